From an optimization exercise on the open Yosys and OpenROAD flow, aimed at small area, a short achievable clock period and few clock cycles per item; shortcuts taken in it are not production practice. Where RTL was checked, it was by simulation tests only, not by an equivalence proof against the original. Order is by start time. A run may have started before the one above it ended, and the first run may already hold edits. Some runs may be left out. An edit can pass the tests and still lose a function that they never use. No functional check of the RTL was part of runs 5 to 8. Power and IR drop assume default switching activity.

**flow/run.sh**
```bash
#!/bin/bash
# synth_recipe.tcl (not shown) runs the flow's synth.tcl, then flattens the netlist and writes it again
# the make line also repeats each setting of config.mk as NAME=value (left out here)
make -C /OpenROAD-flow-scripts/flow DESIGN_CONFIG=/design/flow/config.mk WORK_HOME=/design/flow/orfs CLKGATE_MAP_FILE= SYNTH_SCRIPT=/design/flow/synth_recipe.tcl finish
```
**flow/config.mk**
```make
export PLATFORM = sky130hd
export DESIGN_NAME = future_enc
export DESIGN_NICKNAME = future_enc
export VERILOG_FILES = /design/flow/design.v
export SDC_FILE = /design/flow/constraint.sdc
export NUM_CORES = 4
export LEC_CHECK = 0
export CAP_MARGIN = 20
export CORE_MARGIN = 2
export CORE_UTILIZATION = 40
export SLEW_MARGIN = 20
```
**flow/constraint.sdc**
```tcl
create_clock -name core_clock -period 4.0 [get_ports {clk}]
set_input_delay 0.8000 -clock core_clock [delete_from_list [all_inputs] [get_ports {clk}]]
set_output_delay 0.8000 -clock core_clock [all_outputs]
set_load 0.01 [all_outputs]
```
**flow/design.v**
```verilog
`timescale 1ns / 1ps
module sb1(x0,x1,x2,x3,y0,y1,y2,y3);
	input x0,x1,x2,x3;
	output y0,y1,y2,y3;
	assign y3 = x3;
	assign y2 = x2;
	assign y1 = (x0 & x2) ^ x1;
	assign y0 = x0;
endmodule
`timescale 1ns / 1ps
module sb2(x0,x1,x2,x3,y0,y1,y2,y3);
	input x0,x1,x2,x3;
	output y0,y1,y2,y3;
	assign y3 = x3;
	assign y2 = x2;
	assign y1 = x0;
	assign y0 = ~((x0 & x3) ^ x1); 
endmodule
`timescale 1ns / 1ps
module sb3(x0,x1,x2,x3,y0,y1,y2,y3);
	input x0,x1,x2,x3;
	output y0,y1,y2,y3;
	assign y3 = ( x0 & x2 ) ^ x3;
	assign y2 = x2;
	assign y1 = x1;
	assign y0 = x0;
endmodule
`timescale 1ns / 1ps
module sb4(x0,x1,x2,x3,y0,y1,y2,y3);
	input x0,x1,x2,x3;
	output y0,y1,y2,y3;
	assign y3 = x3;
	assign y2 = ( x1 & x3 ) ^ x2;
	assign y1 = x1;
	assign y0 = x0;
endmodule
`timescale 1ns / 1ps
module sbox(x0,x1,x2,x3,y0,y1,y2,y3);
	input x0,x1,x2,x3;
	output y0,y1,y2,y3;
	sb4 sb4i(x0,x1,x2,x3,t0,t1,t2,t3);
	sb3 sb3i(t0,t1,t2,t3,t4,t5,t6,t7);
	sb2 sb2i(t4,t5,t6,t7,t8,t9,t10,t11);
	sb1 sb1i(t8,t9,t10,t11,y0,y1,y2,y3);
endmodule
`timescale 1ns / 1ps
module m1(b0,b1,b2,b3,b4,b5,b6,b7,b8,b9,b10,b11,b12,b13,b14,b15,c0,c1,c2,c3,c4,c5,c6,c7,c8,c9,c10,c11,c12,c13,c14,c15);
	input b0,b1,b2,b3,b4,b5,b6,b7,b8,b9,b10,b11,b12,b13,b14,b15;
	output c0,c1,c2,c3,c4,c5,c6,c7,c8,c9,c10,c11,c12,c13,c14,c15;
	assign c0= b12 ^ b8;
	assign c1= b13 ^ b9;
	assign c2= b10 ^ b14;
	assign c3= b11 ^ b15;
	assign c4= b0;
	assign c5= b1;
	assign c6= b2;
	assign c7= b3;
	assign c8= b0 ^ b4;
	assign c9= b1 ^ b5;
	assign c10= b2 ^ b6;
	assign c11= b3 ^ b7;
	assign c12= b8;
	assign c13= b9;
	assign c14= b10;
	assign c15= b11;
endmodule
`timescale 1ns / 1ps
module m2(b0,b1,b2,b3,b4,b5,b6,b7,b8,b9,b10,b11,b12,b13,b14,b15,c0,c1,c2,c3,c4,c5,c6,c7,c8,c9,c10,c11,c12,c13,c14,c15);
	input b0,b1,b2,b3,b4,b5,b6,b7,b8,b9,b10,b11,b12,b13,b14,b15;
	output c0,c1,c2,c3,c4,c5,c6,c7,c8,c9,c10,c11,c12,c13,c14,c15;
	assign c0= b13 ^ b8;
	assign c1= b14 ^ b9;
	assign c2= b10 ^ b12 ^ b15;
	assign c3= b11 ^ b12;
	assign c4= b0;
	assign c5= b1;
	assign c6= b2;
	assign c7= b3;
	assign c8= b3 ^ b4;
	assign c9= b0 ^ b5;
	assign c10= b1 ^ b6;
	assign c11= b2 ^ b3 ^ b7;
	assign c12= b8;
	assign c13= b9;
	assign c14= b10;
	assign c15= b11;
endmodule
`timescale 1ns / 1ps
module m3(b0,b1,b2,b3,b4,b5,b6,b7,b8,b9,b10,b11,b12,b13,b14,b15,c0,c1,c2,c3,c4,c5,c6,c7,c8,c9,c10,c11,c12,c13,c14,c15);
	input b0,b1,b2,b3,b4,b5,b6,b7,b8,b9,b10,b11,b12,b13,b14,b15;
	output c0,c1,c2,c3,c4,c5,c6,c7,c8,c9,c10,c11,c12,c13,c14,c15;
	assign c0= b12 ^ b8;
	assign c1= b13 ^ b9;
	assign c2= b10 ^ b14;
	assign c3= b11 ^ b15;
	assign c4= b0;
	assign c5= b1;
	assign c6= b2;
	assign c7= b3;
	assign c8= b3 ^ b4;
	assign c9= b0 ^ b5;
	assign c10= b1 ^ b6;
	assign c11= b2 ^ b3 ^ b7;
	assign c12= b8;
	assign c13= b9;
	assign c14= b10;
	assign c15= b11;
endmodule
`timescale 1ns / 1ps
module m4(b0,b1,b2,b3,b4,b5,b6,b7,b8,b9,b10,b11,b12,b13,b14,b15,c0,c1,c2,c3,c4,c5,c6,c7,c8,c9,c10,c11,c12,c13,c14,c15);
	input b0,b1,b2,b3,b4,b5,b6,b7,b8,b9,b10,b11,b12,b13,b14,b15;
	output c0,c1,c2,c3,c4,c5,c6,c7,c8,c9,c10,c11,c12,c13,c14,c15;
	assign c0= b12 ^ b8;
	assign c1= b13 ^ b9;
	assign c2= b10 ^ b14;
	assign c3= b11 ^ b15;
	assign c4= b0;
	assign c5= b1;
	assign c6= b2;
	assign c7= b3;
	assign c8= b0 ^ b4;
	assign c9= b1 ^ b5;
	assign c10= b2 ^ b6;
	assign c11= b3 ^ b7;
	assign c12= b8;
	assign c13= b9;
	assign c14= b10;
	assign c15= b11;
endmodule
`timescale 1ns / 1ps
module m(b0,b1,b2,b3,b4,b5,b6,b7,b8,b9,b10,b11,b12,b13,b14,b15,c0,c1,c2,c3,c4,c5,c6,c7,c8,c9,c10,c11,c12,c13,c14,c15);
	input b0,b1,b2,b3,b4,b5,b6,b7,b8,b9,b10,b11,b12,b13,b14,b15;
	output c0,c1,c2,c3,c4,c5,c6,c7,c8,c9,c10,c11,c12,c13,c14,c15;
	m4 m4i(b0,b1,b2,b3,b4,b5,b6,b7,b8,b9,b10,b11,b12,b13,b14,b15,t0,t1,t2,t3,t4,t5,t6,t7,t8,t9,t10,t11,t12,t13,t14,t15);
	m3 m3i(t0,t1,t2,t3,t4,t5,t6,t7,t8,t9,t10,t11,t12,t13,t14,t15,tt0,tt1,tt2,tt3,tt4,tt5,tt6,tt7,tt8,tt9,tt10,tt11,tt12,tt13,tt14,tt15);
	m2 m2i(tt0,tt1,tt2,tt3,tt4,tt5,tt6,tt7,tt8,tt9,tt10,tt11,tt12,tt13,tt14,tt15,ttt0,ttt1,ttt2,ttt3,ttt4,ttt5,ttt6,ttt7,ttt8,ttt9,ttt10,ttt11,ttt12,ttt13,ttt14,ttt15);
	m1 m1i(ttt0,ttt1,ttt2,ttt3,ttt4,ttt5,ttt6,ttt7,ttt8,ttt9,ttt10,ttt11,ttt12,ttt13,ttt14,ttt15,c0,c1,c2,c3,c4,c5,c6,c7,c8,c9,c10,c11,c12,c13,c14,c15);
endmodule
`timescale 1ns / 1ps
module mux2x1(a,b,s,c);
	input a,b,s;
	output c;
	assign c = ~s & a | s & b;
endmodule
`timescale 1ns / 1ps
module sbmx(a,s,c);
	input [0:15]a,s;
	output [0:15]c;
	wire [0:15]t,b;
	sbox sb_inst1(.x0(a[0]),.x1(a[1]),.x2(a[2]),.x3(a[3]),.y0(t[0]),.y1(t[1]),.y2(t[2]),.y3(t[3]));
	sbox sb_inst2(.x0(a[4]),.x1(a[5]),.x2(a[6]),.x3(a[7]),.y0(t[4]),.y1(t[5]),.y2(t[6]),.y3(t[7]));
	sbox sb_inst3(.x0(a[8]),.x1(a[9]),.x2(a[10]),.x3(a[11]),.y0(t[8]),.y1(t[9]),.y2(t[10]),.y3(t[11]));
	sbox sb_inst4(.x0(a[12]),.x1(a[13]),.x2(a[14]),.x3(a[15]),.y0(t[12]),.y1(t[13]),.y2(t[14]),.y3(t[15]));
	m m_inst(.b0(t[0]),.b1(t[1]),.b2(t[2]),.b3(t[3]),.b4(t[4]),.b5(t[5]),.b6(t[6]),.b7(t[7]),.b8(t[8]),.b9(t[9]),.b10(t[10]),.b11(t[11]),.b12(t[12]),.b13(t[13]),.b14(t[14]),.b15(t[15]),.c0(b[0]),.c1(b[1]),.c2(b[2]),.c3(b[3]),.c4(b[4]),.c5(b[5]),.c6(b[6]),.c7(b[7]),.c8(b[8]),.c9(b[9]),.c10(b[10]),.c11(b[11]),.c12(b[12]),.c13(b[13]),.c14(b[14]),.c15(b[15]));
	mux2x1 mux_inst1(t[0],b[0],s[0],c[0]);
	mux2x1 mux_inst2(t[1],b[1],s[1],c[1]);
	mux2x1 mux_inst3(t[2],b[2],s[2],c[2]);
	mux2x1 mux_inst4(t[3],b[3],s[3],c[3]);
	mux2x1 mux_inst5(t[4],b[4],s[4],c[4]);
	mux2x1 mux_inst6(t[5],b[5],s[5],c[5]);
	mux2x1 mux_inst7(t[6],b[6],s[6],c[6]);
	mux2x1 mux_inst8(t[7],b[7],s[7],c[7]);
	mux2x1 mux_inst9(t[8],b[8],s[8],c[8]);
	mux2x1 mux_inst10(t[9],b[9],s[9],c[9]);
	mux2x1 mux_inst11(t[10],b[10],s[10],c[10]);
	mux2x1 mux_inst12(t[11],b[11],s[11],c[11]);
	mux2x1 mux_inst13(t[12],b[12],s[12],c[12]);
	mux2x1 mux_inst14(t[13],b[13],s[13],c[13]);
	mux2x1 mux_inst15(t[14],b[14],s[14],c[14]);
	mux2x1 mux_inst16(t[15],b[15],s[15],c[15]);
endmodule
`timescale 1ns / 1ps
module mux2x1_16bit(a,b,s,c);
	input [0:15]a,b,s;
	output [0:15]c;
	assign c= ~s & a | s & b;
endmodule
`timescale 1ns / 1ps
module split1_16(a,b);
	input a;
	output [0:15]b;
	assign b = {a,a,a,a, a,a,a,a, a,a,a,a, a,a,a,a};
endmodule
`timescale 1ns / 1ps
module xor16bit(
    input [0:15] a,
    input [0:15] b,
    output [0:15] c
    );
	assign c = a ^ b;
endmodule
`timescale 1ns / 1ps
module Reg64bit(clk,rst,en,sh16,sh5,sr,x,y);
	input clk,rst,en,sh16,sh5,sr;
	input [0:63]x;
	output reg [0:63]y;
	always@(posedge clk)begin
		if (~en) begin
			y <= y;
		end else begin
			if (rst) begin
				y <= x;
			end else begin
				if (sh16) begin
					y <= (y << 16)|(y >> 48);
				end
				if (sh5) begin
					y <= (y << 5)|(y >> 59);
				end
				if (sr) begin
					y[ 0 ] <= y[ 0 ];
					y[ 1 ] <= y[ 1 ];
					y[ 2 ] <= y[ 2 ];
					y[ 3 ] <= y[ 3 ];
					y[ 4 ] <= y[ 52 ];
					y[ 5 ] <= y[ 53 ];
					y[ 6 ] <= y[ 54 ];
					y[ 7 ] <= y[ 55 ];
					y[ 8 ] <= y[ 40 ];
					y[ 9 ] <= y[ 41 ];
					y[ 10 ] <= y[ 42 ];
					y[ 11 ] <= y[ 43 ];
					y[ 12 ] <= y[ 28 ];
					y[ 13 ] <= y[ 29 ];
					y[ 14 ] <= y[ 30 ];
					y[ 15 ] <= y[ 31 ];
					y[ 16 ] <= y[ 16 ];
					y[ 17 ] <= y[ 17 ];
					y[ 18 ] <= y[ 18 ];
					y[ 19 ] <= y[ 19 ];
					y[ 20 ] <= y[ 4 ];
					y[ 21 ] <= y[ 5 ];
					y[ 22 ] <= y[ 6 ];
					y[ 23 ] <= y[ 7 ];
					y[ 24 ] <= y[ 56 ];
					y[ 25 ] <= y[ 57 ];
					y[ 26 ] <= y[ 58 ];
					y[ 27 ] <= y[ 59 ];
					y[ 28 ] <= y[ 44 ];
					y[ 29 ] <= y[ 45 ];
					y[ 30 ] <= y[ 46 ];
					y[ 31 ] <= y[ 47 ];
					y[ 32 ] <= y[ 32 ];
					y[ 33 ] <= y[ 33 ];
					y[ 34 ] <= y[ 34 ];
					y[ 35 ] <= y[ 35 ];
					y[ 36 ] <= y[ 20 ];
					y[ 37 ] <= y[ 21 ];
					y[ 38 ] <= y[ 22 ];
					y[ 39 ] <= y[ 23 ];
					y[ 40 ] <= y[ 8 ];
					y[ 41 ] <= y[ 9 ];
					y[ 42 ] <= y[ 10 ];
					y[ 43 ] <= y[ 11 ];
					y[ 44 ] <= y[ 60 ];
					y[ 45 ] <= y[ 61 ];
					y[ 46 ] <= y[ 62 ];
					y[ 47 ] <= y[ 63 ];
					y[ 48 ] <= y[ 48 ];
					y[ 49 ] <= y[ 49 ];
					y[ 50 ] <= y[ 50 ];
					y[ 51 ] <= y[ 51 ];
					y[ 52 ] <= y[ 36 ];
					y[ 53 ] <= y[ 37 ];
					y[ 54 ] <= y[ 38 ];
					y[ 55 ] <= y[ 39 ];
					y[ 56 ] <= y[ 24 ];
					y[ 57 ] <= y[ 25 ];
					y[ 58 ] <= y[ 26 ];
					y[ 59 ] <= y[ 27 ];
					y[ 60 ] <= y[ 12 ];
					y[ 61 ] <= y[ 13 ];
					y[ 62 ] <= y[ 14 ];
					y[ 63 ] <= y[ 15 ];
				end
			end
		end
	end
endmodule
`timescale 1ns / 1ps
module full_cir(X_out,clk,X_en,X_rst,X_sh16,X_sr,X_in,K0_en,cip,K0_rst,K0_in,K1_en,K1_rst,K1_in,K_sh16,K_sh5,RC_en,RC_rst,RC_sh16,RC_sh5,RC_in,sm,b0,b1,b2,b3,tw3);
	input clk;
	input X_en,X_rst,X_sh16,X_sr;
	input [0:63]X_in;
	output reg [0:63]X_out;
	input K0_en,K0_rst;
	input [0:63]K0_in;
	wire [0:63]K0_out;
	input K1_en,K1_rst;
	input [0:63]K1_in;
	wire [0:63]K1_out;
	input K_sh16,K_sh5;
	input RC_en,RC_rst,RC_sh16,RC_sh5;
	input [0:63]RC_in;
	wire [0:63]RC_out;
	input b0,b1,b2,b3;
	input sm;
	output [0:15]tw3;
	always @(posedge clk) begin
		if (X_en) begin
			if (X_rst) begin
				X_out <= X_in;
			end else if (X_sh16) begin
				X_out <= (X_out << 16) | (X_out >> 48);
			end else if (X_sr) begin
				X_out[ 0 ] <= X_out[ 0 ];				X_out[ 1 ] <= X_out[ 1 ];				X_out[ 2 ] <= X_out[ 2 ];				X_out[ 3 ] <= X_out[ 3 ];
				X_out[ 4 ] <= X_out[ 52 ];				X_out[ 5 ] <= X_out[ 53 ];				X_out[ 6 ] <= X_out[ 54 ];				X_out[ 7 ] <= X_out[ 55 ];
				X_out[ 8 ] <= X_out[ 40 ];				X_out[ 9 ] <= X_out[ 41 ];				X_out[ 10 ] <= X_out[ 42 ];				X_out[ 11 ] <= X_out[ 43 ];
				X_out[ 12 ] <= X_out[ 28 ];				X_out[ 13 ] <= X_out[ 29 ];				X_out[ 14 ] <= X_out[ 30 ];				X_out[ 15 ] <= X_out[ 31 ];
				X_out[ 16 ] <= X_out[ 16 ];				X_out[ 17 ] <= X_out[ 17 ];				X_out[ 18 ] <= X_out[ 18 ];				X_out[ 19 ] <= X_out[ 19 ];
				X_out[ 20 ] <= X_out[ 4 ];				X_out[ 21 ] <= X_out[ 5 ];				X_out[ 22 ] <= X_out[ 6 ];				X_out[ 23 ] <= X_out[ 7 ];
				X_out[ 24 ] <= X_out[ 56 ];				X_out[ 25 ] <= X_out[ 57 ];				X_out[ 26 ] <= X_out[ 58 ];				X_out[ 27 ] <= X_out[ 59 ];
				X_out[ 28 ] <= X_out[ 44 ];				X_out[ 29 ] <= X_out[ 45 ];				X_out[ 30 ] <= X_out[ 46 ];				X_out[ 31 ] <= X_out[ 47 ];
				X_out[ 32 ] <= X_out[ 32 ];				X_out[ 33 ] <= X_out[ 33 ];				X_out[ 34 ] <= X_out[ 34 ];				X_out[ 35 ] <= X_out[ 35 ];
				X_out[ 36 ] <= X_out[ 20 ];				X_out[ 37 ] <= X_out[ 21 ];				X_out[ 38 ] <= X_out[ 22 ];				X_out[ 39 ] <= X_out[ 23 ];
				X_out[ 40 ] <= X_out[ 8 ];				X_out[ 41 ] <= X_out[ 9 ];				X_out[ 42 ] <= X_out[ 10 ];				X_out[ 43 ] <= X_out[ 11 ];
				X_out[ 44 ] <= X_out[ 60 ];				X_out[ 45 ] <= X_out[ 61 ];				X_out[ 46 ] <= X_out[ 62 ];				X_out[ 47 ] <= X_out[ 63 ];
				X_out[ 48 ] <= X_out[ 48 ];				X_out[ 49 ] <= X_out[ 49 ];				X_out[ 50 ] <= X_out[ 50 ];				X_out[ 51 ] <= X_out[ 51 ];
				X_out[ 52 ] <= X_out[ 36 ];				X_out[ 53 ] <= X_out[ 37 ];				X_out[ 54 ] <= X_out[ 38 ];				X_out[ 55 ] <= X_out[ 39 ];
				X_out[ 56 ] <= X_out[ 24 ];				X_out[ 57 ] <= X_out[ 25 ];				X_out[ 58 ] <= X_out[ 26 ];				X_out[ 59 ] <= X_out[ 27 ];
				X_out[ 60 ] <= X_out[ 12 ];				X_out[ 61 ] <= X_out[ 13 ];				X_out[ 62 ] <= X_out[ 14 ];				X_out[ 63 ] <= X_out[ 15 ];
			end else begin
				X_out <= {tw3 , X_out [16:63]};
			end
		end
	end
	Reg64bit K0Reg64bit(.clk(clk),.rst(K0_rst),.en(K0_en),.sh16(K_sh16 & ~b3),.sh5(K_sh5 & ~b3),.sr(1'b0),.x(K0_in),.y(K0_out)); 
	Reg64bit K1Reg64bit(.clk(clk),.rst(K1_rst),.en(K1_en),.sh16(K_sh16 & b3),.sh5(K_sh5 & b3),.sr(1'b0),.x(K1_in),.y(K1_out)); 
	Reg64bit RCReg64bit(.clk(clk),.rst(RC_rst),.en(RC_en),.sh16(RC_sh16),.sh5(1'b0),.sr(1'b0),.x(RC_in),.y(RC_out)); 
	wire [0:15] w1;
	wire [0:15] rk;
	split1_16 sp1(.a(b3),.b(w1));
	mux2x1_16bit mux1(.a(K0_out[0:15]),.b(K1_out[0:15]),.s(w1),.c(rk));
	wire [0:15] w2;
	wire [0:15] rc;
	split1_16 sp2(.a((b0 ^ b2)|(b1 ^ b3)),.b(w2));
	mux2x1_16bit mux2(.a(16'h0000),.b(RC_out[0:15]),.s(w2),.c(rc));
	wire [0:15] tw1;
	wire [0:15] tw2; 
	xor16bit xor1(.a(X_out[0:15]),.b(rk),.c(tw1));
	xor16bit xor2(.a(tw1),.b(rc),.c(tw2));
	wire [0:15]w3;
	wire [0:15] tw4;
	split1_16 sp3(.a(~(b0 & b2)),.b(w3));
	sbmx sboxMixSel(.a(X_out[0:15]),.s(w3),.c(tw4));
	wire [0:15] w4;
	split1_16 sp4(.a(sm),.b(w4));
	mux2x1_16bit mux0(.a(tw2),.b(tw4),.s(w4),.c(tw3)); 
	output [0:63] cip;
	assign cip = {tw3,X_out[16:63]};
endmodule
`timescale 1ns / 1ps
module counter(clk,en,rst,b0,b1,b2,b3,B0,B1,Xr,X6,K6,K5,C6,sm,d0,d1,d2,d3,C0,C1,Yr,Y6,L6,L5,D6,sm1);
input clk,en,rst;
input b0,b1,b2,b3,B0,B1,Xr,X6,K6,K5,C6,sm;
output reg d0,d1,d2,d3,C0,C1,Yr,Y6,L6,L5,D6,sm1;
always @( posedge clk) begin
	if (en) begin
		if (rst) begin
			d0 <= b0;
			d1 <= b1;
			d2 <= b2;
			d3 <= b3;
			C0 <= B0;
			C1 <= B1;
			Yr <= Xr;
			Y6 <= X6;
			L6 <= K6;
			L5 <= K5;
			D6 <= C6;
			sm1 <= sm;
		end else begin
			d0 <= d0 & ~d1 & ~d2 & d3 & ~Yr & ~Y6 & ~L6 & ~L5 & ~D6 | d0 & ~d1 & ~d3 & C0 & ~Yr & ~Y6 & ~L6 & ~L5 & ~D6 |d0 & ~d1 & ~d3 & C1 & ~Yr & ~Y6 & ~L6 & ~L5 & ~D6 |d0 & ~d1 & ~d3 & ~Yr & ~Y6 & ~L6 & ~L5 & ~D6 & sm1 |d0 & ~d1 & ~d2 & ~Yr & Y6 & L6 & ~L5 & D6 & ~sm1 |d0 & ~d1 & ~d3 & ~Yr & Y6 & L6 & ~L5 & D6 & ~sm1 |d0 & ~d1 & ~d2 & C0 & C1 & ~Y6 & ~L6 & ~L5 & ~D6 & ~sm1 | d0 & ~d1 & ~d3 & C0 & C1 & ~Y6 & ~L6 & ~L5 & ~D6 & ~sm1 | d0 & ~d1 & ~d3 & ~C0 & ~C1 & ~Yr & ~Y6 & ~L6 & L5 & ~D6 & ~sm1 | ~d0 & d1 & d2 & d3 & C0 & C1 & Yr & ~Y6 & ~L6 & ~L5 & ~D6 & ~sm1;
			d1 <= ~d0 & d1 & d3 & ~Yr & ~Y6 & ~L6 & ~L5 & ~D6 | ~d0 & d1 & C0 & ~Yr & ~Y6 & ~L6 & ~L5 & ~D6 | ~d0 & d1 & C1 & ~Yr & ~Y6 & ~L6 & ~L5 & ~D6 | ~d0 & d1 & ~Yr & ~Y6 & ~L6 & ~L5 & ~D6 & sm1 |~d0 & d1 & ~Yr & Y6 & L6 & ~L5 & D6 & ~sm1| ~d0 & d1 & ~d2 & C0 & C1 & ~Y6 & ~L6 & ~L5 & ~D6 & ~sm1 | ~d0 & d1 & ~d3 & C0 & C1 & ~Y6 & ~L6 & ~L5 & ~D6 & ~sm1 | ~d0 & d1 & ~d3 & ~C0 & ~C1 & ~Yr & ~Y6 & ~L6 & L5 & ~D6 & ~sm1 | ~d0 & ~d1 & d2 & d3 & C0 & C1 & Yr & ~Y6 & ~L6 & ~L5 & ~D6 & ~sm1;
			d2 <= ~d0 & d2 & d3 & ~Yr & ~Y6 & ~L6 & ~L5 & ~D6 | ~d0 & d2 & C0 & ~Yr & ~Y6 & ~L6 & ~L5 & ~D6 |~d0 & d2 & C1 & ~Yr & ~Y6 & ~L6 & ~L5 & ~D6 | ~d0 & d2 & ~Yr & ~Y6 & ~L6 & ~L5 & ~D6 & sm1 | ~d0 & d2 & ~Yr & Y6 & L6 & ~L5 & D6 & ~sm1 | ~d1 & d2 & ~d3 & C0 & ~Yr & ~Y6 & ~L6 & ~L5 & ~D6 | ~d1 & d2 & ~d3 & C1 & ~Yr & ~Y6 & ~L6 & ~L5 & ~D6 | ~d1 & d2 & ~d3 & ~Yr & ~Y6 & ~L6 & ~L5 & ~D6 & sm1 | ~d1 & d2 & ~d3 & ~Yr & Y6 & L6 & ~L5 & D6 & ~sm1 | ~d0 & d2 & ~d3 & C0 & C1 & ~Y6 & ~L6 & ~L5 & ~D6 & ~sm1 | ~d1 & d2 & ~d3 & C0 & C1 & ~Y6 & ~L6 & ~L5 & ~D6 & ~sm1 | ~d0 & d2 & ~d3 & ~C0 & ~C1 & ~Yr & ~Y6 & ~L6 & L5 & ~D6 & ~sm1 | ~d1 & d2 & ~d3 & ~C0 & ~C1 & ~Yr & ~Y6 & ~L6 & L5 & ~D6 & ~sm1 | ~d0 & ~d2 & d3 & C0 & C1 & Yr & ~Y6 & ~L6 & ~L5 & ~D6 & ~sm1 | ~d1 & ~d2 & d3 & C0 & C1 & Yr & ~Y6 & ~L6 & ~L5 & ~D6 & ~sm1;
			d3 <= ~d0 & d3 & ~Yr & ~Y6 & ~L6 & ~L5 & ~D6 | ~d1 & ~d2 & d3 & ~Yr & ~Y6 & ~L6 & ~L5 & ~D6 | ~d0 & d3 & ~Yr & Y6 & L6 & ~L5 & D6 & ~sm1 | ~d1 & ~d2 & d3 & ~Yr & Y6 & L6 & ~L5 & D6 & ~sm1 | ~d0 & ~d3 & C0 & C1 & Yr & ~Y6 & ~L6 & ~L5 & ~D6 & ~sm1 | ~d1 & ~d2 & ~d3 & C0 & C1 & Yr & ~Y6 & ~L6 & ~L5 & ~D6 & ~sm1;
			C0 <= ~d0 & C0 & ~Yr & ~Y6 & ~L6 & ~L5 & ~D6 | ~d1 & ~d2 & C0  & ~Yr & ~Y6 & ~L6 & ~L5 & ~D6 | ~d1 & ~d3 & C0 & ~Yr & ~Y6 & ~L6 & ~L5 & ~D6 | ~d0 & C0 & ~Yr & Y6 & L6 & ~L5 & D6 & ~sm1 | ~d0 & C1 & ~Yr & Y6 & L6 & ~L5 & D6 & ~sm1 | ~d1 & ~d2 & C0 & ~Yr & Y6 & L6 & ~L5 & D6 & ~sm1 | ~d1 & ~d3 & C0 & ~Yr & Y6 & L6 & ~L5 & D6 & ~sm1 | ~d1 & ~d2 & C1 & ~Yr & Y6 & L6 & ~L5 & D6 & ~sm1 | ~d1 & ~d3 & C1 & ~Yr & Y6 & L6 & ~L5 & D6 & ~sm1 | d0 & ~d1 & d2 & ~d3 & C0 & C1 & ~Y6 & ~L6 & ~L5 & ~D6 & ~sm1;
			C1 <= ~d0 & C1 & ~Yr & ~Y6 & ~L6 & ~L5 & ~D6 | ~d1 & ~d2 & C1 & ~Yr & ~Y6 & ~L6 & ~L5 & ~D6 | ~d1 & ~d3 & C1 & ~Yr & ~Y6 & ~L6 & ~L5 & ~D6 | ~d0 & C0 & ~Yr & Y6 & L6 & ~L5 & D6 & ~sm1 | ~d0 & ~C1 & ~Yr & Y6 & L6 & ~L5 & D6 & ~sm1 | ~d1 & ~d2 & C0 & ~Yr & Y6 & L6 & ~L5 & D6 & ~sm1 | ~d1 & ~d3 & C0 & ~Yr & Y6 & L6 & ~L5 & D6 & ~sm1 | ~d1 & ~d2 & ~C1 & ~Yr & Y6 & L6 & ~L5 & D6 & ~sm1 | ~d1 & ~d3 & ~C1 & ~Yr & Y6 & L6 & ~L5 & D6 & ~sm1 | d0 & ~d1 & d2 & ~d3 & C0 & C1 & ~Y6 & ~L6 & ~L5 & ~D6 & ~sm1;
			Yr <= ~d0 & C0 & C1 & ~Yr & Y6 & L6 & ~L5 & D6 & ~sm1 | ~d1 & ~d2 & C0 & C1 & ~Yr & Y6 & L6 & ~L5 & D6 & ~sm1 | ~d1 & ~d3 & C0 & C1 & ~Yr & Y6 & L6 & ~L5 & D6 & ~sm1 | d0 & ~d1 & d2 & ~d3 & C0 & C1 & Yr & ~Y6 & ~L6 & ~L5 & ~D6 & ~sm1;
			Y6 <= ~d0 & ~Yr & ~Y6 & ~L6 & ~L5 & ~D6 & sm1 | ~d1 & ~d2 & ~Yr & ~Y6 & ~L6 & ~L5 & ~D6 & sm1 | ~d1 & ~d3 & ~Yr & ~Y6 & ~L6 & ~L5 & ~D6 & sm1;
			L6 <= ~d0 & ~Yr & ~Y6 & ~L6 & ~L5 & ~D6 & sm1 | ~d1 & ~d2 & ~Yr & ~Y6 & ~L6 & ~L5 & ~D6 & sm1 | ~d1 & ~d3 & ~Yr & ~Y6 & ~L6 & ~L5 & ~D6 & sm1;
			L5 <= ~d0 & d3 & C0 & C1 & Yr & ~Y6 & ~L6 & ~L5 & ~D6 & ~sm1 | ~d1 & ~d2 & d3 & C0 & C1 & Yr & ~Y6 & ~L6 & ~L5 & ~D6 & ~sm1;
			D6 <= ~d0 & ~Yr & ~Y6 & ~L6 & ~L5 & ~D6 & sm1 | ~d1 & ~d2 & ~Yr & ~Y6 & ~L6 & ~L5 & ~D6 & sm1 | ~d1 & ~d3 & ~Yr & ~Y6 & ~L6 & ~L5 & ~D6 & sm1;
			sm1 <= ~d0 & d3 & ~Yr & ~Y6 & ~L6 & ~L5 & ~D6 & ~sm1 | ~d0 & C0 & ~Yr & ~Y6 & ~L6 & ~L5 & ~D6 & ~sm1 | ~d0 & C1 & ~Yr & ~Y6 & ~L6 & ~L5 & ~D6 & ~sm1 | ~d0 & ~d1 & ~d2 & ~Yr & ~Y6 & ~L6 & ~L5 & ~D6 & ~sm1 | ~d1 & ~d2 & d3 & ~Yr & ~Y6 & ~L6 & ~L5 & ~D6 & ~sm1 | ~d1 & ~d3 & C0 & ~Yr & ~Y6 & ~L6 & ~L5 & ~D6 & ~sm1 | ~d1 & ~d3 & C1 & ~Yr & ~Y6 & ~L6 & ~L5 & ~D6 & ~sm1 | ~d0 & d1 & ~d3 & ~C0 & ~C1 & ~Yr & ~Y6 & ~L6 & L5 & ~D6 & ~sm1 | d0 & ~d1 & ~d3 & ~C0 & ~C1 & ~Yr & ~Y6 & ~L6 & L5 & ~D6 & ~sm1 | ~d1 & d2 & ~d3 & ~C0 & ~C1 & ~Yr & ~Y6 & ~L6 & L5 & ~D6 & ~sm1;
		end
	end
end
endmodule
`timescale 1ns / 1ps
module future_enc(
	input clk,
	input rst,
	input start,
	input [0:63] pt,
	input [0:63] key0,
	input [0:63] key1,
	input [0:63] rc,
	output [0:63] ct,
	output busy,
	output done
	);
	reg busy_r, done_r;
	wire d0,d1,d2,d3,C0,C1,Yr,Y6,L6,L5,D6,sm1;
	wire load = start & ~busy_r;
	wire run = load | busy_r;
	wire last = busy_r & d0 & ~d1 & d2 & ~d3 & C0 & C1 & Yr;
	wire [0:63] cip;
	wire [0:15] tw3;
	always @(posedge clk) begin
		if (rst) begin
			busy_r <= 1'b0;
			done_r <= 1'b0;
		end else if (load) begin
			busy_r <= 1'b1;
			done_r <= 1'b0;
		end else if (last) begin
			busy_r <= 1'b0;
			done_r <= 1'b1;
		end
	end
	counter seq(.clk(clk),.en(run),.rst(load),
		.b0(1'b0),.b1(1'b0),.b2(1'b0),.b3(1'b0),.B0(1'b0),.B1(1'b0),
		.Xr(1'b0),.X6(1'b0),.K6(1'b0),.K5(1'b0),.C6(1'b0),.sm(1'b0),
		.d0(d0),.d1(d1),.d2(d2),.d3(d3),.C0(C0),.C1(C1),
		.Yr(Yr),.Y6(Y6),.L6(L6),.L5(L5),.D6(D6),.sm1(sm1));
	full_cir dp(.X_out(ct),.clk(clk),
		.X_en(run),.X_rst(load),.X_sh16(Y6),.X_sr(Yr),.X_in(pt),
		.K0_en(run),.K0_rst(load),.K0_in(key0),
		.K1_en(run),.K1_rst(load),.K1_in(key1),
		.K_sh16(L6),.K_sh5(L5),
		.RC_en(run),.RC_rst(load),.RC_sh16(D6),.RC_sh5(1'b0),.RC_in(rc),
		.sm(sm1),.b0(d0),.b1(d1),.b2(d2),.b3(d3),.tw3(tw3),.cip(cip));
	assign busy = busy_r;
	assign done = done_r;
endmodule
```
==> metrics.log, run 1 <==
INFO  metric period_share = 0.735
INFO  metric route.detailed.vias_per_inst = approximately 5.5
INFO  metric count_of_cells_resized_by_post_cts_repair = 0
INFO  metric initial_core_util = 0.407
INFO  metric post_synth_num_cell_types = 65
INFO  metric clock_sinks = 268
INFO  metric setup_viol = 0
INFO  metric num-nets-final = just over 2000
INFO  metric synth_async_sr_flop_share = 0
INFO  metric die_x = roughly 200 um
INFO  metric globalRoute.totalOverflow = 0
INFO  metric drcViolationCount = 0
INFO  metric drt_iter0_markers = between 1000 and 1500
INFO  metric port_buffers = about 320
INFO  metric crit_path_max_incr_delay = between 0.6 and 0.7 ns
INFO  metric post_route_cells_drive_above_1_share = 0.0497
INFO  metric startpoint_type = register
INFO  metric finish.utilization = 0.533
INFO  metric syn-cell-area = between 0.01 and 0.015 mm2
INFO  metric die_outline_area = about 0.039 mm2
INFO  metric crit_family = flip-flops
INFO  metric run_status = complete, no violations
INFO  metric pwr_density_cell = 547 mW/mm2
INFO  metric maxCapViolations = 0
INFO  metric number_of_register_bits_inferred_by_synthesis = 268
INFO  metric cts.htree.levels = 1
INFO  metric slew_viol_final = 0
INFO  metric postRouteWirelength = ~51 mm
INFO  metric timing.clock.skew = roughly 0.018 ns
INFO  metric cts-buffers-inserted = 30
INFO  metric holdCritPathClass = reg -> reg
INFO  metric slowest_stage = edfxtp_1
INFO  metric postLayoutCellArea = a little under 0.02 mm2
INFO  metric maximum_number_of_pins_on_one_net_before_global_route_repair = 166
INFO  metric timing.critical_path.fanout_max = 10
INFO  metric grt_first_pass_wirelength = approximately 75 mm
INFO  metric antenna_found_initial = 4
INFO  metric fin_worst_hold_slack = about 0.51 ns
INFO  metric worst_skew_pair.late_latency = between 0.5 and 0.6 ns
INFO  metric routed-via-count = ~13000
INFO  metric grt.total_usage = 0.259
INFO  metric ant_nets = 0
INFO  metric cts_hold_repair.buffers = 0
INFO  metric clock_tree_from_tritoncts = built
INFO  metric synthFlopType = edfxtp_1
INFO  metric worst_ep_arrival_time = about 3.3 ns
INFO  metric synthCells = approximately 1600
INFO  metric cts.path.max_buffers = 3
INFO  metric grt_pass1_vias = around 12000
INFO  metric worst-path-buf-inv = 0
INFO  metric rows = 70
INFO  metric post-layout-total-power = around 11 mW
INFO  metric drt_pass1_iterations = 5
INFO  metric crit_path_cell_trace = mux2_2 > a22oi_2 > xor2_2 > xor2_1 > xnor2_1 > or4_1 > o211ai_1 > o22ai_1
INFO  metric grt_setup_unrepaired = no
INFO  metric clk_transition_reported_paths = roughly 0.070 ns
INFO  metric synth_edf_count = 266
INFO  metric ir_worst_vdd = 0.352 mV
INFO  metric syn_to_final_growth = 30.8%
INFO  metric ys.warnings.count = 64
INFO  metric synth_seq_area_share = 0.537
INFO  metric worstSetupPathType = reg -> reg
INFO  metric num_io_pins = 325
INFO  metric finalCriticalPeriod = ~2.9 ns
INFO  metric floorplan.core_area = about 0.037 mm2
INFO  metric static-leakage-power = 7.69 nW
INFO  metric die_h = around 200 um
INFO  metric post_dp_area = roughly 0.019 mm2
INFO  metric cts_post_setup_buffers_inserted = 0
INFO  metric dp.final_hpwl = 38.5 mm
INFO  metric maxClockFrequency = 340 MHz
INFO  metric timing.critical_path.required = 4.30 ns
INFO  metric cts_root_buf = clkbuf_16
INFO  metric slew_at_the_pin_with_the_worst_max_slew_slack = between 0.8 and 0.9 ns
INFO  metric critPathCaptureType = register
INFO  metric finalHoldViolations = 0
INFO  metric gp_congestion = between 0.9 and 1
INFO  metric slew_headroom = 0.424
INFO  metric synthesis.area_per_instance = around 9.6 um2
INFO  metric wl_per_cell = ~22 um
==> flip-flops by register name (all words and copies together), names as in the netlist, 64 cells and up <==
name	flops
dp.K0Reg64bit.y	64
dp.K1Reg64bit.y	64
dp.RCReg64bit.y	64
dp.X_out	64
==> cell usage in the layout (no fill, tap or decap), types with 4 or more instances in the layout <==
master             n
buf_4             11
nor3_1            13
o211ai_1           7
xnor2_1           53
nand2b_1           6
edfxtp_1         266
mux2i_1          105
xor2_1            17
clkinv_2           9
nand2_1          511
ha_1               4
a221oi_1           8
clkdlybuf4s50_1  324
a31oi_1           65
clkbuf_1           7
nand3b_1           4
nor2_1           102
inv_1             17
a21oi_1           35
nand3_1            4
nor2b_1            7
bufinv_16          5
or3_1              4
o21ai_0          123
buf_12             9
clkbuf_16         30
o22ai_1            7
==> cell type report <==
cell class	instances	area [um2]
antenna	2	5.00
clock buffer	37	777
clock inverter	19	239
fill	3388	17100
inverter	17	63.8
multi-input combinational	1144	6320
sequential	268	8030
tap	468	586
timing repair buffer	345	3530
==> power breakdown <==
part / total (mW) / internal, mW / switching [mW] / leakage (nW)
Combinational: 3.76 / 1.81 / 1.95 / 4.59
Sequential: 4.04 / 3.59 / 0.451 / 2.61
Clock: 2.89 / 1.71 / 1.18 / 0.497
==> cells in the mapped netlist, drive strengths merged, types with 3 or more instances <==
library cell	count	area, um2
nor4	3	18.8
nand3b	4	30.0
nand3	5	25.0
or3	4	25.0
nor2b	8	50.1
or2	3	18.8
o21ai	128	641
mux2i	105	1050
nand2b	7	43.8
a221o	3	30.0
clkbuf	90	338
inv	17	63.8
a21oi	35	175
buf	44	270
edfxtp	266	7990
and3	3	18.8
a221oi	8	70.1
nand2	514	1930
o211ai	7	52.6
a31oi	65	407
nor2	103	387
xnor2	55	497
o21a	3	22.5
xnor3	3	67.6
nor3	13	65.1
ha	4	50.1
xor2	18	165
o22ai	7	43.8
a22oi	3	41.3
a211oi	3	22.5
==> path summary, 6_finish.rpt <==
kind | startpoint | to | slack [ns] | depth (start not counted)
worst max-delay path | dp.X_out[7]$_DFFE_PP_ | dp.X_out[10]$_DFFE_PP_ | 1.06 | 8
worst min register to register | dp.RCReg64bit.y[26]$_DFFE_PP_ | dp.RCReg64bit.y[10]$_DFFE_PP_ | 0.51 | 2
worst max register to register | dp.X_out[7]$_DFFE_PP_ | dp.X_out[10]$_DFFE_PP_ | 1.06 | 8
worst min-delay path | dp.RCReg64bit.y[26]$_DFFE_PP_ | dp.RCReg64bit.y[10]$_DFFE_PP_ | 0.51 | 2
==> per-stage QoR <==
step	setup WS, ns	setup TNS, ns	instances
3_5_place_dp	1.06	0	2241
3_3_place_gp	1.06	0	2241
6_report	1.06	0	2300
5_1_grt	0.960	0	2300
4_1_cts	1.08	0	2297
2_1_floorplan	-0.661	-84.55	1563
==> kinds of logic (layout without fill, tap and decap cells) <==
family                   count (synthesis)  after routing  synth area share
AO/OA/AOI/OAI                          281            281             0.113
buffers and inverters                  151            418            0.0449
flip-flops                             268            268             0.537
other                                    0              2                 0
XOR/XNOR                                77             77            0.0504
adder cells (fa/ha/maj)                  4              4           0.00335
AND/OR/NAND/NOR                        676            676             0.180
multiplexers                           106            106            0.0711
==> worst reg2reg max path: stages (launching register included) <==
cell and delay [ns]:
edfxtp_1 0.65, mux2_2 0.40, a22oi_2 0.36, xor2_2 0.33, xor2_1 0.20, xnor2_1 0.10, or4_1 0.42, o211ai_1 0.11
o22ai_1 0.10
==> routing by layer <==
metal  track usage  share of wire
met4        0.0618          0.023
met5             0        0.00056
met2         0.396           0.45
met3        0.0420          0.080
met1         0.384           0.45
Testbench counts, summed over its fixed seeds: cycles 18,432, items 128.
==> inputs of run 2 (changes only) <==
==> flow/design.v (replaced) <==
`timescale 1ns / 1ps
module sbox(x0,x1,x2,x3,y0,y1,y2,y3);
	input x0,x1,x2,x3;
	output y0,y1,y2,y3;
	wire t2 = (x1 & x3) ^ x2;
	wire t3 = (x0 & t2) ^ x3;
	assign y0 = ~((x0 & t3) ^ x1);
	assign y1 = (y0 & t2) ^ x0;
	assign y2 = t2;
	assign y3 = t3;
endmodule
`timescale 1ns / 1ps
module m(input [0:15] b, output [0:15] c);
	assign c[0]  = b[0]^b[3]^b[7]^b[8]^b[12]^b[15];
	assign c[1]  = b[0]^b[1]^b[4]^b[9]^b[12]^b[13];
	assign c[2]  = b[1]^b[2]^b[5]^b[10]^b[13]^b[14];
	assign c[3]  = b[2]^b[6]^b[7]^b[11]^b[14];
	assign c[4]  = b[0]^b[1]^b[5]^b[11]^b[15];
	assign c[5]  = b[1]^b[2]^b[6]^b[8]^b[12];
	assign c[6]  = b[0]^b[2]^b[3]^b[4]^b[7]^b[9]^b[13];
	assign c[7]  = b[0]^b[3]^b[4]^b[10]^b[11]^b[14]^b[15];
	assign c[8]  = b[1]^b[4]^b[5]^b[8]^b[11]^b[15];
	assign c[9]  = b[2]^b[5]^b[6]^b[8]^b[9]^b[12];
	assign c[10] = b[0]^b[3]^b[4]^b[6]^b[7]^b[9]^b[10]^b[13];
	assign c[11] = b[0]^b[4]^b[7]^b[10]^b[14]^b[15];
	assign c[12] = b[3]^b[7]^b[8]^b[11]^b[12];
	assign c[13] = b[0]^b[4]^b[8]^b[9]^b[13];
	assign c[14] = b[1]^b[5]^b[9]^b[10]^b[14];
	assign c[15] = b[2]^b[3]^b[6]^b[7]^b[10]^b[15];
endmodule
`timescale 1ns / 1ps
module future_enc(
	input clk,
	input rst,
	input start,
	input [0:63] pt,
	input [0:63] key0,
	input [0:63] key1,
	input [0:63] rc,
	output [0:63] ct,
	output busy,
	output done
	);
	reg busy_r, done_r;
	reg [3:0] cnt;
	reg [0:63] X, K0, K1, R;
	wire load = start & ~busy_r;
	wire last = (cnt == 4'd9);
	function [0:63] srow(input [0:63] x);
		srow = {x[0:3],   x[52:55], x[40:43], x[28:31],
		        x[16:19], x[4:7],   x[56:59], x[44:47],
		        x[32:35], x[20:23], x[8:11],  x[60:63],
		        x[48:51], x[36:39], x[24:27], x[12:15]};
	endfunction
	wire [0:63] sx, mx;
	genvar i;
	generate
		for (i = 0; i < 16; i = i + 1) begin : g_sb
			sbox sb(.x0(X[4*i]),.x1(X[4*i+1]),.x2(X[4*i+2]),.x3(X[4*i+3]),
				.y0(sx[4*i]),.y1(sx[4*i+1]),.y2(sx[4*i+2]),.y3(sx[4*i+3]));
		end
		for (i = 0; i < 4; i = i + 1) begin : g_m
			m mc(.b(sx[16*i +: 16]), .c(mx[16*i +: 16]));
		end
	endgenerate
	wire [0:63] k0r = {K0[0:15], K0[21:63], K0[0:4]};
	wire [0:63] kn = cnt[0] ? k0r : K1;
	wire rcon = (cnt != 4'd4) & (cnt != 4'd9);
	wire [0:63] rkn = kn ^ (R & {64{rcon}});
	wire [0:63] nx = srow(mx) ^ rkn;
	assign ct = srow(sx);
	always @(posedge clk) begin
		if (rst) begin
			busy_r <= 1'b0;
			done_r <= 1'b0;
		end else if (load) begin
			busy_r <= 1'b1;
			done_r <= 1'b0;
		end else if (busy_r & last) begin
			busy_r <= 1'b0;
			done_r <= 1'b1;
		end
	end
	always @(posedge clk) begin
		if (busy_r) begin
			cnt <= cnt + 4'd1;
			X <= nx;
			if (cnt[0]) K0 <= {K0[5:63], K0[0:4]};
		end else begin
			cnt <= 4'd0;
			if (start) begin
				X <= pt ^ key0;
				K0 <= key0;
			end
			K1 <= key1;
			R <= rc;
		end
	end
	assign busy = busy_r;
	assign done = done_r;
endmodule
==> run 2 against run 1 <==
- still clean
- critical path depth is 4 lower
- utilization shrank 2.4 points
- via count shrank 5.7%
- register-to-register slack worse by 0.12 ns
- count of clock-buffer cells in the layout increased by 10
- fmax shrank 15%
- global-route usage is 0.91 points lower
- sequential share of layout area down 4.3 points
- die area up 12%
- setup slack got worse by 0.53 ns
- critical path type is now reg -> out
- largest cell class is now multi-input combinational cells
==> metrics.log, run 2 <==
INFO  metric run_status = complete, no violations
INFO  metric synth_xor_area_frac = 0.214 (+0.164)
INFO  metric number_of_register_bits_inferred_by_synthesis = 262 (-2.2%)
INFO  metric synth_seq_area_share = 0.463 (-0.0737)
INFO  metric synth_async_sr_flop_share = 0 (unchanged)
INFO  metric grt_setup_unrepaired = no
INFO  metric grt_first_pass_wirelength = 78.8 mm (+4.7%)
INFO  metric slew_headroom = 0.271 (-0.154)
INFO  metric floorplan.core_area = 0.0418 mm2 (+14%)
INFO  metric syn-cell-area = 0.0169 mm2 (+13%)
INFO  metric synth.cells.most_frequent = edfxtp_1 (256), xnor2_1 (222), xor2_1 (136)
INFO  metric gp_congestion = 0.839 (-10%)
INFO  metric syn_to_final_growth = 26.1%
INFO  metric synthFlopType = edfxtp_1
INFO  metric clock_sinks = 262 (-2.2%)
INFO  metric timing.critical_path.fanout_max = 10 (unchanged)
INFO  metric route.detailed.vias_per_inst = 5.26 (-3.9%)
INFO  metric setup_viol = 0 (unchanged)
INFO  metric cts_root_buf = clkbuf_16
INFO  metric ys.warnings.count = 1 (-98%)
INFO  metric startpoint_type = register
INFO  metric post_synth_num_cell_types = 69 (+6.2%)
INFO  metric grt_pass1_vias = 11639 (-4.0%)
INFO  metric drt_iter0_markers = 947 (-30%)
INFO  metric layout.cells.most_common_list = clkdlybuf4s50_1 (324), edfxtp_1 (256), xnor2_1 (222)
INFO  metric clock_tree_from_tritoncts = built
INFO  metric count_of_cells_resized_by_post_cts_repair = 0 (unchanged)
INFO  metric synthesis.area_per_instance = 11.5 um2 (+21%)
INFO  metric rows = 75 (+7.1%)
INFO  metric cts_hold_repair.buffers = 0 (unchanged)
INFO  metric synth_top_family_by_area = XOR/XNOR gates
INFO  metric post_route_cells_drive_above_1_share = 0.119 (+0.0697)
INFO  metric crit_path_cell_trace = mux2_2 > a22oi_1 > inv_1 > clkdlybuf4s50_1
INFO  metric grt.total_usage = 0.250 (-0.00914)
INFO  metric maximum_number_of_pins_on_one_net_before_global_route_repair = 112 (-33%)
INFO  metric routed-via-count = 11862 (-5.7%)
INFO  metric holdCritPathClass = reg -> reg
INFO  metric postRouteWirelength = 55.4 mm (+7.6%)
INFO  metric die_h = 209 um (+6.0%)
INFO  metric num-nets-final = 1953 (-5.6%)
INFO  metric die_x = 209 um (+6.0%)
INFO  metric timing.clock.skew = 0.0237 ns (+0.00569 ns)
INFO  metric slew_viol_final = 0 (unchanged)
INFO  metric final.setup.tns = 0 ns (unchanged)
INFO  metric wl_per_cell = 24.6 um (+9.7%)
INFO  metric drcViolationCount = 0 (unchanged)
INFO  metric adder_cell_fraction_of_synth_area = 0.00223 (-0.00112)
INFO  metric cts_post_setup_buffers_inserted = 0 (unchanged)
INFO  metric area_fraction_in_compound_gates_after_synthesis = 0.0880 (-0.0254)
INFO  metric clk_transition_reported_paths = 0.06 ns (about the same)
INFO  metric critPathCaptureType = output port
INFO  metric timing.critical_path.required = 3.20 ns (-1.10 ns)
INFO  metric worstSetupPathType = reg -> out
INFO  metric ant_nets = 0 (unchanged)
INFO  metric initial_core_util = 0.404 (-0.00383)
INFO  metric synthCells = 1461 (-6.5%)
INFO  metric die_outline_area = 0.0438 mm2 (+12%)
INFO  metric maxCapViolations = 0 (unchanged)
INFO  metric worst_skew_pair.late_latency = 0.54 ns (-0.03 ns)
INFO  metric crit_path_max_incr_delay = 0.57 ns (-0.08 ns)
INFO  metric cts.path.max_buffers = 3 (unchanged)
INFO  metric maxClockFrequency = 288 MHz (-15%)
INFO  metric most_common_cell_after_layout_fill_and_taps_aside = clkdlybuf4s50_1
INFO  metric period_share = 0.869 (+0.133)
INFO  metric antenna_found_initial = 3 (-1)
INFO  metric synth.mux.area_fraction = 0.0993 (+0.0283)
INFO  metric worst_ep_arrival_time = 2.67 ns (-0.58 ns)
INFO  metric synth_simple_gate_area_share = 0.0677 (-0.112)
INFO  metric synth_top_area_cell = edfxtp_1
INFO  metric synth_top_area_share = 0.456 (-0.0781)
INFO  metric finalHoldViolations = 0 (unchanged)
INFO  metric synth.most_common_cell = edfxtp_1
INFO  metric slowest_stage = edfxtp_1
INFO  metric cts-buffers-inserted = 34 (+13%)
INFO  metric ys_top_cells_by_area = edfxtp_1 (46%), xnor2_1 (12%), xor2_1 (7.1%)
INFO  metric port_buffers = 324 (unchanged)
INFO  metric finalCriticalPeriod = 3.47 ns (+0.534 ns)
INFO  metric crit_family = buffers and inverters
INFO  metric cts.htree.levels = 2 (+1)
INFO  metric synth_edf_count = 256 (-3.8%)
INFO  metric slew_at_the_pin_with_the_worst_max_slew_slack = 1.09 ns (+0.236 ns)
INFO  metric dp.final_hpwl = 41.7 mm (+8.2%)
INFO  metric globalRoute.totalOverflow = 0 (unchanged)
INFO  metric num_io_pins = 325 (unchanged)
INFO  metric worst-path-buf-inv = 2 (+2)
INFO  metric drt_pass1_iterations = 5 (unchanged)
==> run 2: worst reg2reg max path, delay by kind of cell, from the launching register on <==
family | cells | cell delay (ns)
AO/OA/AOI/OAI | 1 | 0.11
buffers and inverters | 2 | 0.38
XOR/XNOR | 3 | 1.11
adder cells (fa/ha/maj) | 1 | 0.22
AND/OR/NAND/NOR | 2 | 0.24
flip-flops | 1 | 0.71
==> run 2: area by class of cell <==
cell class / count / area [um2]
antenna: 1 / 2.50
clock buffer: 47 / 993
clock inverter: 15 / 149
fill: 3691 / 20500
inverter: 65 / 251
multi-input combinational: 986 / 7950
sequential: 262 / 7820
tap: 539 / 674
timing repair buffer: 342 / 3420
==> run 2: metrics by stage <==
step                      std cells  area (um2)  hold WS (ns)  worst slack [ns]  utilization
after CTS                      2256       21200         0.493             0.522        0.509
final                          2257       21300         0.498             0.526        0.509
after global routing           2257       21300         0.524             0.462        0.509
after detailed placement       2194       20100         0.483             0.926        0.481
after global placement         2194       20100         0.471             0.939        0.481
after floorplan                1461       16900         0.492             0.813            -
==> run 2: cells by family (layout without fill, tap and decap cells) <==
kind of cell	after synthesis	after routing
other cells	0	1
simple gates	242	242
xor+xnor	380	380
compound gates	205	205
flops	262	262
buf+inv	213	469
fa+ha+maj	3	3
mux	156	156
==> run 2: path summary, 6_finish.rpt <==
| path | start | endpoint | slack [ns] | cells after the start |
|---|---|---|---|---|
| min | done_r$_SDFFE_PP0P_ | done_r$_SDFFE_PP0P_ | 0.50 | 2 |
| max | X[61]$_DFFE_PP_ | ct[44] | 0.53 | 4 |
| max reg2reg | cnt[0]$_SDFF_PN0_ | X[8]$_DFFE_PP_ | 0.94 | 9 |
| min reg2reg | done_r$_SDFFE_PP0P_ | done_r$_SDFFE_PP0P_ | 0.50 | 2 |
==> run 2: layer usage <==
layer | global-route usage | share of wire | wire length (um)
met1 | 0.356 | 0.45 | 25100
met2 | 0.387 | 0.45 | 25200
met3 | 0.0423 | 0.065 | 3630
met4 | 0.0823 | 0.028 | 1530
met5 | 0 | 0.00049 | 27
Testbench counts for the RTL of run 2, summed over its fixed seeds: cycles 1,408, items 128.
Power of run 2 is not shown: the default activity estimate is doubtful for this run.
==> inputs of run 3 (changes only) <==
--- a/flow/config.mk
+++ b/flow/config.mk
@@ -6,6 +6,8 @@
 export NUM_CORES = 4
 export LEC_CHECK = 0
+export ABC_CLOCK_PERIOD_IN_PS = 2000
 export CAP_MARGIN = 20
 export CORE_MARGIN = 2
-export CORE_UTILIZATION = 40
+export CORE_UTILIZATION = 55
+export SETUP_SLACK_MARGIN = 1.5
 export SLEW_MARGIN = 20
==> run 3 against run 2 <==
- critical path type unchanged
- via count is 21% higher
- synthesized area stayed put
- first-iteration DRC count increased by 78%
- non-clock buffer count is 357 higher
- hold slack about the same
- largest cell class unchanged
- die area shrank 27%
==> metrics.log, run 3 <==
INFO  metric run_status = complete, no violations
INFO  metric holdCritPathClass = reg -> reg
INFO  metric clk_transition_reported_paths = 0.06 ns (about the same)
INFO  metric post_route_cells_drive_above_1_share = 0.375 (+0.255)
INFO  metric fin_worst_hold_slack = 0.499 ns (+0.000377 ns)
INFO  metric synth_seq_area_share = 0.463 (unchanged)
INFO  metric worstSetupPathType = reg -> out
INFO  metric grt_pass1_vias = 13631 (+17%)
INFO  metric ant_nets = 0 (unchanged)
INFO  metric critical_path_startpoint = X[7]$_DFFE_PP_
INFO  metric worst_ep_arrival_time = 1.98 ns (-0.69 ns)
INFO  metric cts_root_buf = clkbuf_16
INFO  metric cts.htree.levels = 1 (-1)
INFO  metric die_outline_area = 0.0321 mm2 (-27%)
INFO  metric grt_most_used_layer = met2
INFO  metric timing.critical_path.fanout_max = 5 (-5)
INFO  metric dp.final_hpwl = 36.9 mm (-11%)
INFO  metric route.detailed.vias_per_inst = 5.83 (+11%)
INFO  metric synthesis.area_per_instance = 11.5 um2 (unchanged)
INFO  metric port_buffers = 324 (unchanged)
INFO  metric grt.total_usage = 0.351 (+0.101)
INFO  metric die_h = 179 um (-14%)
INFO  metric groute.layer.met1.usage = 0.464 (+0.107)
INFO  metric num-nets-final = 2306 (+18%)
INFO  metric wl_per_cell = 25.1 um (+2.4%)
INFO  metric post_dp_area = 0.0200 mm2 (-0.73%)
INFO  metric layout.cells.most_common_list = buf_4 (277), clkdlybuf4s50_1 (260), edfxtp_1 (256)
INFO  metric drt_iter0_markers = 1690 (+78%)
INFO  metric worst_skew_pair.late_latency = 0.59 ns (+0.05 ns)
INFO  metric synth.cells.most_frequent = edfxtp_1 (256), xnor2_1 (222), xor2_1 (136)
INFO  metric slew_viol_final = 0 (unchanged)
INFO  metric grt_first_pass_wirelength = 82.0 mm (+4.1%)
INFO  metric timing.critical_path.required = 3.20 ns (about the same)
INFO  metric slew_headroom = 0.250 (-0.0202)
INFO  metric critPathCaptureType = output port
INFO  metric ys_top_cells_by_area = edfxtp_1 (46%), xnor2_1 (12%), xor2_1 (7.1%)
INFO  metric die_x = 179 um (-14%)
INFO  metric antenna_found_initial = 0 (-3)
INFO  metric cts.path.max_buffers = 3 (unchanged)
INFO  metric initial_core_util = 0.555 (+0.152)
INFO  metric drcViolationCount = 0 (unchanged)
INFO  metric cts_hold_repair.buffers = 0 (unchanged)
INFO  metric startpoint_type = register
INFO  metric number_of_register_bits_inferred_by_synthesis = 262 (unchanged)
INFO  metric post_synth_num_cell_types = 69 (unchanged)
INFO  metric synth_async_sr_flop_share = 0 (unchanged)
INFO  metric postLayoutCellArea = 0.0252 mm2 (+19%)
INFO  metric final.setup.tns = 0 ns (unchanged)
INFO  metric worst_flop_to_flop_path_startpoint = X[61]$_DFFE_PP_
INFO  metric setup_viol = 0 (unchanged)
INFO  metric period_share = 0.695 (-0.173)
INFO  metric syn-cell-area = 0.0169 mm2 (unchanged)
INFO  metric rows = 64 (-15%)
INFO  metric maxCapViolations = 0 (unchanged)
INFO  metric slew_at_the_pin_with_the_worst_max_slew_slack = 1.12 ns (+0.0303 ns)
INFO  metric synth_top_area_cell = edfxtp_1
INFO  metric maxClockFrequency = 359 MHz (+25%)
INFO  metric finalHoldViolations = 0 (unchanged)
INFO  metric clock_tree_from_tritoncts = built
INFO  metric global_route.usage.met2 = 0.567 (+0.180)
INFO  metric gp_congestion = 0.895 (+6.6%)
INFO  metric floorplan.core_area = 0.0303 mm2 (-27%)
INFO  metric finalCriticalPeriod = 2.78 ns (-0.693 ns)
INFO  metric syn_to_final_growth = 49.6%
INFO  metric num_io_pins = 325 (unchanged)
INFO  metric worst_hold_startpoint = done_r$_SDFFE_PP0P_
INFO  metric grt_setup_unrepaired = yes
INFO  metric synth.most_common_cell = edfxtp_1
INFO  metric ys.warnings.count = 1 (unchanged)
INFO  metric routed-via-count = 14353 (+21%)
INFO  metric synthCells = 1461 (unchanged)
INFO  metric timing.clock.skew = 0.0240 ns (+0.000262 ns)
INFO  metric postRouteWirelength = 61.9 mm (+12%)
INFO  metric grt_util_met3 = 0.0666 (+0.0242)
INFO  metric globalRoute.totalOverflow = 0 (unchanged)
INFO  metric drt_pass1_iterations = 5 (unchanged)
INFO  metric diodes = 0 (-1)
INFO  metric synth_top_area_share = 0.456 (unchanged)
INFO  metric synthFlopType = edfxtp_1
INFO  metric most_common_cell_after_layout_fill_and_taps_aside = buf_4
INFO  metric synth_edf_count = 256 (unchanged)
INFO  metric cts-buffers-inserted = 30 (-12%)
INFO  metric maximum_number_of_pins_on_one_net_before_global_route_repair = 96 (-14%)
INFO  metric clock_sinks = 262 (unchanged)
[run 3: cell counts after synthesis]
No cell type changed its count.
[run 3: final cells by class]
class	instances	area (um2)
Clock buffer	36	773
Clock inverter	18	179
Fill cell	1646	5140
Inverter	65	260
Multi-Input combinational cell	986	9310
Sequential cell	262	7820
Tap cell	396	495
Timing Repair Buffer	699	6370
[run 3: layer usage]
| metal | wire length, um | up-vias |
|---|---|---|
| li1 | - | 6191 |
| met1 | 23700 | 7006 |
| met2 | 28700 | 926 |
| met3 | 5860 | 230 |
| met4 | 3590 | 0 |
| met5 | 0 | - |
[run 3: path summary, 6_finish.rpt]
check / slack, ns / endpoint / cells past startpoint
hold reg to reg: 0.50 / done_r$_SDFFE_PP0P_ / 2
setup reg to reg: 1.29 / X[6]$_DFFE_PP_ / 8
setup / recovery: 1.22 / ct[20] / 4
hold / removal: 0.50 / done_r$_SDFFE_PP0P_ / 2
[run 3: cells by family (layout without fill, tap and decap cells)]
family,count (synthesis),count (layout),synth area share
XOR/XNOR,380,380,0.214
adder cells (fa/ha/maj),3,3,0.00223
AO/OA/AOI/OAI,205,205,0.0880
buffers and inverters,213,818,0.0654
multiplexers,156,156,0.0993
AND/OR/NAND/NOR,242,242,0.0677
flip-flops,262,262,0.463
[run 3: stage by stage]
step,setup slack [ns],util,instances
final,1.22,0.831,2462
after global routing,1.19,0.831,2462
after CTS,1.24,0.789,2390
after detailed placement,1.01,0.658,2051
after global placement,1.09,0.658,2051
after floorplan,1.51,-,1461
[run 3: what timing repair did]
action                                  in CTS  in global routing
cloned                                       0                  1
pin swaps                                   80                 97
gates resized for setup                    469                174
setup buffers                              285                 71
endpoints found under the setup margin      95                 99
[run 3: worst max-delay path: stages, from the launching register on]
cell and delay [ns]:
edfxtp_1 0.54, mux2_4 0.34, a22oi_2 0.28, inv_1 0.08, buf_2 0.15
Power of run 3 is not shown: the default activity estimate is doubtful for this run.
==> inputs of run 4 (changes only) <==
--- a/flow/config.mk
+++ b/flow/config.mk
@@ -6,5 +6,4 @@
 export NUM_CORES = 4
 export LEC_CHECK = 0
-export ABC_CLOCK_PERIOD_IN_PS = 2000
 export CAP_MARGIN = 20
 export CORE_MARGIN = 2
==> run 4 against run 3 <==
- critical path type unchanged
- sequential cell count unchanged
- first-iteration DRC count unchanged
- synthesized area unchanged
==> metrics.log, run 4 <==
INFO  metric synth_top_area_cell = edfxtp_1
INFO  metric initial_core_util = 0.555 (unchanged)
INFO  metric drt_iter0_markers = 1690 (unchanged)
INFO  metric clock_sinks = 262 (unchanged)
INFO  metric gp_congestion = 0.895 (unchanged)
INFO  metric syn-cell-area = 0.0169 mm2 (unchanged)
INFO  metric worst_flop_to_flop_path_startpoint = X[61]$_DFFE_PP_
INFO  metric layout.cells.most_common_list = buf_4 (277), clkdlybuf4s50_1 (260), edfxtp_1 (256)
INFO  metric critPathCaptureType = output port
INFO  metric synth_seq_area_share = 0.463 (unchanged)
INFO  metric postRouteWirelength = 61.9 mm (unchanged)
INFO  metric finalCriticalPeriod = 2.78 ns (unchanged)
INFO  metric synth_async_sr_flop_share = 0 (unchanged)
INFO  metric synthCells = 1461 (unchanged)
INFO  metric r2r.worst_path.cells = 8 (unchanged)
INFO  metric number_of_register_bits_inferred_by_synthesis = 262 (unchanged)
INFO  metric clk_transition_reported_paths = 0.06 ns (about the same)
INFO  metric slew_at_the_pin_with_the_worst_max_slew_slack = 1.12 ns (unchanged)
INFO  metric final.setup.tns = 0 ns (unchanged)
INFO  metric run_status = complete, no violations
INFO  metric antenna_found_initial = 0 (unchanged)
INFO  metric slew_viol_final = 0 (unchanged)
INFO  metric ys_top_cells_by_area = edfxtp_1 (46%), xnor2_1 (12%), xor2_1 (7.1%)
INFO  metric timing.critical_path.required = 3.20 ns (about the same)
INFO  metric most_common_cell_after_layout_fill_and_taps_aside = buf_4
INFO  metric port_buffers = 324 (unchanged)
INFO  metric ant_nets = 0 (unchanged)
INFO  metric grt_pass1_vias = 13631 (unchanged)
INFO  metric rows = 64 (unchanged)
INFO  metric maxClockFrequency = 359 MHz (unchanged)
INFO  metric synth.most_common_cell = edfxtp_1
INFO  metric worst_ep_arrival_time = 1.98 ns (about the same)
INFO  metric syn_to_final_growth = 49.6% (unchanged)
INFO  metric setup_viol = 0 (unchanged)
INFO  metric routed-via-count = 14353 (unchanged)
INFO  metric worstSetupPathType = reg -> out
INFO  metric ys.warnings.count = 1 (unchanged)
INFO  metric critical_path_startpoint = X[7]$_DFFE_PP_
INFO  metric finalHoldViolations = 0 (unchanged)
INFO  metric slew_headroom = 0.250 (unchanged)
INFO  metric num_io_pins = 325 (unchanged)
INFO  metric grt_first_pass_wirelength = 82.0 mm (unchanged)
INFO  metric cts_root_buf = clkbuf_16
INFO  metric timing.clock.skew = 0.0240 ns (unchanged)
INFO  metric fin_worst_hold_slack = 0.499 ns (unchanged)
INFO  metric route.detailed.vias_per_inst = 5.83 (unchanged)
INFO  metric critical_path.endpoint = ct[20]
INFO  metric grt.total_usage = 0.351 (unchanged)
INFO  metric die_outline_area = 0.0321 mm2 (unchanged)
INFO  metric floorplan.core_area = 0.0303 mm2 (unchanged)
INFO  metric period_share = 0.695 (unchanged)
INFO  metric worst_skew_pair.late_latency = 0.59 ns (about the same)
INFO  metric maximum_number_of_pins_on_one_net_before_global_route_repair = 96 (unchanged)
INFO  metric regToRegEndpoint = X[6]$_DFFE_PP_
INFO  metric cts.htree.levels = 1 (unchanged)
INFO  metric maxCapViolations = 0 (unchanged)
INFO  metric cts.path.max_buffers = 3 (unchanged)
INFO  metric synth.cells.most_frequent = edfxtp_1 (256), xnor2_1 (222), xor2_1 (136)
INFO  metric drcViolationCount = 0 (unchanged)
INFO  metric synth_edf_count = 256 (unchanged)
INFO  metric drt_pass1_iterations = 5 (unchanged)
INFO  metric die_x = 179 um (unchanged)
INFO  metric globalRoute.totalOverflow = 0 (unchanged)
INFO  metric synthesis.area_per_instance = 11.5 um2 (unchanged)
INFO  metric synth_top_area_share = 0.456 (unchanged)
INFO  metric timing.critical_path.fanout_max = 5 (unchanged)
INFO  metric diodes = 0 (unchanged)
INFO  metric clock_tree_from_tritoncts = built
INFO  metric reg2reg_slack = 1.29 ns (about the same)
INFO  metric die_h = 179 um (unchanged)
INFO  metric post_synth_num_cell_types = 69 (unchanged)
INFO  metric wl_per_cell = 25.1 um (unchanged)
INFO  metric startpoint_type = register
INFO  metric synthFlopType = edfxtp_1
INFO  metric holdCritPathClass = reg -> reg
INFO  metric grt_setup_unrepaired = yes
INFO  metric post_route_cells_drive_above_1_share = 0.375 (unchanged)
INFO  metric num-nets-final = 2306 (unchanged)
INFO  metric dp.final_hpwl = 36.9 mm (unchanged)
INFO  metric cts-buffers-inserted = 30 (unchanged)
## run 4: cell counts after synthesis
No cell type changed its count.
## run 4: logic make-up (layout without fill, tap and decap cells)
family                     count (synthesis)  in the layout  synth area share
xor gates and xnor gates                 380            380             0.214
DFF                                      262            262             0.463
and+or+nand+nor                          242            242            0.0677
buffers and inverters                    213            818            0.0654
AOI/OAI and AO/OA                        205            205            0.0880
muxes                                    156            156            0.0993
adders and majority gates                  3              3           0.00223
## run 4: critical path, stage by stage (launching register included)
cell      delay [ns]
edfxtp_1        0.54
mux2_4          0.34
a22oi_2         0.28
inv_1           0.08
buf_2           0.15
## run 4: timing repair
item                                    CTS  global route
gates cloned                              0             1
gates resized for setup                 469           174
endpoints found under the setup margin   95            99
pin swaps                                80            97
hold buffers                              0             0
setup buffers                           285            71
## run 4: area by class of cell
type                       instances  area (um2)
tap                              396         495
fill                            1646        5140
clock inverter                    18         179
multi-input combinational        986        9310
timing repair buffer             699        6370
sequential                       262        7820
clock buffer                      36         773
inverter                          65         260
## run 4: routing by layer
metal,GRT usage,wire length (um)
met4,0.149,3590
met2,0.567,28700
met3,0.0666,5860
met5,0,0
met1,0.464,23700
## run 4: worst min-delay path by stage
stage / start / endpoint / slack (ns) / depth (start not counted)
2_1_floorplan: cnt[3]$_SDFF_PN0_ / cnt[3]$_SDFF_PN0_ / 0.49 / 2
3_3_place_gp: done_r$_SDFFE_PP0P_ / done_r$_SDFFE_PP0P_ / 0.47 / 2
3_5_place_dp: done_r$_SDFFE_PP0P_ / done_r$_SDFFE_PP0P_ / 0.49 / 2
4_1_cts: done_r$_SDFFE_PP0P_ / done_r$_SDFFE_PP0P_ / 0.51 / 2
5_1_grt: done_r$_SDFFE_PP0P_ / done_r$_SDFFE_PP0P_ / 0.52 / 2
6_report: done_r$_SDFFE_PP0P_ / done_r$_SDFFE_PP0P_ / 0.50 / 2
## run 4: stage by stage
stage	cells	setup WS (ns)	utilization	area (um2)
6_report	2462	1.22	0.831	25200
5_1_grt	2462	1.19	0.831	25200
4_1_cts	2390	1.24	0.789	23900
3_5_place_dp	2051	1.01	0.658	20000
3_3_place_gp	2051	1.09	0.658	20000
2_1_floorplan	1461	1.51	-	16900
Power of run 4 is not shown: the default activity estimate is doubtful for this run.
==> inputs of run 5 (changes only) <==
--- a/flow/design.v
+++ b/flow/design.v
@@ -44,4 +44,5 @@
 	reg busy_r, done_r;
 	reg [3:0] cnt;
+	reg ksel, rcon;    
 	reg [0:63] X, K0, K1, R;
 	wire load = start & ~busy_r;
@@ -65,6 +66,5 @@
 	endgenerate
 	wire [0:63] k0r = {K0[0:15], K0[21:63], K0[0:4]};
-	wire [0:63] kn = cnt[0] ? k0r : K1;
-	wire rcon = (cnt != 4'd4) & (cnt != 4'd9);
+	wire [0:63] kn = ksel ? k0r : K1;
 	wire [0:63] rkn = kn ^ (R & {64{rcon}});
 	wire [0:63] nx = srow(mx) ^ rkn;
@@ -85,8 +85,12 @@
 		if (busy_r) begin
 			cnt <= cnt + 4'd1;
+			ksel <= ~ksel;
+			rcon <= (cnt != 4'd3) & (cnt != 4'd8);
 			X <= nx;
-			if (cnt[0]) K0 <= {K0[5:63], K0[0:4]};
+			if (ksel) K0 <= {K0[5:63], K0[0:4]};
 		end else begin
 			cnt <= 4'd0;
+			ksel <= 1'b0;
+			rcon <= 1'b1;
 			if (start) begin
 				X <= pt ^ key0;
==> flow/flow/run.sh (new file) <==
#!/bin/bash
# Standard ORFS layout (standard.sh, standard synthesis unchanged), with the
# port buffers that buffer_ports inserts made the smallest buffer instead of
# the default choice.
set -euo pipefail
bash standard.sh BUFFER_PORTS_ARGS="-buffer_cell sky130_fd_sc_hd__buf_1" finish > standard.log 2>&1
==> flow/standard.sh (new file) <==
#!/bin/bash
# synth_recipe.tcl (not shown) runs the flow's synth.tcl, then flattens the netlist and writes it again
# the make line also repeats each setting of config.mk as NAME=value (left out here)
make -C /OpenROAD-flow-scripts/flow DESIGN_CONFIG=/design/flow/config.mk WORK_HOME=/design/flow/orfs CLKGATE_MAP_FILE= SYNTH_SCRIPT=/design/flow/synth_recipe.tcl "${@:-finish}"
--- a/flow/config.mk
+++ b/flow/config.mk
@@ -8,5 +8,4 @@
 export CAP_MARGIN = 20
 export CORE_MARGIN = 2
-export CORE_UTILIZATION = 55
-export SETUP_SLACK_MARGIN = 1.5
+export CORE_UTILIZATION = 40
 export SLEW_MARGIN = 20
removed: flow/run.sh
==> run 5 against run 4 <==
- utilization decreased by 37 points
- die area increased by 34%
- count of clock-buffer cells in the layout increased by 7
- design area decreased by 25%
- synthesized area decreased by 2.3%
- register-to-register slack got worse by 0.23 ns
- via count decreased by 22%
- clock skew decreased by 0.010 ns
- largest cell class is now flip-flops and latches
==> metrics.log, run 5 <==
INFO  metric run_status = complete, no violations
INFO  metric routed-via-count = 11214 (-22%)
INFO  metric number_of_register_bits_inferred_by_synthesis = 264 (+0.76%)
INFO  metric synth_simple_gate_area_share = 0.0669 (-0.000852)
INFO  metric grt_setup_unrepaired = no
INFO  metric syn_to_final_growth = 14.1%
INFO  metric clock_sinks = 264 (+0.76%)
INFO  metric drt_iter0_markers = 707 (-58%)
INFO  metric grt.total_usage = 0.232 (-0.119)
INFO  metric clock_tree_from_tritoncts = built
INFO  metric synthesis.area_per_instance = 11.5 um2 (-0.30%)
INFO  metric grt_first_pass_wirelength = 71.2 mm (-13%)
INFO  metric filler_cell_count = 3883 (+140%)
INFO  metric whs_path_depth = 1 (-1)
INFO  metric seq_area = 0.00786 mm2 (+0.51%)
INFO  metric synth_top_area_share = 0.467 (+0.0106)
INFO  metric slew_viol_final = 0 (unchanged)
INFO  metric worst_skew_pair.late_latency = 0.58 ns (about the same)
INFO  metric synth_edf_count = 256 (unchanged)
INFO  metric adder_cell_fraction_of_synth_area = 0.00228 (+0.0000520)
INFO  metric slew_headroom = 0.255 (+0.00429)
INFO  metric die_h = 207 um (+16%)
INFO  metric post_synth_num_cell_types = 63 (-8.7%)
INFO  metric ant_nets = 0 (unchanged)
INFO  metric critical_path_startpoint = X[56]$_DFFE_PP_
INFO  metric postRouteWirelength = 50.6 mm (-18%)
INFO  metric finalHoldViolations = 0 (unchanged)
INFO  metric maximum_number_of_pins_on_one_net_before_global_route_repair = 123 (+28%)
INFO  metric num-nets-final = 1941 (-16%)
INFO  metric drt_pass1_iterations = 5 (unchanged)
INFO  metric setup_viol = 0 (unchanged)
INFO  metric cts_hold_repair.buffers = 0 (unchanged)
INFO  metric ys_top_cells_by_area = edfxtp_1 (47%), xnor2_1 (14%), xor2_1 (7.0%)
INFO  metric clk_transition_reported_paths = 0.06 ns (about the same)
INFO  metric die_outline_area = 0.0428 mm2 (+34%)
INFO  metric timing.critical_path.required = 3.20 ns (about the same)
INFO  metric multi_input_area = 0.00758 mm2 (-19%)
INFO  metric finalCriticalPeriod = 3.12 ns (+0.343 ns)
INFO  metric maxCapViolations = 0 (unchanged)
INFO  metric timing.critical_path.fanout_max = 7 (+2)
INFO  metric synth.cells.most_frequent = xnor2_1 (258), edfxtp_1 (256), nand2_1 (162)
INFO  metric port_buffers = 324 (unchanged)
INFO  metric regToRegEndpoint = X[12]$_DFFE_PP_
INFO  metric worst_flop_to_flop_path_startpoint = rcon$_SDFF_PN1_
INFO  metric timing.clock.skew = 0.0140 ns (-0.00997 ns)
INFO  metric synth_async_sr_flop_share = 0 (unchanged)
INFO  metric cts_post_setup_buffers_inserted = 0 (-100%)
INFO  metric synth_top_area_cell = edfxtp_1
INFO  metric final.setup.tns = 0 ns (unchanged)
INFO  metric die_x = 207 um (+16%)
INFO  metric dp.final_hpwl = 38.5 mm (+4.3%)
INFO  metric startpoint_type = register
INFO  metric gp_congestion = 0.852 (-4.8%)
INFO  metric critPathCaptureType = output port
INFO  metric post_route_cells_drive_above_1_share = 0.108 (-0.267)
INFO  metric count_of_cells_resized_by_post_cts_repair = 0 (-100%)
INFO  metric synthFlopType = edfxtp_1
INFO  metric syn-cell-area = 0.0165 mm2 (-2.3%)
INFO  metric grt_pass1_vias = 11065 (-19%)
INFO  metric r2r.worst_path.cells = 7 (-1)
INFO  metric synth.mux.area_fraction = 0.0960 (-0.00331)
INFO  metric crit_family = compound AO/OA/AOI/OAI gates
INFO  metric ys.warnings.count = 1 (unchanged)
INFO  metric slowest_stage = a311oi_2
INFO  metric antenna_found_initial = 1 (+1)
INFO  metric floorplan.core_area = 0.0407 mm2 (+34%)
INFO  metric worstSetupPathDepth = 3 (-1)
INFO  metric cts.path.max_buffers = 3 (unchanged)
INFO  metric critical_path.endpoint = ct[27]
INFO  metric most_common_cell_after_layout_fill_and_taps_aside = buf_1
INFO  metric drcViolationCount = 0 (unchanged)
INFO  metric maxClockFrequency = 320 MHz (-11%)
INFO  metric layout.cells.most_common_list = buf_1 (324), xnor2_1 (258), edfxtp_1 (256)
INFO  metric initial_core_util = 0.404 (-0.151)
INFO  metric worst-path-buf-inv = 1 (-1)
INFO  metric synth_xor_area_frac = 0.219 (+0.00499)
INFO  metric wl_per_cell = 22.6 um (-10%)
INFO  metric worst_ep_arrival_time = 2.32 ns (+0.34 ns)
INFO  metric crit_path_cell_trace = and4b_1 > a311oi_2 > buf_1
INFO  metric synth.most_common_cell = xnor2_1
INFO  metric period_share = 0.781 (+0.0857)
INFO  metric cts.htree.levels = 1 (unchanged)
INFO  metric crit_path_max_incr_delay = 0.68 ns (+0.14 ns)
INFO  metric num_io_pins = 325 (unchanged)
INFO  metric synth_seq_area_share = 0.477 (+0.0132)
INFO  metric diodes = 0 (unchanged)
INFO  metric cts_root_buf = clkbuf_16
INFO  metric area_fraction_in_compound_gates_after_synthesis = 0.0755 (-0.0125)
INFO  metric reg2reg_slack = 1.06 ns (-0.23 ns)
INFO  metric worstSetupPathType = reg -> out
INFO  metric fin_worst_hold_slack = 0.380 ns (-0.119 ns)
INFO  metric rows = 74 (+16%)
INFO  metric slew_at_the_pin_with_the_worst_max_slew_slack = 1.12 ns (-0.00643 ns)
INFO  metric globalRoute.totalOverflow = 0 (unchanged)
INFO  metric route.detailed.vias_per_inst = 5.02 (-14%)
INFO  metric cts-buffers-inserted = 31 (+3.3%)
INFO  metric synthCells = 1432 (-2.0%)
INFO  metric synth_top_family_by_area = XOR/XNOR gates
INFO  metric holdCritPathClass = in -> reg
==> run 5: area by class of cell <==
cell class              instances  area share
flip-flops and latches        264       0.418
repair buffers                345      0.0751
well taps                     532      0.0354
multi-input cells             967       0.403
clock buffers                  43      0.0447
inverters                      70      0.0144
clock inverters                13     0.00892
==> run 5: cell families after synthesis <==
| family | Yosys count |
|---|---|
| DFF | 264 |
| muxes | 148 |
| xor gates and xnor gates | 399 |
| adders and majority gates | 3 |
| buffers and inverters | 201 |
| and+or+nand+nor | 238 |
| AOI/OAI and AO/OA | 179 |
==> run 5: worst min path at each step <==
stage                           start                 to  slack, ns
global route                    rc[2]     R[2]$_DFFE_PN_       0.36
finish                       key1[45]   K1[45]$_DFFE_PN_       0.38
floorplan           cnt[0]$_SDFF_PN0_  cnt[0]$_SDFF_PN0_       0.43
global placement    cnt[0]$_SDFF_PN0_  cnt[0]$_SDFF_PN0_       0.45
CTS                          key1[45]   K1[45]$_DFFE_PN_       0.35
detailed placement  cnt[0]$_SDFF_PN0_  cnt[0]$_SDFF_PN0_       0.47
==> run 5: worst register-to-register path, stage by stage, from the launching register on <==
cell and delay, ns:
dfxtp_2 0.86, buf_4 0.33, buf_4 0.20, nand2_1 0.08, xnor2_1 0.27, xnor3_1 0.28, xnor2_1 0.15, o21ai_0 0.48
==> run 5: per-stage QoR <==
stage	instance area, um2	utilization	instances	setup slack [ns]
after floorplan	16500	-	1432	0.726
after global placement	17800	0.436	2178	1.16
after detailed placement	17800	0.436	2178	1.15
after CTS	18800	0.461	2234	0.893
after global routing	18800	0.461	2234	0.835
final	18800	0.461	2234	0.875
==> run 5: routing by layer <==
layer	GRT usage	up-vias	share of wire
met1	0.319	5425	0.44
met5	0	-	0
li1	-	5351	-
met4	0.0560	0	0.020
met2	0.386	387	0.48
met3	0.0331	51	0.059
Power of run 5 is not shown: the default activity estimate is doubtful for this run.
==> inputs of run 6 (changes only) <==
--- a/flow/config.mk
+++ b/flow/config.mk
@@ -9,3 +9,4 @@
 export CORE_MARGIN = 2
 export CORE_UTILIZATION = 40
+export SETUP_SLACK_MARGIN = 1.0
 export SLEW_MARGIN = 20
==> run 6 against run 5 <==
- global-route usage about the same
- synthesized area unchanged
- sequential cell count unchanged
- critical path type unchanged
- critical endpoint is now ct[31]
- largest cell class unchanged
- highest routed layer unchanged
==> metrics.log, run 6 <==
INFO  metric run_status = complete, no violations
INFO  metric numPlacedInstances = 2171 (-0.32%)
INFO  metric slowest_stage = edfxtp_1
INFO  metric most_common_cell_after_layout_fill_and_taps_aside = buf_1
INFO  metric synth.most_common_cell = xnor2_1
INFO  metric port_buffers = 324 (unchanged)
INFO  metric synthCells = 1432 (unchanged)
INFO  metric crit_path_cell_trace = and4b_1 > nor3_1 > buf_1
INFO  metric timing.clock.skew = 0.0197 ns (+0.00564 ns)
INFO  metric drcViolationCount = 0 (unchanged)
INFO  metric crit_path_max_incr_delay = 0.54 ns (-0.14 ns)
INFO  metric adder_cell_fraction_of_synth_area = 0.00228 (unchanged)
INFO  metric drt_pass1_iterations = 5 (unchanged)
INFO  metric initial_core_util = 0.404 (unchanged)
INFO  metric startpoint_type = register
INFO  metric period_share = 0.732 (-0.0487)
INFO  metric slew_headroom = 0.400 (+0.145)
INFO  metric cts_root_buf = clkbuf_16
INFO  metric grt_first_pass_wirelength = 70.9 mm (-0.45%)
INFO  metric number_of_register_bits_inferred_by_synthesis = 264 (unchanged)
INFO  metric critPathCaptureType = output port
INFO  metric worstSetupPathType = reg -> out
INFO  metric timing.critical_path.fanout_max = 12 (+5)
INFO  metric synth_top_area_share = 0.467 (unchanged)
INFO  metric clock_sinks = 264 (unchanged)
INFO  metric route.detailed.vias_per_inst = 5.07 (+1.0%)
INFO  metric cts.path.max_buffers = 3 (unchanged)
INFO  metric floorplan.core_area = 0.0407 mm2 (unchanged)
INFO  metric globalRoute.totalOverflow = 0 (unchanged)
INFO  metric maxClockFrequency = 341 MHz (+6.7%)
INFO  metric synth_seq_area_share = 0.477 (unchanged)
INFO  metric antenna_found_initial = 1 (unchanged)
INFO  metric maxCapViolations = 0 (unchanged)
INFO  metric die_h = 207 um (unchanged)
INFO  metric holdCritPathClass = in -> reg
INFO  metric layout.cells.most_common_list = buf_1 (324), xnor2_1 (257), edfxtp_1 (256)
INFO  metric whs_path_depth = 1 (unchanged)
INFO  metric postLayoutCellArea = 0.0189 mm2 (+0.76%)
INFO  metric ant_nets = 0 (unchanged)
INFO  metric area_fraction_in_compound_gates_after_synthesis = 0.0755 (unchanged)
INFO  metric post_dp_area = 0.0177 mm2 (-0.37%)
INFO  metric r2r.worst_path.cells = 7 (unchanged)
INFO  metric synth_top_family_by_area = XOR/XNOR gates
INFO  metric slew_viol_final = 0 (unchanged)
INFO  metric synth_xor_area_frac = 0.219 (unchanged)
INFO  metric grt_setup_unrepaired = yes
INFO  metric synth_top_area_cell = edfxtp_1
INFO  metric routed-via-count = 11346 (+1.2%)
INFO  metric cts.htree.levels = 2 (+1)
INFO  metric synth_edf_count = 256 (unchanged)
INFO  metric finalCriticalPeriod = 2.93 ns (-0.195 ns)
INFO  metric grt_pass1_vias = 11066 (+0.0090%)
INFO  metric worst_ep_arrival_time = 2.13 ns (-0.19 ns)
INFO  metric final.setup.tns = 0 ns (unchanged)
INFO  metric reg2reg_slack = 1.27 ns (+0.21 ns)
INFO  metric num_io_pins = 325 (unchanged)
INFO  metric ys_top_cells_by_area = edfxtp_1 (47%), xnor2_1 (14%), xor2_1 (7.0%)
INFO  metric ys.warnings.count = 1 (unchanged)
INFO  metric cts_hold_repair.buffers = 0 (unchanged)
INFO  metric wl_per_cell = 22.5 um (-0.74%)
INFO  metric crit_family = simple AND/OR/NAND/NOR gates
INFO  metric diodes = 0 (unchanged)
INFO  metric worst-path-buf-inv = 1 (unchanged)
INFO  metric synthFlopType = edfxtp_1
INFO  metric synth.cells.most_frequent = xnor2_1 (258), edfxtp_1 (256), nand2_1 (162)
INFO  metric syn-cell-area = 0.0165 mm2 (unchanged)
INFO  metric worst_skew_pair.late_latency = 0.55 ns (-0.03 ns)
INFO  metric post_synth_num_cell_types = 63 (unchanged)
INFO  metric num-nets-final = 1943 (+0.10%)
INFO  metric clock_tree_from_tritoncts = built
INFO  metric post_route_cells_drive_above_1_share = 0.116 (+0.00743)
INFO  metric maximum_number_of_pins_on_one_net_before_global_route_repair = 104 (-15%)
INFO  metric gp_congestion = 0.882 (+3.6%)
INFO  metric synthesis.area_per_instance = 11.5 um2 (unchanged)
INFO  metric postRouteWirelength = 50.3 mm (-0.61%)
INFO  metric cts-buffers-inserted = 35 (+13%)
INFO  metric layout.cells.non_filler = 2237 (+0.13%)
INFO  metric die_outline_area = 0.0428 mm2 (unchanged)
INFO  metric drt_iter0_markers = 718 (+1.6%)
INFO  metric timing.critical_path.required = 3.20 ns (about the same)
INFO  metric slew_at_the_pin_with_the_worst_max_slew_slack = 0.900 ns (-0.218 ns)
INFO  metric clk_transition_reported_paths = 0.06 ns (about the same)
INFO  metric dp.final_hpwl = 37.8 mm (-1.7%)
INFO  metric finish.utilization = 0.465 (+0.00350)
INFO  metric die_x = 207 um (unchanged)
INFO  metric grt.total_usage = 0.232 (about the same)
INFO  metric synth_async_sr_flop_share = 0 (unchanged)
INFO  metric finalHoldViolations = 0 (unchanged)
INFO  metric synth_simple_gate_area_share = 0.0669 (unchanged)
INFO  metric syn_to_final_growth = 15.0%
INFO  metric worstSetupPathDepth = 3 (unchanged)
INFO  metric setup_viol = 0 (unchanged)
INFO  metric synth.mux.area_fraction = 0.0960 (unchanged)
INFO  metric rows = 74 (unchanged)
==> run 6: changes by cell type in the layout (fill, tap and decap cells not counted), moves of 2 or more <==
cell and delta:
a22oi_2 +4, buf_4 -2, clkinvlp_4 +2, a22oi_1 -4
clkbuf_16 +4, inv_6 +3, a311oi_4 +2, clkinv_1 +3
clkbuf_1 -6
==> run 6: metrics by stage <==
step / hold slack (ns) / setup WS [ns]
global route: 0.383 / 0.982
global placement: 0.453 / 1.08
floorplan: 0.430 / 1.13
CTS: 0.373 / 1.01
finish: 0.410 / 1.07
detailed placement: 0.460 / 1.10
==> run 6: final timing paths <==
path / startpoint / end
min: rc[0] / R[0]$_DFFE_PN_
max reg2reg: rcon$_SDFF_PN1_ / X[56]$_DFFE_PP_
min reg2reg: cnt[0]$_SDFF_PN0_ / cnt[0]$_SDFF_PN0_
max: X[47]$_DFFE_PP_ / ct[31]
==> run 6: cell families after synthesis <==
family	after synthesis
AOI/OAI and AO/OA	179
xor gates and xnor gates	399
muxes	148
buffers and inverters	201
adders and majority gates	3
DFF	264
and+or+nand+nor	238
==> run 6: repair_timing <==
action,4_1_cts,5_1_grt
setup endpoints to repair,0,11
resized for setup,0,9
setup buffers,0,5
==> run 6: area by class of cell <==
type,count,area (um2)
repair buffers,343,1390
multi-input cells,967,7640
clock buffers,41,918
clock inverters,20,194
flip-flops and latches,264,7860
well taps,532,666
fillers,3868,21800
inverters,70,270
==> run 6: per-layer routing <==
metal,share of wire,track usage,wire (um),up-vias
met1,0.44,0.311,22000,5542
met5,0,0,0,-
met2,0.48,0.386,24300,388
met3,0.060,0.0402,3040,53
li1,-,-,-,5363
met4,0.020,0.0633,1010,0
Power of run 6 is not shown: the default activity estimate is doubtful for this run.
==> inputs of run 7 (changes only) <==
--- a/flow/config.mk
+++ b/flow/config.mk
@@ -9,4 +9,4 @@
 export CORE_MARGIN = 2
 export CORE_UTILIZATION = 40
-export SETUP_SLACK_MARGIN = 1.0
+export SETUP_SLACK_MARGIN = 1.5
 export SLEW_MARGIN = 20
==> run 7 against run 6 <==
- wire length is 12% higher
- still clean on timing, DRC and antenna
- register-to-register slack better by 0.12 ns
- via count is 13% higher
- sequential share of layout area is 6.1 points lower
- hold slack worse by 0.0043 ns
- clock skew is 0.0043 ns higher
- die area stayed put
- synthesized cell count stayed put
- global-route usage is 2.2 points higher
- cell count is 11% higher
- fmax is 9.4% higher
==> metrics.log, run 7 <==
INFO  metric run_status = complete, no violations
INFO  metric timing.critical_path.fanout_max = 6 (-6)
INFO  metric ys.warnings.count = 1 (unchanged)
INFO  metric finalCriticalPeriod = 2.68 ns (-0.252 ns)
INFO  metric number_of_register_bits_inferred_by_synthesis = 264 (unchanged)
INFO  metric synth_top_area_share = 0.467 (unchanged)
INFO  metric multi_input_area = 0.00862 mm2 (+13%)
INFO  metric syn_to_final_growth = 35.0%
INFO  metric most_common_cell_after_layout_fill_and_taps_aside = buf_1
INFO  metric crit_path_cell_trace = buf_4 > a21oi_1 > a311oi_4 > buf_2
INFO  metric slowest_stage = edfxtp_1
INFO  metric num-nets-final = 2196 (+13%)
INFO  metric worst_skew_pair.late_latency = 0.56 ns (about the same)
INFO  metric clock_sinks = 264 (unchanged)
INFO  metric drt_pass1_iterations = 5 (unchanged)
INFO  metric critPathCaptureType = output port
INFO  metric clk_transition_reported_paths = 0.06 ns (about the same)
INFO  metric synth_seq_area_share = 0.477 (unchanged)
INFO  metric cts-buffers-inserted = 35 (unchanged)
INFO  metric synthCells = 1432 (unchanged)
INFO  metric worstSetupPathType = reg -> out
INFO  metric syn-cell-area = 0.0165 mm2 (unchanged)
INFO  metric maximum_number_of_pins_on_one_net_before_global_route_repair = 197 (+89%)
INFO  metric synth.cells.most_frequent = xnor2_1 (258), edfxtp_1 (256), nand2_1 (162)
INFO  metric synthFlopType = edfxtp_1
INFO  metric gp_congestion = 0.875 (-0.78%)
INFO  metric die_h = 207 um (unchanged)
INFO  metric worst-path-buf-inv = 2 (+1)
INFO  metric die_outline_area = 0.0428 mm2 (unchanged)
INFO  metric globalRoute.totalOverflow = 0 (unchanged)
INFO  metric ant_nets = 0 (unchanged)
INFO  metric grt_setup_unrepaired = yes
INFO  metric postRouteWirelength = 56.4 mm (+12%)
INFO  metric grt_pass1_vias = 12675 (+15%)
INFO  metric drt_iter0_markers = 1077 (+50%)
INFO  metric slew_at_the_pin_with_the_worst_max_slew_slack = 1.14 ns (+0.240 ns)
INFO  metric grt_first_pass_wirelength = 78.5 mm (+11%)
INFO  metric rows = 74 (unchanged)
INFO  metric setup_viol = 0 (unchanged)
INFO  metric floorplan.core_area = 0.0407 mm2 (unchanged)
INFO  metric clock_tree_from_tritoncts = built
INFO  metric numPlacedInstances = 2169 (-0.092%)
INFO  metric seq_area = 0.00786 mm2 (unchanged)
INFO  metric antenna_found_initial = 1 (unchanged)
INFO  metric synth.most_common_cell = xnor2_1
INFO  metric cts.path.max_buffers = 3 (unchanged)
INFO  metric slew_headroom = 0.240 (-0.160)
INFO  metric filler_cell_count = 3503 (-9.4%)
INFO  metric timing.critical_path.required = 3.20 ns (about the same)
INFO  metric drcViolationCount = 0 (unchanged)
INFO  metric timing.clock.skew = 0.0239 ns (+0.00429 ns)
INFO  metric maxClockFrequency = 373 MHz (+9.4%)
INFO  metric ys_top_cells_by_area = edfxtp_1 (47%), xnor2_1 (14%), xor2_1 (7.0%)
INFO  metric final.setup.tns = 0 ns (unchanged)
INFO  metric slew_viol_final = 0 (unchanged)
INFO  metric dp.final_hpwl = 37.5 mm (-0.90%)
INFO  metric post_synth_num_cell_types = 63 (unchanged)
INFO  metric die_x = 207 um (unchanged)
INFO  metric wl_per_cell = 22.6 um (+0.78%)
INFO  metric worst_ep_arrival_time = 1.88 ns (-0.25 ns)
INFO  metric route.detailed.vias_per_inst = 5.14 (+1.3%)
INFO  metric cts.htree.levels = 2 (unchanged)
INFO  metric port_buffers = 324 (unchanged)
INFO  metric initial_core_util = 0.404 (unchanged)
INFO  metric holdCritPathClass = in -> reg
INFO  metric cts_hold_repair.buffers = 0 (unchanged)
INFO  metric num_io_pins = 325 (unchanged)
INFO  metric synth_edf_count = 256 (unchanged)
INFO  metric finalHoldViolations = 0 (unchanged)
INFO  metric crit_path_max_incr_delay = 0.51 ns (-0.03 ns)
INFO  metric post_route_cells_drive_above_1_share = 0.313 (+0.197)
INFO  metric synth_async_sr_flop_share = 0 (unchanged)
INFO  metric synthesis.area_per_instance = 11.5 um2 (unchanged)
INFO  metric synth_top_area_cell = edfxtp_1
INFO  metric grt.total_usage = 0.254 (+0.0224)
INFO  metric layout.cells.non_filler = 2492 (+11%)
INFO  metric cts_root_buf = clkbuf_16
INFO  metric maxCapViolations = 0 (unchanged)
INFO  metric crit_family = flip-flops
INFO  metric period_share = 0.670 (-0.0629)
INFO  metric layout.cells.most_common_list = buf_1 (276), edfxtp_1 (256), xnor2_1 (232)
INFO  metric routed-via-count = 12803 (+13%)
INFO  metric startpoint_type = register
run 7: path summary, 6_finish.rpt:
kind                        to  slack [ns]  cells past startpoint         startpoint
max                     ct[43]        1.32                      4    X[11]$_DFFE_PP_
min            R[58]$_DFFE_PN_        0.41                      1             rc[58]
max reg2reg    X[29]$_DFFE_PP_        1.39                     11    X[41]$_DFFE_PP_
min reg2reg  cnt[0]$_SDFF_PN0_        0.47                      1  cnt[0]$_SDFF_PN0_
run 7: kinds of logic (layout without fill, tap and decap cells):
kind of cell             after synthesis  count (layout)  share of synthesized area
XOR/XNOR                             399             399                      0.219
flip-flops                           264             264                      0.477
AND/OR/NAND/NOR                      238             238                     0.0669
buffers and inverters                201             728                     0.0637
AO/OA/AOI/OAI                        179             179                     0.0755
multiplexers                         148             148                     0.0960
adder cells (fa/ha/maj)                3               3                    0.00228
other                                  0               1                          0
run 7: worst register-to-register path: cells and delay by family, from the launching register on:
kind / cells / cell delay, ns
buffers and inverters: 5 / 0.70
xor gates and xnor gates: 3 / 0.69
DFF: 1 / 0.49
AOI/OAI and AO/OA: 2 / 0.24
and+or+nand+nor: 1 / 0.15
run 7: area by class of cell:
| cell class | count | share of cell area |
|---|---|---|
| clock inverter | 19 | 0.00935 |
| clock buffer | 43 | 0.0408 |
| tap | 532 | 0.0300 |
| inverter | 70 | 0.0124 |
| sequential | 264 | 0.354 |
| timing repair buffer | 596 | 0.166 |
| multi-input combinational | 967 | 0.388 |
| antenna | 1 | 0.000113 |
run 7: metal layers:
layer | wire length, um | GRT usage | part of all wire | vias up
met5 | 0 | 0 | 0 | -
met4 | 2360 | 0.109 | 0.042 | 0
met3 | 3380 | 0.0378 | 0.060 | 132
met2 | 26600 | 0.411 | 0.47 | 494
met1 | 24100 | 0.340 | 0.43 | 6323
li1 | - | - | - | 5854
run 7: metrics by stage:
step / util / hold WS [ns] / cell area (um2) / setup slack, ns
2_1_floorplan: - / 0.430 / 16500 / 1.56
3_3_place_gp: 0.435 / 0.451 / 17700 / 0.985
3_5_place_dp: 0.435 / 0.456 / 17700 / 0.978
4_1_cts: 0.515 / 0.382 / 21000 / 1.25
5_1_grt: 0.546 / 0.391 / 22200 / 1.28
6_report: 0.546 / 0.406 / 22200 / 1.32
run 7: timing repair:
item                       4_1_cts  5_1_grt
pin swaps                       60       63
gates cloned                     0        0
gates resized for setup        173      156
setup endpoints to repair       89       89
buffers inserted               179       81
Power of run 7 is not shown: the default activity estimate is doubtful for this run.
==> inputs of run 8 (changes only) <==
--- a/flow/config.mk
+++ b/flow/config.mk
@@ -8,5 +8,5 @@
 export CAP_MARGIN = 20
 export CORE_MARGIN = 2
-export CORE_UTILIZATION = 40
+export CORE_UTILIZATION = 60
 export SETUP_SLACK_MARGIN = 1.5
 export SLEW_MARGIN = 20
==> run 8 against run 7 <==
- still clean on timing, DRC and antenna
- utilization rose by 27 points
- setup slack better by 0.0056 ns
- wire length decreased by 9.4%
- via count is 1.0% higher
- critical path depth unchanged
- sequential share of layout area is 0.57 points higher
- clock skew down 0.0099 ns
- hold slack better by 0.0037 ns
- global-route usage up 7.6 points
- synthesized area did not move
- register-to-register slack better by 0.04 ns
- fmax rose by 0.21%
==> metrics.log, run 8 <==
INFO  metric crit_path_max_incr_delay = 0.48 ns (-0.03 ns)
INFO  metric synthFlopType = edfxtp_1
INFO  metric worst_skew_pair.late_latency = 0.56 ns (about the same)
INFO  metric finalHoldViolations = 0 (unchanged)
INFO  metric period_share = 0.668 (-0.00139)
INFO  metric worst-path-buf-inv = 2 (unchanged)
INFO  metric critPathCaptureType = output port
INFO  metric globalRoute.totalOverflow = 0 (unchanged)
INFO  metric setup_viol = 0 (unchanged)
INFO  metric maxClockFrequency = 374 MHz (+0.21%)
INFO  metric num_io_pins = 325 (unchanged)
INFO  metric grt_first_pass_wirelength = 70.8 mm (-9.8%)
INFO  metric synthCells = 1432 (unchanged)
INFO  metric grt_pass1_vias = 12319 (-2.8%)
INFO  metric post_synth_num_cell_types = 63 (unchanged)
INFO  metric syn-cell-area = 0.0165 mm2 (unchanged)
INFO  metric synth_async_sr_flop_share = 0 (unchanged)
INFO  metric timing.critical_path.fanout_max = 5 (-1)
INFO  metric grt_util_met3 = 0.0599 (+0.0221)
INFO  metric maxCapViolations = 0 (unchanged)
INFO  metric ys.warnings.count = 1 (unchanged)
INFO  metric final.setup.tns = 0 ns (unchanged)
INFO  metric reg2reg_slack = 1.43 ns (+0.04 ns)
INFO  metric grt_most_used_layer = met2
INFO  metric synth_top_area_cell = edfxtp_1
INFO  metric timing.critical_path.required = 3.20 ns (about the same)
INFO  metric die_outline_area = 0.0288 mm2 (-33%)
INFO  metric num-nets-final = 2190 (-0.27%)
INFO  metric dp.final_hpwl = 32.2 mm (-14%)
INFO  metric post_route_cells_drive_above_1_share = 0.316 (+0.00350)
INFO  metric filler_cell_count = 1620 (-54%)
INFO  metric route.detailed.vias_per_inst = 5.64 (+9.8%)
INFO  metric routed-via-count = 12931 (+1.0%)
INFO  metric die_x = 170 um (-18%)
INFO  metric synth_edf_count = 256 (unchanged)
INFO  metric cts-buffers-inserted = 29 (-17%)
INFO  metric crit_family = flip-flops
INFO  metric synth_seq_area_share = 0.477 (unchanged)
INFO  metric cts.htree.levels = 1 (-1)
INFO  metric drcViolationCount = 0 (unchanged)
INFO  metric synthesis.area_per_instance = 11.5 um2 (unchanged)
INFO  metric postRouteWirelength = 51.1 mm (-9.4%)
INFO  metric crit_path_cell_trace = mux2_4 > a22oi_2 > inv_1 > clkbuf_2
INFO  metric layout.cells.most_common_list = buf_1 (275), edfxtp_1 (256), xnor2_1 (239)
INFO  metric floorplan.core_area = 0.0270 mm2 (-34%)
INFO  metric synth.cells.most_frequent = xnor2_1 (258), edfxtp_1 (256), nand2_1 (162)
INFO  metric port_buffers = 324 (unchanged)
INFO  metric finalCriticalPeriod = 2.67 ns (-0.00555 ns)
INFO  metric initial_core_util = 0.611 (+0.207)
INFO  metric startpoint_type = register
INFO  metric number_of_register_bits_inferred_by_synthesis = 264 (unchanged)
INFO  metric most_common_cell_after_layout_fill_and_taps_aside = buf_1
INFO  metric clock_tree_from_tritoncts = built
INFO  metric cts_hold_repair.buffers = 0 (unchanged)
INFO  metric maximum_number_of_pins_on_one_net_before_global_route_repair = 131 (-34%)
INFO  metric cts.path.max_buffers = 3 (unchanged)
INFO  metric clock_sinks = 264 (unchanged)
INFO  metric groute.layer.met1.usage = 0.449 (+0.108)
INFO  metric slew_at_the_pin_with_the_worst_max_slew_slack = 0.915 ns (-0.225 ns)
INFO  metric slowest_stage = edfxtp_1
INFO  metric antenna_found_initial = 1 (unchanged)
INFO  metric wl_per_cell = 22.3 um (-1.5%)
INFO  metric slew_headroom = 0.390 (+0.150)
INFO  metric rows = 60 (-19%)
INFO  metric run_status = complete, no violations
INFO  metric cts_root_buf = clkbuf_16
INFO  metric synth.most_common_cell = xnor2_1
INFO  metric slew_viol_final = 0 (unchanged)
INFO  metric global_route.usage.met2 = 0.538 (+0.127)
INFO  metric ant_nets = 0 (unchanged)
INFO  metric grt.total_usage = 0.330 (+0.0758)
INFO  metric drt_pass1_iterations = 5 (unchanged)
INFO  metric worst_ep_arrival_time = 1.87 ns (about the same)
INFO  metric clk_transition_reported_paths = 0.07 ns (about the same)
INFO  metric holdCritPathClass = in -> reg
INFO  metric gp_congestion = 0.862 (-1.5%)
INFO  metric ys_top_cells_by_area = edfxtp_1 (47%), xnor2_1 (14%), xor2_1 (7.0%)
INFO  metric timing.clock.skew = 0.0140 ns (-0.00991 ns)
INFO  metric drt_iter0_markers = 1319 (+22%)
INFO  metric synth_top_area_share = 0.467 (unchanged)
INFO  metric grt_setup_unrepaired = yes
INFO  metric syn_to_final_growth = 32.9%
INFO  metric worstSetupPathType = reg -> out
INFO  metric die_h = 170 um (-18%)
[run 8: through the flow]
step	instances	hold WS [ns]	util	setup slack (ns)	area (um2)
2_1_floorplan	1432	0.430	-	1.56	16500
3_3_place_gp	1977	0.448	0.648	1.32	17500
3_5_place_dp	1977	0.458	0.648	1.26	17500
4_1_cts	2208	0.397	0.768	1.32	20700
5_1_grt	2291	0.397	0.812	1.28	21900
6_report	2292	0.409	0.812	1.33	21900
[run 8: cell families (layout without fill, tap and decap cells)]
logic type	count (synthesis)	in the layout	synth area share
AO/OA/AOI/OAI	179	179	0.0755
XOR/XNOR	399	399	0.219
adder cells (fa/ha/maj)	3	3	0.00228
buffers and inverters	201	719	0.0637
flip-flops	264	264	0.477
multiplexers	148	148	0.0960
other	0	1	0
AND/OR/NAND/NOR	238	238	0.0669
[run 8: cell type report]
type,instances,area (um2),area share
repair buffers,596,3640,0.166
clock buffers,38,790,0.0361
well taps,341,427,0.0195
diodes,1,2.50,0.000114
flip-flops and latches,264,7860,0.359
clock inverters,15,196,0.00898
multi-input cells,967,8680,0.397
inverters,70,284,0.0130
[run 8: timing repair]
action | 4_1_cts | 5_1_grt
gates cloned | 0 | 0
gates resized for setup | 182 | 145
pin swaps | 67 | 76
setup endpoints to repair | 79 | 85
buffers inserted | 178 | 83
[run 8: metal layers]
metal	share of wire	vias up
met2	0.48	693
met4	0.041	0
li1	-	5850
met5	0	-
met1	0.39	6264
met3	0.086	124
[run 8: final timing paths]
path / depth (start not counted) / from / to
max: 4 / X[41]$_DFFE_PP_ / ct[8]
min: 1 / key1[54] / K1[54]$_DFFE_PN_
max reg2reg: 13 / X[57]$_DFFE_PP_ / X[25]$_DFFE_PP_
min reg2reg: 1 / cnt[0]$_SDFF_PN0_ / cnt[0]$_SDFF_PN0_
Power of run 8 is not shown: the default activity estimate is doubtful for this run.
==> inputs of run 9 (changes only) <==
--- a/flow/design.v
+++ b/flow/design.v
@@ -45,5 +45,5 @@
 	reg [3:0] cnt;
 	reg ksel, rcon;    
-	reg [0:63] X, K0, K1, R;
+	reg [0:63] Y, K0, K1, R;
 	wire load = start & ~busy_r;
 	wire last = (cnt == 4'd9);
@@ -54,20 +54,22 @@
 		        x[48:51], x[36:39], x[24:27], x[12:15]};
 	endfunction
-	wire [0:63] sx, mx;
-	genvar i;
-	generate
-		for (i = 0; i < 16; i = i + 1) begin : g_sb
-			sbox sb(.x0(X[4*i]),.x1(X[4*i+1]),.x2(X[4*i+2]),.x3(X[4*i+3]),
-				.y0(sx[4*i]),.y1(sx[4*i+1]),.y2(sx[4*i+2]),.y3(sx[4*i+3]));
-		end
-		for (i = 0; i < 4; i = i + 1) begin : g_m
-			m mc(.b(sx[16*i +: 16]), .c(mx[16*i +: 16]));
-		end
-	endgenerate
 	wire [0:63] k0r = {K0[0:15], K0[21:63], K0[0:4]};
 	wire [0:63] kn = ksel ? k0r : K1;
 	wire [0:63] rkn = kn ^ (R & {64{rcon}});
-	wire [0:63] nx = srow(mx) ^ rkn;
-	assign ct = srow(sx);
+	wire [0:63] mx, sin, sy;
+	genvar i;
+	generate
+		for (i = 0; i < 4; i = i + 1) begin : g_m
+			m mc(.b(Y[16*i +: 16]), .c(mx[16*i +: 16]));
+		end
+	endgenerate
+	assign sin = busy_r ? (srow(mx) ^ rkn) : (pt ^ key0);
+	generate
+		for (i = 0; i < 16; i = i + 1) begin : g_sb
+			sbox sb(.x0(sin[4*i]),.x1(sin[4*i+1]),.x2(sin[4*i+2]),.x3(sin[4*i+3]),
+				.y0(sy[4*i]),.y1(sy[4*i+1]),.y2(sy[4*i+2]),.y3(sy[4*i+3]));
+		end
+	endgenerate
+	assign ct = srow(Y);
 	always @(posedge clk) begin
 		if (rst) begin
@@ -83,9 +85,9 @@
 	end
 	always @(posedge clk) begin
+		if (busy_r | start) Y <= sy;
 		if (busy_r) begin
 			cnt <= cnt + 4'd1;
 			ksel <= ~ksel;
 			rcon <= (cnt != 4'd3) & (cnt != 4'd8);
-			X <= nx;
 			if (ksel) K0 <= {K0[5:63], K0[0:4]};
 		end else begin
@@ -93,8 +95,5 @@
 			ksel <= 1'b0;
 			rcon <= 1'b1;
-			if (start) begin
-				X <= pt ^ key0;
-				K0 <= key0;
-			end
+			if (start) K0 <= key0;
 			K1 <= key1;
 			R <= rc;
--- a/flow/config.mk
+++ b/flow/config.mk
@@ -8,5 +8,5 @@
 export CAP_MARGIN = 20
 export CORE_MARGIN = 2
-export CORE_UTILIZATION = 60
-export SETUP_SLACK_MARGIN = 1.5
+export CORE_UTILIZATION = 40
+export SETUP_SLACK_MARGIN = 0.5
 export SLEW_MARGIN = 20
==> run 9 against run 8 <==
- fmax shrank 16%
- synthesized cell count shrank 17%
- global-route usage down 9.1 points
- utilization decreased by 33 points
- count of clock-buffer cells in the layout is 6 higher
- critical path type is now reg -> reg
==> metrics.log, run 9 <==
INFO  metric num_io_pins = 325 (unchanged)
INFO  metric num-nets-final = 1788 (-18%)
INFO  metric grt_setup_unrepaired = no
INFO  metric layout.cells.non_filler = 2062 (-10%)
INFO  metric finish.utilization = 0.484 (-0.327)
INFO  metric ant_nets = 0 (unchanged)
INFO  metric synth_top_area_share = 0.500 (+0.0333)
INFO  metric critPathCaptureType = register
INFO  metric port_buffers = 324 (unchanged)
INFO  metric synth.most_common_cell = edfxtp_1
INFO  metric cts-buffers-inserted = 34 (+17%)
INFO  metric multi_input_area = 0.00727 mm2 (-16%)
INFO  metric drt_iter0_markers = 907 (-31%)
INFO  metric clock_sinks = 264 (unchanged)
INFO  metric clk_transition_reported_paths = 0.06 ns (about the same)
INFO  metric number_of_register_bits_inferred_by_synthesis = 264 (unchanged)
INFO  metric rows = 71 (+18%)
INFO  metric cts_post_setup_buffers_inserted = 0 (-100%)
INFO  metric drcViolationCount = 0 (unchanged)
INFO  metric post-layout-total-power = 18.5 mW
INFO  metric worst_skew_pair.late_latency = 0.54 ns (-0.02 ns)
INFO  metric diodes = 0 (-1)
INFO  metric period_share = 0.793 (+0.125)
INFO  metric whs_path_depth = 1 (unchanged)
INFO  metric maxCapViolations = 0 (unchanged)
INFO  metric timing.critical_path.required = 4.26 ns (+1.06 ns)
INFO  metric ir_worst_vdd = slightly below 0.4 mV
INFO  metric grt.total_usage = 0.239 (-0.0906)
INFO  metric filler_cell_count = 3463 (+110%)
INFO  metric globalRoute.totalOverflow = 0 (unchanged)
INFO  metric startpoint_type = register
INFO  metric pre_cts_ws = 0.784 ns (-0.479 ns)
INFO  metric gp_congestion = 0.898 (+4.2%)
INFO  metric routed-via-count = 10560 (-18%)
INFO  metric holdCritPathClass = in -> reg
INFO  metric timing.clock.skew = 0.0200 ns (+0.00598 ns)
INFO  metric synthFlopType = edfxtp_1
INFO  metric ys.warnings.count = 1 (unchanged)
INFO  metric postRouteWirelength = 48.3 mm (-5.5%)
INFO  metric synthesis.area_per_instance = 13.0 um2 (+13%)
INFO  metric finalCriticalPeriod = 3.17 ns (+0.500 ns)
INFO  metric die_x = 200 um (+18%)
INFO  metric clock_tree_from_tritoncts = built
INFO  metric initial_core_util = 0.407 (-0.204)
INFO  metric dp.final_hpwl = 37.3 mm (+16%)
INFO  metric route.detailed.vias_per_inst = 5.12 (-9.2%)
INFO  metric post_synth_num_cell_types = 47 (-25%)
INFO  metric cts_hold_repair.buffers = 0 (unchanged)
INFO  metric maxClockFrequency = 315 MHz (-16%)
INFO  metric wl_per_cell = 23.4 um (+5.0%)
INFO  metric post_route_cells_drive_above_1_share = 0.109 (-0.207)
INFO  metric die_h = 200 um (+18%)
INFO  metric finalWorstSetupSlack = 0.827 ns (-0.500 ns)
INFO  metric cts_root_buf = clkbuf_16
INFO  metric synth_async_sr_flop_share = 0 (unchanged)
INFO  metric synth.cells.most_frequent = edfxtp_1 (256), xnor2_1 (163), nand2_1 (127)
INFO  metric seq_area = 0.00786 mm2 (about the same)
INFO  metric final.setup.tns = 0 ns (unchanged)
INFO  metric worst_ep_arrival_time = 3.43 ns (+1.56 ns)
INFO  metric count_of_cells_resized_by_post_cts_repair = 0 (-100%)
INFO  metric slew_headroom = 0.461 (+0.0710)
INFO  metric ys_top_cells_by_area = edfxtp_1 (50%), xnor2_1 (9.3%), xnor3_1 (7.9%)
INFO  metric cts.htree.levels = 2 (+1)
INFO  metric synth_edf_count = 256 (unchanged)
INFO  metric static-leakage-power = around 6.9 nW
INFO  metric slew_at_the_pin_with_the_worst_max_slew_slack = 0.807 ns (-0.108 ns)
INFO  metric drt_pass1_iterations = 5 (unchanged)
INFO  metric synthCells = 1185 (-17%)
INFO  metric syn-cell-area = 0.0154 mm2 (-6.7%)
INFO  metric numPlacedInstances = 2001 (+1.2%)
INFO  metric worstSetupPathType = reg -> reg
INFO  metric pwr_density_cell = 1010 mW/mm2
INFO  metric grt_first_pass_wirelength = 67.5 mm (-4.7%)
INFO  metric syn_to_final_growth = 19.0%
INFO  metric run_status = complete, no violations
INFO  metric layout.cells.most_common_list = buf_1 (324), edfxtp_1 (256), xnor2_1 (163)
INFO  metric synth_seq_area_share = 0.511 (+0.0340)
INFO  metric grt_pass1_vias = 10457 (-15%)
INFO  metric setup_viol = 0 (unchanged)
INFO  metric most_common_cell_after_layout_fill_and_taps_aside = buf_1
INFO  metric synth_top_area_cell = edfxtp_1
INFO  metric timing.critical_path.fanout_max = 33 (+28)
INFO  metric maximum_number_of_pins_on_one_net_before_global_route_repair = 105 (-20%)
INFO  metric finalHoldViolations = 0 (unchanged)
INFO  metric antenna_found_initial = 0 (-1)
INFO  metric cts.path.max_buffers = 3 (unchanged)
INFO  metric floorplan.core_area = 0.0378 mm2 (+40%)
INFO  metric die_outline_area = 0.0400 mm2 (+39%)
INFO  metric slew_viol_final = 0 (unchanged)
INFO  metric r2r.worst_path.cells = 8 (-5)
-- run 9: report_power, final --
group | internal, mW | switching [mW]
Sequential | 3.94 | 0.836
Clock | 1.73 | 1.22
Combinational | 5.42 | 5.38
Total | 11.1 | 7.43
-- run 9: kinds of logic after synthesis --
logic type / Yosys count / synth area share
DFF: 264 / 0.511
and+or+nand+nor: 253 / 0.0702
muxes: 145 / 0.101
AOI/OAI and AO/OA: 135 / 0.0588
xor gates and xnor gates: 328 / 0.241
adders and majority gates: 3 / 0.00244
buffers and inverters: 57 / 0.0168
-- run 9: worst max-delay path: stages, from the launching register on --
cell	delay, ns
dfxtp_2	0.82
buf_12	0.29
nand2_1	0.12
xnor2_1	0.48
xnor2_1	0.15
xnor2_1	0.16
a21oi_2	0.30
nor4b_1	0.40
a221oi_1	0.13
-- run 9: worst paths after layout --
kind / startpoint / to / slack, ns
worst min-delay path: rc[22] / R[22]$_DFFE_PN_ / 0.42
worst min register to register: cnt[0]$_SDFF_PN0_ / cnt[0]$_SDFF_PN0_ / 0.47
worst max-delay path: rcon$_SDFF_PN1_ / Y[5]$_DFFE_PP_ / 0.83
worst max register to register: rcon$_SDFF_PN1_ / Y[5]$_DFFE_PP_ / 0.83
-- run 9: routing by layer --
layer / share of wire / vias up / GRT usage
met1: 0.43 / 5134 / 0.328
met4: 0.017 / 0 / 0.0606
li1: - / 4912 / -
met5: 0 / - / 0
met2: 0.48 / 460 / 0.396
met3: 0.075 / 54 / 0.0413
-- run 9: layout make-up --
cell class                 instances  area share
tap                              511      0.0350
sequential                       264       0.430
clock buffer                      44      0.0497
inverter                          21     0.00472
multi-input combinational        864       0.398
clock inverter                    17     0.00725
timing repair buffer             341      0.0762
-- run 9: through the flow --
stage / hold WS, ns / instance area, um2
after floorplan: 0.430 / 15400
after global placement: 0.450 / 17200
after detailed placement: 0.456 / 17200
after CTS: 0.397 / 18300
after global routing: 0.411 / 18300
final: 0.424 / 18300
Testbench counts for the RTL of run 9, summed over its fixed seeds: cycles 1,408, items 128.
==> inputs of run 10 (changes only) <==
--- a/flow/config.mk
+++ b/flow/config.mk
@@ -9,4 +9,4 @@
 export CORE_MARGIN = 2
 export CORE_UTILIZATION = 40
-export SETUP_SLACK_MARGIN = 0.5
+export SETUP_SLACK_MARGIN = 1.0
 export SLEW_MARGIN = 20
==> run 10 against run 9 <==
- non-clock buffer count shrank 4
- register-to-register slack improved by 0.29 ns
- utilization shrank 0.18 points
- sequential share of layout area increased by 0.17 points
- total power is 0.88% lower
- critical path depth decreased by 1
- clock power is 4% lower
- synthesized cell count unchanged
- count of clock-buffer cells in the layout is 6 lower
- design area down 0.36%
- highest routed layer unchanged
==> metrics.log, run 10 <==
INFO  metric slew_at_the_pin_with_the_worst_max_slew_slack = 0.906 ns (+0.0988 ns)
INFO  metric postRouteWirelength = 48.8 mm (+0.97%)
INFO  metric drt_iter0_markers = 823 (-9.3%)
INFO  metric post_synth_num_cell_types = 47 (unchanged)
INFO  metric post-layout-total-power = 18.4 mW (-0.88%)
INFO  metric rows = 71 (unchanged)
INFO  metric synth_top_family_by_area = XOR/XNOR gates
INFO  metric synth_seq_area_share = 0.511 (unchanged)
INFO  metric synth_async_sr_flop_share = 0 (unchanged)
INFO  metric clk_transition_reported_paths = 0.06 ns (about the same)
INFO  metric dp.final_hpwl = 37.0 mm (-0.89%)
INFO  metric grt_setup_unrepaired = no
INFO  metric die_x = 200 um (unchanged)
INFO  metric cts-buffers-inserted = 31 (-8.8%)
INFO  metric area_fraction_in_compound_gates_after_synthesis = 0.0588 (unchanged)
INFO  metric seq_area = 0.00786 mm2 (about the same)
INFO  metric power.net_switching = 7.33 mW (-1.4%)
INFO  metric cts.htree.levels = 1 (-1)
INFO  metric setup_viol = 0 (unchanged)
INFO  metric syn_to_final_growth = 18.6%
INFO  metric cts_hold_repair.buffers = 0 (unchanged)
INFO  metric timing.clock.skew = 0.0104 ns (-0.00965 ns)
INFO  metric finish.utilization = 0.483 (-0.00176)
INFO  metric static-leakage-power = 6.88 nW (-0.68%)
INFO  metric most_common_cell_after_layout_fill_and_taps_aside = buf_1
INFO  metric clock_tree_from_tritoncts = built
INFO  metric synth_simple_gate_area_share = 0.0702 (unchanged)
INFO  metric drcViolationCount = 0 (unchanged)
INFO  metric syn-cell-area = 0.0154 mm2 (unchanged)
INFO  metric cell_internal_pwr = 11.0 mW (-0.53%)
INFO  metric slew_headroom = 0.396 (-0.0646)
INFO  metric finalHoldViolations = 0 (unchanged)
INFO  metric synth_xor_area_frac = 0.241 (unchanged)
INFO  metric worst_flop_to_flop_path_startpoint = Y[14]$_DFFE_PP_
INFO  metric worst_skew_pair.late_latency = 0.58 ns (+0.04 ns)
INFO  metric critPathCaptureType = register
INFO  metric timing.critical_path.required = 4.32 ns (+0.06 ns)
INFO  metric worst_hold_startpoint = key1[1]
INFO  metric critical_path_startpoint = Y[14]$_DFFE_PP_
INFO  metric startpoint_type = register
INFO  metric cts.path.max_buffers = 3 (unchanged)
INFO  metric pwr-share-comb = 0.586 (+0.003)
INFO  metric power.share.switching = 0.399 (-0.00207)
INFO  metric final.setup.tns = 0 ns (unchanged)
INFO  metric crit_path_max_incr_delay = 0.52 ns (-0.30 ns)
INFO  metric die_outline_area = 0.0400 mm2 (unchanged)
INFO  metric synth.cells.most_frequent = edfxtp_1 (256), xnor2_1 (163), nand2_1 (127)
INFO  metric diodes = 0 (unchanged)
INFO  metric drt_pass1_iterations = 5 (unchanged)
INFO  metric timing.critical_path.mode_cell = xnor3_1
INFO  metric maxCapViolations = 0 (unchanged)
INFO  metric wl_per_cell = 23.8 um (+1.5%)
INFO  metric port_buffers = 324 (unchanged)
INFO  metric die_h = 200 um (unchanged)
INFO  metric grt_pass1_vias = 10521 (+0.61%)
INFO  metric maxClockFrequency = 346 MHz (+9.9%)
INFO  metric synthFlopType = edfxtp_1
INFO  metric cts_root_buf = clkbuf_16
INFO  metric p_clk_frac = 0.153 (-0.006)
INFO  metric finalCriticalPeriod = 2.89 ns (-0.286 ns)
INFO  metric antenna_found_initial = 0 (unchanged)
INFO  metric routed-via-count = 10592 (+0.30%)
INFO  metric maximum_number_of_pins_on_one_net_before_global_route_repair = 132 (+26%)
INFO  metric run_status = complete, no violations
INFO  metric synthesis.area_per_instance = 13.0 um2 (unchanged)
INFO  metric synth_top_area_cell = edfxtp_1
INFO  metric finalWorstSetupSlack = 1.11 ns (+0.286 ns)
INFO  metric slowest_stage = edfxtp_1
INFO  metric worstSetupPathType = reg -> reg
INFO  metric adder_cell_fraction_of_synth_area = 0.00244 (unchanged)
INFO  metric pwr_density_cell = 1010 mW/mm2 (-0.52%)
INFO  metric number_of_register_bits_inferred_by_synthesis = 264 (unchanged)
INFO  metric pre_cts_ws = 1.05 ns (+0.263 ns)
INFO  metric period_share = 0.722 (-0.0716)
INFO  metric crit_path_cell_trace = xor2_1 > xnor3_1 > xnor3_1 > o21ai_1 > nand2_1 > mux2_2 > o22a_1
INFO  metric timing.critical_path.fanout_max = 6 (-82%)
INFO  metric ant_nets = 0 (unchanged)
INFO  metric ir_worst_vdd = 0.682 mV (+72%)
INFO  metric synth_edf_count = 256 (unchanged)
INFO  metric ys.warnings.count = 1 (unchanged)
INFO  metric post_route_cells_drive_above_1_share = 0.108 (-0.00117)
INFO  metric num-nets-final = 1781 (-0.39%)
INFO  metric synth.mux.area_fraction = 0.101 (unchanged)
INFO  metric initial_core_util = 0.407 (unchanged)
INFO  metric synthCells = 1185 (unchanged)
INFO  metric ys_top_cells_by_area = edfxtp_1 (50%), xnor2_1 (9.3%), xnor3_1 (7.9%)
INFO  metric worst_ep_arrival_time = 3.21 ns (-0.22 ns)
INFO  metric filler_cell_count = 3452 (-0.32%)
INFO  metric synth_top_area_share = 0.500 (unchanged)
INFO  metric route.detailed.vias_per_inst = 5.16 (+0.84%)
INFO  metric layout.cells.most_common_list = buf_1 (324), edfxtp_1 (256), xnor2_1 (162)
INFO  metric holdCritPathClass = in -> reg
INFO  metric grt.total_usage = 0.241 (+0.00162)
INFO  metric gp_congestion = 0.893 (-0.55%)
INFO  metric globalRoute.totalOverflow = 0 (unchanged)
INFO  metric worst-path-buf-inv = 0 (-1)
INFO  metric floorplan.core_area = 0.0378 mm2 (unchanged)
INFO  metric clock_sinks = 264 (unchanged)
INFO  metric slew_viol_final = 0 (unchanged)
INFO  metric num_io_pins = 325 (unchanged)
INFO  metric fin_worst_hold_slack = 0.389 ns (-0.0349 ns)
INFO  metric synth.most_common_cell = edfxtp_1
INFO  metric crit_family = XOR/XNOR gates
INFO  metric grt_first_pass_wirelength = 68.6 mm (+1.6%)
INFO  metric sequentialPowerShare = 0.261 (+0.003)
INFO  metric multi_input_area = 0.00729 mm2 (+0.21%)
-- run 10: cell counts after synthesis --
Identical to the previous run, type by type.
-- run 10: layout make-up --
class / count / area share
clock buffers: 38 / 0.0440
flip-flops and latches: 264 / 0.431
well taps: 511 / 0.0351
inverters: 21 / 0.00474
multi-input cells: 864 / 0.400
clock inverters: 16 / 0.00982
repair buffers: 337 / 0.0752
-- run 10: worst reg2reg max path, cell delays in order (launching register included) --
cell	delay [ns]
edfxtp_1	0.52
xor2_1	0.35
xnor3_1	0.43
xnor3_1	0.38
o21ai_1	0.33
nand2_1	0.16
mux2_2	0.29
o22a_1	0.18
-- run 10: power groups by stage --
stage                     Clock (mW)  Combinational (mW)  Sequential (mW)
final                           2.82                10.8             4.80
after global routing            2.97                11.6             4.86
after CTS                       2.88                10.8             4.80
after detailed placement           0                10.7             4.85
after global placement             0                10.5             4.85
after floorplan                    0                8.11             4.62
-- run 10: per-stage QoR --
stage               std cells  instance area, um2
floorplan                1185               15400
global placement         1996               17200
detailed placement       1996               17200
CTS                      2051               18200
global route             2051               18200
finish                   2051               18200
-- run 10: cells by family after synthesis --
group	after synthesis
DFF	264
buffers and inverters	57
AOI/OAI and AO/OA	135
muxes	145
and+or+nand+nor	253
adders and majority gates	3
xor gates and xnor gates	328
-- run 10: worst paths after layout --
kind                  endpoint  slack, ns  cells after the start
max            Y[41]$_DFFE_PP_       1.11                      7
min            K1[1]$_DFFE_PN_       0.39                      1
max reg2reg    Y[41]$_DFFE_PP_       1.11                      7
min reg2reg  cnt[0]$_SDFF_PN0_       0.47                      1
-- run 10: layer usage --
layer,GRT usage,share of wire
met3,0.0373,0.071
met4,0.0738,0.028
met5,0,0
met2,0.397,0.47
met1,0.329,0.43
-- run 10: timing repair --
action / 4_1_cts / 5_1_grt
setup buffers: 1 / 0
gates cloned: 0 / 0
resized for setup: 0 / 5
pin swaps: 0 / 0
endpoints found under the setup margin: 1 / 11
==> inputs of run 11 (changes only) <==
--- a/flow/config.mk
+++ b/flow/config.mk
@@ -8,5 +8,5 @@
 export CAP_MARGIN = 20
 export CORE_MARGIN = 2
-export CORE_UTILIZATION = 40
-export SETUP_SLACK_MARGIN = 1.0
+export CORE_UTILIZATION = 60
+export SETUP_SLACK_MARGIN = 1.6
 export SLEW_MARGIN = 20
==> run 11 against run 10 <==
- design area rose by 12%
- still clean on timing, DRC and antenna
- register-to-register slack improved by 0.33 ns
- critical path depth fell by 1
- first-iteration DRC count rose by 80%
- clock skew rose by 0.0020 ns
- fmax rose by 13%
==> metrics.log, run 11 <==
INFO  metric post_dp_area = 0.0171 mm2 (-0.89%)
INFO  metric timing.clock.skew = 0.0124 ns (+0.00204 ns)
INFO  metric cts_root_buf = clkbuf_16
INFO  metric synth_edf_count = 256 (unchanged)
INFO  metric route.detailed.vias_per_inst = 5.79 (+12%)
INFO  metric slew_at_the_pin_with_the_worst_max_slew_slack = 0.965 ns (+0.0588 ns)
INFO  metric synth_async_sr_flop_share = 0 (unchanged)
INFO  metric finalCriticalPeriod = 2.56 ns (-0.327 ns)
INFO  metric filler_cell_count = 1483 (-57%)
INFO  metric wl_per_cell = 23.9 um (+0.40%)
INFO  metric post_synth_num_cell_types = 47 (unchanged)
INFO  metric synthesis.area_per_instance = 13.0 um2 (unchanged)
INFO  metric number_of_register_bits_inferred_by_synthesis = 264 (unchanged)
INFO  metric holdCritPathClass = in -> reg
INFO  metric maximum_number_of_pins_on_one_net_before_global_route_repair = 115 (-13%)
INFO  metric worstSetupPathType = reg -> reg
INFO  metric startpoint_type = register
INFO  metric clock_sinks = 264 (unchanged)
INFO  metric ys_top_cells_by_area = edfxtp_1 (50%), xnor2_1 (9.3%), xnor3_1 (7.9%)
INFO  metric timing.critical_path.required = 4.35 ns (+0.03 ns)
INFO  metric worst_ep_arrival_time = 2.91 ns (-0.30 ns)
INFO  metric grt_setup_unrepaired = yes
INFO  metric layout.cells.most_common_list = buf_1 (324), edfxtp_1 (256), buf_4 (150)
INFO  metric final.setup.tns = 0 ns (unchanged)
INFO  metric rows = 58 (-18%)
INFO  metric synth_top_area_cell = edfxtp_1
INFO  metric die_x = 164 um (-18%)
INFO  metric crit_path_cell_trace = xor2_2 > xor2_1 > xnor3_2 > a21oi_4 > nor2_1 > a221oi_2
INFO  metric port_buffers = 324 (unchanged)
INFO  metric grt.total_usage = 0.329 (+0.0878)
INFO  metric syn-cell-area = 0.0154 mm2 (unchanged)
INFO  metric postRouteWirelength = 48.5 mm (-0.43%)
INFO  metric crit_path_max_incr_delay = 0.50 ns (-0.02 ns)
INFO  metric seq_area = 0.00786 mm2 (unchanged)
INFO  metric clock_tree_from_tritoncts = built
INFO  metric slew_headroom = 0.357 (-0.0392)
INFO  metric most_common_cell_after_layout_fill_and_taps_aside = buf_1
INFO  metric drt_pass1_iterations = 6 (+1)
INFO  metric die_outline_area = 0.0269 mm2 (-33%)
INFO  metric worst-path-buf-inv = 0 (unchanged)
INFO  metric slew_viol_final = 0 (unchanged)
INFO  metric drcViolationCount = 0 (unchanged)
INFO  metric critPathCaptureType = register
INFO  metric num-nets-final = 1943 (+9.1%)
INFO  metric globalRoute.totalOverflow = 0 (unchanged)
INFO  metric period_share = 0.640 (-0.0818)
INFO  metric cts-buffers-inserted = 29 (-6.5%)
INFO  metric gp_congestion = 0.885 (-0.87%)
INFO  metric postLayoutCellArea = 0.0204 mm2 (+12%)
INFO  metric clk_transition_reported_paths = 0.06 ns (about the same)
INFO  metric ant_nets = 0 (unchanged)
INFO  metric synth.cells.most_frequent = edfxtp_1 (256), xnor2_1 (163), nand2_1 (127)
INFO  metric initial_core_util = 0.610 (+0.203)
INFO  metric routed-via-count = 11773 (+11%)
INFO  metric cts.path.max_buffers = 3 (unchanged)
INFO  metric maxCapViolations = 0 (unchanged)
INFO  metric grt_first_pass_wirelength = 64.3 mm (-6.1%)
INFO  metric antenna_found_initial = 1 (+1)
INFO  metric grt_pass1_vias = 10923 (+3.8%)
INFO  metric timing.critical_path.fanout_max = 5 (-1)
INFO  metric num_io_pins = 325 (unchanged)
INFO  metric cts_hold_repair.buffers = 0 (unchanged)
INFO  metric post_route_cells_drive_above_1_share = 0.278 (+0.170)
INFO  metric slowest_stage = edfxtp_1
INFO  metric die_h = 164 um (-18%)
INFO  metric drt_iter0_markers = 1480 (+80%)
INFO  metric synthFlopType = edfxtp_1
INFO  metric multi_input_area = 0.00837 mm2 (+15%)
INFO  metric synth_seq_area_share = 0.511 (unchanged)
INFO  metric syn_to_final_growth = 32.9%
INFO  metric synth_top_area_share = 0.500 (unchanged)
INFO  metric worst_skew_pair.late_latency = 0.56 ns (-0.02 ns)
INFO  metric finalHoldViolations = 0 (unchanged)
INFO  metric synth.most_common_cell = edfxtp_1
INFO  metric crit_family = XOR/XNOR gates
INFO  metric run_status = complete, no violations
INFO  metric synthCells = 1185 (unchanged)
INFO  metric ys.warnings.count = 1 (unchanged)
INFO  metric dp.final_hpwl = 31.9 mm (-14%)
INFO  metric cts.htree.levels = 1 (unchanged)
INFO  metric maxClockFrequency = 391 MHz (+13%)
INFO  metric floorplan.core_area = 0.0252 mm2 (-33%)
INFO  metric setup_viol = 0 (unchanged)
==> run 11: cells by family after synthesis <==
family,count (synthesis),share of synthesized area
adder cells (fa/ha/maj),3,0.00244
AO/OA/AOI/OAI,135,0.0588
XOR/XNOR,328,0.241
buffers and inverters,57,0.0168
AND/OR/NAND/NOR,253,0.0702
flip-flops,264,0.511
multiplexers,145,0.101
==> run 11: per-layer routing <==
metal / vias up / track usage / wire length (um)
met3: 100 / 0.0437 / 4400
li1: 5224 / - / -
met2: 715 / 0.554 / 23800
met1: 5734 / 0.451 / 18800
met4: 0 / 0.0917 / 1550
met5: - / 0 / 0
==> run 11: what timing repair did <==
item / in CTS / in global routing
setup buffers: 73 / 82
gates resized for setup: 92 / 131
pin swaps: 34 / 73
endpoints found under the setup margin: 128 / 58
gates cloned: 0 / 3
==> run 11: final timing paths <==
kind	start	end	slack (ns)	depth (start not counted)
worst max-delay path	Y[39]$_DFFE_PP_	Y[8]$_DFFE_PP_	1.44	6
worst min-delay path	key1[23]	K1[23]$_DFFE_PN_	0.40	1
worst max register to register	Y[39]$_DFFE_PP_	Y[8]$_DFFE_PP_	1.44	6
worst min register to register	cnt[0]$_SDFF_PN0_	cnt[0]$_SDFF_PN0_	0.47	1
==> run 11: layout make-up <==
type,instances,area share
multi-input combinational,864,0.410
sequential,264,0.385
timing repair buffer,500,0.135
clock buffer,35,0.0366
tap,330,0.0202
clock inverter,18,0.00680
inverter,21,0.00533
timing repair inverter,1,0.000551
antenna,1,0.000123
==> run 11: stage by stage <==
stage / utilization / instances / hold WS (ns) / worst slack [ns]
global route: 0.811 / 2034 / 0.395 / 1.40
floorplan: - / 1185 / 0.430 / 1.42
finish: 0.811 / 2034 / 0.404 / 1.44
CTS: 0.755 / 1948 / 0.394 / 1.51
detailed placement: 0.677 / 1822 / 0.463 / 0.796
global placement: 0.677 / 1822 / 0.448 / 0.890
==> run 11: worst register-to-register path: cells and delay by family, from the launching register on <==
kind	cells	cell delay, ns
AOI/OAI and AO/OA	2	0.63
DFF	1	0.50
xor gates and xnor gates	3	1.10
and+or+nand+nor	1	0.12
Power of run 11 is not shown: the default activity estimate is doubtful for this run.
==> inputs of run 12 (changes only) <==
--- a/flow/config.mk
+++ b/flow/config.mk
@@ -9,4 +9,4 @@
 export CORE_MARGIN = 2
 export CORE_UTILIZATION = 60
-export SETUP_SLACK_MARGIN = 1.6
+export SETUP_SLACK_MARGIN = 1.3
 export SLEW_MARGIN = 20
==> run 12 against run 11 <==
- first-iteration DRC count down 26%
- setup slack worse by 0.16 ns
- synthesized area unchanged
- sequential share of layout area up 4.3 points
- clock skew up 0.0052 ns
- die area unchanged
- utilization down 8.1 points
- wire length down 10%
- sequential cell count unchanged
- count of clock-buffer cells in the layout down 4
- synthesized cell count unchanged
- cell count down 7.3%
- critical endpoint is now Y[53]$_DFFE_PP_
- largest cell class is now flip-flops and latches
==> metrics.log, run 12 <==
INFO  metric rows = 58 (unchanged)
INFO  metric worst_ep_arrival_time = 3.05 ns (+0.14 ns)
INFO  metric final.setup.tns = 0 ns (unchanged)
INFO  metric post_synth_num_cell_types = 47 (unchanged)
INFO  metric timing.critical_path.fanout_max = 6 (+1)
INFO  metric ant_nets = 0 (unchanged)
INFO  metric p_clk_frac = 0.141
INFO  metric slew_headroom = 0.406 (+0.0495)
INFO  metric timing.critical_path.required = 4.33 ns (-0.02 ns)
INFO  metric clk_transition_reported_paths = 0.06 ns (about the same)
INFO  metric ys_top_cells_by_area = edfxtp_1 (50%), xnor2_1 (9.3%), xnor3_1 (7.9%)
INFO  metric die_h = 164 um (unchanged)
INFO  metric drt_pass1_iterations = 6 (unchanged)
INFO  metric reg2reg_slack = 1.28 ns (-0.16 ns)
INFO  metric slew_at_the_pin_with_the_worst_max_slew_slack = 0.888 ns (-0.0762 ns)
INFO  metric grt_pass1_vias = 10418 (-4.6%)
INFO  metric static-leakage-power = 7.08 nW
INFO  metric postRouteWirelength = 43.5 mm (-10%)
INFO  metric ir_worst_vdd = 0.545 mV
INFO  metric synthCells = 1185 (unchanged)
INFO  metric groute.layer.met1.usage = 0.432 (-0.0193)
INFO  metric route.detailed.vias_per_inst = 5.67 (-2.1%)
INFO  metric startpoint_type = register
INFO  metric grt_most_used_layer = met2
INFO  metric synth.most_common_cell = edfxtp_1
INFO  metric maxClockFrequency = 368 MHz (-5.9%)
INFO  metric finalCriticalPeriod = 2.72 ns (+0.161 ns)
INFO  metric power.net_switching = around 7.5 mW
INFO  metric synth_async_sr_flop_share = 0 (unchanged)
INFO  metric worstSetupPathType = reg -> reg
INFO  metric cts.path.max_buffers = 3 (unchanged)
INFO  metric finish.utilization = 0.730 (-0.0806)
INFO  metric clock_sinks = 264 (unchanged)
INFO  metric slew_viol_final = 0 (unchanged)
INFO  metric seq_area = 0.00786 mm2 (unchanged)
INFO  metric cell_internal_pwr = roughly 11 mW
INFO  metric worst_skew_pair.late_latency = 0.56 ns (about the same)
INFO  metric synth_top_area_cell = edfxtp_1
INFO  metric regToRegEndpoint = Y[53]$_DFFE_PP_
INFO  metric critPathCaptureType = register
INFO  metric diodes = 0 (-1)
INFO  metric post_route_cells_drive_above_1_share = 0.142 (-0.136)
INFO  metric drcViolationCount = 0 (unchanged)
INFO  metric globalRoute.totalOverflow = 0 (unchanged)
INFO  metric cts.htree.levels = 1 (unchanged)
INFO  metric most_common_cell_after_layout_fill_and_taps_aside = buf_1
INFO  metric grt_first_pass_wirelength = 61.6 mm (-4.3%)
INFO  metric syn_to_final_growth = 19.6%
INFO  metric cts_hold_repair.buffers = 0 (unchanged)
INFO  metric synth_top_area_share = 0.500 (unchanged)
INFO  metric die_x = 164 um (unchanged)
INFO  metric synth_edf_count = 256 (unchanged)
INFO  metric clock_tree_from_tritoncts = built
INFO  metric synth_seq_area_share = 0.511 (unchanged)
INFO  metric grt_util_met3 = 0.0503 (+0.00657)
INFO  metric r2r.worst_path.cells = 6 (unchanged)
INFO  metric ys.warnings.count = 1 (unchanged)
INFO  metric critical_path.endpoint = Y[53]$_DFFE_PP_
INFO  metric dp.final_hpwl = 31.9 mm (about the same)
INFO  metric grt.total_usage = 0.317 (-0.0119)
INFO  metric grt_setup_unrepaired = yes
INFO  metric multi_input_area = 0.00756 mm2 (-9.7%)
INFO  metric synthFlopType = edfxtp_1
INFO  metric port_buffers = 324 (unchanged)
INFO  metric holdCritPathClass = in -> reg
INFO  metric die_outline_area = 0.0269 mm2 (unchanged)
INFO  metric num-nets-final = 1794 (-7.7%)
INFO  metric filler_cell_count = 1801 (+21%)
INFO  metric gp_congestion = 0.895 (+1.1%)
INFO  metric routed-via-count = 10679 (-9.3%)
INFO  metric maximum_number_of_pins_on_one_net_before_global_route_repair = 128 (+11%)
INFO  metric number_of_register_bits_inferred_by_synthesis = 264 (unchanged)
INFO  metric initial_core_util = 0.610 (unchanged)
INFO  metric setup_viol = 0 (unchanged)
INFO  metric timing.clock.skew = 0.0176 ns (+0.00516 ns)
INFO  metric cts_root_buf = clkbuf_16
INFO  metric drt_iter0_markers = 1100 (-26%)
INFO  metric num_io_pins = 325 (unchanged)
INFO  metric synth.cells.most_frequent = edfxtp_1 (256), xnor2_1 (163), nand2_1 (127)
INFO  metric finalHoldViolations = 0 (unchanged)
INFO  metric antenna_found_initial = 0 (-1)
INFO  metric sequentialPowerShare = 0.258
INFO  metric period_share = 0.680 (+0.0404)
INFO  metric cts-buffers-inserted = 29 (unchanged)
INFO  metric pwr-share-comb = 0.601
INFO  metric syn-cell-area = 0.0154 mm2 (unchanged)
INFO  metric pwr_density_cell = approximately 1000 mW/mm2
INFO  metric power.share.switching = 0.400
INFO  metric layout.cells.most_common_list = buf_1 (324), edfxtp_1 (256), xnor2_1 (143)
INFO  metric synthesis.area_per_instance = 13.0 um2 (unchanged)
INFO  metric floorplan.core_area = 0.0252 mm2 (unchanged)
INFO  metric maxCapViolations = 0 (unchanged)
INFO  metric worst_flop_to_flop_path_startpoint = Y[47]$_DFFE_PP_
INFO  metric wl_per_cell = 23.1 um (-3.3%)
INFO  metric run_status = complete, no violations
INFO  metric global_route.usage.met2 = 0.520 (-0.0342)
INFO  metric critical_path_startpoint = Y[47]$_DFFE_PP_
==> run 12: worst min path at each step <==
stage,cells after the start,slack (ns),from,to
floorplan,1,0.43,cnt[0]$_SDFF_PN0_,cnt[0]$_SDFF_PN0_
global placement,1,0.45,cnt[0]$_SDFF_PN0_,cnt[0]$_SDFF_PN0_
detailed placement,1,0.46,cnt[0]$_SDFF_PN0_,cnt[0]$_SDFF_PN0_
CTS,1,0.39,rc[10],R[10]$_DFFE_PN_
global route,1,0.40,key1[41],K1[41]$_DFFE_PN_
finish,1,0.41,rc[51],R[51]$_DFFE_PN_
==> run 12: layout make-up <==
cell class                 count  share of cell area
multi-input combinational    864               0.411
inverter                      21             0.00476
clock inverter                23             0.00980
sequential                   264               0.427
timing repair buffer         352              0.0846
tap                          330              0.0225
clock buffer                  31              0.0399
==> run 12: power by group through the flow <==
stage / combinational, mW / clock, mW / sequential [mW]
after floorplan: 8.11 / 0 / 4.62
after global placement: 10.3 / 0 / 4.84
after detailed placement: 10.4 / 0 / 4.83
after CTS: 10.7 / 2.64 / 4.77
after global routing: 11.9 / 2.73 / 4.86
final: 11.2 / 2.62 / 4.83
==> run 12: timing repair <==
| action | CTS | global route |
|---|---|---|
| setup endpoints to repair | 46 | 36 |
| gates resized for setup | 14 | 38 |
| setup buffers | 9 | 7 |
| pin swaps | 3 | 5 |
==> run 12: worst max-delay path: stages (launching register included) <==
cell and delay [ns]:
edfxtp_1 0.53, xnor2_2 0.28, xnor3_1 0.45, xnor2_1 0.18, a21oi_1 0.51, nor2_1 0.15
a311oi_1 0.39
==> run 12: logic make-up (layout without fill, tap and decap cells) <==
kind of cell,after synthesis,in the layout,share of synthesized area
XOR/XNOR,328,328,0.241
AND/OR/NAND/NOR,253,253,0.0702
buffers and inverters,57,427,0.0168
multiplexers,145,145,0.101
AO/OA/AOI/OAI,135,135,0.0588
flip-flops,264,264,0.511
adder cells (fa/ha/maj),3,3,0.00244
==> run 12: through the flow <==
step	power [mW]	std cells	hold WS [ns]	setup WS [ns]	instance area (um2)
finish	18.7	1885	0.408	1.28	18400
global route	19.5	1885	0.398	1.24	18400
CTS	18.1	1878	0.395	1.26	18100
detailed placement	15.2	1815	0.461	0.959	17000
global placement	15.1	1815	0.446	1.06	17000
floorplan	12.7	1185	0.430	1.34	15400
==> run 12: per-layer routing <==
metal,part of all wire,routed length [um],vias up
li1,-,-,4936
met1,0.41,17900,5114
met2,0.48,20700,548
met5,0,0,-
met4,0.037,1610,0
met3,0.074,3220,81
==> inputs of run 13 (changes only) <==
--- a/flow/config.mk
+++ b/flow/config.mk
@@ -6,7 +6,7 @@
 export NUM_CORES = 4
 export LEC_CHECK = 0
-export CAP_MARGIN = 20
+export CAP_MARGIN = 5
 export CORE_MARGIN = 2
 export CORE_UTILIZATION = 60
 export SETUP_SLACK_MARGIN = 1.3
-export SLEW_MARGIN = 20
+export SLEW_MARGIN = 5
==> run 13 against run 12 <==
- non-clock buffer count unchanged
- fmax unchanged
- cell count unchanged
- synthesized area unchanged
- critical path depth unchanged
- hold slack unchanged
- sequential cell count unchanged
- utilization unchanged
- critical path type unchanged
- largest cell class unchanged
- largest power group unchanged
==> metrics.log, run 13 <==
INFO  metric clk_transition_reported_paths = 0.06 ns (about the same)
INFO  metric worst_ep_arrival_time = 3.05 ns (about the same)
INFO  metric reg2reg_slack = 1.28 ns (about the same)
INFO  metric grt_setup_unrepaired = yes
INFO  metric cts.htree.levels = 1 (unchanged)
INFO  metric synth_async_sr_flop_share = 0 (unchanged)
INFO  metric postLayoutCellArea = 0.0184 mm2 (unchanged)
INFO  metric fin_worst_hold_slack = 0.408 ns (unchanged)
INFO  metric synth_top_area_share = 0.500 (unchanged)
INFO  metric finalCriticalPeriod = 2.72 ns (unchanged)
INFO  metric maxCapViolations = 0 (unchanged)
INFO  metric synthFlopType = edfxtp_1
INFO  metric postRouteWirelength = 43.5 mm (unchanged)
INFO  metric setup_viol = 0 (unchanged)
INFO  metric filler_cell_count = 1801 (unchanged)
INFO  metric antenna_found_initial = 0 (unchanged)
INFO  metric most_common_cell_after_layout_fill_and_taps_aside = buf_1
INFO  metric timing.critical_path.required = 4.33 ns (about the same)
INFO  metric drcViolationCount = 0 (unchanged)
INFO  metric initial_core_util = 0.610 (unchanged)
INFO  metric clock_tree_from_tritoncts = built
INFO  metric layout.cells.most_common_list = buf_1 (324), edfxtp_1 (256), xnor2_1 (143)
INFO  metric timing.critical_path.fanout_max = 6 (unchanged)
INFO  metric seq_area = 0.00786 mm2 (unchanged)
INFO  metric clock_sinks = 264 (unchanged)
INFO  metric pwr_density_cell = 1020 mW/mm2 (unchanged)
INFO  metric synth.most_common_cell = edfxtp_1
INFO  metric number_of_register_bits_inferred_by_synthesis = 264 (unchanged)
INFO  metric drt_iter0_markers = 1100 (unchanged)
INFO  metric slew_headroom = 0.406 (unchanged)
INFO  metric slowest_stage = edfxtp_1
INFO  metric timing.hold.worst_endpoint = R[51]$_DFFE_PN_
INFO  metric final.setup.tns = 0 ns (unchanged)
INFO  metric regToRegEndpoint = Y[53]$_DFFE_PP_
INFO  metric synth.cells.most_frequent = edfxtp_1 (256), xnor2_1 (163), nand2_1 (127)
INFO  metric cts_hold_repair.buffers = 0 (unchanged)
INFO  metric timing.clock.skew = 0.0176 ns (unchanged)
INFO  metric num_io_pins = 325 (unchanged)
INFO  metric die_h = 164 um (unchanged)
INFO  metric maximum_number_of_pins_on_one_net_before_global_route_repair = 128 (unchanged)
INFO  metric grt_pass1_vias = 10418 (unchanged)
INFO  metric startpoint_type = register
INFO  metric layout.cells.non_filler = 1885 (unchanged)
INFO  metric run_status = complete, no violations
INFO  metric crit_family = XOR/XNOR gates
INFO  metric post_synth_num_cell_types = 47 (unchanged)
INFO  metric maxClockFrequency = 368 MHz (unchanged)
INFO  metric die_x = 164 um (unchanged)
INFO  metric grt_first_pass_wirelength = 61.6 mm (unchanged)
INFO  metric ant_nets = 0 (unchanged)
INFO  metric synth_edf_count = 256 (unchanged)
INFO  metric worstSetupPathDepth = 6 (unchanged)
INFO  metric cts_root_buf = clkbuf_16
INFO  metric whs_path_depth = 1 (unchanged)
INFO  metric critPathCaptureType = register
INFO  metric ys.warnings.count = 1 (unchanged)
INFO  metric slew_viol_final = 0 (unchanged)
INFO  metric post_route_cells_drive_above_1_share = 0.142 (unchanged)
INFO  metric slew_at_the_pin_with_the_worst_max_slew_slack = 0.888 ns (unchanged)
INFO  metric holdCritPathClass = in -> reg
INFO  metric multi_input_area = 0.00756 mm2 (unchanged)
INFO  metric grt.total_usage = 0.317 (unchanged)
INFO  metric worst_hold_startpoint = rc[51]
INFO  metric syn-cell-area = 0.0154 mm2 (unchanged)
INFO  metric globalRoute.totalOverflow = 0 (unchanged)
INFO  metric diodes = 0 (unchanged)
INFO  metric synthesis.area_per_instance = 13.0 um2 (unchanged)
INFO  metric drt_pass1_iterations = 6 (unchanged)
INFO  metric syn_to_final_growth = 19.6% (unchanged)
INFO  metric numPlacedInstances = 1815 (unchanged)
INFO  metric worst_flop_to_flop_path_startpoint = Y[47]$_DFFE_PP_
INFO  metric synthCells = 1185 (unchanged)
INFO  metric crit_path_cell_trace = xnor2_2 > xnor3_1 > xnor2_1 > a21oi_1 > nor2_1 > a311oi_1
INFO  metric worst_skew_pair.late_latency = 0.56 ns (about the same)
INFO  metric ir_worst_vdd = 0.545 mV (unchanged)
INFO  metric cts.path.max_buffers = 3 (unchanged)
INFO  metric routed-via-count = 10679 (unchanged)
INFO  metric port_buffers = 324 (unchanged)
INFO  metric finalHoldViolations = 0 (unchanged)
INFO  metric static-leakage-power = 7.08 nW (unchanged)
INFO  metric synth_top_area_cell = edfxtp_1
INFO  metric cts-buffers-inserted = 29 (unchanged)
INFO  metric ys_top_cells_by_area = edfxtp_1 (50%), xnor2_1 (9.3%), xnor3_1 (7.9%)
INFO  metric crit_path_max_incr_delay = 0.53 ns (about the same)
INFO  metric r2r.worst_path.cells = 6 (unchanged)
INFO  metric route.detailed.vias_per_inst = 5.67 (unchanged)
INFO  metric die_outline_area = 0.0269 mm2 (unchanged)
INFO  metric worstSetupPathType = reg -> reg
INFO  metric synth_seq_area_share = 0.511 (unchanged)
INFO  metric num-nets-final = 1794 (unchanged)
INFO  metric floorplan.core_area = 0.0252 mm2 (unchanged)
INFO  metric rows = 58 (unchanged)
INFO  metric gp_congestion = 0.895 (unchanged)
INFO  metric period_share = 0.680 (unchanged)
INFO  metric worst-path-buf-inv = 0 (unchanged)
INFO  metric dp.final_hpwl = 31.9 mm (unchanged)
INFO  metric wl_per_cell = 23.1 um (unchanged)
INFO  metric post_dp_area = 0.0170 mm2 (unchanged)
[run 13: report_power, final]
group | internal [mW] | total [mW] | switching (mW)
clock network | 1.51 | 2.62 | 1.12
registers | 3.94 | 4.83 | 0.882
logic | 5.76 | 11.2 | 5.47
total | 11.2 | 18.7 | 7.46
[run 13: area by class of cell]
cell class,instances,area share
flip-flops and latches,264,0.427
multi-input cells,864,0.411
repair buffers,352,0.0846
clock buffers,31,0.0399
well taps,330,0.0225
clock inverters,23,0.00980
inverters,21,0.00476
[run 13: through the flow]
stage / total power, mW / util / worst slack, ns
after floorplan: 12.7 / - / 1.34
after global placement: 15.1 / 0.676 / 1.06
after detailed placement: 15.2 / 0.676 / 0.959
after CTS: 18.1 / 0.720 / 1.26
after global routing: 19.5 / 0.730 / 1.24
final: 18.7 / 0.730 / 1.28
[run 13: worst max path at each step]
stage / start / to / slack [ns]
after floorplan: busy_r$_SDFFE_PP0P_ / K0[0]$_DFFE_PP_ / 1.34
after global placement: ksel$_SDFF_PN0_ / Y[8]$_DFFE_PP_ / 1.06
after detailed placement: ksel$_SDFF_PN0_ / Y[8]$_DFFE_PP_ / 0.96
after CTS: Y[39]$_DFFE_PP_ / Y[53]$_DFFE_PP_ / 1.26
after global routing: Y[47]$_DFFE_PP_ / Y[11]$_DFFE_PP_ / 1.24
final: Y[47]$_DFFE_PP_ / Y[53]$_DFFE_PP_ / 1.28
[run 13: kinds of logic (layout without fill, tap and decap cells)]
group           after synthesis  after routing  synth area share
flops                       264            264             0.511
simple gates                253            253            0.0702
fa+ha+maj                     3              3           0.00244
buf+inv                      57            427            0.0168
xor+xnor                    328            328             0.241
compound gates              135            135            0.0588
mux                         145            145             0.101
[run 13: repair_timing]
action                                  in CTS  in global routing
endpoints found under the setup margin      46                 36
pin swaps                                    3                  5
resized for setup                           14                 38
setup buffers                                9                  7
[run 13: metal layers]
layer | track usage | up-vias | routed length, um
li1 | - | 4936 | -
met1 | 0.432 | 5114 | 17900
met2 | 0.520 | 548 | 20700
met3 | 0.0503 | 81 | 3220
met4 | 0.112 | 0 | 1610
met5 | 0 | - | 0
==> inputs of run 14 (changes only) <==
--- a/flow/config.mk
+++ b/flow/config.mk
@@ -6,7 +6,8 @@
 export NUM_CORES = 4
 export LEC_CHECK = 0
-export CAP_MARGIN = 5
+export CAP_MARGIN = 20
 export CORE_MARGIN = 2
 export CORE_UTILIZATION = 60
+export CTS_BUF_LIST = sky130_fd_sc_hd__clkbuf_8
 export SETUP_SLACK_MARGIN = 1.3
-export SLEW_MARGIN = 5
+export SLEW_MARGIN = 20
==> run 14 against run 13 <==
- still clean
- critical path depth up 1
- synthesized area unchanged
- hold slack worse by 0.014 ns
==> metrics.log, run 14 <==
INFO  metric post_synth_num_cell_types = 47 (unchanged)
INFO  metric syn-cell-area = 0.0154 mm2 (unchanged)
INFO  metric wl_per_cell = 22.7 um (-1.8%)
INFO  metric slowest_stage = edfxtp_1
INFO  metric timing.critical_path.fanout_max = 5 (-1)
INFO  metric postRouteWirelength = 43.5 mm (about the same)
INFO  metric rows = 58 (unchanged)
INFO  metric antenna_found_initial = 0 (unchanged)
INFO  metric slew_headroom = 0.412 (+0.00581)
INFO  metric num-nets-final = 1816 (+1.2%)
INFO  metric synthFlopType = edfxtp_1
INFO  metric gp_congestion = 0.895 (unchanged)
INFO  metric grt_pass1_vias = 10451 (+0.32%)
INFO  metric final.setup.tns = 0 ns (unchanged)
INFO  metric synthesis.area_per_instance = 13.0 um2 (unchanged)
INFO  metric clk_transition_reported_paths = 0.06 ns (about the same)
INFO  metric period_share = 0.678 (-0.00244)
INFO  metric post_dp_area = 0.0170 mm2 (unchanged)
INFO  metric synth_top_area_cell = edfxtp_1
INFO  metric initial_core_util = 0.610 (unchanged)
INFO  metric cts.path.max_buffers = 3 (unchanged)
INFO  metric globalRoute.totalOverflow = 0 (unchanged)
INFO  metric most_common_cell_after_layout_fill_and_taps_aside = buf_1
INFO  metric seq_area = 0.00786 mm2 (unchanged)
INFO  metric ys_top_cells_by_area = edfxtp_1 (50%), xnor2_1 (9.3%), xnor3_1 (7.9%)
INFO  metric postLayoutCellArea = 0.0184 mm2 (-0.12%)
INFO  metric grt_setup_unrepaired = yes
INFO  metric crit_path_cell_trace = xnor2_1 > xnor2_2 > xnor3_1 > a21oi_2 > nand3b_1 > nor2_1 > a311oi_1
INFO  metric post_route_cells_drive_above_1_share = 0.155 (+0.0128)
INFO  metric synth_edf_count = 256 (unchanged)
INFO  metric critPathCaptureType = register
INFO  metric die_h = 164 um (unchanged)
INFO  metric cts-buffers-inserted = 46 (+59%)
INFO  metric synth.most_common_cell = edfxtp_1
INFO  metric ir_worst_vdd = 0.488 mV (-10%)
INFO  metric worst_ep_arrival_time = 3.08 ns (+0.03 ns)
INFO  metric cts.htree.levels = 2 (+1)
INFO  metric layout.cells.non_filler = 1918 (+1.8%)
INFO  metric diodes = 0 (unchanged)
INFO  metric drt_pass1_iterations = 5 (-1)
INFO  metric route.detailed.vias_per_inst = 5.67 (about the same)
INFO  metric die_x = 164 um (unchanged)
INFO  metric floorplan.core_area = 0.0252 mm2 (unchanged)
INFO  metric finalCriticalPeriod = 2.71 ns (-0.00975 ns)
INFO  metric slew_at_the_pin_with_the_worst_max_slew_slack = 0.880 ns (-0.00870 ns)
INFO  metric maxClockFrequency = 369 MHz (+0.36%)
INFO  metric pwr_density_cell = 1000 mW/mm2 (-1.5%)
INFO  metric port_buffers = 324 (unchanged)
INFO  metric worstSetupPathType = reg -> reg
INFO  metric slew_viol_final = 0 (unchanged)
INFO  metric worst_skew_pair.late_latency = 0.57 ns (about the same)
INFO  metric drt_iter0_markers = 983 (-11%)
INFO  metric ant_nets = 0 (unchanged)
INFO  metric clock_sinks = 264 (unchanged)
INFO  metric synthCells = 1185 (unchanged)
INFO  metric maximum_number_of_pins_on_one_net_before_global_route_repair = 128 (unchanged)
INFO  metric syn_to_final_growth = 19.5%
INFO  metric die_outline_area = 0.0269 mm2 (unchanged)
INFO  metric routed-via-count = 10866 (+1.8%)
INFO  metric layout.cells.most_common_list = buf_1 (324), edfxtp_1 (256), xnor2_1 (143)
INFO  metric timing.critical_path.required = 4.37 ns (+0.04 ns)
INFO  metric dp.final_hpwl = 31.9 mm (unchanged)
INFO  metric grt.total_usage = 0.317 (about the same)
INFO  metric clock_tree_from_tritoncts = built
INFO  metric timing.clock.skew = 0.0190 ns (+0.00141 ns)
INFO  metric setup_viol = 0 (unchanged)
INFO  metric crit_path_max_incr_delay = 0.56 ns (+0.03 ns)
INFO  metric synth.cells.most_frequent = edfxtp_1 (256), xnor2_1 (163), nand2_1 (127)
INFO  metric finalHoldViolations = 0 (unchanged)
INFO  metric filler_cell_count = 1854 (+2.9%)
INFO  metric startpoint_type = register
INFO  metric num_io_pins = 325 (unchanged)
INFO  metric synth_async_sr_flop_share = 0 (unchanged)
INFO  metric run_status = complete, no violations
INFO  metric cts_root_buf = clkbuf_8
INFO  metric holdCritPathClass = in -> reg
INFO  metric drcViolationCount = 0 (unchanged)
INFO  metric maxCapViolations = 0 (unchanged)
INFO  metric static-leakage-power = 7.16 nW (+1.1%)
INFO  metric synth_top_area_share = 0.500 (unchanged)
INFO  metric ys.warnings.count = 1 (unchanged)
INFO  metric grt_first_pass_wirelength = 61.5 mm (-0.10%)
INFO  metric synth_seq_area_share = 0.511 (unchanged)
INFO  metric number_of_register_bits_inferred_by_synthesis = 264 (unchanged)
INFO  metric numPlacedInstances = 1815 (unchanged)
INFO  metric multi_input_area = 0.00757 mm2 (+0.17%)
run 14: repair_timing:
item	4_1_cts	5_1_grt
gates resized for setup	11	42
setup buffers	6	15
pin swaps	1	6
endpoints found under the setup margin	46	41
hold buffers	0	0
run 14: stage by stage:
step,power [mW],setup WS (ns),hold WS (ns),utilization
floorplan,12.7,1.34,0.430,-
global placement,15.1,1.06,0.446,0.676
detailed placement,15.2,0.959,0.461,0.676
CTS,17.8,1.23,0.362,0.715
global route,19.3,1.21,0.370,0.729
finish,18.4,1.29,0.394,0.729
run 14: report_power, final:
part           total [mW]  switching (mW)  internal, mW
registers            4.83           0.882          3.95
logic                11.2            5.45          5.73
clock network        2.36            1.11          1.25
total                18.4            7.44          10.9
run 14: worst max-delay path, delay by kind of cell, from the launching register on:
kind,cells,cell delay (ns)
XOR/XNOR,3,1.10
AO/OA/AOI/OAI,2,0.60
flip-flops,1,0.56
AND/OR/NAND/NOR,2,0.24
run 14: per-layer routing:
layer,vias to the layer above,global-route usage,share of wire
met5,-,0,0
li1,4984,-,-
met3,76,0.0505,0.090
met2,627,0.523,0.48
met4,0,0.103,0.028
met1,5179,0.433,0.40
run 14: logic make-up (layout without fill, tap and decap cells):
kind of cell / Yosys count / count (layout) / share of synthesized area
buffers and inverters: 57 / 460 / 0.0168
xor gates and xnor gates: 328 / 328 / 0.241
muxes: 145 / 145 / 0.101
AOI/OAI and AO/OA: 135 / 135 / 0.0588
and+or+nand+nor: 253 / 253 / 0.0702
DFF: 264 / 264 / 0.511
adders and majority gates: 3 / 3 / 0.00244
run 14: worst paths after layout:
path                                           to  slack [ns]  cells after the start              start
worst max-delay path              Y[21]$_DFFE_PP_        1.29                      7     Y[9]$_DFFE_PP_
worst min-delay path              K1[4]$_DFFE_PN_        0.39                      1            key1[4]
worst max register to register    Y[21]$_DFFE_PP_        1.29                      7     Y[9]$_DFFE_PP_
worst min register to register  cnt[0]$_SDFF_PN0_        0.47                      1  cnt[0]$_SDFF_PN0_
run 14: final cells by class:
cell class	instances	area share
clock buffers	52	0.0390
clock inverters	30	0.00804
inverters	21	0.00477
multi-input cells	864	0.412
flip-flops and latches	264	0.428
well taps	330	0.0225
repair buffers	357	0.0856
==> inputs of run 15 (changes only) <==
--- a/flow/config.mk
+++ b/flow/config.mk
@@ -10,4 +10,5 @@
 export CORE_UTILIZATION = 60
 export CTS_BUF_LIST = sky130_fd_sc_hd__clkbuf_8
-export SETUP_SLACK_MARGIN = 1.3
+export SETUP_SLACK_MARGIN = 1.4
 export SLEW_MARGIN = 20
+export TNS_END_PERCENT = 5
==> run 15 against run 14 <==
- setup slack improved by 0.061 ns
- fmax increased by 2.3%
- still clean
- via count increased by 0.90%
- hold slack improved by 0.0062 ns
- synthesized area unchanged
- critical path depth unchanged
- global-route usage increased by 0.56 points
- cell count increased by 1.7%
- highest routed layer unchanged
- utilization increased by 1.2 points
- clock skew increased by 0.0057 ns
- design area increased by 1.6%
- sequential share of layout area decreased by 0.70 points
==> metrics.log, run 15 <==
INFO  metric dp.final_hpwl = 32.8 mm (+2.7%)
INFO  metric clock_tree_from_tritoncts = built
INFO  metric grt_first_pass_wirelength = 62.6 mm (+1.8%)
INFO  metric worst-path-buf-inv = 0 (unchanged)
INFO  metric synth_top_area_share = 0.500 (unchanged)
INFO  metric gp_congestion = 0.888 (-0.75%)
INFO  metric cts-buffers-inserted = 45 (-2.2%)
INFO  metric globalRoute.totalOverflow = 0 (unchanged)
INFO  metric syn_to_final_growth = 21.5%
INFO  metric maxClockFrequency = 377 MHz (+2.3%)
INFO  metric synthesis.area_per_instance = 13.0 um2 (unchanged)
INFO  metric critPathCaptureType = register
INFO  metric worst_ep_arrival_time = 2.96 ns (-0.12 ns)
INFO  metric slew_headroom = 0.438 (+0.0259)
INFO  metric clock_sinks = 264 (unchanged)
INFO  metric cts.path.max_buffers = 3 (unchanged)
INFO  metric synthCells = 1185 (unchanged)
INFO  metric post_route_cells_drive_above_1_share = 0.178 (+0.0235)
INFO  metric ant_nets = 0 (unchanged)
INFO  metric synth_async_sr_flop_share = 0 (unchanged)
INFO  metric filler_cell_count = 1766 (-4.7%)
INFO  metric die_outline_area = 0.0269 mm2 (unchanged)
INFO  metric worstSetupPathType = reg -> reg
INFO  metric grt_pass1_vias = 10658 (+2.0%)
INFO  metric rows = 58 (unchanged)
INFO  metric drt_iter0_markers = 1203 (+22%)
INFO  metric grt_setup_unrepaired = yes
INFO  metric drcViolationCount = 0 (unchanged)
INFO  metric diodes = 0 (unchanged)
INFO  metric maximum_number_of_pins_on_one_net_before_global_route_repair = 115 (-10%)
INFO  metric crit_path_cell_trace = xor2_2 > xnor3_2 > xnor3_1 > o21ai_4 > nand2_1 > mux2_2 > o22a_1
INFO  metric routed-via-count = 10964 (+0.90%)
INFO  metric holdCritPathClass = in -> reg
INFO  metric num_io_pins = 325 (unchanged)
INFO  metric drt_pass1_iterations = 5 (unchanged)
INFO  metric final.setup.tns = 0 ns (unchanged)
INFO  metric layout.cells.most_common_list = buf_1 (324), edfxtp_1 (256), xnor2_1 (145)
INFO  metric synth.most_common_cell = edfxtp_1
INFO  metric grt.total_usage = 0.322 (+0.00564)
INFO  metric synth_top_area_cell = edfxtp_1
INFO  metric floorplan.core_area = 0.0252 mm2 (unchanged)
INFO  metric period_share = 0.663 (-0.0151)
INFO  metric cts_hold_repair.buffers = 0 (unchanged)
INFO  metric most_common_cell_after_layout_fill_and_taps_aside = buf_1
INFO  metric crit_path_max_incr_delay = 0.47 ns (-0.09 ns)
INFO  metric antenna_found_initial = 0 (unchanged)
INFO  metric cts_root_buf = clkbuf_8
INFO  metric number_of_register_bits_inferred_by_synthesis = 264 (unchanged)
INFO  metric timing.critical_path.required = 4.31 ns (-0.06 ns)
INFO  metric clk_transition_reported_paths = 0.06 ns (about the same)
INFO  metric fin_worst_hold_slack = 0.400 ns (+0.00615 ns)
INFO  metric worst_skew_pair.late_latency = 0.56 ns (about the same)
INFO  metric ys_top_cells_by_area = edfxtp_1 (50%), xnor2_1 (9.3%), xnor3_1 (7.9%)
INFO  metric die_h = 164 um (unchanged)
INFO  metric ys.warnings.count = 1 (unchanged)
INFO  metric crit_family = XOR/XNOR gates
INFO  metric run_status = complete, no violations
INFO  metric post_synth_num_cell_types = 47 (unchanged)
INFO  metric synthFlopType = edfxtp_1
INFO  metric finalCriticalPeriod = 2.65 ns (-0.0606 ns)
INFO  metric timing.clock.skew = 0.0247 ns (+0.00571 ns)
INFO  metric synth.cells.most_frequent = edfxtp_1 (256), xnor2_1 (163), nand2_1 (127)
INFO  metric slew_at_the_pin_with_the_worst_max_slew_slack = 0.841 ns (-0.0387 ns)
INFO  metric wl_per_cell = 22.9 um (+0.84%)
INFO  metric die_x = 164 um (unchanged)
INFO  metric num-nets-final = 1847 (+1.7%)
INFO  metric cts.htree.levels = 2 (unchanged)
INFO  metric slowest_stage = edfxtp_1
INFO  metric startpoint_type = register
INFO  metric setup_viol = 0 (unchanged)
INFO  metric syn-cell-area = 0.0154 mm2 (unchanged)
INFO  metric finalHoldViolations = 0 (unchanged)
INFO  metric initial_core_util = 0.610 (unchanged)
INFO  metric synth_edf_count = 256 (unchanged)
INFO  metric slew_viol_final = 0 (unchanged)
INFO  metric maxCapViolations = 0 (unchanged)
INFO  metric timing.critical_path.fanout_max = 6 (+1)
INFO  metric route.detailed.vias_per_inst = 5.62 (-0.75%)
INFO  metric port_buffers = 324 (unchanged)
INFO  metric synth_seq_area_share = 0.511 (unchanged)
INFO  metric postRouteWirelength = 44.6 mm (+2.5%)
-- run 15: cell counts after synthesis --
No cell type changed its count.
-- run 15: final timing paths --
kind / startpoint / end / slack (ns) / depth (start not counted)
worst max-delay path: Y[14]$_DFFE_PP_ / Y[41]$_DFFE_PP_ / 1.35 / 7
worst min-delay path: rc[13] / R[13]$_DFFE_PN_ / 0.40 / 1
worst min register to register: cnt[0]$_SDFF_PN0_ / cnt[0]$_SDFF_PN0_ / 0.47 / 1
worst max register to register: Y[14]$_DFFE_PP_ / Y[41]$_DFFE_PP_ / 1.35 / 7
-- run 15: cell type report --
cell class / count / area [um2] / area share
clock buffers: 47 / 647 / 0.0346
well taps: 330 / 413 / 0.0221
inverters: 21 / 95.1 / 0.00509
flip-flops and latches: 264 / 7860 / 0.421
repair buffers: 389 / 1830 / 0.0980
clock inverters: 35 / 199 / 0.0107
multi-input cells: 864 / 7630 / 0.409
-- run 15: through the flow --
step	area [um2]	util	cells	worst slack [ns]
2_1_floorplan	15400	-	1185	1.40
3_3_place_gp	17000	0.676	1818	1.09
3_5_place_dp	17000	0.676	1818	1.13
4_1_cts	18000	0.716	1911	1.31
5_1_grt	18700	0.741	1950	1.29
6_report	18700	0.741	1950	1.35
-- run 15: logic make-up (layout without fill, tap and decap cells) --
| family | Yosys count | in the layout | share of synthesized area |
|---|---|---|---|
| xor+xnor | 328 | 328 | 0.241 |
| flops | 264 | 264 | 0.511 |
| simple gates | 253 | 253 | 0.0702 |
| mux | 145 | 145 | 0.101 |
| compound gates | 135 | 135 | 0.0588 |
| buf+inv | 57 | 492 | 0.0168 |
| fa+ha+maj | 3 | 3 | 0.00244 |
-- run 15: per-layer routing --
metal,share of wire,track usage,vias to the layer above
li1,-,-,5037
met1,0.40,0.436,5266
met2,0.47,0.532,566
met3,0.083,0.0490,95
met4,0.041,0.121,0
met5,0,0,-
-- run 15: repair_timing --
action / 4_1_cts / 5_1_grt
hold endpoints to repair: 0 / 0
gates resized for setup: 14 / 63
buffers inserted: 11 / 37
pin swaps: 2 / 11
endpoints found under the setup margin: 47 / 55
gates cloned: 0 / 2
Power of run 15 is not shown: the default activity estimate is doubtful for this run.
==> inputs of run 16 (changes only) <==
--- a/flow/config.mk
+++ b/flow/config.mk
@@ -9,6 +9,6 @@
 export CORE_MARGIN = 2
 export CORE_UTILIZATION = 60
-export CTS_BUF_LIST = sky130_fd_sc_hd__clkbuf_8
-export SETUP_SLACK_MARGIN = 1.4
+export CTS_CLUSTER_DIAMETER = 200
+export CTS_CLUSTER_SIZE = 30
+export SETUP_SLACK_MARGIN = 1.3
 export SLEW_MARGIN = 20
-export TNS_END_PERCENT = 5
==> run 16 against run 15 <==
- still clean
- critical path type unchanged
- sequential share of layout area increased by 1.8 points
- critical endpoint is now Y[21]$_DFFE_PP_
- clock skew decreased by 0.0022 ns
- critical path depth increased by 1
- highest routed layer unchanged
- count of clock-buffer cells in the layout decreased by 32
==> metrics.log, run 16 <==
INFO  metric run_status = complete, no violations
INFO  metric grt_setup_unrepaired = yes
INFO  metric diodes = 0 (unchanged)
INFO  metric synth_top_area_share = 0.500 (unchanged)
INFO  metric crit_path_cell_trace = buf_4 > mux2i_1 > xor2_1 > xnor3_1 > a21oi_2 > nand3b_1 > nor2_1 > a311oi_1
INFO  metric clock_tree_from_tritoncts = built
INFO  metric p_clk_frac = 0.083
INFO  metric clock_sinks = 264 (unchanged)
INFO  metric grt_first_pass_wirelength = 60.3 mm (-3.7%)
INFO  metric sequentialPowerShare = 0.273
INFO  metric synth_seq_area_share = 0.511 (unchanged)
INFO  metric grt.total_usage = 0.311 (-0.0118)
INFO  metric filler_cell_count = 1878 (+6.3%)
INFO  metric numPlacedInstances = 1815 (-0.17%)
INFO  metric slew_at_the_pin_with_the_worst_max_slew_slack = 0.895 ns (+0.0542 ns)
INFO  metric slew_viol_final = 0 (unchanged)
INFO  metric drt_iter0_markers = 1177 (-2.2%)
INFO  metric postRouteWirelength = 42.9 mm (-3.9%)
INFO  metric wl_per_cell = 23.0 um (+0.69%)
INFO  metric synth.cells.most_frequent = edfxtp_1 (256), xnor2_1 (163), nand2_1 (127)
INFO  metric routed-via-count = 10562 (-3.7%)
INFO  metric post_route_cells_drive_above_1_share = 0.138 (-0.0407)
INFO  metric globalRoute.totalOverflow = 0 (unchanged)
INFO  metric die_x = 164 um (unchanged)
INFO  metric timing.clock.skew = 0.0225 ns (-0.00222 ns)
INFO  metric maximum_number_of_pins_on_one_net_before_global_route_repair = 128 (+11%)
INFO  metric startpoint_type = register
INFO  metric pwr-share-comb = 0.644
INFO  metric most_common_cell_after_layout_fill_and_taps_aside = buf_1
INFO  metric synth.most_common_cell = edfxtp_1
INFO  metric cts.htree.levels = 1 (-1)
INFO  metric synth_async_sr_flop_share = 0 (unchanged)
INFO  metric finalCriticalPeriod = 2.66 ns (+0.0124 ns)
INFO  metric initial_core_util = 0.610 (unchanged)
INFO  metric cts.path.max_buffers = 3 (unchanged)
INFO  metric power.share.switching = 0.410
INFO  metric die_outline_area = 0.0269 mm2 (unchanged)
INFO  metric port_buffers = 324 (unchanged)
INFO  metric synth_top_area_cell = edfxtp_1
INFO  metric power.net_switching = 7.22 mW
INFO  metric ys_top_cells_by_area = edfxtp_1 (50%), xnor2_1 (9.3%), xnor3_1 (7.9%)
INFO  metric crit_path_max_incr_delay = 0.48 ns (about the same)
INFO  metric floorplan.core_area = 0.0252 mm2 (unchanged)
INFO  metric slowest_stage = dfxtp_4
INFO  metric num-nets-final = 1792 (-3.0%)
INFO  metric cts_hold_repair.buffers = 0 (unchanged)
INFO  metric die_h = 164 um (unchanged)
INFO  metric ir_worst_vdd = between 0.5 and 0.6 mV
INFO  metric timing.critical_path.required = 4.32 ns (about the same)
INFO  metric setup_viol = 0 (unchanged)
INFO  metric num_io_pins = 325 (unchanged)
INFO  metric holdCritPathClass = in -> reg
INFO  metric static-leakage-power = slightly below 7 nW
INFO  metric cts-buffers-inserted = 12 (-73%)
INFO  metric synthCells = 1185 (unchanged)
INFO  metric slew_headroom = 0.402 (-0.0362)
INFO  metric final.setup.tns = 0 ns (unchanged)
INFO  metric cell_internal_pwr = ~10 mW
INFO  metric critPathCaptureType = register
INFO  metric drcViolationCount = 0 (unchanged)
INFO  metric clk_transition_reported_paths = 0.12 ns (+0.06 ns)
INFO  metric syn-cell-area = 0.0154 mm2 (unchanged)
INFO  metric worst_skew_pair.late_latency = 0.51 ns (-0.05 ns)
INFO  metric worst_ep_arrival_time = 2.98 ns (+0.02 ns)
INFO  metric synth_edf_count = 256 (unchanged)
INFO  metric maxCapViolations = 0 (unchanged)
INFO  metric route.detailed.vias_per_inst = 5.67 (+0.89%)
INFO  metric period_share = 0.666 (+0.00309)
INFO  metric dp.final_hpwl = 31.9 mm (-2.6%)
INFO  metric worst-path-buf-inv = 1 (+1)
INFO  metric rows = 58 (unchanged)
INFO  metric crit_family = XOR/XNOR gates
INFO  metric synthesis.area_per_instance = 13.0 um2 (unchanged)
INFO  metric cts_root_buf = clkbuf_16
INFO  metric layout.cells.most_common_list = buf_1 (324), edfxtp_1 (256), xnor2_1 (143)
INFO  metric syn_to_final_growth = 16.5%
INFO  metric synthFlopType = edfxtp_1
INFO  metric finalHoldViolations = 0 (unchanged)
INFO  metric ys.warnings.count = 1 (unchanged)
INFO  metric grt_pass1_vias = 10165 (-4.6%)
INFO  metric maxClockFrequency = 376 MHz (-0.46%)
INFO  metric timing.critical_path.fanout_max = 8 (+2)
INFO  metric worstSetupPathType = reg -> reg
INFO  metric gp_congestion = 0.895 (+0.75%)
INFO  metric pwr_density_cell = around 980 mW/mm2
INFO  metric number_of_register_bits_inferred_by_synthesis = 264 (unchanged)
INFO  metric drt_pass1_iterations = 5 (unchanged)
INFO  metric antenna_found_initial = 0 (unchanged)
INFO  metric ant_nets = 0 (unchanged)
INFO  metric layout.cells.non_filler = 1862 (-4.5%)
INFO  metric post_synth_num_cell_types = 47 (unchanged)
[run 16: cell counts after synthesis]
No cell type changed its count.
[run 16: stage by stage]
| step | area (um2) | power, mW | setup slack [ns] | util | hold WS [ns] |
|---|---|---|---|---|---|
| after detailed placement | 17000 | 15.2 | 0.959 | 0.676 | 0.461 |
| after floorplan | 15400 | 12.7 | 1.34 | - | 0.430 |
| after CTS | 17500 | 16.9 | 1.25 | 0.697 | 0.437 |
| after global placement | 17000 | 15.1 | 1.06 | 0.676 | 0.446 |
| after global routing | 17900 | 18.5 | 1.25 | 0.711 | 0.441 |
| final | 17900 | 17.6 | 1.34 | 0.711 | 0.449 |
[run 16: power by group through the flow]
stage	clock network, mW	registers [mW]	logic [mW]
3_5_place_dp	0	4.83	10.4
5_1_grt	1.56	4.83	12.1
4_1_cts	1.48	4.76	10.7
2_1_floorplan	0	4.62	8.11
3_3_place_gp	0	4.84	10.3
6_report	1.46	4.80	11.3
[run 16: cells by family (layout without fill, tap and decap cells)]
kind of cell | count (synthesis) | in the layout | share of synthesized area
AND/OR/NAND/NOR | 253 | 253 | 0.0702
multiplexers | 145 | 145 | 0.101
flip-flops | 264 | 264 | 0.511
buffers and inverters | 57 | 404 | 0.0168
XOR/XNOR | 328 | 328 | 0.241
adder cells (fa/ha/maj) | 3 | 3 | 0.00244
AO/OA/AOI/OAI | 135 | 135 | 0.0588
[run 16: path summary, 6_finish.rpt]
check,from,to,slack (ns),cells past startpoint
worst min register to register,cnt[0]$_SDFF_PN0_,cnt[0]$_SDFF_PN0_,0.48,1
worst min-delay path,rc[58],R[58]$_DFFE_PN_,0.45,1
worst max register to register,ksel$_SDFF_PN0_,Y[21]$_DFFE_PP_,1.34,8
worst max-delay path,ksel$_SDFF_PN0_,Y[21]$_DFFE_PP_,1.34,8
[run 16: layout make-up]
cell class,count,area [um2],area share
well taps,330,413,0.0230
repair buffers,367,1650,0.0919
clock inverters,1,8.76,0.000489
flip-flops and latches,264,7860,0.439
clock buffers,15,333,0.0186
multi-input cells,864,7570,0.422
inverters,21,87.6,0.00489
[run 16: timing repair]
action,CTS,global route
setup buffers,11,20
pin swaps,1,6
endpoints found under the setup margin,46,40
resized for setup,14,41
[run 16: routing by layer]
metal / vias to the layer above / GRT usage / wire length [um]
met5: - / 0 / 0
met1: 5055 / 0.431 / 17400
met4: 0 / 0.102 / 1320
li1: 4891 / - / -
met2: 550 / 0.509 / 20500
met3: 66 / 0.0447 / 3660
==> inputs of run 17 (changes only) <==
--- a/flow/config.mk
+++ b/flow/config.mk
@@ -10,5 +10,5 @@
 export CORE_UTILIZATION = 60
 export CTS_CLUSTER_DIAMETER = 200
-export CTS_CLUSTER_SIZE = 30
+export CTS_CLUSTER_SIZE = 20
 export SETUP_SLACK_MARGIN = 1.3
 export SLEW_MARGIN = 20
==> run 17 against run 16 <==
- total power is 1.6% higher
- critical endpoint is now Y[12]$_DFFE_PP_
- design area is 0.32% higher
- sequential power hardly changed
- fmax is 1.7% lower
- non-clock buffer count is 6 lower
- register-to-register slack worse by 0.05 ns
==> metrics.log, run 17 <==
INFO  metric run_status = complete, no violations
INFO  metric grt.total_usage = 0.314 (+0.00330)
INFO  metric post_synth_num_cell_types = 47 (unchanged)
INFO  metric floorplan.core_area = 0.0252 mm2 (unchanged)
INFO  metric number_of_register_bits_inferred_by_synthesis = 264 (unchanged)
INFO  metric crit_family = XOR/XNOR gates
INFO  metric finalHoldViolations = 0 (unchanged)
INFO  metric die_outline_area = 0.0269 mm2 (unchanged)
INFO  metric finalCriticalPeriod = 2.71 ns (+0.0472 ns)
INFO  metric drt_iter0_markers = 1148 (-2.5%)
INFO  metric clk_transition_reported_paths = 0.09 ns (-0.03 ns)
INFO  metric cts_root_buf = clkbuf_16
INFO  metric layout.cells.non_filler = 1864 (+0.11%)
INFO  metric synth_async_sr_flop_share = 0 (unchanged)
INFO  metric worst-path-buf-inv = 1 (unchanged)
INFO  metric postLayoutCellArea = 0.0180 mm2 (+0.32%)
INFO  metric clock_sinks = 264 (unchanged)
INFO  metric holdCritPathClass = in -> reg
INFO  metric diodes = 0 (unchanged)
INFO  metric timing.critical_path.fanout_max = 5 (-3)
INFO  metric cts-buffers-inserted = 17 (+5)
INFO  metric synthesis.area_per_instance = 13.0 um2 (unchanged)
INFO  metric syn_to_final_growth = 16.9%
INFO  metric ant_nets = 0 (unchanged)
INFO  metric drt_pass1_iterations = 5 (unchanged)
INFO  metric synthFlopType = edfxtp_1
INFO  metric crit_path_max_incr_delay = 0.54 ns (+0.06 ns)
INFO  metric ir_worst_vdd = 0.582 mV (+10%)
INFO  metric initial_core_util = 0.610 (unchanged)
INFO  metric drcViolationCount = 0 (unchanged)
INFO  metric clock_tree_from_tritoncts = built
INFO  metric crit_path_cell_trace = xnor2_1 > xnor2_1 > xnor3_1 > a21oi_2 > inv_1 > mux2_2 > o22ai_1
INFO  metric rows = 58 (unchanged)
INFO  metric maxClockFrequency = 369 MHz (-1.7%)
INFO  metric synth_seq_area_share = 0.511 (unchanged)
INFO  metric syn-cell-area = 0.0154 mm2 (unchanged)
INFO  metric maximum_number_of_pins_on_one_net_before_global_route_repair = 128 (unchanged)
INFO  metric worst_ep_arrival_time = 3.04 ns (+0.06 ns)
INFO  metric ys.warnings.count = 1 (unchanged)
INFO  metric timing.critical_path.mode_cell = xnor2_1
INFO  metric cts.path.max_buffers = 3 (unchanged)
INFO  metric worst_skew_pair.late_latency = 0.50 ns (about the same)
INFO  metric post_dp_area = 0.0170 mm2 (unchanged)
INFO  metric timing.clock.skew = 0.0189 ns (-0.00362 ns)
INFO  metric numPlacedInstances = 1815 (unchanged)
INFO  metric die_h = 164 um (unchanged)
INFO  metric synthCells = 1185 (unchanged)
INFO  metric gp_congestion = 0.895 (unchanged)
INFO  metric pre_cts_ws = 0.959 ns (unchanged)
INFO  metric die_x = 164 um (unchanged)
INFO  metric post_route_cells_drive_above_1_share = 0.135 (-0.00279)
INFO  metric finalWorstSetupSlack = 1.29 ns (-0.0472 ns)
INFO  metric timing.critical_path.required = 4.33 ns (about the same)
INFO  metric port_buffers = 324 (unchanged)
INFO  metric period_share = 0.678 (+0.0118)
INFO  metric grt_pass1_vias = 10295 (+1.3%)
INFO  metric static-leakage-power = 6.88 nW (+0.18%)
INFO  metric most_common_cell_after_layout_fill_and_taps_aside = buf_1
INFO  metric grt_first_pass_wirelength = 60.9 mm (+1.1%)
INFO  metric post-layout-total-power = 17.9 mW (+1.6%)
INFO  metric postRouteWirelength = 43.1 mm (+0.55%)
INFO  metric cts.htree.levels = 1 (unchanged)
INFO  metric slew_viol_final = 0 (unchanged)
INFO  metric routed-via-count = 10586 (+0.23%)
INFO  metric maxCapViolations = 0 (unchanged)
INFO  metric synth.cells.most_frequent = edfxtp_1 (256), xnor2_1 (163), nand2_1 (127)
INFO  metric wl_per_cell = 23.1 um (+0.44%)
INFO  metric worstSetupPathType = reg -> reg
INFO  metric startpoint_type = register
INFO  metric pwr_density_cell = 995 mW/mm2 (+1.3%)
INFO  metric layout.cells.most_common_list = buf_1 (324), edfxtp_1 (256), xnor2_1 (145)
INFO  metric cts_hold_repair.buffers = 0 (unchanged)
INFO  metric final.setup.tns = 0 ns (unchanged)
INFO  metric num-nets-final = 1791 (-0.056%)
INFO  metric synth_edf_count = 256 (unchanged)
INFO  metric grt_setup_unrepaired = yes
INFO  metric globalRoute.totalOverflow = 0 (unchanged)
INFO  metric ys_top_cells_by_area = edfxtp_1 (50%), xnor2_1 (9.3%), xnor3_1 (7.9%)
INFO  metric slew_headroom = 0.416 (+0.0142)
INFO  metric critPathCaptureType = register
INFO  metric antenna_found_initial = 0 (unchanged)
INFO  metric setup_viol = 0 (unchanged)
INFO  metric synth_top_area_cell = edfxtp_1
INFO  metric slowest_stage = edfxtp_1
INFO  metric synth.most_common_cell = edfxtp_1
INFO  metric route.detailed.vias_per_inst = 5.68 (+0.12%)
INFO  metric num_io_pins = 325 (unchanged)
INFO  metric dp.final_hpwl = 31.9 mm (unchanged)
INFO  metric synth_top_area_share = 0.500 (unchanged)
INFO  metric slew_at_the_pin_with_the_worst_max_slew_slack = 0.874 ns (-0.0212 ns)
-- run 17: cell count changes in the layout (fill, tap and decap cells not counted), sizes merged --
| cell | delta |
|---|---|
| clkbuf | +8 |
| clkinv | -1 |
| buf | -6 |
| inv | +1 |
-- run 17: kinds of logic after synthesis --
group,Yosys count,share of synthesized area
and+or+nand+nor,253,0.0702
AOI/OAI and AO/OA,135,0.0588
xor gates and xnor gates,328,0.241
muxes,145,0.101
buffers and inverters,57,0.0168
DFF,264,0.511
adders and majority gates,3,0.00244
-- run 17: layout make-up --
class                      count  area, um2
clock inverter                 1       16.3
multi-input combinational    864       7560
fill                        1896       7210
clock buffer                  23        448
sequential                   264       7860
inverter                      21       87.6
tap                          330        413
timing repair buffer         361       1590
-- run 17: path summary, 6_finish.rpt --
check,cells past startpoint,startpoint,to,slack [ns]
setup / recovery,7,Y[25]$_DFFE_PP_,Y[12]$_DFFE_PP_,1.29
hold / removal,1,rc[3],R[3]$_DFFE_PN_,0.45
hold reg to reg,1,cnt[0]$_SDFF_PN0_,cnt[0]$_SDFF_PN0_,0.47
setup reg to reg,7,Y[25]$_DFFE_PP_,Y[12]$_DFFE_PP_,1.29
-- run 17: metrics by stage --
stage          utilization  hold slack (ns)
2_1_floorplan            -            0.430
3_3_place_gp         0.676            0.446
3_5_place_dp         0.676            0.461
4_1_cts              0.701            0.432
5_1_grt              0.714            0.443
6_report             0.714            0.453
-- run 17: repair_timing --
| action | CTS | global route |
|---|---|---|
| resized for setup | 14 | 39 |
| endpoints found under the setup margin | 46 | 44 |
| gates cloned | 0 | 0 |
| endpoints found under the hold margin | 0 | 0 |
| setup buffers | 9 | 16 |
| pin swaps | 2 | 4 |
-- run 17: routing by layer --
metal  up-vias  share of wire  global-route usage
met5         -              0                   0
met4         0          0.040               0.117
met3        81          0.085              0.0523
met2       551           0.47               0.509
met1      5057           0.40               0.429
li1       4897              -                   -
-- run 17: worst register-to-register path, cell delays in order, from the launching register on --
cell	delay, ns
edfxtp_1	0.54
xnor2_1	0.23
xnor2_1	0.42
xnor3_1	0.50
a21oi_2	0.26
inv_1	0.10
mux2_2	0.29
o22ai_1	0.20
-- run 17: report_power, final --
part / internal, mW / total (mW) / switching, mW
registers: 3.94 / 4.80 / 0.866
clock network: 0.795 / 1.73 / 0.933
logic: 5.85 / 11.4 / 5.51
==> inputs of run 18 (changes only) <==
--- a/flow/config.mk
+++ b/flow/config.mk
@@ -9,6 +9,6 @@
 export CORE_MARGIN = 2
 export CORE_UTILIZATION = 60
-export CTS_CLUSTER_DIAMETER = 200
-export CTS_CLUSTER_SIZE = 20
+export CTS_CLUSTER_DIAMETER = 150
+export CTS_CLUSTER_SIZE = 24
 export SETUP_SLACK_MARGIN = 1.3
 export SLEW_MARGIN = 20
==> run 18 against run 17 <==
- clock skew rose by 0.0040 ns
- sequential share of layout area rose by 0.089 points
- design area fell by 0.20%
- critical path type unchanged
==> metrics.log, run 18 <==
INFO  metric run_status = complete, no violations
INFO  metric synth_xor_area_frac = 0.241 (unchanged)
INFO  metric cts_hold_repair.buffers = 0 (unchanged)
INFO  metric worst_hold_startpoint = rc[58]
INFO  metric ys_top_cells_by_area = edfxtp_1 (50%), xnor2_1 (9.3%), xnor3_1 (7.9%)
INFO  metric synth.mux.area_fraction = 0.101 (unchanged)
INFO  metric drt_pass1_iterations = 6 (+1)
INFO  metric routed-via-count = 10607 (+0.20%)
INFO  metric wl_per_cell = 23.1 um (-0.24%)
INFO  metric synthFlopType = edfxtp_1
INFO  metric setup_viol = 0 (unchanged)
INFO  metric worst_ep_arrival_time = 2.94 ns (-0.10 ns)
INFO  metric dp.final_hpwl = 31.9 mm (unchanged)
INFO  metric clk_transition_reported_paths = 0.11 ns (+0.02 ns)
INFO  metric grt_pass1_vias = 10225 (-0.68%)
INFO  metric cts.htree.levels = 1 (unchanged)
INFO  metric die_outline_area = 0.0269 mm2 (unchanged)
INFO  metric gp_congestion = 0.895 (unchanged)
INFO  metric synth.cells.most_frequent = edfxtp_1 (256), xnor2_1 (163), nand2_1 (127)
INFO  metric reg2reg_slack = 1.32 ns (+0.03 ns)
INFO  metric postLayoutCellArea = 0.0179 mm2 (-0.20%)
INFO  metric synth_edf_count = 256 (unchanged)
INFO  metric grt_first_pass_wirelength = 60.7 mm (-0.36%)
INFO  metric die_h = 164 um (unchanged)
INFO  metric port_buffers = 324 (unchanged)
INFO  metric grt_setup_unrepaired = yes
INFO  metric num-nets-final = 1787 (-0.22%)
INFO  metric synth_top_family_by_area = XOR/XNOR gates
INFO  metric maxCapViolations = 0 (unchanged)
INFO  metric diodes = 0 (unchanged)
INFO  metric maximum_number_of_pins_on_one_net_before_global_route_repair = 128 (unchanged)
INFO  metric ant_nets = 0 (unchanged)
INFO  metric most_common_cell_after_layout_fill_and_taps_aside = buf_1
INFO  metric maxClockFrequency = 373 MHz (+1.1%)
INFO  metric clock_tree_from_tritoncts = built
INFO  metric timing.hold.worst_endpoint = R[58]$_DFFE_PN_
INFO  metric finalHoldViolations = 0 (unchanged)
INFO  metric postRouteWirelength = 42.9 mm (-0.51%)
INFO  metric r2r.worst_path.cells = 8 (+1)
INFO  metric worstSetupPathType = reg -> reg
INFO  metric critPathCaptureType = register
INFO  metric synth_top_area_share = 0.500 (unchanged)
INFO  metric syn-cell-area = 0.0154 mm2 (unchanged)
INFO  metric die_x = 164 um (unchanged)
INFO  metric cts.path.max_buffers = 3 (unchanged)
INFO  metric slew_headroom = 0.395 (-0.0208)
INFO  metric finalCriticalPeriod = 2.68 ns (-0.0306 ns)
INFO  metric adder_cell_fraction_of_synth_area = 0.00244 (unchanged)
INFO  metric post_dp_area = 0.0170 mm2 (unchanged)
INFO  metric final.setup.tns = 0 ns (unchanged)
INFO  metric cts-buffers-inserted = 14 (-3)
INFO  metric synth_async_sr_flop_share = 0 (unchanged)
INFO  metric timing.critical_path.fanout_max = 17 (+12)
INFO  metric synth_seq_area_share = 0.511 (unchanged)
INFO  metric worst_skew_pair.late_latency = 0.50 ns (about the same)
INFO  metric worst_flop_to_flop_path_startpoint = ksel$_SDFF_PN0_
INFO  metric synthCells = 1185 (unchanged)
INFO  metric layout.cells.most_common_list = buf_1 (324), edfxtp_1 (256), xnor2_1 (141)
INFO  metric syn_to_final_growth = 16.7%
INFO  metric ir_worst_vdd = 0.598 mV (+2.7%)
INFO  metric fin_worst_hold_slack = 0.454 ns (+0.000706 ns)
INFO  metric slew_at_the_pin_with_the_worst_max_slew_slack = 0.905 ns (+0.0312 ns)
INFO  metric static-leakage-power = 6.87 nW (about the same)
INFO  metric drcViolationCount = 0 (unchanged)
INFO  metric holdCritPathClass = in -> reg
INFO  metric synth.most_common_cell = edfxtp_1
INFO  metric startpoint_type = register
INFO  metric cts_root_buf = clkbuf_16
INFO  metric grt.total_usage = 0.311 (-0.00306)
INFO  metric antenna_found_initial = 0 (unchanged)
INFO  metric period_share = 0.670 (-0.00765)
INFO  metric globalRoute.totalOverflow = 0 (unchanged)
INFO  metric num_io_pins = 325 (unchanged)
INFO  metric ys.warnings.count = 1 (unchanged)
INFO  metric clock_sinks = 264 (unchanged)
INFO  metric filler_cell_count = 1888 (-0.42%)
INFO  metric synth_simple_gate_area_share = 0.0702 (unchanged)
INFO  metric post-layout-total-power = 17.8 mW (-0.69%)
INFO  metric whs_path_depth = 1 (unchanged)
INFO  metric timing.clock.skew = 0.0228 ns (+0.00396 ns)
INFO  metric synthesis.area_per_instance = 13.0 um2 (unchanged)
INFO  metric rows = 58 (unchanged)
INFO  metric initial_core_util = 0.610 (unchanged)
INFO  metric area_fraction_in_compound_gates_after_synthesis = 0.0588 (unchanged)
INFO  metric slew_viol_final = 0 (unchanged)
INFO  metric floorplan.core_area = 0.0252 mm2 (unchanged)
INFO  metric regToRegEndpoint = Y[41]$_DFFE_PP_
INFO  metric timing.critical_path.required = 4.26 ns (-0.07 ns)
INFO  metric synth_top_area_cell = edfxtp_1
INFO  metric pwr_density_cell = 990 mW/mm2 (-0.49%)
INFO  metric number_of_register_bits_inferred_by_synthesis = 264 (unchanged)
INFO  metric post_route_cells_drive_above_1_share = 0.136 (+0.00110)
INFO  metric post_synth_num_cell_types = 47 (unchanged)
INFO  metric drt_iter0_markers = 1013 (-12%)
INFO  metric route.detailed.vias_per_inst = 5.71 (+0.47%)
==> run 18: critical path: stages, from the launching register on <==
cell and delay, ns:
dfxtp_4 0.49, buf_4 0.16, buf_12 0.19, mux2i_1 0.23, xnor3_1 0.42, o21ai_1 0.30, nand2_1 0.15, mux2_2 0.28
o22a_1 0.17
==> run 18: report_power, final <==
part | total (mW) | switching, mW | leakage [nW] | internal [mW]
Combinational | 11.4 | 5.52 | 4.05 | 5.87
Sequential | 4.81 | 0.875 | 2.63 | 3.93
Clock | 1.57 | 0.878 | 0.191 | 0.693
Total | 17.8 | 7.27 | 6.87 | 10.5
==> run 18: per-stage QoR <==
step / setup slack (ns) / instances / util
after global placement: 1.06 / 1815 / 0.676
after CTS: 1.26 / 1845 / 0.698
after floorplan: 1.34 / 1185 / -
after global routing: 1.23 / 1859 / 0.712
after detailed placement: 0.959 / 1815 / 0.676
final: 1.32 / 1859 / 0.712
==> run 18: timing repair <==
item                                    in CTS  in global routing
endpoints found under the setup margin      45                 41
setup buffers                               10                 14
pin swaps                                    2                  5
resized for setup                           14                 43
==> run 18: final cells by class <==
| cell class | instances | area [um2] | area share |
|---|---|---|---|
| inverters | 21 | 87.6 | 0.00488 |
| flip-flops and latches | 264 | 7860 | 0.438 |
| well taps | 330 | 413 | 0.0230 |
| multi-input cells | 864 | 7590 | 0.423 |
| repair buffers | 360 | 1590 | 0.0889 |
| clock buffers | 20 | 394 | 0.0220 |
==> run 18: how the worst max path moves through the flow <==
stage | startpoint | endpoint | slack, ns
finish | ksel$_SDFF_PN0_ | Y[41]$_DFFE_PP_ | 1.32
global placement | ksel$_SDFF_PN0_ | Y[8]$_DFFE_PP_ | 1.06
detailed placement | ksel$_SDFF_PN0_ | Y[8]$_DFFE_PP_ | 0.96
floorplan | busy_r$_SDFFE_PP0P_ | K0[0]$_DFFE_PP_ | 1.34
CTS | Y[39]$_DFFE_PP_ | Y[53]$_DFFE_PP_ | 1.26
global route | ksel$_SDFF_PN0_ | Y[27]$_DFFE_PP_ | 1.23
==> run 18: cells by family (layout without fill, tap and decap cells) <==
kind of cell    after synthesis  count (layout)
flops                       264             264
mux                         145             145
compound gates              135             135
xor+xnor                    328             328
simple gates                253             253
buf+inv                      57             401
fa+ha+maj                     3               3
==> run 18: metal layers <==
layer	share of wire	up-vias	GRT usage
li1	-	4890	-
met1	0.42	5115	0.434
met2	0.48	543	0.522
met3	0.069	59	0.0331
met4	0.026	0	0.0881
met5	0	-	0
==> inputs of run 19 (changes only) <==
--- a/flow/config.mk
+++ b/flow/config.mk
@@ -8,7 +8,7 @@
 export CAP_MARGIN = 20
 export CORE_MARGIN = 2
-export CORE_UTILIZATION = 60
+export CORE_UTILIZATION = 75
 export CTS_CLUSTER_DIAMETER = 150
 export CTS_CLUSTER_SIZE = 24
-export SETUP_SLACK_MARGIN = 1.3
+export SETUP_SLACK_MARGIN = 1.45
 export SLEW_MARGIN = 20
==> run 19 against run 18 <==
- fmax is 4.7% lower
- hold slack worse by 0.019 ns
- still clean
- wire length up 35%
- critical path depth shrank 1
- highest routed layer is now met5
- non-clock buffer count is 88 higher
==> metrics.log, run 19 <==
INFO  metric maximum_number_of_pins_on_one_net_before_global_route_repair = 132 (+3.1%)
INFO  metric postRouteWirelength = 58.1 mm (+35%)
INFO  metric synth_top_area_share = 0.500 (unchanged)
INFO  metric r2r.worst_path.cells = 7 (-1)
INFO  metric gp_congestion = 0.907 (+1.4%)
INFO  metric synth_top_area_cell = edfxtp_1
INFO  metric number_of_register_bits_inferred_by_synthesis = 264 (unchanged)
INFO  metric timing.critical_path.fanout_max = 5 (-12)
INFO  metric regToRegEndpoint = Y[63]$_DFFE_PP_
INFO  metric synthesis.area_per_instance = 13.0 um2 (unchanged)
INFO  metric reg2reg_slack = 1.19 ns (-0.13 ns)
INFO  metric drt_iter0_markers = 1955 (+93%)
INFO  metric slew_viol_final = 0 (unchanged)
INFO  metric die_x = 147 um (-10%)
INFO  metric cts.path.max_buffers = 3 (unchanged)
INFO  metric grt_first_pass_wirelength = 67.4 mm (+11%)
INFO  metric seq_area = 0.00786 mm2 (about the same)
INFO  metric ys_top_cells_by_area = edfxtp_1 (50%), xnor2_1 (9.3%), xnor3_1 (7.9%)
INFO  metric cts.htree.levels = 1 (unchanged)
INFO  metric floorplan.core_area = 0.0202 mm2 (-20%)
INFO  metric antenna_found_initial = 2 (+2)
INFO  metric die_outline_area = 0.0217 mm2 (-20%)
INFO  metric cts_hold_repair.buffers = 0 (unchanged)
INFO  metric num-nets-final = 1875 (+4.9%)
INFO  metric finalHoldViolations = 0 (unchanged)
INFO  metric final.setup.tns = 0 ns (unchanged)
INFO  metric cts-buffers-inserted = 14 (unchanged)
INFO  metric initial_core_util = 0.762 (+0.152)
INFO  metric timing.critical_path.required = 4.31 ns (+0.05 ns)
INFO  metric syn-cell-area = 0.0154 mm2 (unchanged)
INFO  metric maxClockFrequency = 356 MHz (-4.7%)
INFO  metric run_status = complete, no violations
INFO  metric drt_pass1_iterations = 7 (+1)
INFO  metric worst_flop_to_flop_path_startpoint = Y[7]$_DFFE_PP_
INFO  metric worst_skew_pair.late_latency = 0.53 ns (+0.03 ns)
INFO  metric grt_pass1_vias = 11649 (+14%)
INFO  metric die_h = 147 um (-10%)
INFO  metric globalRoute.totalOverflow = 0 (unchanged)
INFO  metric timing.clock.skew = 0.0357 ns (+0.0128 ns)
INFO  metric syn_to_final_growth = 23.0%
INFO  metric ys.warnings.count = 1 (unchanged)
INFO  metric wl_per_cell = 30.8 um (+33%)
INFO  metric finalCriticalPeriod = 2.81 ns (+0.133 ns)
INFO  metric drcViolationCount = 0 (unchanged)
INFO  metric clock_tree_from_tritoncts = built
INFO  metric synth.most_common_cell = edfxtp_1
INFO  metric holdCritPathClass = in -> reg
INFO  metric post_route_cells_drive_above_1_share = 0.215 (+0.0792)
INFO  metric worstSetupPathType = reg -> reg
INFO  metric clk_transition_reported_paths = 0.11 ns (about the same)
INFO  metric layout.cells.most_common_list = buf_1 (324), edfxtp_1 (256), xnor2_1 (129)
INFO  metric route.detailed.vias_per_inst = 7.03 (+23%)
INFO  metric dp.final_hpwl = 32.1 mm (+0.58%)
INFO  metric clock_sinks = 264 (unchanged)
INFO  metric grt.total_usage = 0.420 (+0.109)
INFO  metric worst_hold_startpoint = rc[22]
INFO  metric synthCells = 1185 (unchanged)
INFO  metric cts_root_buf = clkbuf_16
INFO  metric timing.hold.worst_endpoint = R[22]$_DFFE_PN_
INFO  metric maxCapViolations = 0 (unchanged)
INFO  metric startpoint_type = register
INFO  metric synth_seq_area_share = 0.511 (unchanged)
INFO  metric rows = 52 (-10%)
INFO  metric filler_cell_count = 591 (-69%)
INFO  metric synthFlopType = edfxtp_1
INFO  metric synth_edf_count = 256 (unchanged)
INFO  metric most_common_cell_after_layout_fill_and_taps_aside = buf_1
INFO  metric period_share = 0.703 (+0.0332)
INFO  metric setup_viol = 0 (unchanged)
INFO  metric num_io_pins = 325 (unchanged)
INFO  metric routed-via-count = 13265 (+25%)
INFO  metric grt_setup_unrepaired = yes
INFO  metric port_buffers = 324 (unchanged)
INFO  metric ant_nets = 0 (unchanged)
INFO  metric post_synth_num_cell_types = 47 (unchanged)
INFO  metric whs_path_depth = 1 (unchanged)
INFO  metric critPathCaptureType = register
INFO  metric synth_async_sr_flop_share = 0 (unchanged)
INFO  metric synth.cells.most_frequent = edfxtp_1 (256), xnor2_1 (163), nand2_1 (127)
INFO  metric multi_input_area = 0.00795 mm2 (+4.8%)
INFO  metric slew_at_the_pin_with_the_worst_max_slew_slack = 0.895 ns (-0.00994 ns)
INFO  metric slew_headroom = 0.403 (+0.00790)
INFO  metric worst_ep_arrival_time = 3.12 ns (+0.18 ns)
## run 19: worst max-delay path by stage
stage                        startpoint               to  slack (ns)  depth (start not counted)
floorplan           busy_r$_SDFFE_PP0P_  K0[0]$_DFFE_PP_        1.42                          6
global placement        ksel$_SDFF_PN0_  Y[16]$_DFFE_PP_        1.17                          8
detailed placement      ksel$_SDFF_PN0_  Y[35]$_DFFE_PP_        1.02                          8
CTS                     Y[21]$_DFFE_PP_  Y[15]$_DFFE_PP_        1.33                          7
global route            ksel$_SDFF_PN0_  Y[25]$_DFFE_PP_        1.10                          8
finish                   Y[7]$_DFFE_PP_  Y[63]$_DFFE_PP_        1.19                          7
## run 19: through the flow
stage / util / hold slack, ns / cells / instance area, um2 / setup WS [ns]
detailed placement: 0.840 / 0.482 / 1756 / 16900 / 1.02
floorplan: - / 0.430 / 1185 / 15400 / 1.42
global route: 0.937 / 0.441 / 1887 / 18900 / 1.10
finish: 0.937 / 0.435 / 1888 / 18900 / 1.19
global placement: 0.840 / 0.448 / 1756 / 16900 / 1.17
CTS: 0.886 / 0.453 / 1806 / 17900 / 1.33
## run 19: kinds of logic after synthesis
family                     count (synthesis)  synth area share
muxes                                    145             0.101
AOI/OAI and AO/OA                        135            0.0588
DFF                                      264             0.511
xor gates and xnor gates                 328             0.241
and+or+nand+nor                          253            0.0702
adders and majority gates                  3           0.00244
buffers and inverters                     57            0.0168
## run 19: final cells by class
class,count,area share
well taps,270,0.0179
diodes,1,0.000132
multi-input cells,864,0.421
flip-flops and latches,264,0.416
inverters,21,0.00503
repair buffers,448,0.120
clock buffers,20,0.0209
## run 19: routing by layer
layer	track usage	share of wire	up-vias
met5	0	0.00028	-
met4	0.211	0.11	2
met3	0.0509	0.15	551
met2	0.720	0.46	1603
met1	0.534	0.29	6040
li1	-	-	5069
## run 19: critical path: stages (launching register included)
cell and delay (ns):
edfxtp_1 0.60, xor2_2 0.25, buf_4 0.18, xor2_2 0.22, xnor3_1 0.43, mux2_4 0.37
and4_1 0.27, nor3_1 0.28
## run 19: repair_timing
item / in CTS / in global routing
pin swaps: 17 / 45
setup endpoints to repair: 58 / 51
resized for setup: 54 / 79
buffers inserted: 30 / 81
Power of run 19 is not shown: the default activity estimate is doubtful for this run.
==> inputs of run 20 (changes only) <==
--- a/flow/config.mk
+++ b/flow/config.mk
@@ -11,4 +11,4 @@
 export CTS_CLUSTER_DIAMETER = 150
 export CTS_CLUSTER_SIZE = 24
-export SETUP_SLACK_MARGIN = 1.45
+export SETUP_SLACK_MARGIN = 1.3
 export SLEW_MARGIN = 20
==> run 20 against run 19 <==
- synthesized cell count unchanged
- sequential share of layout area increased by 2.3 points
- synthesized area unchanged
- wire length decreased by 22%
- critical path depth unchanged
- still clean
- largest cell class is now flip-flops and latches
- die area unchanged
==> metrics.log, run 20 <==
INFO  metric critical_path_startpoint = Y[26]$_DFFE_PP_
INFO  metric dp.final_hpwl = 31.2 mm (-2.7%)
INFO  metric worstSetupPathType = reg -> reg
INFO  metric top_signal_layer_used = met4
INFO  metric worst_flop_to_flop_path_startpoint = Y[26]$_DFFE_PP_
INFO  metric worst_ep_arrival_time = 3.05 ns (-0.07 ns)
INFO  metric grt_setup_unrepaired = yes
INFO  metric ys.warnings.count = 1 (unchanged)
INFO  metric maxCapViolations = 0 (unchanged)
INFO  metric timing.critical_path.required = 4.30 ns (about the same)
INFO  metric synth.most_common_cell = edfxtp_1
INFO  metric route.detailed.vias_per_inst = 6.32 (-10%)
INFO  metric filler_cell_count = 878 (+49%)
INFO  metric synthesis.area_per_instance = 13.0 um2 (unchanged)
INFO  metric gp_congestion = 0.918 (+1.2%)
INFO  metric drcViolationCount = 0 (unchanged)
INFO  metric port_buffers = 324 (unchanged)
INFO  metric slew_headroom = 0.492 (+0.0884)
INFO  metric syn_to_final_growth = 16.5%
INFO  metric startpoint_type = register
INFO  metric post_route_cells_drive_above_1_share = 0.143 (-0.0722)
INFO  metric maximum_number_of_pins_on_one_net_before_global_route_repair = 128 (-3.0%)
INFO  metric routed-wl-met3 = 5.42 mm (-37%)
INFO  metric final.setup.tns = 0 ns (unchanged)
INFO  metric grt_first_pass_wirelength = 63.6 mm (-5.6%)
INFO  metric finalHoldViolations = 0 (unchanged)
INFO  metric layout.cells.most_common_list = buf_1 (324), edfxtp_1 (256), xnor2_1 (146)
INFO  metric ant_nets = 0 (unchanged)
INFO  metric cts_root_buf = clkbuf_16
INFO  metric post_synth_num_cell_types = 47 (unchanged)
INFO  metric number_of_register_bits_inferred_by_synthesis = 264 (unchanged)
INFO  metric synth_edf_count = 256 (unchanged)
INFO  metric routed-via-count = 11476 (-13%)
INFO  metric worst_skew_pair.late_latency = 0.51 ns (-0.02 ns)
INFO  metric rows = 52 (unchanged)
INFO  metric clock_sinks = 264 (unchanged)
INFO  metric wl_met2 = 22.5 mm (-15%)
INFO  metric diodes = 0 (-1)
INFO  metric cts.htree.levels = 1 (unchanged)
INFO  metric synth_top_area_share = 0.500 (unchanged)
INFO  metric postRouteWirelength = 45.5 mm (-22%)
INFO  metric synth_async_sr_flop_share = 0 (unchanged)
INFO  metric floorplan.core_area = 0.0202 mm2 (unchanged)
INFO  metric clock_tree_from_tritoncts = built
INFO  metric antenna_found_initial = 0 (-2)
INFO  metric worst_hold_startpoint = rc[5]
INFO  metric grt_pass1_vias = 11100 (-4.7%)
INFO  metric slew_viol_final = 0 (unchanged)
INFO  metric cts.path.max_buffers = 3 (unchanged)
INFO  metric drt_pass1_iterations = 5 (-2)
INFO  metric timing.clock.skew = 0.0175 ns (-0.0181 ns)
INFO  metric ys_top_cells_by_area = edfxtp_1 (50%), xnor2_1 (9.3%), xnor3_1 (7.9%)
INFO  metric cts_hold_repair.buffers = 0 (unchanged)
INFO  metric period_share = 0.688 (-0.0150)
INFO  metric cts-buffers-inserted = 14 (unchanged)
INFO  metric synth_top_area_cell = edfxtp_1
INFO  metric critPathCaptureType = register
INFO  metric maxClockFrequency = 363 MHz (+2.2%)
INFO  metric num-nets-final = 1804 (-3.8%)
INFO  metric syn-cell-area = 0.0154 mm2 (unchanged)
INFO  metric initial_core_util = 0.762 (unchanged)
INFO  metric wl_per_cell = 25.1 um (-18%)
INFO  metric setup_viol = 0 (unchanged)
INFO  metric clk_transition_reported_paths = 0.10 ns (about the same)
INFO  metric drt_iter0_markers = 1355 (-31%)
INFO  metric run_status = complete, no violations
INFO  metric slew_at_the_pin_with_the_worst_max_slew_slack = 0.763 ns (-0.133 ns)
INFO  metric synthFlopType = edfxtp_1
INFO  metric die_x = 147 um (unchanged)
INFO  metric synthCells = 1185 (unchanged)
INFO  metric die_outline_area = 0.0217 mm2 (unchanged)
INFO  metric globalRoute.totalOverflow = 0 (unchanged)
INFO  metric grt.total_usage = 0.396 (-0.0242)
INFO  metric most_common_cell_after_layout_fill_and_taps_aside = buf_1
INFO  metric finalCriticalPeriod = 2.75 ns (-0.0600 ns)
INFO  metric die_h = 147 um (unchanged)
INFO  metric synth_seq_area_share = 0.511 (unchanged)
INFO  metric timing.critical_path.fanout_max = 6 (+1)
INFO  metric num_io_pins = 325 (unchanged)
INFO  metric holdCritPathClass = in -> reg
INFO  metric routedLengthMet1 = 15.4 mm (-8.7%)
INFO  metric synth.cells.most_frequent = edfxtp_1 (256), xnor2_1 (163), nand2_1 (127)
[run 20: cell counts after synthesis]
Identical to the previous run, type by type.
[run 20: repair_timing]
item	4_1_cts	5_1_grt
pin swaps	3	6
cloned	0	0
resized for setup	9	43
buffers inserted	15	20
endpoints found under the setup margin	48	43
[run 20: final timing paths]
check	to	slack (ns)	cells past startpoint
worst max-delay path	Y[15]$_DFFE_PP_	1.25	7
worst min-delay path	R[5]$_DFFE_PN_	0.45	1
worst max register to register	Y[15]$_DFFE_PP_	1.25	7
worst min register to register	cnt[0]$_SDFF_PN0_	0.49	1
[run 20: worst max-delay path, cell delays in order, from the launching register on]
cell and delay [ns]:
edfxtp_1 0.52, xnor2_2 0.22, xnor2_1 0.39, xnor3_1 0.50, a21oi_2 0.32, nand2b_1 0.19
nor3_1 0.07, a221oi_1 0.32
[run 20: kinds of logic (layout without fill, tap and decap cells)]
family	count (synthesis)	in the layout	synth area share
XOR/XNOR	328	328	0.241
flip-flops	264	264	0.511
AND/OR/NAND/NOR	253	253	0.0702
multiplexers	145	145	0.101
AO/OA/AOI/OAI	135	135	0.0588
buffers and inverters	57	417	0.0168
adder cells (fa/ha/maj)	3	3	0.00244
[run 20: metal layers]
layer  GRT usage  vias up
met4       0.163        0
met1       0.512     5476
met2       0.673      930
met5           0        -
met3      0.0658      160
li1            -     4910
[run 20: layout make-up]
class / count / area (um2) / area share
clock buffer: 19 / 390 / 0.0218
sequential: 264 / 7860 / 0.439
tap: 270 / 338 / 0.0189
multi-input combinational: 864 / 7540 / 0.421
timing repair buffer: 377 / 1700 / 0.0947
inverter: 21 / 87.6 / 0.00489
[run 20: through the flow]
step,hold slack [ns],cell area (um2),util,std cells,worst slack (ns)
floorplan,0.430,15400,-,1185,1.34
global placement,0.447,17000,0.841,1761,1.15
detailed placement,0.463,17000,0.841,1761,0.998
CTS,0.458,17500,0.869,1795,1.23
global route,0.454,17900,0.888,1815,1.16
finish,0.452,17900,0.888,1815,1.25
Power of run 20 is not shown: the default activity estimate is doubtful for this run.
==> inputs of run 21 (changes only) <==
--- a/flow/design.v
+++ b/flow/design.v
@@ -44,5 +44,6 @@
 	reg busy_r, done_r;
 	reg [3:0] cnt;
-	reg ksel, rcon;    
+	reg rcon;          
+	wire ksel = cnt[0];    
 	reg [0:63] Y, K0, K1, R;
 	wire load = start & ~busy_r;
@@ -88,10 +89,8 @@
 		if (busy_r) begin
 			cnt <= cnt + 4'd1;
-			ksel <= ~ksel;
 			rcon <= (cnt != 4'd3) & (cnt != 4'd8);
 			if (ksel) K0 <= {K0[5:63], K0[0:4]};
 		end else begin
 			cnt <= 4'd0;
-			ksel <= 1'b0;
 			rcon <= 1'b1;
 			if (start) K0 <= key0;
--- a/flow/config.mk
+++ b/flow/config.mk
@@ -8,5 +8,5 @@
 export CAP_MARGIN = 20
 export CORE_MARGIN = 2
-export CORE_UTILIZATION = 75
+export CORE_UTILIZATION = 60
 export CTS_CLUSTER_DIAMETER = 150
 export CTS_CLUSTER_SIZE = 24
==> run 21 against run 20 <==
- critical path type unchanged
- highest routed layer is now met5
- critical path depth unchanged
- still clean
- sequential cell count is 1 lower
- count of clock-buffer cells in the layout is 1 higher
- utilization down 18 points
- cell count up 2.4%
- clock skew grew 0.0043 ns
- sequential share of layout area is essentially flat
- fmax rose by 1.4%
- via count is 7.1% lower
- design area is 0.28% lower
- non-clock buffer count fell by 13
==> metrics.log, run 21 <==
INFO  metric worst_skew_pair.late_latency = 0.50 ns (about the same)
INFO  metric worst_hold_startpoint = rc[55]
INFO  metric postRouteWirelength = 43.0 mm (-5.6%)
INFO  metric cts_root_buf = clkbuf_16
INFO  metric synthCells = 1182 (-0.25%)
INFO  metric die_outline_area = 0.0270 mm2 (+25%)
INFO  metric synth_seq_area_share = 0.507 (-0.00324)
INFO  metric setup_viol = 0 (unchanged)
INFO  metric ys.warnings.count = 1 (unchanged)
INFO  metric holdCritPathClass = in -> reg
INFO  metric layout.cells.most_common_list = buf_1 (324), edfxtp_1 (256), xnor2_1 (150)
INFO  metric rows = 58 (+12%)
INFO  metric postLayoutCellArea = 0.0179 mm2 (-0.28%)
INFO  metric grt_pass1_vias = 10196 (-8.1%)
INFO  metric timing.hold.worst_endpoint = R[55]$_DFFE_PN_
INFO  metric finalCriticalPeriod = 2.71 ns (-0.0375 ns)
INFO  metric cts.path.max_buffers = 3 (unchanged)
INFO  metric cts.htree.levels = 1 (unchanged)
INFO  metric critPathCaptureType = register
INFO  metric antenna_found_initial = 2 (+2)
INFO  metric drt_iter0_markers = 1143 (-16%)
INFO  metric clock_tree_from_tritoncts = built
INFO  metric cts_hold_repair.buffers = 0 (unchanged)
INFO  metric num-nets-final = 1787 (-0.94%)
INFO  metric finish.utilization = 0.709 (-0.179)
INFO  metric r2r.worst_path.cells = 7 (unchanged)
INFO  metric grt_setup_unrepaired = yes
INFO  metric cts-buffers-inserted = 14 (unchanged)
INFO  metric wl_per_cell = 23.1 um (-7.8%)
INFO  metric post_dp_area = 0.0170 mm2 (+0.46%)
INFO  metric reg2reg_slack = 1.29 ns (+0.04 ns)
INFO  metric diodes = 0 (unchanged)
INFO  metric finalHoldViolations = 0 (unchanged)
INFO  metric num_io_pins = 325 (unchanged)
INFO  metric route.detailed.vias_per_inst = 5.74 (-9.3%)
INFO  metric synthFlopType = edfxtp_1
INFO  metric ys_top_cells_by_area = edfxtp_1 (50%), xnor2_1 (9.4%), xnor3_1 (7.9%)
INFO  metric floorplan.core_area = 0.0252 mm2 (+25%)
INFO  metric gp_congestion = 0.869 (-5.3%)
INFO  metric routed-via-count = 10664 (-7.1%)
INFO  metric synthesis.area_per_instance = 13.1 um2 (+0.64%)
INFO  metric port_buffers = 324 (unchanged)
INFO  metric drcViolationCount = 0 (unchanged)
INFO  metric post_route_cells_drive_above_1_share = 0.137 (-0.00570)
INFO  metric syn-cell-area = 0.0154 mm2 (+0.38%)
INFO  metric clock_sinks = 263 (-0.38%)
INFO  metric whs_path_depth = 1 (unchanged)
INFO  metric run_status = complete, no violations
INFO  metric syn_to_final_growth = 15.8%
INFO  metric globalRoute.totalOverflow = 0 (unchanged)
INFO  metric grt.total_usage = 0.308 (-0.0871)
INFO  metric maximum_number_of_pins_on_one_net_before_global_route_repair = 82 (-36%)
INFO  metric maxClockFrequency = 368 MHz (+1.4%)
INFO  metric startpoint_type = register
INFO  metric drt_pass1_iterations = 5 (unchanged)
INFO  metric slew_viol_final = 0 (unchanged)
INFO  metric synth_async_sr_flop_share = 0 (unchanged)
INFO  metric worst_ep_arrival_time = 3.05 ns (about the same)
INFO  metric grt_first_pass_wirelength = 60.5 mm (-4.9%)
INFO  metric die_h = 164 um (+12%)
INFO  metric synth_edf_count = 256 (unchanged)
INFO  metric synth.most_common_cell = edfxtp_1
INFO  metric layout.cells.non_filler = 1859 (+2.4%)
INFO  metric synth_top_area_share = 0.498 (-0.00191)
INFO  metric dp.final_hpwl = 32.5 mm (+4.2%)
INFO  metric synth_top_area_cell = edfxtp_1
INFO  metric clk_transition_reported_paths = 0.11 ns (about the same)
INFO  metric number_of_register_bits_inferred_by_synthesis = 263 (-0.38%)
INFO  metric worstSetupPathType = reg -> reg
INFO  metric final.setup.tns = 0 ns (unchanged)
INFO  metric slew_headroom = 0.527 (+0.0355)
INFO  metric synth.cells.most_frequent = edfxtp_1 (256), xnor2_1 (165), nand2_1 (124)
INFO  metric timing.critical_path.fanout_max = 22 (+16)
INFO  metric initial_core_util = 0.613 (-0.149)
INFO  metric timing.clock.skew = 0.0218 ns (+0.00429 ns)
INFO  metric period_share = 0.679 (-0.00938)
INFO  metric numPlacedInstances = 1817 (+3.2%)
INFO  metric regToRegEndpoint = Y[4]$_DFFE_PP_
INFO  metric maxCapViolations = 0 (unchanged)
INFO  metric timing.critical_path.required = 4.33 ns (+0.03 ns)
INFO  metric ant_nets = 0 (unchanged)
INFO  metric slew_at_the_pin_with_the_worst_max_slew_slack = 0.709 ns (-0.0533 ns)
INFO  metric post_synth_num_cell_types = 53 (+13%)
INFO  metric most_common_cell_after_layout_fill_and_taps_aside = buf_1
INFO  metric die_x = 164 um (+12%)
INFO  metric worst_flop_to_flop_path_startpoint = cnt[0]$_SDFF_PN0_
-- run 21: changes by cell type in the layout (fill, tap and decap cells not counted), sizes merged, moves of 2 or more --
cell	change
xor2	-2
a21oi	+2
o21ai	-2
nor2b	-2
xnor2	+2
buf	-13
nand2	-3
-- run 21: how the worst max path moves through the flow --
| stage | startpoint | endpoint | slack (ns) | depth (start not counted) |
|---|---|---|---|---|
| 2_1_floorplan | busy_r$_SDFFE_PP0P_ | K0[0]$_DFFE_PP_ | 1.30 | 6 |
| 3_3_place_gp | cnt[0]$_SDFF_PN0_ | Y[29]$_DFFE_PP_ | 1.18 | 8 |
| 3_5_place_dp | cnt[0]$_SDFF_PN0_ | Y[29]$_DFFE_PP_ | 1.06 | 8 |
| 4_1_cts | Y[33]$_DFFE_PP_ | Y[29]$_DFFE_PP_ | 1.20 | 7 |
| 5_1_grt | cnt[0]$_SDFF_PN0_ | Y[25]$_DFFE_PP_ | 1.19 | 8 |
| 6_report | cnt[0]$_SDFF_PN0_ | Y[4]$_DFFE_PP_ | 1.29 | 7 |
-- run 21: cell families after synthesis --
family,Yosys count,synth area share
buffers and inverters,57,0.0202
adder cells (fa/ha/maj),3,0.00243
AND/OR/NAND/NOR,250,0.0693
AO/OA/AOI/OAI,135,0.0593
flip-flops,263,0.507
XOR/XNOR,328,0.240
multiplexers,146,0.102
-- run 21: worst max-delay path: stages (launching register included) --
cell and delay, ns:
dfxtp_4 0.51, buf_12 0.25, mux2i_1 0.46, xnor2_1 0.15, xnor2_1 0.46, a21oi_2 0.20, mux2_2 0.31, o22ai_1 0.20
-- run 21: area by class of cell --
class                   count  area, um2
inverters                  20       83.8
well taps                 330        413
clock buffers              20        394
fillers                  1863       7320
multi-input cells         862       7560
repair buffers            364       1570
flip-flops and latches    263       7840
-- run 21: metal layers --
metal / up-vias / routed length (um) / GRT usage
li1: 4892 / - / -
met1: 5168 / 17300 / 0.423
met2: 532 / 20900 / 0.520
met3: 70 / 3620 / 0.0396
met4: 2 / 1230 / 0.0869
met5: - / 17 / 0
-- run 21: per-stage QoR --
stage / setup WS [ns] / hold slack (ns)
floorplan: 1.30 / 0.487
global placement: 1.18 / 0.470
detailed placement: 1.06 / 0.477
CTS: 1.20 / 0.453
global route: 1.19 / 0.453
finish: 1.29 / 0.461
-- run 21: repair_timing --
action / 4_1_cts / 5_1_grt
buffers inserted: 3 / 19
setup endpoints to repair: 43 / 41
endpoints found under the hold margin: 0 / 0
pin swaps: 1 / 6
gates resized for setup: 14 / 41
Testbench counts for the RTL of run 21, summed over its fixed seeds: cycles 1,408, items 128.
Power of run 21 is not shown: the default activity estimate is doubtful for this run.
==> inputs of run 22 (changes only) <==
--- a/flow/config.mk
+++ b/flow/config.mk
@@ -11,4 +11,4 @@
 export CTS_CLUSTER_DIAMETER = 150
 export CTS_CLUSTER_SIZE = 24
-export SETUP_SLACK_MARGIN = 1.3
+export SETUP_SLACK_MARGIN = 1.2
 export SLEW_MARGIN = 20
==> run 22 against run 21 <==
- critical path depth stayed put
- clock skew down 0.0027 ns
- design area is 1.1% lower
- critical path type unchanged
- cell count decreased by 0.70%
- sequential share of layout area rose by 0.46 points
- setup slack got worse by 0.10 ns
- wire length shrank 0.53%
- via count decreased by 1.7%
- utilization down 0.76 points
- fmax fell by 3.7%
- synthesized cell count unchanged
- global-route usage increased by 0.23 points
==> metrics.log, run 22 <==
INFO  metric grt_util_met3 = 0.0399 (+0.000253)
INFO  metric layout.cells.most_common_list = buf_1 (324), edfxtp_1 (256), xnor2_1 (155)
INFO  metric die_x = 164 um (unchanged)
INFO  metric seq_area = 0.00784 mm2 (about the same)
INFO  metric critPathCaptureType = register
INFO  metric static-leakage-power = 6.71 nW
INFO  metric area_fraction_in_compound_gates_after_synthesis = 0.0593 (unchanged)
INFO  metric synth.most_common_cell = edfxtp_1
INFO  metric p_clk_frac = 0.090
INFO  metric timing.critical_path.fanout_max = 5 (-77%)
INFO  metric grt.total_usage = 0.311 (+0.00227)
INFO  metric num_io_pins = 325 (unchanged)
INFO  metric ant_nets = 0 (unchanged)
INFO  metric ys_top_cells_by_area = edfxtp_1 (50%), xnor2_1 (9.4%), xnor3_1 (7.9%)
INFO  metric maxClockFrequency = 355 MHz (-3.7%)
INFO  metric cts.htree.levels = 1 (unchanged)
INFO  metric post_synth_num_cell_types = 53 (unchanged)
INFO  metric post_route_cells_drive_above_1_share = 0.115 (-0.0219)
INFO  metric startpoint_type = register
INFO  metric finalHoldViolations = 0 (unchanged)
INFO  metric globalRoute.totalOverflow = 0 (unchanged)
INFO  metric route.detailed.vias_per_inst = 5.68 (-0.97%)
INFO  metric antenna_found_initial = 0 (-2)
INFO  metric worst_skew_pair.late_latency = 0.51 ns (about the same)
INFO  metric die_h = 164 um (unchanged)
INFO  metric die_outline_area = 0.0270 mm2 (unchanged)
INFO  metric num-nets-final = 1775 (-0.67%)
INFO  metric drt_iter0_markers = 1033 (-9.6%)
INFO  metric syn-cell-area = 0.0154 mm2 (unchanged)
INFO  metric synth_top_family_by_area = XOR/XNOR gates
INFO  metric most_common_cell_after_layout_fill_and_taps_aside = buf_1
INFO  metric slew_headroom = 0.577 (+0.0497)
INFO  metric power.share.switching = 0.412
INFO  metric synthesis.area_per_instance = 13.1 um2 (unchanged)
INFO  metric drcViolationCount = 0 (unchanged)
INFO  metric cts-buffers-inserted = 14 (unchanged)
INFO  metric timing.critical_path.required = 4.30 ns (-0.03 ns)
INFO  metric maximum_number_of_pins_on_one_net_before_global_route_repair = 102 (+24%)
INFO  metric number_of_register_bits_inferred_by_synthesis = 263 (unchanged)
INFO  metric cts_hold_repair.buffers = 0 (unchanged)
INFO  metric worst_ep_arrival_time = 3.11 ns (+0.06 ns)
INFO  metric synth_simple_gate_area_share = 0.0693 (unchanged)
INFO  metric timing.clock.skew = 0.0191 ns (-0.00270 ns)
INFO  metric floorplan.core_area = 0.0252 mm2 (unchanged)
INFO  metric run_status = complete, no violations
INFO  metric ir_worst_vdd = between 0.5 and 0.6 mV
INFO  metric dp.final_hpwl = 32.2 mm (-0.84%)
INFO  metric grt_pass1_vias = 10142 (-0.53%)
INFO  metric power.net_switching = 7.19 mW
INFO  metric pwr-share-comb = 0.638
INFO  metric grt_setup_unrepaired = yes
INFO  metric maxCapViolations = 0 (unchanged)
INFO  metric cell_internal_pwr = about 10 mW
INFO  metric adder_cell_fraction_of_synth_area = 0.00243 (unchanged)
INFO  metric wl_per_cell = 23.2 um (+0.17%)
INFO  metric clock_tree_from_tritoncts = built
INFO  metric clock_sinks = 263 (unchanged)
INFO  metric synth.mux.area_fraction = 0.102 (unchanged)
INFO  metric grt_first_pass_wirelength = 60.6 mm (+0.15%)
INFO  metric gp_congestion = 0.874 (+0.54%)
INFO  metric setup_viol = 0 (unchanged)
INFO  metric finalCriticalPeriod = 2.82 ns (+0.104 ns)
INFO  metric slew_viol_final = 0 (unchanged)
INFO  metric synth_xor_area_frac = 0.240 (unchanged)
INFO  metric drt_pass1_iterations = 5 (unchanged)
INFO  metric filler_cell_count = 1859 (-0.21%)
INFO  metric clk_transition_reported_paths = 0.10 ns (about the same)
INFO  metric layout.cells.non_filler = 1846 (-0.70%)
INFO  metric cts.path.max_buffers = 3 (unchanged)
INFO  metric postRouteWirelength = 42.8 mm (-0.53%)
INFO  metric multi_input_area = 0.00740 mm2 (-2.1%)
INFO  metric slew_at_the_pin_with_the_worst_max_slew_slack = 0.628 ns (-0.0812 ns)
INFO  metric holdCritPathClass = in -> reg
INFO  metric rows = 58 (unchanged)
INFO  metric syn_to_final_growth = 14.5%
INFO  metric synthFlopType = edfxtp_1
INFO  metric synth_async_sr_flop_share = 0 (unchanged)
INFO  metric diodes = 0 (unchanged)
INFO  metric synth_edf_count = 256 (unchanged)
INFO  metric grt_most_used_layer = met2
INFO  metric synth_top_area_cell = edfxtp_1
INFO  metric port_buffers = 324 (unchanged)
INFO  metric sequentialPowerShare = 0.272
INFO  metric ys.warnings.count = 1 (unchanged)
INFO  metric final.setup.tns = 0 ns (unchanged)
INFO  metric cts_root_buf = clkbuf_16
INFO  metric synth_top_area_share = 0.498 (unchanged)
INFO  metric groute.layer.met1.usage = 0.424 (+0.00183)
INFO  metric initial_core_util = 0.613 (unchanged)
INFO  metric synthCells = 1182 (unchanged)
INFO  metric global_route.usage.met2 = 0.532 (+0.0126)
INFO  metric synth.cells.most_frequent = edfxtp_1 (256), xnor2_1 (165), nand2_1 (124)
INFO  metric worstSetupPathType = reg -> reg
INFO  metric pwr_density_cell = ~1000 mW/mm2
INFO  metric synth_seq_area_share = 0.507 (unchanged)
INFO  metric numPlacedInstances = 1813 (-0.22%)
INFO  metric routed-via-count = 10487 (-1.7%)
INFO  metric period_share = 0.705 (+0.0261)
[run 22: cell type report]
class / count / area share
Sequential cell: 263 / 0.443
Tap cell: 330 / 0.0234
Timing Repair Buffer: 352 / 0.0870
Clock buffer: 19 / 0.0221
Multi-Input combinational cell: 862 / 0.419
Inverter: 20 / 0.00517
[run 22: power by group through the flow]
stage	logic, mW	clock network, mW	registers [mW]
final	11.1	1.57	4.75
after global routing	11.8	1.67	4.79
after CTS	10.8	1.59	4.72
after detailed placement	10.6	0	4.79
after global placement	10.5	0	4.80
after floorplan	8.15	0	4.61
[run 22: per-stage QoR]
| stage | power, mW | util | instance area, um2 | setup slack (ns) | hold slack, ns |
|---|---|---|---|---|---|
| after floorplan | 12.8 | - | 15500 | 1.25 | 0.487 |
| after global placement | 15.3 | 0.675 | 17000 | 1.08 | 0.471 |
| after detailed placement | 15.4 | 0.675 | 17000 | 0.982 | 0.481 |
| after CTS | 17.1 | 0.696 | 17500 | 1.19 | 0.446 |
| after global routing | 18.3 | 0.702 | 17700 | 1.11 | 0.446 |
| final | 17.5 | 0.702 | 17700 | 1.18 | 0.454 |
[run 22: path summary, 6_finish.rpt]
check	from	to	slack (ns)	cells past startpoint
worst max register to register	Y[34]$_DFFE_PP_	Y[55]$_DFFE_PP_	1.18	7
worst max-delay path	Y[34]$_DFFE_PP_	Y[55]$_DFFE_PP_	1.18	7
worst min-delay path	key1[38]	K1[38]$_DFFE_PN_	0.45	1
worst min register to register	done_r$_SDFFE_PP0P_	done_r$_SDFFE_PP0P_	0.50	2
[run 22: critical path, stage by stage (launching register included)]
cell and delay, ns:
edfxtp_1 0.50, xor2_1 0.40, xor2_1 0.48, xnor3_1 0.35, a21oi_2 0.28, inv_1 0.11, a21o_1 0.18, a221oi_1 0.32
[run 22: what timing repair did]
item | CTS | global route
buffers inserted | 8 | 6
endpoints found under the hold margin | 0 | 0
cloned | 0 | 0
pin swaps | 0 | 3
gates resized for setup | 3 | 23
setup endpoints to repair | 31 | 29
[run 22: cell families after synthesis]
group           count (synthesis)
xor+xnor                      328
flops                         263
simple gates                  250
mux                           146
compound gates                135
buf+inv                        57
fa+ha+maj                       3
[run 22: metal layers]
metal / routed length (um) / vias to the layer above
met1: 17400 / 5082
li1: - / 4854
met5: 0 / -
met3: 3380 / 57
met4: 917 / 0
met2: 21100 / 494
==> inputs of run 23 (changes only) <==
--- a/flow/config.mk
+++ b/flow/config.mk
@@ -8,7 +8,7 @@
 export CAP_MARGIN = 20
 export CORE_MARGIN = 2
-export CORE_UTILIZATION = 60
+export CORE_UTILIZATION = 50
 export CTS_CLUSTER_DIAMETER = 150
 export CTS_CLUSTER_SIZE = 24
-export SETUP_SLACK_MARGIN = 1.2
+export SETUP_SLACK_MARGIN = 1.4
 export SLEW_MARGIN = 20
==> run 23 against run 22 <==
- largest cell class is now multi-input combinational cells
- clock skew is 0.00056 ns higher
- utilization is 8.6 points lower
- via count is 3.0% higher
- sequential cell count stayed put
- synthesized cell count stayed put
==> metrics.log, run 23 <==
INFO  metric run_status = complete, no violations
INFO  metric cts_hold_repair.buffers = 0 (unchanged)
INFO  metric worst-path-buf-inv = 2 (+1)
INFO  metric initial_core_util = 0.506 (-0.107)
INFO  metric synth_seq_area_share = 0.507 (unchanged)
INFO  metric worst_ep_arrival_time = 2.92 ns (-0.19 ns)
INFO  metric gp_congestion = 0.896 (+2.6%)
INFO  metric number_of_register_bits_inferred_by_synthesis = 263 (unchanged)
INFO  metric postRouteWirelength = 46.8 mm (+9.5%)
INFO  metric rows = 64 (+10%)
INFO  metric synth_top_area_cell = edfxtp_1
INFO  metric synthFlopType = edfxtp_1
INFO  metric die_x = 180 um (+9.3%)
INFO  metric synthCells = 1182 (unchanged)
INFO  metric ys_top_cells_by_area = edfxtp_1 (50%), xnor2_1 (9.4%), xnor3_1 (7.9%)
INFO  metric maximum_number_of_pins_on_one_net_before_global_route_repair = 108 (+5.9%)
INFO  metric maxCapViolations = 0 (unchanged)
INFO  metric clk_transition_reported_paths = 0.11 ns (about the same)
INFO  metric port_buffers = 324 (unchanged)
INFO  metric floorplan.core_area = 0.0305 mm2 (+21%)
INFO  metric layout.cells.most_common_list = buf_1 (324), edfxtp_1 (256), xnor2_1 (136)
INFO  metric timing.critical_path.required = 4.31 ns (about the same)
INFO  metric slowest_stage = dfxtp_4
INFO  metric final.setup.tns = 0 ns (unchanged)
INFO  metric cts-buffers-inserted = 14 (unchanged)
INFO  metric synthesis.area_per_instance = 13.1 um2 (unchanged)
INFO  metric drt_iter0_markers = 920 (-11%)
INFO  metric grt_pass1_vias = 10421 (+2.8%)
INFO  metric globalRoute.totalOverflow = 0 (unchanged)
INFO  metric synth_async_sr_flop_share = 0 (unchanged)
INFO  metric ys.warnings.count = 1 (unchanged)
INFO  metric most_common_cell_after_layout_fill_and_taps_aside = buf_1
INFO  metric filler_cell_count = 2515 (+35%)
INFO  metric holdCritPathClass = in -> reg
INFO  metric synth_edf_count = 256 (unchanged)
INFO  metric clock_sinks = 263 (unchanged)
INFO  metric cts_root_buf = clkbuf_16
INFO  metric crit_path_max_incr_delay = 0.39 ns (-0.11 ns)
INFO  metric slew_at_the_pin_with_the_worst_max_slew_slack = 0.819 ns (+0.190 ns)
INFO  metric synth_top_area_share = 0.498 (unchanged)
INFO  metric num_io_pins = 325 (unchanged)
INFO  metric diodes = 0 (unchanged)
INFO  metric clock_tree_from_tritoncts = built
INFO  metric dp.final_hpwl = 34.9 mm (+8.2%)
INFO  metric slew_viol_final = 0 (unchanged)
INFO  metric synth.most_common_cell = edfxtp_1
INFO  metric cts.path.max_buffers = 3 (unchanged)
INFO  metric grt_setup_unrepaired = yes
INFO  metric cts.htree.levels = 1 (unchanged)
INFO  metric die_h = 180 um (+9.3%)
INFO  metric worstSetupPathType = reg -> reg
INFO  metric critPathCaptureType = register
INFO  metric wl_per_cell = 23.7 um (+2.1%)
INFO  metric setup_viol = 0 (unchanged)
INFO  metric syn_to_final_growth = 21.8%
INFO  metric worst_skew_pair.late_latency = 0.51 ns (about the same)
INFO  metric crit_family = XOR/XNOR gates
INFO  metric period_share = 0.654 (-0.0506)
INFO  metric die_outline_area = 0.0323 mm2 (+19%)
INFO  metric crit_path_cell_trace = buf_12 > buf_16 > mux2_2 > xnor3_1 > xnor3_2 > a21oi_4 > nor2_1 > a211oi_1
INFO  metric drt_pass1_iterations = 9 (+4)
INFO  metric maxClockFrequency = 382 MHz (+7.7%)
INFO  metric syn-cell-area = 0.0154 mm2 (unchanged)
INFO  metric num-nets-final = 1841 (+3.7%)
INFO  metric routed-via-count = 10800 (+3.0%)
INFO  metric finalHoldViolations = 0 (unchanged)
INFO  metric synth.cells.most_frequent = edfxtp_1 (256), xnor2_1 (165), nand2_1 (124)
INFO  metric ant_nets = 0 (unchanged)
INFO  metric finalCriticalPeriod = 2.62 ns (-0.203 ns)
INFO  metric post_route_cells_drive_above_1_share = 0.198 (+0.0822)
INFO  metric timing.clock.skew = 0.0197 ns (+0.000556 ns)
INFO  metric slew_headroom = 0.454 (-0.122)
INFO  metric grt.total_usage = 0.278 (-0.0332)
INFO  metric drcViolationCount = 0 (unchanged)
INFO  metric grt_first_pass_wirelength = 66.4 mm (+9.6%)
INFO  metric route.detailed.vias_per_inst = 5.45 (-4.0%)
INFO  metric startpoint_type = register
INFO  metric antenna_found_initial = 1 (+1)
INFO  metric timing.critical_path.fanout_max = 14 (+9)
INFO  metric post_synth_num_cell_types = 53 (unchanged)
[run 23: per-stage QoR]
| step | area (um2) | hold WS (ns) | utilization | cells | setup WS [ns] |
|---|---|---|---|---|---|
| 2_1_floorplan | 15500 | 0.487 | - | 1182 | 1.41 |
| 3_3_place_gp | 17100 | 0.476 | 0.562 | 1883 | 1.06 |
| 3_5_place_dp | 17100 | 0.485 | 0.562 | 1883 | 1.03 |
| 4_1_cts | 18000 | 0.435 | 0.591 | 1929 | 1.29 |
| 5_1_grt | 18800 | 0.443 | 0.616 | 1980 | 1.32 |
| 6_report | 18800 | 0.452 | 0.616 | 1980 | 1.38 |
[run 23: cells by family after synthesis]
logic type / after synthesis / synth area share
adder cells (fa/ha/maj): 3 / 0.00243
AO/OA/AOI/OAI: 135 / 0.0593
flip-flops: 263 / 0.507
multiplexers: 146 / 0.102
AND/OR/NAND/NOR: 250 / 0.0693
buffers and inverters: 57 / 0.0202
XOR/XNOR: 328 / 0.240
[run 23: area by class of cell]
cell class | count | area (um2) | area share
clock buffer | 21 | 398 | 0.0212
inverter | 20 | 91.3 | 0.00486
multi-input combinational | 862 | 7890 | 0.420
sequential | 263 | 7840 | 0.417
tap | 396 | 495 | 0.0264
timing repair buffer | 418 | 2080 | 0.111
[run 23: repair_timing]
item	CTS	global route
gates cloned	1	0
gates resized for setup	48	78
pin swaps	6	35
setup buffers	24	51
endpoints found under the setup margin	102	63
endpoints found under the hold margin	0	0
[run 23: per-layer routing]
| metal | global-route usage | vias to the layer above | part of all wire |
|---|---|---|---|
| li1 | - | 4995 | - |
| met1 | 0.385 | 5316 | 0.43 |
| met2 | 0.472 | 435 | 0.49 |
| met3 | 0.0348 | 52 | 0.060 |
| met4 | 0.0563 | 2 | 0.023 |
| met5 | 0 | - | 0.00023 |
[run 23: final timing paths]
kind                                          start             endpoint  slack, ns  cells past startpoint
worst max-delay path              cnt[0]$_SDFF_PN0_       Y[9]$_DFFE_PP_       1.38                      8
worst min-delay path                         rc[39]      R[39]$_DFFE_PN_       0.45                      1
worst max register to register    cnt[0]$_SDFF_PN0_       Y[9]$_DFFE_PP_       1.38                      8
worst min register to register  done_r$_SDFFE_PP0P_  done_r$_SDFFE_PP0P_       0.50                      2
Power of run 23 is not shown: the default activity estimate is doubtful for this run.
==> inputs of run 24 (changes only) <==
--- a/flow/config.mk
+++ b/flow/config.mk
@@ -8,7 +8,8 @@
 export CAP_MARGIN = 20
 export CORE_MARGIN = 2
-export CORE_UTILIZATION = 50
+export CORE_UTILIZATION = 60
 export CTS_CLUSTER_DIAMETER = 150
 export CTS_CLUSTER_SIZE = 24
-export SETUP_SLACK_MARGIN = 1.4
+export SETUP_SLACK_MARGIN = 1.35
 export SLEW_MARGIN = 20
+export TNS_END_PERCENT = 10
==> run 24 against run 23 <==
- first-iteration DRC count increased by 9.5%
- die area decreased by 16%
- utilization increased by 9.5 points
- synthesized cell count unchanged
- wire length decreased by 8.1%
- setup slack got worse by 0.075 ns
==> metrics.log, run 24 <==
INFO  metric slew_headroom = 0.336 (-0.118)
INFO  metric num_io_pins = 325 (unchanged)
INFO  metric timing.critical_path.fanout_max = 6 (-8)
INFO  metric synthCells = 1182 (unchanged)
INFO  metric synth.cells.most_frequent = edfxtp_1 (256), xnor2_1 (165), nand2_1 (124)
INFO  metric cts_hold_repair.buffers = 0 (unchanged)
INFO  metric maxClockFrequency = 372 MHz (-2.8%)
INFO  metric number_of_register_bits_inferred_by_synthesis = 263 (unchanged)
INFO  metric syn_to_final_growth = 16.1%
INFO  metric port_buffers = 324 (unchanged)
INFO  metric grt_most_used_layer = met2
INFO  metric drt_pass1_iterations = 5 (-4)
INFO  metric synth_edf_count = 256 (unchanged)
INFO  metric finalCriticalPeriod = 2.69 ns (+0.0751 ns)
INFO  metric drt_iter0_markers = 1007 (+9.5%)
INFO  metric syn-cell-area = 0.0154 mm2 (unchanged)
INFO  metric drcViolationCount = 0 (unchanged)
INFO  metric maximum_number_of_pins_on_one_net_before_global_route_repair = 72 (-33%)
INFO  metric grt_pass1_vias = 10317 (-1.0%)
INFO  metric grt_first_pass_wirelength = 61.5 mm (-7.5%)
INFO  metric ys_top_cells_by_area = edfxtp_1 (50%), xnor2_1 (9.4%), xnor3_1 (7.9%)
INFO  metric slew_viol_final = 0 (unchanged)
INFO  metric postRouteWirelength = 43.0 mm (-8.1%)
INFO  metric die_h = 164 um (-8.5%)
INFO  metric initial_core_util = 0.613 (+0.107)
INFO  metric gp_congestion = 0.873 (-2.6%)
INFO  metric final.setup.tns = 0 ns (unchanged)
INFO  metric numPlacedInstances = 1816 (-3.6%)
INFO  metric timing.clock.skew = 0.0156 ns (-0.00406 ns)
INFO  metric holdCritPathClass = in -> reg
INFO  metric antenna_found_initial = 1 (unchanged)
INFO  metric die_x = 164 um (-8.5%)
INFO  metric rows = 58 (-9.4%)
INFO  metric groute.layer.met1.usage = 0.436 (+0.0502)
INFO  metric grt_setup_unrepaired = yes
INFO  metric slew_at_the_pin_with_the_worst_max_slew_slack = 0.996 ns (+0.177 ns)
INFO  metric layout.cells.non_filler = 1868 (-5.7%)
INFO  metric timing.critical_path.required = 4.25 ns (-0.06 ns)
INFO  metric worst_ep_arrival_time = 2.95 ns (+0.03 ns)
INFO  metric routed-via-count = 10621 (-1.7%)
INFO  metric period_share = 0.673 (+0.0188)
INFO  metric filler_cell_count = 1836 (-27%)
INFO  metric finalWorstSetupSlack = 1.31 ns (-0.0751 ns)
INFO  metric synth.most_common_cell = edfxtp_1
INFO  metric clk_transition_reported_paths = 0.10 ns (about the same)
INFO  metric worst_flop_to_flop_path_startpoint = Y[14]$_DFFE_PP_
INFO  metric r2r.worst_path.cells = 7 (-1)
INFO  metric synth_async_sr_flop_share = 0 (unchanged)
INFO  metric global_route.usage.met2 = 0.532 (+0.0595)
INFO  metric cts-buffers-inserted = 14 (unchanged)
INFO  metric worstSetupPathType = reg -> reg
INFO  metric wl_per_cell = 23.0 um (-2.6%)
INFO  metric whs_path_depth = 1 (unchanged)
INFO  metric setup_viol = 0 (unchanged)
INFO  metric clock_sinks = 263 (unchanged)
INFO  metric synthFlopType = edfxtp_1
INFO  metric cts_root_buf = clkbuf_16
INFO  metric finalHoldViolations = 0 (unchanged)
INFO  metric critical_path_startpoint = Y[14]$_DFFE_PP_
INFO  metric synthesis.area_per_instance = 13.1 um2 (unchanged)
INFO  metric synth_top_area_cell = edfxtp_1
INFO  metric post_synth_num_cell_types = 53 (unchanged)
INFO  metric synth_top_area_share = 0.498 (unchanged)
INFO  metric maxCapViolations = 0 (unchanged)
INFO  metric startpoint_type = register
INFO  metric run_status = complete, no violations
INFO  metric critPathCaptureType = register
INFO  metric clock_tree_from_tritoncts = built
INFO  metric route.detailed.vias_per_inst = 5.69 (+4.2%)
INFO  metric ant_nets = 0 (unchanged)
INFO  metric grt.total_usage = 0.314 (+0.0360)
INFO  metric most_common_cell_after_layout_fill_and_taps_aside = buf_1
INFO  metric ys.warnings.count = 1 (unchanged)
INFO  metric num-nets-final = 1797 (-2.4%)
INFO  metric cts.htree.levels = 1 (unchanged)
INFO  metric dp.final_hpwl = 32.3 mm (-7.5%)
INFO  metric die_outline_area = 0.0270 mm2 (-16%)
INFO  metric globalRoute.totalOverflow = 0 (unchanged)
INFO  metric floorplan.core_area = 0.0252 mm2 (-17%)
INFO  metric cts.path.max_buffers = 3 (unchanged)
INFO  metric post_route_cells_drive_above_1_share = 0.143 (-0.0546)
INFO  metric worst_skew_pair.late_latency = 0.50 ns (about the same)
INFO  metric grt_util_met3 = 0.0316 (-0.00328)
INFO  metric diodes = 0 (unchanged)
INFO  metric synth_seq_area_share = 0.507 (unchanged)
INFO  metric pre_cts_ws = 0.895 ns (-0.135 ns)
INFO  metric layout.cells.most_common_list = buf_1 (324), edfxtp_1 (256), xnor2_1 (149)
INFO  metric worst_hold_startpoint = key1[6]
run 24: cell counts after synthesis:
No cell type changed its count.
run 24: cell type report:
cell class | instances | area, um2 | share of cell area
inverters | 20 | 83.8 | 0.00468
repair buffers | 374 | 1650 | 0.0919
flip-flops and latches | 263 | 7840 | 0.437
well taps | 330 | 413 | 0.0231
multi-input cells | 862 | 7540 | 0.421
clock buffers | 19 | 390 | 0.0218
run 24: metal layers:
metal	routed length, um	part of all wire
met4	1000	0.023
met5	0	0
met1	17900	0.42
met3	2950	0.068
met2	21200	0.49
run 24: path summary, 6_finish.rpt:
| path | to | slack (ns) |
|---|---|---|
| worst max-delay path | Y[41]$_DFFE_PP_ | 1.31 |
| worst min-delay path | K1[6]$_DFFE_PN_ | 0.46 |
| worst max register to register | Y[41]$_DFFE_PP_ | 1.31 |
| worst min register to register | done_r$_SDFFE_PP0P_ | 0.49 |
run 24: critical path, stage by stage, from the launching register on:
cell and delay (ns):
edfxtp_1 0.51, xor2_2 0.27, xnor3_1 0.42, xnor3_1 0.41, o21ai_2 0.24, nand2_1 0.14, mux2_2 0.29, o22a_1 0.19
run 24: repair_timing:
action | in CTS | in global routing
endpoints found under the hold margin | 0 | 0
gates cloned | 0 | 0
pin swaps | 1 | 6
buffers inserted | 8 | 25
gates resized for setup | 10 | 42
endpoints found under the setup margin | 49 | 53
run 24: per-stage QoR:
stage,instance area (um2),hold WS [ns],utilization
floorplan,15500,0.487,-
global placement,17000,0.474,0.676
detailed placement,17000,0.480,0.676
CTS,17500,0.448,0.696
global route,17900,0.447,0.711
finish,17900,0.463,0.711
run 24: kinds of logic after synthesis:
| logic type | share of synthesized area |
|---|---|
| DFF | 0.507 |
| and+or+nand+nor | 0.0693 |
| muxes | 0.102 |
| buffers and inverters | 0.0202 |
| xor gates and xnor gates | 0.240 |
| AOI/OAI and AO/OA | 0.0593 |
| adders and majority gates | 0.00243 |
Power of run 24 is not shown: the default activity estimate is doubtful for this run.
==> inputs of run 25 (changes only) <==
==> flow/flow/run.sh (replaced) <==
#!/bin/bash
# Standard ORFS layout (standard.sh, standard synthesis unchanged), with the
# port buffers that buffer_ports inserts made the smallest buffer instead of
# the default choice.
set -euo pipefail
bash standard.sh BUFFER_PORTS_ARGS="-buffer_cell sky130_fd_sc_hd__buf_1" REMOVE_ABC_BUFFERS=1 finish > standard.log 2>&1
--- a/flow/config.mk
+++ b/flow/config.mk
@@ -11,5 +11,4 @@
 export CTS_CLUSTER_DIAMETER = 150
 export CTS_CLUSTER_SIZE = 24
-export SETUP_SLACK_MARGIN = 1.35
+export SETUP_SLACK_MARGIN = 1.3
 export SLEW_MARGIN = 20
-export TNS_END_PERCENT = 10
==> run 25 against run 24 <==
- sequential share of layout area down 0.10 points
- setup slack worse by 0.048 ns
- count of clock-buffer cells in the layout up 1
- design area up 0.23%
- global-route usage down 0.84 points
- sequential cell count unchanged
- synthesized cell count unchanged
- via count down 0.27%
==> metrics.log, run 25 <==
INFO  metric ys_top_cells_by_area = edfxtp_1 (50%), xnor2_1 (9.4%), xnor3_1 (7.9%)
INFO  metric most_common_cell_after_layout_fill_and_taps_aside = buf_1
INFO  metric synthCells = 1182 (unchanged)
INFO  metric die_x = 164 um (unchanged)
INFO  metric synth.most_common_cell = edfxtp_1
INFO  metric synth_top_area_cell = edfxtp_1
INFO  metric worstSetupPathType = reg -> reg
INFO  metric slew_viol_final = 0 (unchanged)
INFO  metric crit_path_cell_trace = xnor2_1 > xnor2_2 > xnor3_1 > a21oi_2 > nand2b_1 > nor3_1 > a211oi_1
INFO  metric worst_skew_pair.late_latency = 0.50 ns (about the same)
INFO  metric pwr_density_cell = around 990 mW/mm2
INFO  metric synth.mux.area_fraction = 0.102 (unchanged)
INFO  metric rows = 58 (unchanged)
INFO  metric syn-cell-area = 0.0154 mm2 (unchanged)
INFO  metric synthFlopType = edfxtp_1
INFO  metric timing.critical_path.required = 4.31 ns (+0.06 ns)
INFO  metric synth_top_family_by_area = XOR/XNOR gates
INFO  metric post-layout-total-power = roughly 18 mW
INFO  metric slew_headroom = 0.438 (+0.102)
INFO  metric wl_per_cell = 22.6 um (-1.8%)
INFO  metric maxCapViolations = 0 (unchanged)
INFO  metric synthesis.area_per_instance = 13.1 um2 (unchanged)
INFO  metric synth_top_area_share = 0.498 (unchanged)
INFO  metric critPathCaptureType = register
INFO  metric drcViolationCount = 0 (unchanged)
INFO  metric initial_core_util = 0.613 (unchanged)
INFO  metric die_h = 164 um (unchanged)
INFO  metric setup_viol = 0 (unchanged)
INFO  metric ys.warnings.count = 1 (unchanged)
INFO  metric grt_first_pass_wirelength = 59.7 mm (-2.9%)
INFO  metric antenna_found_initial = 0 (-1)
INFO  metric run_status = complete, no violations
INFO  metric cell_internal_pwr = between 10 and 15 mW
INFO  metric slew_at_the_pin_with_the_worst_max_slew_slack = 0.843 ns (-0.153 ns)
INFO  metric grt_pass1_vias = 9945 (-3.6%)
INFO  metric ir_worst_vdd = between 0.4 and 0.5 mV
INFO  metric post_route_cells_drive_above_1_share = 0.141 (-0.00242)
INFO  metric dp.final_hpwl = 31.6 mm (-2.2%)
INFO  metric port_buffers = 324 (unchanged)
INFO  metric p_clk_frac = 0.089
INFO  metric routed-via-count = 10592 (-0.27%)
INFO  metric pre_cts_ws = 0.887 ns (-0.00843 ns)
INFO  metric drt_pass1_iterations = 6 (+1)
INFO  metric die_outline_area = 0.0270 mm2 (unchanged)
INFO  metric drt_iter0_markers = 956 (-5.1%)
INFO  metric globalRoute.totalOverflow = 0 (unchanged)
INFO  metric post_synth_num_cell_types = 53 (unchanged)
INFO  metric finalCriticalPeriod = 2.74 ns (+0.0485 ns)
INFO  metric power.net_switching = 7.23 mW
INFO  metric gp_congestion = 0.923 (+5.8%)
INFO  metric clk_transition_reported_paths = 0.10 ns (about the same)
INFO  metric cts.htree.levels = 1 (unchanged)
INFO  metric period_share = 0.685 (+0.0121)
INFO  metric synth_edf_count = 256 (unchanged)
INFO  metric cts-buffers-inserted = 14 (unchanged)
INFO  metric synth_simple_gate_area_share = 0.0693 (unchanged)
INFO  metric ant_nets = 0 (unchanged)
INFO  metric worst_ep_arrival_time = 3.05 ns (+0.10 ns)
INFO  metric clock_sinks = 263 (unchanged)
INFO  metric route.detailed.vias_per_inst = 5.67 (-0.22%)
INFO  metric cts_root_buf = clkbuf_16
INFO  metric timing.critical_path.fanout_max = 6 (unchanged)
INFO  metric synth.cells.most_frequent = edfxtp_1 (256), xnor2_1 (165), nand2_1 (124)
INFO  metric postRouteWirelength = 42.3 mm (-1.8%)
INFO  metric multi_input_area = 0.00757 mm2 (+0.35%)
INFO  metric seq_area = 0.00784 mm2 (unchanged)
INFO  metric grt.total_usage = 0.305 (-0.00836)
INFO  metric slowest_stage = edfxtp_1
INFO  metric holdCritPathClass = in -> reg
INFO  metric pwr-share-comb = 0.642
INFO  metric floorplan.core_area = 0.0252 mm2 (unchanged)
INFO  metric syn_to_final_growth = 16.4%
INFO  metric crit_path_max_incr_delay = 0.52 ns (about the same)
INFO  metric synth_xor_area_frac = 0.240 (unchanged)
INFO  metric power.share.switching = 0.408
INFO  metric maxClockFrequency = 365 MHz (-1.8%)
INFO  metric clock_tree_from_tritoncts = built
INFO  metric finalWorstSetupSlack = 1.26 ns (-0.0485 ns)
INFO  metric number_of_register_bits_inferred_by_synthesis = 263 (unchanged)
INFO  metric synth_async_sr_flop_share = 0 (unchanged)
INFO  metric adder_cell_fraction_of_synth_area = 0.00243 (unchanged)
INFO  metric maximum_number_of_pins_on_one_net_before_global_route_repair = 129 (+79%)
INFO  metric sequentialPowerShare = 0.269
INFO  metric timing.clock.skew = 0.0143 ns (-0.00137 ns)
INFO  metric grt_setup_unrepaired = yes
INFO  metric num-nets-final = 1794 (-0.17%)
INFO  metric area_fraction_in_compound_gates_after_synthesis = 0.0593 (unchanged)
INFO  metric fin_worst_hold_slack = 0.457 ns (-0.00629 ns)
INFO  metric layout.cells.most_common_list = buf_1 (324), edfxtp_1 (256), xnor2_1 (148)
INFO  metric filler_cell_count = 1856 (+1.1%)
INFO  metric num_io_pins = 325 (unchanged)
INFO  metric startpoint_type = register
INFO  metric synth_seq_area_share = 0.507 (unchanged)
INFO  metric cts.path.max_buffers = 3 (unchanged)
INFO  metric static-leakage-power = about 6.9 nW
INFO  metric finalHoldViolations = 0 (unchanged)
## run 25: path summary, 6_finish.rpt
kind | from | end | slack [ns] | cells past startpoint
worst max-delay path | Y[26]$_DFFE_PP_ | Y[13]$_DFFE_PP_ | 1.26 | 7
worst min-delay path | rc[37] | R[37]$_DFFE_PN_ | 0.46 | 1
worst max register to register | Y[26]$_DFFE_PP_ | Y[13]$_DFFE_PP_ | 1.26 | 7
worst min register to register | done_r$_SDFFE_PP0P_ | done_r$_SDFFE_PP0P_ | 0.50 | 2
## run 25: repair_timing
| item | 4_1_cts | 5_1_grt |
|---|---|---|
| resized for setup | 17 | 37 |
| hold buffers | 0 | 0 |
| buffers inserted | 12 | 14 |
| pin swaps | 3 | 6 |
| hold endpoints to repair | 0 | 0 |
| setup endpoints to repair | 55 | 71 |
| gates cloned | 0 | 1 |
## run 25: cell families (layout without fill, tap and decap cells)
group,Yosys count,in the layout
xor gates and xnor gates,328,328
DFF,263,263
and+or+nand+nor,250,251
muxes,146,146
AOI/OAI and AO/OA,135,135
buffers and inverters,57,410
adders and majority gates,3,3
other,0,1
## run 25: final cells by class
type,instances,share of cell area
timing repair buffer,370,0.0919
clock buffer,20,0.0220
multi-input combinational,863,0.422
antenna,1,0.000139
inverter,20,0.00495
tap,330,0.0230
sequential,263,0.436
## run 25: power groups by stage
stage / Clock [mW] / Sequential (mW) / Combinational (mW)
2_1_floorplan: 0 / 4.67 / 8.11
3_3_place_gp: 0 / 4.81 / 10.3
3_5_place_dp: 0 / 4.80 / 10.5
4_1_cts: 1.59 / 4.73 / 10.7
5_1_grt: 1.68 / 4.81 / 12.1
6_report: 1.57 / 4.77 / 11.4
## run 25: per-layer routing
layer	global-route usage	wire length, um	up-vias
met5	0	0	-
met4	0.0941	1380	0
met3	0.0432	3450	61
met2	0.504	20200	522
met1	0.421	17300	5100
li1	-	-	4909
## run 25: per-stage QoR
step | util | std cells | instance area (um2) | TNS [ns]
floorplan | - | 1145 | 15200 | -1322.98
global placement | 0.677 | 1819 | 17000 | 0
detailed placement | 0.677 | 1819 | 17000 | 0
CTS | 0.700 | 1851 | 17600 | 0
global route | 0.713 | 1866 | 18000 | 0
finish | 0.713 | 1867 | 18000 | 0
## run 25: worst max-delay path, delay by kind of cell, from the launching register on
| family | cells | cell delay, ns |
|---|---|---|
| AOI/OAI and AO/OA | 2 | 0.70 |
| xor gates and xnor gates | 3 | 1.06 |
| DFF | 1 | 0.52 |
| and+or+nand+nor | 2 | 0.28 |
==> inputs of run 26 (changes only) <==
==> flow/flow/run.sh (replaced) <==
#!/bin/bash
# Standard ORFS layout (standard.sh, standard synthesis unchanged), with the
# port buffers that buffer_ports inserts made the smallest buffer instead of
# the default choice.
set -euo pipefail
bash standard.sh BUFFER_PORTS_ARGS="-buffer_cell sky130_fd_sc_hd__buf_1" SKIP_CTS_REPAIR_TIMING=1 finish > standard.log 2>&1
==> run 26 against run 25 <==
- register-to-register slack better by 0.04 ns
- sequential share of layout area is 0.29 points higher
- critical path type unchanged
- synthesized area stayed put
- setup slack better by 0.045 ns
- non-clock buffer count is 11 lower
==> metrics.log, run 26 <==
INFO  metric run_status = complete, no violations
INFO  metric dp.final_hpwl = 32.5 mm (+3.0%)
INFO  metric timing.critical_path.fanout_max = 7 (+1)
INFO  metric grt_setup_unrepaired = yes
INFO  metric slew_viol_final = 0 (unchanged)
INFO  metric syn-cell-area = 0.0154 mm2 (unchanged)
INFO  metric clock_sinks = 263 (unchanged)
INFO  metric gp_congestion = 0.869 (-5.9%)
INFO  metric floorplan.core_area = 0.0252 mm2 (unchanged)
INFO  metric post_route_cells_drive_above_1_share = 0.136 (-0.00414)
INFO  metric worst_skew_pair.late_latency = 0.50 ns (about the same)
INFO  metric ant_nets = 0 (unchanged)
INFO  metric syn_to_final_growth = 15.6%
INFO  metric post_synth_num_cell_types = 53 (unchanged)
INFO  metric synthesis.area_per_instance = 13.1 um2 (unchanged)
INFO  metric grt_pass1_vias = 10124 (+1.8%)
INFO  metric synth.cells.most_frequent = edfxtp_1 (256), xnor2_1 (165), nand2_1 (124)
INFO  metric die_x = 164 um (unchanged)
INFO  metric route.detailed.vias_per_inst = 5.71 (+0.70%)
INFO  metric number_of_register_bits_inferred_by_synthesis = 263 (unchanged)
INFO  metric routed-via-count = 10592 (unchanged)
INFO  metric slew_at_the_pin_with_the_worst_max_slew_slack = 0.705 ns (-0.138 ns)
INFO  metric grt_first_pass_wirelength = 60.3 mm (+0.89%)
INFO  metric cts-buffers-inserted = 14 (unchanged)
INFO  metric timing.clock.skew = 0.0203 ns (+0.00601 ns)
INFO  metric maximum_number_of_pins_on_one_net_before_global_route_repair = 82 (-36%)
INFO  metric worst-path-buf-inv = 0 (unchanged)
INFO  metric most_common_cell_after_layout_fill_and_taps_aside = buf_1
INFO  metric cts.path.max_buffers = 3 (unchanged)
INFO  metric cts.htree.levels = 1 (unchanged)
INFO  metric maxCapViolations = 0 (unchanged)
INFO  metric setup_viol = 0 (unchanged)
INFO  metric slew_headroom = 0.530 (+0.0920)
INFO  metric timing.critical_path.required = 4.28 ns (-0.03 ns)
INFO  metric worstSetupPathType = reg -> reg
INFO  metric synth_edf_count = 256 (unchanged)
INFO  metric crit_path_max_incr_delay = 0.51 ns (about the same)
INFO  metric drt_pass1_iterations = 5 (-1)
INFO  metric startpoint_type = register
INFO  metric crit_path_cell_trace = xnor2_2 > xor3_2 > xnor3_1 > a21oi_4 > nor2_1 > and3b_1 > a221oi_1
INFO  metric slowest_stage = edfxtp_1
INFO  metric synth.most_common_cell = edfxtp_1
INFO  metric ys.warnings.count = 1 (unchanged)
INFO  metric initial_core_util = 0.613 (unchanged)
INFO  metric global_route.usage.met2 = 0.517 (+0.0124)
INFO  metric groute.layer.met1.usage = 0.419 (-0.00203)
INFO  metric diodes = 0 (-1)
INFO  metric finalHoldViolations = 0 (unchanged)
INFO  metric cts_root_buf = clkbuf_16
INFO  metric crit_family = XOR/XNOR gates
INFO  metric antenna_found_initial = 2 (+2)
INFO  metric num-nets-final = 1782 (-0.67%)
INFO  metric period_share = 0.674 (-0.0112)
INFO  metric grt_most_used_layer = met2
INFO  metric synthCells = 1182 (unchanged)
INFO  metric ys_top_cells_by_area = edfxtp_1 (50%), xnor2_1 (9.4%), xnor3_1 (7.9%)
INFO  metric wl_per_cell = 23.2 um (+2.4%)
INFO  metric synth_top_area_share = 0.498 (unchanged)
INFO  metric clk_transition_reported_paths = 0.10 ns (about the same)
INFO  metric drcViolationCount = 0 (unchanged)
INFO  metric holdCritPathClass = in -> reg
INFO  metric drt_iter0_markers = 1128 (+18%)
INFO  metric grt_util_met3 = 0.0424 (-0.000758)
INFO  metric worst_ep_arrival_time = 2.97 ns (-0.08 ns)
INFO  metric layout.cells.most_common_list = buf_1 (324), edfxtp_1 (256), xnor2_1 (149)
INFO  metric globalRoute.totalOverflow = 0 (unchanged)
INFO  metric grt.total_usage = 0.307 (+0.00172)
INFO  metric maxClockFrequency = 371 MHz (+1.7%)
INFO  metric die_outline_area = 0.0270 mm2 (unchanged)
INFO  metric num_io_pins = 325 (unchanged)
INFO  metric critPathCaptureType = register
INFO  metric filler_cell_count = 1871 (+0.81%)
INFO  metric synth_top_area_cell = edfxtp_1
INFO  metric port_buffers = 324 (unchanged)
INFO  metric die_h = 164 um (unchanged)
INFO  metric synth_seq_area_share = 0.507 (unchanged)
INFO  metric postRouteWirelength = 43.0 mm (+1.6%)
INFO  metric synthFlopType = edfxtp_1
INFO  metric finalCriticalPeriod = 2.70 ns (-0.0448 ns)
INFO  metric clock_tree_from_tritoncts = built
INFO  metric synth_async_sr_flop_share = 0 (unchanged)
INFO  metric final.setup.tns = 0 ns (unchanged)
INFO  metric rows = 58 (unchanged)
-- run 26: routing by layer --
| metal | vias up | wire [um] |
|---|---|---|
| met1 | 5102 | 17400 |
| met2 | 529 | 20800 |
| li1 | 4891 | - |
| met5 | - | 17 |
| met4 | 2 | 1180 |
| met3 | 68 | 3540 |
-- run 26: cell type report --
class / instances / area (um2) / share of cell area
Tap cell: 330 / 413 / 0.0231
Timing Repair Buffer: 359 / 1540 / 0.0863
Multi-Input combinational cell: 862 / 7570 / 0.424
Clock buffer: 20 / 394 / 0.0221
Sequential cell: 263 / 7840 / 0.439
Inverter: 20 / 83.8 / 0.00470
-- run 26: stage by stage --
| stage | cell area (um2) | util | hold slack (ns) | instances | setup slack [ns] |
|---|---|---|---|---|---|
| after global placement | 17000 | 0.677 | 0.470 | 1817 | 1.18 |
| after global routing | 17800 | 0.708 | 0.453 | 1854 | 1.18 |
| after floorplan | 15500 | - | 0.487 | 1182 | 1.30 |
| final | 17800 | 0.708 | 0.462 | 1854 | 1.30 |
| after CTS | 17400 | 0.692 | 0.453 | 1837 | 0.994 |
| after detailed placement | 17000 | 0.677 | 0.477 | 1817 | 1.06 |
-- run 26: path summary, 6_finish.rpt --
path	start	to	slack [ns]	cells after the start
max	Y[26]$_DFFE_PP_	Y[59]$_DFFE_PP_	1.30	7
min	rc[55]	R[55]$_DFFE_PN_	0.46	1
max reg2reg	Y[26]$_DFFE_PP_	Y[59]$_DFFE_PP_	1.30	7
min reg2reg	done_r$_SDFFE_PP0P_	done_r$_SDFFE_PP0P_	0.49	2
-- run 26: kinds of logic after synthesis --
logic type	after synthesis	share of synthesized area
fa+ha+maj	3	0.00243
mux	146	0.102
flops	263	0.507
xor+xnor	328	0.240
buf+inv	57	0.0202
simple gates	250	0.0693
compound gates	135	0.0593
Power of run 26 is not shown: the default activity estimate is doubtful for this run.
==> inputs of run 27 (changes only) <==
--- a/flow/config.mk
+++ b/flow/config.mk
@@ -11,4 +11,4 @@
 export CTS_CLUSTER_DIAMETER = 150
 export CTS_CLUSTER_SIZE = 24
-export SETUP_SLACK_MARGIN = 1.3
+export SETUP_SLACK_MARGIN = 1.4
 export SLEW_MARGIN = 20
==> run 27 against run 26 <==
- via count grew 2.7%
- utilization grew 3.0 points
- design area grew 4.2%
- clock skew shrank 0.0047 ns
- critical endpoint is now Y[13]$_DFFE_PP_
- fmax grew 1.6%
- still clean on timing, DRC and antenna
- non-clock buffer count grew 60
- synthesized area is the same
- largest cell class unchanged
- critical path depth is the same
- highest routed layer unchanged
==> metrics.log, run 27 <==
INFO  metric run_status = complete, no violations
INFO  metric route.detailed.vias_per_inst = 5.68 (-0.49%)
INFO  metric die_x = 164 um (unchanged)
INFO  metric post_route_cells_drive_above_1_share = 0.188 (+0.0518)
INFO  metric layout.cells.most_common_list = buf_1 (324), edfxtp_1 (256), xnor2_1 (134)
INFO  metric synthCells = 1182 (unchanged)
INFO  metric drt_pass1_iterations = 7 (+2)
INFO  metric post_synth_num_cell_types = 53 (unchanged)
INFO  metric finalCriticalPeriod = 2.65 ns (-0.0416 ns)
INFO  metric holdCritPathClass = in -> reg
INFO  metric postRouteWirelength = 43.7 mm (+1.7%)
INFO  metric synth.cells.most_frequent = edfxtp_1 (256), xnor2_1 (165), nand2_1 (124)
INFO  metric die_h = 164 um (unchanged)
INFO  metric timing.critical_path.fanout_max = 6 (-1)
INFO  metric crit_family = XOR/XNOR gates
INFO  metric clock_sinks = 263 (unchanged)
INFO  metric ys_top_cells_by_area = edfxtp_1 (50%), xnor2_1 (9.4%), xnor3_1 (7.9%)
INFO  metric wl_per_cell = 22.8 um (-1.5%)
INFO  metric cts_root_buf = clkbuf_16
INFO  metric grt_setup_unrepaired = yes
INFO  metric cts-buffers-inserted = 14 (unchanged)
INFO  metric filler_cell_count = 1749 (-6.5%)
INFO  metric pre_cts_ws = 1.03 ns (-0.0365 ns)
INFO  metric crit_path_cell_trace = xnor2_2 > xnor2_2 > xnor3_1 > a21oi_2 > nand2b_1 > nor3_2 > a211oi_1
INFO  metric worst_skew_pair.late_latency = 0.50 ns (about the same)
INFO  metric cts.path.max_buffers = 3 (unchanged)
INFO  metric worst_ep_arrival_time = 2.94 ns (-0.03 ns)
INFO  metric gp_congestion = 0.916 (+5.5%)
INFO  metric syn_to_final_growth = 20.5%
INFO  metric synthesis.area_per_instance = 13.1 um2 (unchanged)
INFO  metric routed-via-count = 10875 (+2.7%)
INFO  metric numPlacedInstances = 1813 (-0.22%)
INFO  metric floorplan.core_area = 0.0252 mm2 (unchanged)
INFO  metric routed-wl-met3 = 3.49 mm (-1.3%)
INFO  metric r2r.worst_path.cells = 7 (unchanged)
INFO  metric crit_path_max_incr_delay = 0.53 ns (+0.02 ns)
INFO  metric antenna_found_initial = 1 (-1)
INFO  metric top_signal_layer_used = met5
INFO  metric cts.htree.levels = 1 (unchanged)
INFO  metric slew_at_the_pin_with_the_worst_max_slew_slack = 0.815 ns (+0.111 ns)
INFO  metric die_outline_area = 0.0270 mm2 (unchanged)
INFO  metric port_buffers = 324 (unchanged)
INFO  metric slew_viol_final = 0 (unchanged)
INFO  metric regToRegEndpoint = Y[13]$_DFFE_PP_
INFO  metric maxClockFrequency = 377 MHz (+1.6%)
INFO  metric globalRoute.totalOverflow = 0 (unchanged)
INFO  metric finalHoldViolations = 0 (unchanged)
INFO  metric startpoint_type = register
INFO  metric worst_hold_startpoint = key1[1]
INFO  metric synth_async_sr_flop_share = 0 (unchanged)
INFO  metric grt_first_pass_wirelength = 60.1 mm (-0.25%)
INFO  metric setup_viol = 0 (unchanged)
INFO  metric worstSetupPathType = reg -> reg
INFO  metric timing.critical_path.required = 4.29 ns (about the same)
INFO  metric wl_met2 = 21.2 mm (+1.8%)
INFO  metric dp.final_hpwl = 31.8 mm (-2.1%)
INFO  metric critPathCaptureType = register
INFO  metric timing.critical_path.mode_cell = xnor2_2
INFO  metric synth.most_common_cell = edfxtp_1
INFO  metric worst-path-buf-inv = 0 (unchanged)
INFO  metric synth_top_area_share = 0.498 (unchanged)
INFO  metric layout.cells.non_filler = 1913 (+3.2%)
INFO  metric synth_edf_count = 256 (unchanged)
INFO  metric slew_headroom = 0.456 (-0.0738)
INFO  metric ys.warnings.count = 1 (unchanged)
INFO  metric grt_pass1_vias = 10035 (-0.88%)
INFO  metric maxCapViolations = 0 (unchanged)
INFO  metric period_share = 0.663 (-0.0104)
INFO  metric worst_flop_to_flop_path_startpoint = Y[30]$_DFFE_PP_
INFO  metric clk_transition_reported_paths = 0.10 ns (about the same)
INFO  metric routedLengthMet1 = 17.6 mm (+0.95%)
INFO  metric slowest_stage = edfxtp_1
INFO  metric grt.total_usage = 0.308 (+0.000644)
INFO  metric drt_iter0_markers = 1239 (+9.8%)
INFO  metric diodes = 0 (unchanged)
INFO  metric timing.hold.worst_endpoint = K1[1]$_DFFE_PN_
INFO  metric num_io_pins = 325 (unchanged)
INFO  metric ant_nets = 0 (unchanged)
INFO  metric maximum_number_of_pins_on_one_net_before_global_route_repair = 133 (+62%)
INFO  metric initial_core_util = 0.613 (unchanged)
INFO  metric synth_seq_area_share = 0.507 (unchanged)
INFO  metric reg2reg_slack = 1.35 ns (+0.04 ns)
INFO  metric finalWorstSetupSlack = 1.35 ns (+0.0416 ns)
INFO  metric synth_top_area_cell = edfxtp_1
INFO  metric synthFlopType = edfxtp_1
INFO  metric finish.utilization = 0.738 (+0.0297)
INFO  metric whs_path_depth = 1 (unchanged)
INFO  metric syn-cell-area = 0.0154 mm2 (unchanged)
INFO  metric number_of_register_bits_inferred_by_synthesis = 263 (unchanged)
INFO  metric most_common_cell_after_layout_fill_and_taps_aside = buf_1
INFO  metric num-nets-final = 1842 (+3.4%)
INFO  metric drcViolationCount = 0 (unchanged)
INFO  metric rows = 58 (unchanged)
INFO  metric clock_tree_from_tritoncts = built
INFO  metric timing.clock.skew = 0.0156 ns (-0.00465 ns)
INFO  metric final.setup.tns = 0 ns (unchanged)
-- run 27: final cells by class --
cell class	count	area, um2	area share
timing repair buffer	419	2050	0.111
inverter	20	91.3	0.00491
sequential	263	7840	0.422
multi-input combinational	862	7800	0.420
clock buffer	19	390	0.0210
tap	330	413	0.0222
-- run 27: worst max path at each step --
stage	endpoint	slack, ns	depth (start not counted)	startpoint
floorplan	Y[0]$_DFFE_PP_	1.41	6	busy_r$_SDFFE_PP0P_
global placement	Y[37]$_DFFE_PP_	1.08	7	Y[23]$_DFFE_PP_
detailed placement	Y[55]$_DFFE_PP_	1.03	7	cnt[0]$_SDFF_PN0_
CTS	Y[37]$_DFFE_PP_	0.99	7	Y[23]$_DFFE_PP_
global route	Y[59]$_DFFE_PP_	1.22	7	Y[30]$_DFFE_PP_
finish	Y[13]$_DFFE_PP_	1.35	7	Y[30]$_DFFE_PP_
-- run 27: cells by family after synthesis --
logic type	after synthesis	share of synthesized area
AO/OA/AOI/OAI	135	0.0593
XOR/XNOR	328	0.240
adder cells (fa/ha/maj)	3	0.00243
buffers and inverters	57	0.0202
flip-flops	263	0.507
multiplexers	146	0.102
AND/OR/NAND/NOR	250	0.0693
-- run 27: worst register-to-register path, delay by kind of cell (launching register included) --
kind                      cells  cell delay (ns)
and+or+nand+nor               2             0.27
AOI/OAI and AO/OA             2             0.67
xor gates and xnor gates      3             0.98
DFF                           1             0.53
-- run 27: metrics by stage --
stage / area (um2) / hold WS, ns
5_1_grt: 18600 / 0.451
3_5_place_dp: 17000 / 0.499
3_3_place_gp: 17000 / 0.471
4_1_cts: 17400 / 0.456
2_1_floorplan: 15500 / 0.487
6_report: 18600 / 0.460
-- run 27: layer usage --
layer,GRT usage,up-vias
met5,0,-
met4,0.0997,2
met3,0.0477,74
met2,0.510,571
met1,0.418,5239
li1,-,4989
Power of run 27 is not shown: the default activity estimate is doubtful for this run.
==> inputs of run 28 (changes only) <==
--- a/flow/config.mk
+++ b/flow/config.mk
@@ -8,7 +8,7 @@
 export CAP_MARGIN = 20
 export CORE_MARGIN = 2
-export CORE_UTILIZATION = 60
+export CORE_UTILIZATION = 65
 export CTS_CLUSTER_DIAMETER = 150
 export CTS_CLUSTER_SIZE = 24
-export SETUP_SLACK_MARGIN = 1.4
+export SETUP_SLACK_MARGIN = 1.3
 export SLEW_MARGIN = 20
==> run 28 against run 27 <==
- still clean
- register-to-register slack got worse by 0.04 ns
- clock skew rose by 0.0027 ns
- synthesized area did not move
- design area fell by 3.2%
- cell count fell by 1.9%
- critical path depth did not move
- setup slack got worse by 0.040 ns
- global-route usage rose by 2.2 points
- fmax fell by 1.5%
- via count fell by 0.16%
- critical path type unchanged
- highest routed layer is now met4
==> metrics.log, run 28 <==
INFO  metric grt_pass1_vias = 10216 (+1.8%)
INFO  metric filler_cell_count = 1536 (-12%)
INFO  metric num-nets-final = 1816 (-1.4%)
INFO  metric synthesis.area_per_instance = 13.1 um2 (unchanged)
INFO  metric maxCapViolations = 0 (unchanged)
INFO  metric timing.clock.skew = 0.0183 ns (+0.00269 ns)
INFO  metric area_fraction_in_compound_gates_after_synthesis = 0.0593 (unchanged)
INFO  metric drcViolationCount = 0 (unchanged)
INFO  metric grt_first_pass_wirelength = 59.9 mm (-0.36%)
INFO  metric synthFlopType = edfxtp_1
INFO  metric wl_per_cell = 23.1 um (+1.3%)
INFO  metric number_of_register_bits_inferred_by_synthesis = 263 (unchanged)
INFO  metric critical_path.endpoint = Y[9]$_DFFE_PP_
INFO  metric rows = 56 (-3.4%)
INFO  metric cts-buffers-inserted = 14 (unchanged)
INFO  metric synth_top_area_share = 0.498 (unchanged)
INFO  metric timing.critical_path.required = 4.25 ns (-0.04 ns)
INFO  metric worstSetupPathType = reg -> reg
INFO  metric ant_nets = 0 (unchanged)
INFO  metric diodes = 0 (unchanged)
INFO  metric postRouteWirelength = 43.4 mm (-0.65%)
INFO  metric setup_viol = 0 (unchanged)
INFO  metric grt_setup_unrepaired = yes
INFO  metric holdCritPathClass = in -> reg
INFO  metric cts_root_buf = clkbuf_16
INFO  metric dp.final_hpwl = 32.0 mm (+0.47%)
INFO  metric adder_cell_fraction_of_synth_area = 0.00243 (unchanged)
INFO  metric seq_area = 0.00784 mm2 (about the same)
INFO  metric globalRoute.totalOverflow = 0 (unchanged)
INFO  metric synth_async_sr_flop_share = 0 (unchanged)
INFO  metric grt.total_usage = 0.330 (+0.0222)
INFO  metric syn-cell-area = 0.0154 mm2 (unchanged)
INFO  metric num_io_pins = 325 (unchanged)
INFO  metric r2r.worst_path.cells = 7 (unchanged)
INFO  metric synth.mux.area_fraction = 0.102 (unchanged)
INFO  metric post_synth_num_cell_types = 53 (unchanged)
INFO  metric slew_at_the_pin_with_the_worst_max_slew_slack = 0.852 ns (+0.0364 ns)
INFO  metric run_status = complete, no violations
INFO  metric initial_core_util = 0.659 (+0.0466)
INFO  metric clk_transition_reported_paths = 0.10 ns (about the same)
INFO  metric gp_congestion = 0.948 (+3.4%)
INFO  metric route.detailed.vias_per_inst = 5.78 (+1.8%)
INFO  metric multi_input_area = 0.00748 mm2 (-4.1%)
INFO  metric critPathCaptureType = register
INFO  metric post_route_cells_drive_above_1_share = 0.149 (-0.0393)
INFO  metric most_common_cell_after_layout_fill_and_taps_aside = buf_1
INFO  metric maximum_number_of_pins_on_one_net_before_global_route_repair = 122 (-8.3%)
INFO  metric clock_tree_from_tritoncts = built
INFO  metric routed-via-count = 10858 (-0.16%)
INFO  metric ys_top_cells_by_area = edfxtp_1 (50%), xnor2_1 (9.4%), xnor3_1 (7.9%)
INFO  metric cts.htree.levels = 1 (unchanged)
INFO  metric slew_headroom = 0.432 (-0.0243)
INFO  metric period_share = 0.673 (+0.00998)
INFO  metric regToRegEndpoint = Y[9]$_DFFE_PP_
INFO  metric synth.most_common_cell = edfxtp_1
INFO  metric synth_edf_count = 256 (unchanged)
INFO  metric synth_simple_gate_area_share = 0.0693 (unchanged)
INFO  metric floorplan.core_area = 0.0234 mm2 (-7.1%)
INFO  metric synth_seq_area_share = 0.507 (unchanged)
INFO  metric clock_sinks = 263 (unchanged)
INFO  metric die_h = 158 um (-3.8%)
INFO  metric startpoint_type = register
INFO  metric worst_flop_to_flop_path_startpoint = Y[32]$_DFFE_PP_
INFO  metric cts.path.max_buffers = 3 (unchanged)
INFO  metric synthCells = 1182 (unchanged)
INFO  metric worst_ep_arrival_time = 2.95 ns (about the same)
INFO  metric antenna_found_initial = 0 (-1)
INFO  metric timing.critical_path.fanout_max = 5 (-1)
INFO  metric drt_pass1_iterations = 5 (-2)
INFO  metric worst_skew_pair.late_latency = 0.51 ns (about the same)
INFO  metric reg2reg_slack = 1.31 ns (-0.04 ns)
INFO  metric finalHoldViolations = 0 (unchanged)
INFO  metric synth_top_family_by_area = XOR/XNOR gates
INFO  metric syn_to_final_growth = 16.6%
INFO  metric synth.cells.most_frequent = edfxtp_1 (256), xnor2_1 (165), nand2_1 (124)
INFO  metric slew_viol_final = 0 (unchanged)
INFO  metric final.setup.tns = 0 ns (unchanged)
INFO  metric die_outline_area = 0.0250 mm2 (-7.5%)
INFO  metric critical_path_startpoint = Y[32]$_DFFE_PP_
INFO  metric synth_top_area_cell = edfxtp_1
INFO  metric layout.cells.most_common_list = buf_1 (324), edfxtp_1 (256), xnor2_1 (155)
INFO  metric die_x = 158 um (-3.8%)
INFO  metric ys.warnings.count = 1 (unchanged)
INFO  metric finalCriticalPeriod = 2.69 ns (+0.0399 ns)
INFO  metric maxClockFrequency = 371 MHz (-1.5%)
INFO  metric port_buffers = 324 (unchanged)
INFO  metric synth_xor_area_frac = 0.240 (unchanged)
INFO  metric drt_iter0_markers = 996 (-20%)
[run 28: cell counts after synthesis]
Identical to the previous run, type by type.
[run 28: cell type report]
class / count / share of cell area
clock buffers: 20 / 0.0219
inverters: 20 / 0.00480
multi-input cells: 862 / 0.416
flip-flops and latches: 263 / 0.436
well taps: 319 / 0.0222
repair buffers: 393 / 0.0998
[run 28: worst min-delay path by stage]
| stage | to | slack, ns | start | cells after the start |
|---|---|---|---|---|
| final | K1[43]$_DFFE_PN_ | 0.45 | key1[43] | 1 |
| after global routing | R[55]$_DFFE_PN_ | 0.44 | rc[55] | 1 |
| after CTS | R[37]$_DFFE_PN_ | 0.44 | rc[37] | 1 |
| after detailed placement | done_r$_SDFFE_PP0P_ | 0.50 | done_r$_SDFFE_PP0P_ | 2 |
| after global placement | done_r$_SDFFE_PP0P_ | 0.47 | done_r$_SDFFE_PP0P_ | 2 |
| after floorplan | rcon$_SDFF_PN1_ | 0.49 | cnt[2]$_SDFF_PN0_ | 2 |
[run 28: kinds of logic after synthesis]
kind of cell | Yosys count
xor gates and xnor gates | 328
DFF | 263
and+or+nand+nor | 250
muxes | 146
AOI/OAI and AO/OA | 135
buffers and inverters | 57
adders and majority gates | 3
[run 28: per-stage QoR]
step	util	instance area, um2	hold slack (ns)	setup WS, ns	cells
after floorplan	-	15500	0.487	1.30	1182
after global placement	0.726	17000	0.470	0.991	1802
after detailed placement	0.726	17000	0.497	0.985	1802
after CTS	0.742	17400	0.442	0.961	1822
after global routing	0.769	18000	0.441	1.22	1877
final	0.769	18000	0.447	1.31	1877
[run 28: per-layer routing]
| metal | track usage | vias to the layer above | routed length [um] |
|---|---|---|---|
| li1 | - | 4945 | - |
| met5 | 0 | - | 0 |
| met1 | 0.446 | 5201 | 17000 |
| met4 | 0.132 | 0 | 1660 |
| met2 | 0.546 | 622 | 21000 |
| met3 | 0.0441 | 90 | 3720 |
[run 28: worst max-delay path, cell delays in order, from the launching register on]
cell	delay, ns
edfxtp_1	0.50
xnor2_1	0.36
xnor3_1	0.47
xnor3_1	0.43
o21ai_2	0.25
nand2_1	0.12
nor3_1	0.22
a211oi_1	0.07
Power of run 28 is not shown: the default activity estimate is doubtful for this run.

-- port drivers added, routing unchanged --
In the flow no input, the clock included, has a driving cell. The finished layouts below were timed again as built, in two steps. Step 1 (the two cells are an assumption about what drives the block):
set clk [get_ports {clk}]
set_driving_cell -lib_cell sky130_fd_sc_hd__clkbuf_16 $clk
set_driving_cell -lib_cell sky130_fd_sc_hd__buf_2 [delete_from_list [all_inputs] $clk]
Step 2 adds t to the input delays and takes it off the output delays; t is the mean of the earliest and latest rising clock arrival at the registers after step 1. Input paths then give back, and output paths get back, about the clock's delay inside the block. Three values: ideal, step 1, step 2; two values: the first two.
| run | shift t [ns] | setup WS [ns] | hold slack, ns |
|---|---|---|---|
| run 1 | 0.616 | 1.059 / 1.059 / 0.968 | 0.513 / 0.513 / 0.513 |
| run 2 | 0.586 | 0.526 / 0.471 / 0.945 | 0.498 / 0.498 / 0.498 |
| run 3 | 0.631 | 1.218 / 1.164 / 1.122 | 0.499 / 0.499 / 0.499 |
| run 4 | 0.631 | 1.218 / 1.164 / 1.122 | 0.499 / 0.499 / 0.499 |
| run 5 | 0.629 | 0.875 / 0.821 / 1.059 | 0.380 / 0.354 / 0.473 |
| run 6 | 0.601 | 1.070 / 1.014 / 1.274 | 0.410 / 0.380 / 0.466 |
| run 7 | 0.601 | 1.322 / 1.268 / 1.300 | 0.406 / 0.380 / 0.471 |
| run 8 | 0.599 | 1.327 / 1.277 / 1.258 | 0.409 / 0.382 / 0.476 |
| run 9 | 0.587 | 0.827 / 0.827 / 0.827 | 0.424 / 0.396 / 0.467 |
| run 10 | 0.623 | 1.113 / 1.113 / 1.113 | 0.389 / 0.359 / 0.466 |
| run 11 | 0.605 | 1.441 / 1.441 / 1.441 | 0.404 / 0.377 / 0.471 |
| run 12 | 0.597 | 1.279 / 1.279 / 1.142 | 0.408 / 0.381 / 0.468 |
| run 13 | 0.597 | 1.279 / 1.279 / 1.142 | 0.408 / 0.381 / 0.468 |
| run 14 | 0.609 | 1.289 / 1.289 / 1.145 | 0.394 / 0.375 / 0.467 |
| run 15 | 0.597 | 1.349 / 1.349 / 1.174 | 0.400 / 0.380 / 0.468 |
| run 16 | 0.546 | 1.337 / 1.337 / 1.143 | 0.449 / 0.424 / 0.481 |
| run 17 | 0.548 | 1.290 / 1.290 / 1.176 | 0.453 / 0.426 / 0.473 |
| run 18 | 0.540 | 1.320 / 1.320 / 1.135 | 0.454 / 0.430 / 0.479 |
| run 19 | 0.557 | 1.188 / 1.188 / 1.188 | 0.435 / 0.409 / 0.521 |
| run 20 | 0.551 | 1.248 / 1.248 / 1.248 | 0.452 / 0.425 / 0.487 |
| run 21 | 0.544 | 1.285 / 1.285 / 1.285 | 0.461 / 0.432 / 0.494 |
| run 22 | 0.546 | 1.181 / 1.181 / 1.181 | 0.454 / 0.427 / 0.500 |
| run 23 | 0.551 | 1.383 / 1.383 / 1.335 | 0.452 / 0.425 / 0.500 |
| run 24 | 0.540 | 1.308 / 1.306 / 1.193 | 0.463 / 0.438 / 0.494 |
| run 25 | 0.546 | 1.260 / 1.260 / 1.260 | 0.457 / 0.427 / 0.501 |
| run 26 | 0.538 | 1.305 / 1.305 / 1.305 | 0.462 / 0.434 / 0.493 |
| run 27 | 0.544 | 1.346 / 1.346 / 1.346 | 0.460 / 0.430 / 0.528 |
| run 28 | 0.555 | 1.306 / 1.306 / 1.306 | 0.447 / 0.423 / 0.515 |
After both steps every run listed still meets setup and hold. The setup slack of run 16, which loses most, moves by 0.000 ns with the drivers and by -0.194 ns with both steps.
